Background: an optimization exercise with open tools, aiming at small area. Do not read the settings as production practice. Where RTL was checked, it was by simulation tests only, not by an equivalence proof against the original. Order is by start time. A run may have started before the one above it ended, and the first run may already hold edits. Not every run is shown, and edits may drop behaviour that the tests do not exercise. Only the layout flow was run in runs 3 to 5, 10 and 11; the RTL was not checked for function there. No driver is modelled on the clock port, so clocking that relies on it looks cheaper here than on a real chip. Power figures rest on the tool's default switching activity, not on a simulated workload.

==> design/flow/config.mk <==
export PLATFORM = sky130hd
export DESIGN_NAME = channel_ctrl
export DESIGN_NICKNAME = channel_ctrl
export VERILOG_FILES = /design/flow/design.v
export SDC_FILE = /design/flow/constraint.sdc
export NUM_CORES = 4
export LEC_CHECK = 0
export CAP_MARGIN = 20
export CORE_MARGIN = 2
export CORE_UTILIZATION = 40
export SLEW_MARGIN = 20
==> design/flow/constraint.sdc <==
create_clock -name core_clock -period 10.0 [get_ports {clk}]
set_input_delay 2.0000 -clock core_clock [delete_from_list [all_inputs] [get_ports {clk}]]
set_output_delay 2.0000 -clock core_clock [all_outputs]
set_load 0.01 [all_outputs]
==> design/flow/design.v <==
module fifo_latch
    #(parameter FIFO_WIDTH = 64,  
    parameter integer unsigned FIFO_DEPTH = 8,    
    parameter FIFO_BITS = $clog2(FIFO_DEPTH)      
    )
    (output logic [FIFO_WIDTH-1:0] data_out,  
    output logic [FIFO_BITS:0] fifo_counter,  
    output logic fifo_full,          
    output logic fifo_half,          
    output logic fifo_empty,         
    input logic [FIFO_WIDTH-1:0] data_in,  
    input logic read_n,                 
    input logic write_n,                
    input logic clk, 
    input logic reset_n);              
logic [FIFO_WIDTH-1:0] fifo_mem [0:FIFO_DEPTH-1];
logic  [FIFO_BITS:0] read_pointer;  
logic [FIFO_BITS:0] write_pointer;  
always_comb begin
    fifo_counter = (write_pointer >= read_pointer) ? (write_pointer - read_pointer + 1'b1) : (FIFO_DEPTH + write_pointer - read_pointer +1'b1);
    fifo_full = (fifo_counter == FIFO_DEPTH-1) ? 1'b1 : 1'b0;
    fifo_half = (fifo_counter >= (FIFO_DEPTH >> 1)) ? 1'b1 : 1'b0;
    fifo_empty = (fifo_counter == 1) ? 1'b1 : 1'b0;
end  
always_ff @ (posedge clk or negedge reset_n) 
    if (!reset_n) 
        read_pointer <= '0;
    else if (!read_n) begin
        if (!fifo_empty) begin
            if (read_pointer >= FIFO_DEPTH-1'b1) 
                read_pointer <= '0;
            else
                read_pointer <= read_pointer + 1'b1;
        end
    end
always_ff @ (posedge clk or negedge reset_n)
    if (!reset_n)
        write_pointer <= '0;
    else if (!write_n) begin
        if (!fifo_full) begin
            if (write_pointer >= FIFO_DEPTH-1'b1) 
                write_pointer <= '0;
            else
                write_pointer <= write_pointer + 1'b1;
        end
    end
always_ff @(posedge clk)
    if (!write_n)
        fifo_mem[write_pointer[FIFO_BITS-1:0]] <= data_in;
always_ff  @(negedge clk or negedge reset_n)
    if (!reset_n)
        data_out <= '0;
    else if (!read_n) 
        data_out <= fifo_mem[read_pointer];
endmodule  
module channel_ctrl
    #(parameter integer unsigned WIDTH = 64,   
    parameter integer unsigned MAIN_FIFO_BITS = 12,
    parameter integer unsigned LOCAL_FIFO_DEPTH = 8) 
    (output logic [WIDTH-2:0] channel_event,  
    output logic [9:0] adc_word,  
    output logic fifo_empty,     
    output logic triggered_natural,   
    output logic csa_reset,      
    output logic sample,         
    output logic clk_out,        
    input logic channel_enabled,  
    input logic hit,             
    input logic [9:0] dout,      
    input logic done,            
    input logic [7:0] chip_id,   
    input logic [5:0] channel_id, 
    input logic [7:0] adc_burst, 
    input logic [7:0] adc_hold_delay, 
    input logic [31:0] timestamp_32b,      
    input logic unsigned [7:0] reset_length,    
    input logic enable_dynamic_reset,   
    input logic cds_mode,            
    input logic mark_first_packet,  
    input logic read_local_fifo_n,   
    input logic external_trigger,      
    input logic cross_trigger,         
    input logic periodic_trigger,    
    input logic periodic_reset,    
    input logic enable_min_delta_adc,  
    input logic threshold_polarity,  
    input logic [9:0] dynamic_reset_threshold,  
    input logic [9:0] digital_threshold,  
    input logic [7:0] min_delta_adc,  
    input logic fifo_full,             
    input logic fifo_half,             
    input logic enable_local_fifo_diagnostics, 
    input logic channel_mask,          
    input logic external_trigger_mask, 
    input logic cross_trigger_mask,        
    input logic periodic_trigger_mask,  
    input logic enable_periodic_trigger_veto,  
    input logic enable_hit_veto,  
    input logic clk,         
    input logic reset_n);    
localparam LOCAL_FIFO_BITS = $clog2(LOCAL_FIFO_DEPTH);  
enum logic [3:0]  
            {IDLE = 4'h0,
            SAMPLE = 4'h1,
            GET_RESET_SAMPLE = 4'h2,
            RESET_CSA = 4'h3,
            CONVERT = 4'h4,
            SAR_DONE = 4'h5,
            SAVE_RESET_SAMPLE = 4'h6,
            REQUEST_READOUT = 4'h7,
            TRANSFER_RESET_SAMPLE = 4'h8,
            WAIT_STATE = 4'h9, 
            TRANSFER_ADC_CODE = 4'ha,
            MODE_RESET = 4'hb} State, Next;
logic triggered_external;    
logic triggered_cross;       
logic triggered_periodic;     
logic triggered_channel;     
logic [1:0] trigger_type;  
logic [1:0] trigger_type_latched;  
logic [7:0] sample_counter;
logic [31:0] timestamp_latched;  
logic strobe_en;   
logic [7:0] adc_burst_counter;  
logic [2:0] wait_counter;  
logic unsigned [7:0] reset_counter;  
logic [WIDTH-2:0] pre_event;  
logic [WIDTH-2:0] reset_event;  
logic [WIDTH-2:0] fifo_event;  
logic [10:0] delta_adc;  
logic [9:0] previous_adc_word;  
logic first_conversion;  
logic periodic_reset_triggered;  
logic csa_reset_triggered;  
logic csa_reset_held;  
logic csa_reset_flag;  
logic last_call;  
logic final_conversion;  
logic readout_mode;  
logic have_reset_sample;  
logic write_local_fifo_n;  
logic [LOCAL_FIFO_BITS:0] local_fifo_counter;  
logic local_fifo_full;  
logic local_fifo_half;  
logic strobe_BAR;  
always_comb clk_out = 1'b0;
always_comb begin
    triggered_natural = hit & ~channel_mask;
    triggered_external = (external_trigger & ~external_trigger_mask);
    triggered_cross = (cross_trigger & ~cross_trigger_mask);
    triggered_periodic = (periodic_trigger & ~periodic_trigger_mask
        & ~(hit & enable_periodic_trigger_veto) & (State == IDLE)); 
    triggered_channel = (triggered_natural | triggered_external
        | triggered_cross | triggered_periodic);
    case ({triggered_natural,triggered_external,
            triggered_cross,triggered_periodic}) 
        4'b1000: trigger_type = 2'b00;
        4'b0100: trigger_type = 2'b01;
        4'b0010: trigger_type = 2'b10;
        4'b0001: trigger_type = 2'b11;
        default: trigger_type = 2'b00;
    endcase
end  
always_comb begin
    csa_reset = ( csa_reset_triggered
                | csa_reset_flag 
                | periodic_reset_triggered);
end  
always_comb begin
    if (have_reset_sample)
        fifo_event = reset_event;
    else
        fifo_event = pre_event;
end  
always_ff @(posedge clk or negedge reset_n) begin
    if (!reset_n) begin
        csa_reset_held <= 1'b0;
        csa_reset_flag <= 1'b0;      
        reset_counter <= 8'h00; 
    end
    else begin
        if (csa_reset_triggered & (reset_length >= 8'h01) ) begin
            if (reset_counter < (reset_length - 1'b1)) begin
                csa_reset_flag <= 1'b1;
                csa_reset_held <= 1'b1;
                reset_counter <= reset_counter + 1'b1;
            end
        end
        if (csa_reset_flag & (!csa_reset_triggered)) begin
            if (reset_counter < (reset_length - 2'b10) ) begin
                csa_reset_held <= 1'b1;
                reset_counter <= reset_counter + 1'b1;
            end
            else begin  
                csa_reset_held <= 1'b0;
                reset_counter <= 8'h00;
                csa_reset_flag <= 1'b0;
            end
        end
        else begin 
            csa_reset_held <= 1'b0;
            reset_counter <= 8'h00;
        end
    end
end  
always_ff @(posedge clk or negedge reset_n) begin
    if (!reset_n)
        State <= IDLE;
    else
        State <= Next;
end  
always_comb begin
    case (State)
        IDLE:   if (channel_enabled) begin
                    if (triggered_channel)      Next = SAMPLE; 
                    else if ((cds_mode == 1'b1)
                            && (have_reset_sample == 1'b0)
                            && (adc_burst_counter == 1'b0)) 
                                                Next = GET_RESET_SAMPLE;
                    else                        Next = IDLE;
                end
                else                        Next = IDLE;
        SAMPLE: if (trigger_type_latched != 2'b00)  Next = RESET_CSA;
                else if (sample_counter < adc_hold_delay) Next = SAMPLE;
                else if (adc_burst_counter < adc_burst) Next = RESET_CSA;
                else if (enable_hit_veto & !hit) Next = IDLE; 
                else                        Next = RESET_CSA;
        GET_RESET_SAMPLE: if ((sample_counter < adc_hold_delay)
                            && (adc_burst_counter < adc_burst)) 
                                            Next = GET_RESET_SAMPLE;
                else                        Next = CONVERT;
        RESET_CSA: if (!first_conversion & enable_dynamic_reset)   Next = CONVERT; 
                else if (adc_burst >= adc_burst_counter) Next = CONVERT;
                else if (reset_counter >= reset_length)   Next = CONVERT;
                else                        Next = CONVERT;
        CONVERT:  if (done == 1'b1)       Next = SAR_DONE;
                else                        Next = CONVERT;
        SAR_DONE: if ((cds_mode == 1'b1)
                        && (have_reset_sample == 1'b0)
                        && (adc_burst_counter == 1'b0)) Next = SAVE_RESET_SAMPLE;
                  else Next = REQUEST_READOUT;
        SAVE_RESET_SAMPLE: Next = IDLE;
        REQUEST_READOUT: if (!local_fifo_full) begin
                            if (have_reset_sample == 1'b1) Next = TRANSFER_RESET_SAMPLE;
                            else              Next = TRANSFER_ADC_CODE;
                            end
                else                        Next = REQUEST_READOUT;
        TRANSFER_RESET_SAMPLE:              Next = WAIT_STATE;
        WAIT_STATE:   if (wait_counter >= 3'b100)  Next = TRANSFER_ADC_CODE;
                    else                            Next = WAIT_STATE;
        TRANSFER_ADC_CODE: if (adc_burst == 8'h00)   Next = IDLE;
                  else if ((adc_burst_counter >= adc_burst) 
                        && (adc_burst > 8'h00)) Next = IDLE;
                  else if (final_conversion == 1'b1)   Next = IDLE;
                  else                      Next = SAMPLE;
        MODE_RESET: if (reset_counter >= reset_length) Next = IDLE;
                  else                      Next = MODE_RESET;
        default:                            Next = IDLE;
    endcase
end  
always_ff @(posedge clk  or negedge reset_n) begin
    if (!reset_n) begin
        pre_event <= 63'b0;
        reset_event <= 63'b0;
        csa_reset_triggered <= 1'b1;
        periodic_reset_triggered <= 1'b0;
        sample <= 1'b1;
        strobe_en <= 1'b0;
        adc_word <= 8'b0;
        sample_counter <= 8'b0;
        adc_burst_counter <= 8'b0;
        timestamp_latched <= 32'b0;
        trigger_type_latched <= 2'b0;
        write_local_fifo_n <= 1'b1;
        previous_adc_word <= 8'b0;
        delta_adc <= 9'h1ff;
        first_conversion <= 1'b1;
        final_conversion <= 1'b0;
        readout_mode <= 1'b0;
        last_call <= 1'b0;
        have_reset_sample <= 1'b0;
        wait_counter <= 3'b0;
    end else begin
        csa_reset_triggered <= 1'b0;
        periodic_reset_triggered <= 1'b0;
        sample <= 1'b0;
        strobe_en <= 1'b0;
        write_local_fifo_n <= 1'b1;
        readout_mode <= 1'b0;
        case(Next)
            IDLE:       begin
                            pre_event <= 63'b0;
                            sample <= 1'b1;
                            adc_burst_counter <= 8'b0;
                            trigger_type_latched <= 2'b0;
                            adc_word <= 8'b0;
                            first_conversion <= 1'b1;
                            final_conversion <= 1'b0;
                            delta_adc <= 9'h1ff;
                            previous_adc_word <= 8'b0;
                            last_call <= 1'b0;
                            wait_counter <= 3'b0;
                            if (periodic_reset) begin
                                periodic_reset_triggered <= 1'b1;
                            end
                        end
            SAMPLE:     begin
                            adc_word <= 8'b0;
                            sample_counter <= sample_counter + 1'b1;
                            if (adc_burst_counter >= adc_burst)
                                trigger_type_latched <= trigger_type;
                            sample <= 1'b1;
                            if (last_call) begin
                                final_conversion <= 1'b1;
                            end
                        end
            GET_RESET_SAMPLE: begin
                            adc_word <= 8'b0;
                            timestamp_latched <= timestamp_32b[27:0];
                            sample_counter <= sample_counter + 1'b1;
                        end
            RESET_CSA:  begin
                            timestamp_latched <= timestamp_32b[27:0];
                            if (mark_first_packet) begin
                                if (first_conversion) begin 
                                    timestamp_latched[27] <= 1'b1; 
                                end
                                else begin
                                    timestamp_latched[27] <= 1'b0; 
                                end
                            end
                            if ( ((reset_counter <= reset_length) 
                                && (first_conversion & (adc_burst == 8'h00)))
                                && (!enable_dynamic_reset)
                                && (!enable_min_delta_adc) 
                                || (adc_burst_counter == (adc_burst-1'b1) )
                                || (final_conversion == 1'b1)) begin
                                csa_reset_triggered <= 1'b1;
                            end
                        end
            CONVERT:  begin 
                            first_conversion <= 1'b0;
                            last_call <= 1'b0;
                            sample_counter <= 16'b0;
                        end  
            SAR_DONE:  begin
                           adc_word <= dout;
                           sample <= 1'b1;
                        end
            SAVE_RESET_SAMPLE: begin
                             have_reset_sample <= 1'b1;
                             reset_event[1:0] <= 2'b01;  
                             reset_event[9:2] <= chip_id;
                             reset_event[15:10] <= channel_id;
                             reset_event[43:16] <= timestamp_latched[27:0];
                             reset_event[45:44] <= 2'b11;  
                             reset_event[55:46] <= adc_word;
                             reset_event[57:56] <= trigger_type_latched;
                             reset_event[59:58] <= {fifo_full,fifo_half};
                             reset_event[61:60] <= {local_fifo_full,local_fifo_half};
                             reset_event[62] <= 1'b1;  
                            if (enable_local_fifo_diagnostics) begin
                                reset_event[43:40] <= local_fifo_counter;
                            end
                            sample <= 1'b1;  
                            end  
            REQUEST_READOUT:begin
                             readout_mode       <= 1'b1;
                             pre_event[1:0]     <= 2'b01;  
                             pre_event[9:2]     <= chip_id;
                             pre_event[15:10]   <= channel_id;
                             pre_event[43:16]   <= timestamp_latched[27:0];
                             pre_event[44]      <= 1'b0;
                             pre_event[45]      <= cds_mode;
                             pre_event[55:46]   <= adc_word;
                             pre_event[57:56]   <= trigger_type_latched;
                             pre_event[59:58]   <= {fifo_full,fifo_half};
                             pre_event[61:60]   <= {local_fifo_full,local_fifo_half};
                             pre_event[62]      <= 1'b1;  
                            if (enable_local_fifo_diagnostics) begin
                                pre_event[43:40] <= local_fifo_counter;
                            end
                            if (threshold_polarity)
                                delta_adc <= adc_word - previous_adc_word;
                            else
                                delta_adc <= previous_adc_word - adc_word;
                            previous_adc_word <= adc_word;
                            sample <= 1'b1;  
                            end  
            TRANSFER_RESET_SAMPLE: begin
                            readout_mode <= 1'b1;
                            write_local_fifo_n <= 1'b0;
                            sample <= 1'b1;
                            end
            WAIT_STATE: begin
                            have_reset_sample <= 1'b0;  
                            wait_counter <= wait_counter + 1'b1;
                            sample <= 1'b1;      
                        end                    
            TRANSFER_ADC_CODE:   begin
                            readout_mode <= 1'b1;
                            adc_burst_counter <= adc_burst_counter + 1'b1;
                            if (adc_word >= digital_threshold)
                                write_local_fifo_n <= 1'b0;
                            sample <= 1'b1;
                            if ( (enable_dynamic_reset & threshold_polarity)
                                && (adc_word >= dynamic_reset_threshold) )
                                last_call <= 1'b1;
                            else if ( (enable_dynamic_reset & !threshold_polarity) 
                                && (adc_word <= dynamic_reset_threshold) )
                                last_call <= 1'b1;
                            else if ( (enable_min_delta_adc)
                            && (delta_adc[9:0] < min_delta_adc) )
                                last_call <= 1'b1;
                            if (final_conversion) last_call <= 1'b0;
                        end
            MODE_RESET:  begin
                            readout_mode <= 1'b1;
                            csa_reset_triggered <= 1'b1;
                            sample <= 1'b1;
                        end
            default:    ;
        endcase
    end
end  
fifo_latch
    #(.FIFO_WIDTH(WIDTH-1),
    .FIFO_DEPTH(LOCAL_FIFO_DEPTH),
    .FIFO_BITS(LOCAL_FIFO_BITS)
    ) fifo_inst (
    .data_out       (channel_event),
    .fifo_counter   (local_fifo_counter),
    .fifo_full      (local_fifo_full),
    .fifo_half      (local_fifo_half),
    .fifo_empty     (fifo_empty),
    .data_in        (fifo_event),
    .read_n         (read_local_fifo_n),
    .write_n        (write_local_fifo_n),
    .clk            (clk),
    .reset_n        (reset_n)
    );
endmodule
==> design/flow/run.sh <==
#!/bin/bash
# synth_recipe.tcl (not shown) runs the flow's synth.tcl, then flattens the netlist and writes it again
# the make line also repeats each setting of config.mk as NAME=value (left out here)
make -C /OpenROAD-flow-scripts/flow DESIGN_CONFIG=/design/flow/config.mk WORK_HOME=/design/flow/orfs CLKGATE_MAP_FILE= SYNTH_SCRIPT=/design/flow/synth_recipe.tcl finish
==> reports/summary.txt, run 1 <==
status: complete, no violations
worst path cell trace: clkdlybuf4s50_1
Area Overhead vs Synth: 17.9%
Power Internal: 7.64 mW
Gate power share: 0.324
Psw: 3.74 mW
post_cts resized: 0
Post-Synth Simple-Gate Area: 0.0537
kind of critical path: reg -> out
Iter 0 DRT Violations: 1300
clk sink count: 766
HPWL after DPL: 46200 um
Placer Congestion: 0.823
DIE HEIGHT: 292 um
placed cell area: 36500 um2
CTS root buf: clkbuf_16
Routed WL per cell: 21.4 um
first-pass GRT wire length: 118000 um
sequential area share after synthesis: 0.650
DRC viols: 0
worst path arrival time: 6.71 ns
Port Buffers: 203
cell with the most instances after synthesis: edfxtp_1
crit path capture type: primary output
# IOs: 210
WL final: 75900 um
clock slew at reported path FFs: 0.04 ns
design area: 39200 um2
#FFs+latches synth: 766
Clock Latency Late Sink: 0.63 ns
Syn Area/Cell: 15.2 um2
ys async rst share: 0.363
CP max stage delay: 0.58 ns
Worst Tran Pin Value: 1.15 ns
Synth top area share: 0.440
DIE AREA: 85500 um2
worst hold margin: 0.429 ns
adder-cell share of the synthesized area: 0.0408
vias in the first global route: 19700
EDFF count, synth: 488
via count: 18800
Slew HR: 0.236
GRT overflow: 0
Syn Inst Count: 2184
leakage: 15.0 nW
clk_skew: 0.0377 ns
Sw Ratio: 0.328
cell taking the most area after synthesis: edfxtp_1
Main synth FF type: edfxtp_1
HP Class: reg -> reg
Placement Rows: 105
DRT antenna net count: 0
Die Width: 292 um
initial antenna violation count: 4
maximum VDD drop: 153 uV
CTS Hold Bufs: 0
first-pass detailed-route iteration total: 5
Worst setup SP type: register
setup tns final: 0 ns
gr usage total: 0.180
Buf+Inv Stages, Crit Path: 1
Post CTS Setup Buffer Count: 0
Post-layout nets: 2638
largest cells by area after synthesis: edfxtp_1 44%, dfrtp_1 15%, mux4_2 8.3%
Max Cap Viol: 0
largest family of logic cells by synthesized area: multiplexers
Ys Warns: 2
post-synthesis compound-gate area fraction: 0.0636
CTS tree: yes
CP max-delay cell: clkdlybuf4s50_1
Fin. Hold Viols: 0
DR vias/cell: 5.32
post-synthesis mux area share: 0.154
Pins Over Slew Limit: 0
P per Cell Area: 290 nW/um2
Seq pwr share: 0.409
H-tree depth: 3
share of layout cells above drive strength 1: 0.184
maximum root-to-sink buffer count: 3
top cells by count, synth: 488 x edfxtp_1, 220 x nand2_1, 204 x dfrtp_1
Post-Synth XOR/XNOR Area: 0.0113
total core area: 82200 um2
Setup-failing EPs final: 0
TritonCTS Buffers: 83
largest net degree at the start of global routing: 116
mapped cell area: 33300 um2
critical path's top delay family: buffers and inverters
Critical Path RT: 8.00 ns
Initial Util: 0.405
CP max FO: 2
clock power share: 0.267
RSZ-0062 raised after global routing: no
Unique masters post-synth: 85
## flip-flops by register name, summed over array words and instances, names as in the netlist, 4 cells and up
signal	count
fifo_inst.fifo_mem	488
fifo_inst.data_out	61
reset_event	59
pre_event	51
timestamp_latched	28
adc_word	10
delta_adc	10
previous_adc_word	9
adc_burst_counter	8
reset_counter	8
sample_counter	8
State	4
fifo_inst.read_pointer	4
fifo_inst.write_pointer	4
## power by group through the flow
stage	combinational (mW)	sequential (mW)	clock (mW)
2_1_floorplan	2.54	4.55	0
3_3_place_gp	3.66	4.69	0
3_5_place_dp	3.75	4.73	0
4_1_cts	3.77	4.67	3.11
5_1_grt	4.05	4.74	3.24
6_report	3.69	4.65	3.03
## placed cells by master (no fill, tap or decap), types with 15 or more instances in the layout
cell type | Yosys | final
a21o_1 | 16 | 16
a21oi_1 | 22 | 22
buf_4 | 3 | 32
clkbuf_1 | 60 | 24
clkbuf_16 | 0 | 86
clkdlybuf4s50_1 | 0 | 201
dfrtn_1 | 61 | 61
dfrtp_1 | 204 | 201
edfxtp_1 | 488 | 488
ha_1 | 102 | 102
inv_1 | 104 | 104
mux2_2 | 82 | 82
mux2_4 | 45 | 45
mux2i_1 | 78 | 78
mux4_2 | 122 | 122
nand2_1 | 220 | 220
nand3_1 | 24 | 24
nor2_1 | 45 | 42
o21ai_0 | 170 | 168
o21ai_1 | 13 | 15
o22ai_1 | 21 | 21
xnor2_1 | 32 | 32
## cell type report
class                   instances  area, um2
clock buffers                 125       2430
repair buffers                235       2290
inverters                     106        402
clock inverters                30        300
diodes                          1       2.50
fillers                      7044      43000
multi-input cells            1208      10800
well taps                    1070       1340
flip-flops and latches        766      21600
## cell families after synthesis
group / Yosys count
other: 1
and+or+nand+nor: 389
xor gates and xnor gates: 43
buffers and inverters: 211
AOI/OAI and AO/OA: 341
DFF: 766
muxes: 327
adders and majority gates: 106
## path summary, 6_finish.rpt
check                                                      start                                  to  slack (ns)  depth (start not counted)
setup reg to reg           fifo_inst.read_pointer[0]$_DFFE_PN0P_  fifo_inst.data_out[53]$_DFFE_NN0N_        2.17                          4
max in group asynchronous                                reset_n  fifo_inst.data_out[61]$_DFFE_NN0N_        2.82                          2
setup / recovery              fifo_inst.data_out[57]$_DFFE_NN0N_                   channel_event[57]        1.29                          1
hold reg to reg               fifo_inst.data_out[35]$_DFFE_NN0N_  fifo_inst.data_out[35]$_DFFE_NN0N_        0.43                          2
hold / removal                fifo_inst.data_out[35]$_DFFE_NN0N_  fifo_inst.data_out[35]$_DFFE_NN0N_        0.43                          2
min in group asynchronous                                reset_n          reset_event[6]$_DFFE_PN0P_        1.43                          1
## per-stage QoR
stage	setup slack [ns]	util	cells	total power [mW]
5_1_grt	1.22	0.477	3540	12.0
3_5_place_dp	1.53	0.444	3385	8.48
2_1_floorplan	2.25	-	2185	7.09
4_1_cts	1.27	0.477	3540	11.5
3_3_place_gp	1.56	0.444	3385	8.36
6_report	1.29	0.477	3541	11.4
## metal layers
| layer | wire [um] | up-vias | global-route usage |
|---|---|---|---|
| li1 | - | 8647 | - |
| met1 | 33800 | 9645 | 0.247 |
| met2 | 36700 | 442 | 0.294 |
| met3 | 4080 | 104 | 0.0313 |
| met4 | 1370 | 4 | 0.0497 |
| met5 | 23 | - | 0 |
==> inputs of run 2 (changes only) <==
==> design/flow/design.v (replaced) <==
module fifo_latch
    #(parameter TS_W = 24,           
      parameter EV_W = 22)           
    (output logic [TS_W-1:0] ts_out,
    output logic [EV_W-1:0] ev_out,
    output logic loaded,             
    output logic [2:0] fifo_count,   
    output logic fifo_full,
    output logic fifo_half,
    output logic fifo_empty,
    input logic [TS_W-1:0] ts_in,
    input logic [EV_W-1:0] ev_in,
    input logic wr_offset,           
    input logic we_ts,               
    input logic we_ev,               
    input logic read_n,
    input logic write_n,             
    input logic clk,
    input logic reset_n);
logic [TS_W-1:0] mem_ts [0:7];
logic [EV_W-1:0] mem_ev [0:7];
logic [2:0] read_pointer, write_pointer, wa;
always_comb begin
    fifo_count = write_pointer - read_pointer;
    fifo_full = (fifo_count == 3'd6);
    fifo_half = (fifo_count >= 3'd3);
    fifo_empty = (fifo_count == 3'd0);
    wa = write_pointer + {2'b0, wr_offset};
end
always_ff @(posedge clk or negedge reset_n)
    if (!reset_n)
        read_pointer <= '0;
    else if (!read_n & !fifo_empty)
        read_pointer <= read_pointer + 1'b1;
always_ff @(posedge clk or negedge reset_n)
    if (!reset_n)
        write_pointer <= '0;
    else if (!write_n & !fifo_full)
        write_pointer <= write_pointer + 1'b1;
always_ff @(posedge clk) begin
    if (we_ts)
        mem_ts[wa] <= ts_in;
    if (we_ev)
        mem_ev[wa] <= ev_in;
end
always_ff @(negedge clk or negedge reset_n)
    if (!reset_n) begin
        ts_out <= '0;
        ev_out <= '0;
        loaded <= 1'b0;
    end else if (!read_n) begin
        ts_out <= mem_ts[read_pointer];
        ev_out <= mem_ev[read_pointer];
        loaded <= 1'b1;
    end
endmodule  
module channel_ctrl
    #(parameter integer WIDTH = 64,
    parameter integer MAIN_FIFO_BITS = 12,
    parameter integer LOCAL_FIFO_DEPTH = 8)
    (output logic [WIDTH-2:0] channel_event,
    output logic [9:0] adc_word,
    output logic fifo_empty,
    output logic triggered_natural,
    output logic csa_reset,
    output logic sample,
    output logic clk_out,
    input logic channel_enabled,
    input logic hit,
    input logic [9:0] dout,
    input logic done,
    input logic [7:0] chip_id,
    input logic [5:0] channel_id,
    input logic [7:0] adc_burst,
    input logic [7:0] adc_hold_delay,
    input logic [31:0] timestamp_32b,
    input logic unsigned [7:0] reset_length,
    input logic enable_dynamic_reset,
    input logic cds_mode,
    input logic mark_first_packet,
    input logic read_local_fifo_n,
    input logic external_trigger,
    input logic cross_trigger,
    input logic periodic_trigger,
    input logic periodic_reset,
    input logic enable_min_delta_adc,
    input logic threshold_polarity,
    input logic [9:0] dynamic_reset_threshold,
    input logic [9:0] digital_threshold,
    input logic [7:0] min_delta_adc,
    input logic fifo_full,
    input logic fifo_half,
    input logic enable_local_fifo_diagnostics,
    input logic channel_mask,
    input logic external_trigger_mask,
    input logic cross_trigger_mask,
    input logic periodic_trigger_mask,
    input logic enable_periodic_trigger_veto,
    input logic enable_hit_veto,
    input logic clk,
    input logic reset_n);
localparam logic [3:0] IDLE = 4'h0,
            SAMPLE = 4'h1,
            GET_RESET_SAMPLE = 4'h2,
            RESET_CSA = 4'h3,
            CONVERT = 4'h4,
            SAR_DONE = 4'h5,
            SAVE_RESET_SAMPLE = 4'h6,
            REQUEST_READOUT = 4'h7,
            TRANSFER_RESET_SAMPLE = 4'h8,
            WAIT_STATE = 4'h9,
            TRANSFER_ADC_CODE = 4'ha;
logic [3:0] State, Next;
logic triggered_external, triggered_cross, triggered_periodic, triggered_channel;
logic [1:0] trigger_type, trigger_type_latched;
logic [7:0] sample_counter;
logic [3:0] ts_hi;               
logic [7:0] adc_burst_counter;
logic [2:0] wait_counter;
logic [7:0] reset_counter;
logic [9:0] delta_adc;
logic [9:0] previous_adc_word;
logic first_conversion, periodic_reset_triggered, csa_reset_triggered;
logic csa_reset_flag, last_call, final_conversion, have_reset_sample;
logic write_local_fifo_n;
logic [2:0] local_fifo_count;
logic local_fifo_full, local_fifo_half, loaded;
logic [23:0] q_ts;
logic [21:0] q_ev, ev_in;
logic we_ts, we_ev, is_reset_event;
always_comb clk_out = 1'b0;
always_comb begin
    triggered_natural = hit & ~channel_mask;
    triggered_external = external_trigger & ~external_trigger_mask;
    triggered_cross = cross_trigger & ~cross_trigger_mask;
    triggered_periodic = periodic_trigger & ~periodic_trigger_mask
        & ~(hit & enable_periodic_trigger_veto) & (State == IDLE);
    triggered_channel = triggered_natural | triggered_external
        | triggered_cross | triggered_periodic;
    case ({triggered_natural,triggered_external,
            triggered_cross,triggered_periodic})
        4'b0100: trigger_type = 2'b01;
        4'b0010: trigger_type = 2'b10;
        4'b0001: trigger_type = 2'b11;
        default: trigger_type = 2'b00;
    endcase
end
always_comb csa_reset = csa_reset_triggered | csa_reset_flag | periodic_reset_triggered;
always_ff @(posedge clk or negedge reset_n) begin
    if (!reset_n) begin
        csa_reset_flag <= 1'b0;
        reset_counter <= 8'h00;
    end else begin
        if (csa_reset_triggered) begin
            if ((reset_length >= 8'h01) && (reset_counter < (reset_length - 1'b1)))
                csa_reset_flag <= 1'b1;
            reset_counter <= 8'h00;
        end else if (csa_reset_flag) begin
            if (reset_counter < (reset_length - 2'b10))
                reset_counter <= reset_counter + 1'b1;
            else begin
                reset_counter <= 8'h00;
                csa_reset_flag <= 1'b0;
            end
        end else
            reset_counter <= 8'h00;
    end
end
always_ff @(posedge clk or negedge reset_n)
    if (!reset_n)
        State <= IDLE;
    else
        State <= Next;
always_comb begin
    case (State)
        IDLE:   if (channel_enabled & triggered_channel) Next = SAMPLE;
                else if (channel_enabled && cds_mode && !have_reset_sample
                        && (adc_burst_counter == 8'h00)) Next = GET_RESET_SAMPLE;
                else Next = IDLE;
        SAMPLE: if (trigger_type_latched != 2'b00) Next = RESET_CSA;
                else if (sample_counter < adc_hold_delay) Next = SAMPLE;
                else if (adc_burst_counter < adc_burst) Next = RESET_CSA;
                else if (enable_hit_veto & !hit) Next = IDLE;
                else Next = RESET_CSA;
        GET_RESET_SAMPLE: if ((sample_counter < adc_hold_delay)
                            && (adc_burst_counter < adc_burst)) Next = GET_RESET_SAMPLE;
                else Next = CONVERT;
        RESET_CSA: Next = CONVERT;
        CONVERT: if (done) Next = SAR_DONE;
                else Next = CONVERT;
        SAR_DONE: if (cds_mode && !have_reset_sample && (adc_burst_counter == 8'h00))
                    Next = SAVE_RESET_SAMPLE;
                else Next = REQUEST_READOUT;
        SAVE_RESET_SAMPLE: Next = IDLE;
        REQUEST_READOUT: if (!local_fifo_full) begin
                    if (have_reset_sample) Next = TRANSFER_RESET_SAMPLE;
                    else Next = TRANSFER_ADC_CODE;
                end else Next = REQUEST_READOUT;
        TRANSFER_RESET_SAMPLE: Next = WAIT_STATE;
        WAIT_STATE: if (wait_counter >= 3'b100) Next = TRANSFER_ADC_CODE;
                else Next = WAIT_STATE;
        TRANSFER_ADC_CODE: if ((adc_burst_counter >= adc_burst) || final_conversion) Next = IDLE;
                else Next = SAMPLE;
        default: Next = IDLE;
    endcase
end
always_ff @(posedge clk)
    if (Next == REQUEST_READOUT) begin
        if (threshold_polarity)
            delta_adc <= adc_word - previous_adc_word;
        else
            delta_adc <= previous_adc_word - adc_word;
    end
always_ff @(posedge clk)
    if (Next == GET_RESET_SAMPLE)
        ts_hi <= timestamp_32b[27:24];
    else if (Next == RESET_CSA)
        ts_hi <= {mark_first_packet ? first_conversion : timestamp_32b[27],
                  timestamp_32b[26:24]};
always_ff @(posedge clk or negedge reset_n) begin
    if (!reset_n) begin
        csa_reset_triggered <= 1'b1;
        periodic_reset_triggered <= 1'b0;
        sample <= 1'b1;
        adc_word <= 10'b0;
        sample_counter <= 8'b0;
        adc_burst_counter <= 8'b0;
        trigger_type_latched <= 2'b0;
        write_local_fifo_n <= 1'b1;
        previous_adc_word <= 10'b0;
        first_conversion <= 1'b1;
        final_conversion <= 1'b0;
        last_call <= 1'b0;
        have_reset_sample <= 1'b0;
        wait_counter <= 3'b0;
    end else begin
        csa_reset_triggered <= 1'b0;
        periodic_reset_triggered <= 1'b0;
        sample <= 1'b0;
        write_local_fifo_n <= 1'b1;
        case (Next)
            IDLE: begin
                sample <= 1'b1;
                adc_burst_counter <= 8'b0;
                trigger_type_latched <= 2'b0;
                adc_word <= 10'b0;
                first_conversion <= 1'b1;
                final_conversion <= 1'b0;
                previous_adc_word <= 10'b0;
                last_call <= 1'b0;
                wait_counter <= 3'b0;
                if (periodic_reset)
                    periodic_reset_triggered <= 1'b1;
            end
            SAMPLE: begin
                adc_word <= 10'b0;
                sample_counter <= sample_counter + 1'b1;
                if (adc_burst_counter >= adc_burst)
                    trigger_type_latched <= trigger_type;
                sample <= 1'b1;
                if (last_call)
                    final_conversion <= 1'b1;
            end
            GET_RESET_SAMPLE: begin
                adc_word <= 10'b0;
                sample_counter <= sample_counter + 1'b1;
            end
            RESET_CSA: begin
                if (((reset_counter <= reset_length)
                        && first_conversion && (adc_burst == 8'h00)
                        && !enable_dynamic_reset && !enable_min_delta_adc)
                    || (adc_burst_counter == (adc_burst - 1'b1))
                    || final_conversion)
                    csa_reset_triggered <= 1'b1;
            end
            CONVERT: begin
                first_conversion <= 1'b0;
                last_call <= 1'b0;
                sample_counter <= 8'b0;
            end
            SAR_DONE: begin
                adc_word <= dout;
                sample <= 1'b1;
            end
            SAVE_RESET_SAMPLE: begin
                have_reset_sample <= 1'b1;
                sample <= 1'b1;
            end
            REQUEST_READOUT: begin
                previous_adc_word <= adc_word;
                sample <= 1'b1;
            end
            TRANSFER_RESET_SAMPLE: begin
                write_local_fifo_n <= 1'b0;
                sample <= 1'b1;
            end
            WAIT_STATE: begin
                have_reset_sample <= 1'b0;
                wait_counter <= wait_counter + 1'b1;
                sample <= 1'b1;
            end
            TRANSFER_ADC_CODE: begin
                adc_burst_counter <= adc_burst_counter + 1'b1;
                if (adc_word >= digital_threshold)
                    write_local_fifo_n <= 1'b0;
                sample <= 1'b1;
                if (final_conversion)
                    last_call <= 1'b0;
                else if ((enable_dynamic_reset & threshold_polarity)
                        && (adc_word >= dynamic_reset_threshold))
                    last_call <= 1'b1;
                else if ((enable_dynamic_reset & !threshold_polarity)
                        && (adc_word <= dynamic_reset_threshold))
                    last_call <= 1'b1;
                else if (enable_min_delta_adc && (delta_adc < {2'b00, min_delta_adc}))
                    last_call <= 1'b1;
            end
            default: ;
        endcase
    end
end
always_comb begin
    we_ts = (Next == GET_RESET_SAMPLE) | (Next == RESET_CSA);
    is_reset_event = (Next == SAVE_RESET_SAMPLE);
    we_ev = is_reset_event | (Next == REQUEST_READOUT);
    ev_in[3:0] = enable_local_fifo_diagnostics ? {1'b0, local_fifo_count + 3'd1} : ts_hi;
    ev_in[5:4] = {is_reset_event | cds_mode, is_reset_event};
    ev_in[15:6] = adc_word;
    ev_in[17:16] = trigger_type_latched;
    ev_in[19:18] = {fifo_full, fifo_half};
    ev_in[21:20] = {local_fifo_full, local_fifo_half};
end
fifo_latch fifo_inst (
    .ts_out     (q_ts),
    .ev_out     (q_ev),
    .loaded     (loaded),
    .fifo_count (local_fifo_count),
    .fifo_full  (local_fifo_full),
    .fifo_half  (local_fifo_half),
    .fifo_empty (fifo_empty),
    .ts_in      (timestamp_32b[23:0]),
    .ev_in      (ev_in),
    .wr_offset  (have_reset_sample),
    .we_ts      (we_ts),
    .we_ev      (we_ev),
    .read_n     (read_local_fifo_n),
    .write_n    (write_local_fifo_n),
    .clk        (clk),
    .reset_n    (reset_n));
always_comb begin
    channel_event[1:0] = {1'b0, loaded};
    channel_event[9:2] = loaded ? chip_id : 8'h00;
    channel_event[15:10] = loaded ? channel_id : 6'h00;
    channel_event[39:16] = q_ts;
    channel_event[61:40] = q_ev;
    channel_event[62] = loaded;
end
endmodule
==> reports/summary.txt, run 2 <==
status: complete, no violations
initial antenna violation count: 0 (-4)
CP max-delay cell: dfrtn_1
Initial Util: 0.404 (about the same)
Area Overhead vs Synth: 21.2%
share of layout cells above drive strength 1: 0.130 (-0.0539)
CTS root buf: clkbuf_16
Main synth FF type: edfxtp_1
P per Cell Area: 270 nW/um2 (-6.9%)
DRC viols: 0 (unchanged)
Post-Synth Simple-Gate Area: 0.0630 (+0.00932)
TritonCTS Buffers: 53 (-36%)
most common cell after layout, fill and taps aside: edfxtp_1
maximum VDD drop: 149 uV (-2.2%)
top cells by count, synth: 382 x edfxtp_1, 102 x ha_1, 94 x nand2_1
reg2reg setup slack: 2.50 ns (+0.33 ns)
CTS tree: yes
first-pass detailed-route iteration total: 5 (unchanged)
Unique masters post-synth: 68 (-20%)
worst path cell trace: and2_1, clkdlybuf4s50_1
Clock Latency Late Sink: 0.60 ns (-0.03 ns)
post-layout util: 0.490 (+0.0130)
Inserted Diodes: 0 (-1)
total core area: 55100 um2 (-33%)
Iter 0 DRT Violations: 690 (-47%)
WL final: 49200 um (-35%)
Placement Rows: 86 (-18%)
DR vias/cell: 5.23 (-1.6%)
Post CTS Setup Buffer Count: 0 (unchanged)
Post-Synth XOR/XNOR Area: 0.0194 (+0.00812)
EDFF count, synth: 382 (-22%)
dpl cells: 2352 (-31%)
Worst Tran Pin Value: 1.09 ns (-0.0592 ns)
Pins Over Slew Limit: 0 (unchanged)
hold path endpoint: fifo_inst.ts_out[18]$_DFFE_NN0N_
post_cts resized: 0 (unchanged)
CTS Hold Bufs: 0 (unchanged)
beginning of the worst hold path: fifo_inst.ts_out[18]$_DFFE_NN0N_
Syn Area/Cell: 15.3 um2 (+0.53%)
DRT antenna net count: 0 (unchanged)
Synth top area share: 0.515 (+0.0747)
via count: 12800 (-32%)
ys async rst share: 0.231 (-0.132)
RR Endpoint: fifo_inst.ts_out[11]$_DFFE_NN0N_
cell with the most instances after synthesis: edfxtp_1
Fin. Hold Viols: 0 (unchanged)
CP max FO: 17 (+15)
worst reg2reg path startpoint: fifo_inst.read_pointer[0]$_DFFE_PN0P_
most frequent cells in the layout: 382 x edfxtp_1, 201 x clkdlybuf4s50_1, 102 x ha_1
HP Class: reg -> reg
gr usage total: 0.174 (-0.00580)
worst path arrival time: 6.89 ns (+0.18 ns)
Syn Inst Count: 1454 (-33%)
largest family of logic cells by synthesized area: multiplexers
worst reg2reg path depth: 4 (unchanged)
cell taking the most area after synthesis: edfxtp_1
sequential area share after synthesis: 0.645 (-0.00540)
maximum root-to-sink buffer count: 3 (unchanged)
Post-layout nets: 1897 (-28%)
Routed WL per cell: 20.1 um (-6.3%)
setup tns final: 0 ns (unchanged)
clk_skew: 0.0351 ns (-0.00264 ns)
crit path from: fifo_inst.loaded$_DFFE_NN0N_
max FFs per register: 192 (-61%)
HPWL after DPL: 30500 um (-34%)
CP max stage delay: 0.60 ns (+0.02 ns)
Die Width: 240 um (-18%)
Port Buffers: 203 (unchanged)
Worst Hold Depth: 2 (unchanged)
DIE AREA: 57600 um2 (-33%)
crit path capture type: primary output
Critical Path RT: 8.00 ns (about the same)
# IOs: 210 (unchanged)
mapped cell area: 22300 um2 (-33%)
adder-cell share of the synthesized area: 0.0600 (+0.0192)
largest cells by area after synthesis: edfxtp_1 52%, mux4_2 9.3%, dfrtp_1 7.2%
Placer Congestion: 0.818 (-0.61%)
clk sink count: 497 (-35%)
Worst setup SP type: register
largest net degree at the start of global routing: 74 (-36%)
post-synthesis compound-gate area fraction: 0.0636 (about the same)
#FFs+latches synth: 497 (-35%)
post-synthesis mux area share: 0.120 (-0.0343)
Setup-failing EPs final: 0 (unchanged)
final std cells w/o fill: 2452 (-31%)
Max Cap Viol: 0 (unchanged)
kind of critical path: reg -> out
Ys Warns: 2 (unchanged)
clock slew at reported path FFs: 0.05 ns (about the same)
DIE HEIGHT: 240 um (-18%)
vias in the first global route: 13100 (-34%)
H-tree depth: 2 (-1)
RSZ-0062 raised after global routing: no
leakage: 9.97 nW (-34%)
GRT overflow: 0 (unchanged)
Slew HR: 0.276 (+0.0394)
first-pass GRT wire length: 76100 um (-35%)
[run 2: where the power goes]
part,internal (mW),switching (mW),total [mW],leakage (nW)
combinational,1.08,1.25,2.33,4.14
clock,1.20,0.810,2.01,0.868
sequential,2.66,0.299,2.96,4.96
total,4.93,2.36,7.29,9.97
[run 2: worst max-delay path by stage]
stage | endpoint | slack (ns)
4_1_cts | channel_event[14] | 1.05
6_report | channel_event[14] | 1.11
5_1_grt | channel_event[2] | 0.98
3_3_place_gp | fifo_inst.ev_out[15]$_DFFE_NN0N_ | 1.63
2_1_floorplan | channel_event[10] | 2.16
3_5_place_dp | fifo_inst.ev_out[11]$_DFFE_NN0N_ | 1.62
[run 2: kinds of logic (layout without fill, tap and decap cells)]
kind of cell | Yosys count | after routing
multiplexers | 151 | 151
AO/OA/AOI/OAI | 215 | 215
other | 1 | 2
AND/OR/NAND/NOR | 280 | 280
XOR/XNOR | 47 | 47
adder cells (fa/ha/maj) | 105 | 105
flip-flops | 497 | 497
buffers and inverters | 158 | 407
[run 2: metal layers]
metal | GRT usage | wire length [um] | part of all wire | up-vias
met5 | 0 | 0 | 0 | -
met4 | 0.0382 | 807 | 0.016 | 0
met3 | 0.0276 | 2160 | 0.044 | 60
met2 | 0.286 | 23800 | 0.48 | 290
met1 | 0.244 | 22500 | 0.46 | 6541
li1 | - | - | - | 5943
[run 2: metrics by stage]
step	setup slack, ns	hold slack [ns]	total power, mW	area, um2
2_1_floorplan	2.16	0.454	4.44	22300
3_3_place_gp	1.63	0.427	5.31	25200
3_5_place_dp	1.62	0.433	5.34	25200
4_1_cts	1.05	0.434	7.37	27000
5_1_grt	0.976	0.450	7.70	27000
6_report	1.11	0.430	7.29	27000
[run 2: layout make-up]
| type | count | area (um2) |
|---|---|---|
| Timing Repair Buffer | 216 | 2170 |
| Clock buffer | 74 | 1450 |
| Fill cell | 4688 | 28100 |
| Clock inverter | 25 | 360 |
| Inverter | 92 | 345 |
| Tap cell | 748 | 936 |
| Sequential cell | 497 | 14400 |
| Multi-Input combinational cell | 800 | 7380 |
[run 2: critical path: cells and delay by family, from the launching register on]
kind	cells	cell delay (ns)
AND/OR/NAND/NOR	1	0.18
flip-flops	1	0.60
buffers and inverters	1	0.53
==> inputs of run 3 (changes only) <==
--- a/design/flow/design.v
+++ b/design/flow/design.v
@@ -117,6 +117,10 @@
 logic [3:0] ts_hi;               
-logic [7:0] adc_burst_counter;
+logic [7:0] adc_burst_counter, burst_next;
+logic burst_lt, burst_zero;
 logic [2:0] wait_counter;
 logic [7:0] reset_counter;
+logic [8:0] rst_diff;
+logic rst_ge0, rst_ge2, rst_more;
 logic [9:0] delta_adc;
+logic rr_repeat, delta_small, past_threshold;
 logic [9:0] previous_adc_word;
@@ -147,3 +151,16 @@
 end
+always_comb begin
+    burst_next = adc_burst_counter + 8'd1;
+    burst_lt = adc_burst_counter < adc_burst;
+    burst_zero = adc_burst_counter == 8'h00;
+end
 always_comb csa_reset = csa_reset_triggered | csa_reset_flag | periodic_reset_triggered;
+always_comb begin
+    rst_diff = {1'b0, reset_length} - {1'b0, reset_counter};
+    rst_ge0 = ~rst_diff[8];                           
+    rst_ge2 = ~rst_diff[8] & (rst_diff[7:1] != 7'd0);  
+    rst_more = (reset_length[7:1] != 7'd0)             
+        ? (~rst_diff[8] & (rst_diff[7:0] > 8'd2))
+        : (reset_counter < {7'h7f, reset_length[0]});
+end
 always_ff @(posedge clk or negedge reset_n) begin
@@ -154,3 +171,3 @@
         if (csa_reset_triggered) begin
-            if ((reset_length >= 8'h01) && (reset_counter < (reset_length - 1'b1)))
+            if (rst_ge2)
                 csa_reset_flag <= 1'b1;
@@ -158,3 +175,3 @@
         end else if (csa_reset_flag) begin
-            if (reset_counter < (reset_length - 2'b10))
+            if (rst_more)
                 reset_counter <= reset_counter + 1'b1;
@@ -177,3 +194,3 @@
                 else if (channel_enabled && cds_mode && !have_reset_sample
-                        && (adc_burst_counter == 8'h00)) Next = GET_RESET_SAMPLE;
+                        && burst_zero) Next = GET_RESET_SAMPLE;
                 else Next = IDLE;
@@ -181,3 +198,3 @@
                 else if (sample_counter < adc_hold_delay) Next = SAMPLE;
-                else if (adc_burst_counter < adc_burst) Next = RESET_CSA;
+                else if (burst_lt) Next = RESET_CSA;
                 else if (enable_hit_veto & !hit) Next = IDLE;
@@ -185,3 +202,3 @@
         GET_RESET_SAMPLE: if ((sample_counter < adc_hold_delay)
-                            && (adc_burst_counter < adc_burst)) Next = GET_RESET_SAMPLE;
+                            && burst_lt) Next = GET_RESET_SAMPLE;
                 else Next = CONVERT;
@@ -190,3 +207,3 @@
                 else Next = CONVERT;
-        SAR_DONE: if (cds_mode && !have_reset_sample && (adc_burst_counter == 8'h00))
+        SAR_DONE: if (cds_mode && !have_reset_sample && burst_zero)
                     Next = SAVE_RESET_SAMPLE;
@@ -201,3 +218,3 @@
                 else Next = WAIT_STATE;
-        TRANSFER_ADC_CODE: if ((adc_burst_counter >= adc_burst) || final_conversion) Next = IDLE;
+        TRANSFER_ADC_CODE: if (!burst_lt || final_conversion) Next = IDLE;
                 else Next = SAMPLE;
@@ -207,8 +224,12 @@
 always_ff @(posedge clk)
-    if (Next == REQUEST_READOUT) begin
-        if (threshold_polarity)
-            delta_adc <= adc_word - previous_adc_word;
-        else
-            delta_adc <= previous_adc_word - adc_word;
-    end
+    if (Next == REQUEST_READOUT)
+        rr_repeat <= (State == REQUEST_READOUT);
+always_comb begin
+    delta_adc = (adc_word + ~previous_adc_word + {9'b0, threshold_polarity})
+                ^ {10{~threshold_polarity}};
+    past_threshold = threshold_polarity ? (adc_word >= dynamic_reset_threshold)
+                                        : (adc_word <= dynamic_reset_threshold);
+    delta_small = rr_repeat ? (min_delta_adc != 8'h00)
+                            : (delta_adc < {2'b00, min_delta_adc});
+end
 always_ff @(posedge clk)
@@ -257,3 +278,3 @@
                 sample_counter <= sample_counter + 1'b1;
-                if (adc_burst_counter >= adc_burst)
+                if (!burst_lt)
                     trigger_type_latched <= trigger_type;
@@ -268,6 +289,6 @@
             RESET_CSA: begin
-                if (((reset_counter <= reset_length)
+                if ((rst_ge0
                         && first_conversion && (adc_burst == 8'h00)
                         && !enable_dynamic_reset && !enable_min_delta_adc)
-                    || (adc_burst_counter == (adc_burst - 1'b1))
+                    || (burst_next == adc_burst)
                     || final_conversion)
@@ -289,3 +310,2 @@
             REQUEST_READOUT: begin
-                previous_adc_word <= adc_word;
                 sample <= 1'b1;
@@ -302,3 +322,4 @@
             TRANSFER_ADC_CODE: begin
-                adc_burst_counter <= adc_burst_counter + 1'b1;
+                previous_adc_word <= adc_word;
+                adc_burst_counter <= burst_next;
                 if (adc_word >= digital_threshold)
@@ -308,9 +329,5 @@
                     last_call <= 1'b0;
-                else if ((enable_dynamic_reset & threshold_polarity)
-                        && (adc_word >= dynamic_reset_threshold))
-                    last_call <= 1'b1;
-                else if ((enable_dynamic_reset & !threshold_polarity)
-                        && (adc_word <= dynamic_reset_threshold))
+                else if (enable_dynamic_reset && past_threshold)
                     last_call <= 1'b1;
-                else if (enable_min_delta_adc && (delta_adc < {2'b00, min_delta_adc}))
+                else if (enable_min_delta_adc && delta_small)
                     last_call <= 1'b1;
==> design/flow/flow/run.sh (new file) <==
#!/bin/bash
# Standard layout, with the port buffers made from the smallest buffer cell.
export BUFFER_PORTS_ARGS="-buffer_cell sky130_fd_sc_hd__buf_1"
bash standard.sh > standard.log 2>&1
==> design/flow/standard.sh (new file) <==
#!/bin/bash
# synth_recipe.tcl (not shown) runs the flow's synth.tcl, then flattens the netlist and writes it again
# the make line also repeats each setting of config.mk as NAME=value (left out here)
make -C /OpenROAD-flow-scripts/flow DESIGN_CONFIG=/design/flow/config.mk WORK_HOME=/design/flow/orfs CLKGATE_MAP_FILE= SYNTH_SCRIPT=/design/flow/synth_recipe.tcl "${@:-finish}"
removed: design/flow/run.sh
==> reports/summary.txt, run 3 <==
RR Endpoint: fifo_inst.ts_out[14]$_DFFE_NN0N_
Seq pwr share: 0.409 (+0.004)
share of layout cells above drive strength 1: 0.136 (+0.00619)
Post-layout nets: 1800 (-5.1%)
DIE HEIGHT: 236 um (-1.8%)
DRC viols: 0 (unchanged)
Fin. Hold Viols: 0 (unchanged)
first-pass GRT wire length: 74100 um (-2.6%)
cell with the most instances after synthesis: edfxtp_1
Post CTS Setup Buffer Count: 0 (unchanged)
worst reg2reg path startpoint: fifo_inst.read_pointer[0]$_DFFE_PN0P_
initial antenna violation count: 2 (+2)
setup tns final: 0 ns (unchanged)
end of the critical path: channel_event[3]
dpl cells: 2225 (-5.4%)
cell taking the most area after synthesis: edfxtp_1
Unique masters post-synth: 75 (+10%)
largest net degree at the start of global routing: 81 (+9.5%)
Worst Tran Pin Value: 1.04 ns (-0.0452 ns)
clock slew at reported path FFs: 0.04 ns (about the same)
Iter 0 DRT Violations: 664 (-3.8%)
Die Width: 236 um (-1.8%)
Area Overhead vs Synth: 15.2%
H-tree depth: 2 (unchanged)
worst reg2reg path depth: 4 (unchanged)
slack of the critical path: 1.45 ns (+0.332 ns)
sequential area share after synthesis: 0.656 (+0.0119)
Initial Util: 0.407 (+0.00243)
mapped cell area: 21500 um2 (-3.7%)
DR top layer: met5
TritonCTS Buffers: 51 (-3.8%)
first-pass detailed-route iteration total: 5 (unchanged)
Syn Area/Cell: 15.5 um2 (+1.2%)
Synth top area share: 0.522 (+0.00696)
pre-CTS WS: 1.60 ns (-0.0239 ns)
crit path from: fifo_inst.loaded$_DFFE_NN0N_
M1 WL: 21600 um (-3.9%)
Gate power share: 0.340 (+0.021)
largest cells by area after synthesis: edfxtp_1 52%, mux4_2 9.7%, dfrtp_1 7.5%
CTS root buf: clkbuf_16
Ys Warns: 2 (unchanged)
Pins Over Slew Limit: 0 (unchanged)
DR vias/cell: 5.31 (+1.5%)
Port Buffers: 203 (unchanged)
reg2reg setup slack: 2.42 ns (-0.08 ns)
Worst setup SP type: register
metal3 WL: 2170 um (+0.37%)
kind of critical path: reg -> out
most frequent cells in the layout: 373 x edfxtp_1, 201 x buf_1, 98 x nand2_1
CTS tree: yes
RSZ-0062 raised after global routing: no
DRT antenna net count: 0 (unchanged)
FILL cells: 4650 (-0.81%)
maximum root-to-sink buffer count: 3 (unchanged)
Sw Ratio: 0.352 (+0.0285)
Psw: 2.62 mW (+11%)
Critical Path RT: 8.00 ns (about the same)
EDFF count, synth: 373 (-2.4%)
HPWL after DPL: 29700 um (-2.4%)
gr usage total: 0.173 (-0.000226)
DIE AREA: 55500 um2 (-3.6%)
CTS Hold Bufs: 0 (unchanged)
post_cts resized: 0 (unchanged)
register area: 14100 um2 (-1.9%)
max FFs per register: 192 (unchanged)
Routed WL per cell: 20.5 um (+2.3%)
Placer Congestion: 0.799 (-2.4%)
# IOs: 210 (unchanged)
#FFs+latches synth: 488 (-1.8%)
worst hold margin: 0.426 ns (-0.00417 ns)
maximum VDD drop: 211 uV (+41%)
Main synth FF type: edfxtp_1
Clock Latency Late Sink: 0.62 ns (+0.02 ns)
CP max FO: 17 (unchanged)
leakage: 8.91 nW (-11%)
most common cell after layout, fill and taps aside: edfxtp_1
P per Cell Area: 301 nW/um2 (+11%)
ys async rst share: 0.236 (+0.00427)
clk sink count: 488 (-1.8%)
Slew HR: 0.301 (+0.0254)
Setup-failing EPs final: 0 (unchanged)
Max Cap Viol: 0 (unchanged)
worst path arrival time: 6.55 ns (-0.34 ns)
top cells by count, synth: 373 x edfxtp_1, 98 x nand2_1, 92 x mux4_2
Power Internal: 4.82 mW (-2.3%)
vias in the first global route: 12600 (-3.6%)
clock power share: 0.251 (-0.025)
WL final: 47700 um (-3.0%)
multi-input logic area: 6880 um2 (-6.9%)
crit path capture type: primary output
via count: 12300 (-3.8%)
total core area: 52800 um2 (-4.2%)
Placement Rows: 84 (-2.3%)
status: complete, no violations
HP Class: reg -> reg
Met2 Wirelength: 22900 um (-3.7%)
Syn Inst Count: 1384 (-4.8%)
GRT overflow: 0 (unchanged)
clk_skew: 0.0674 ns (+0.0323 ns)
final std cells w/o fill: 2324 (-5.2%)
-- run 3: cell count changes after synthesis, moves of 8 or more --
cell      change
ha_1         -29
a22o_1        -9
nor3_1        +8
edfxtp_1      -9
nor2b_1       -9
nor2_1       -10
inv_1         -8
xnor2_1      +10
-- run 3: worst min-delay path by stage --
stage	slack (ns)	cells after the start	to	startpoint
4_1_cts	0.43	2	fifo_inst.ts_out[8]$_DFFE_NN0N_	fifo_inst.ts_out[8]$_DFFE_NN0N_
6_report	0.43	2	fifo_inst.ts_out[14]$_DFFE_NN0N_	fifo_inst.ts_out[14]$_DFFE_NN0N_
2_1_floorplan	0.46	1	wait_counter[0]$_DFFE_PN0P_	wait_counter[0]$_DFFE_PN0P_
3_3_place_gp	0.42	2	fifo_inst.ts_out[16]$_DFFE_NN0N_	fifo_inst.ts_out[16]$_DFFE_NN0N_
5_1_grt	0.45	2	fifo_inst.ev_out[4]$_DFFE_NN0N_	fifo_inst.ev_out[4]$_DFFE_NN0N_
3_5_place_dp	0.43	2	fifo_inst.ts_out[8]$_DFFE_NN0N_	fifo_inst.ts_out[8]$_DFFE_NN0N_
-- run 3: cell families after synthesis --
kind of cell             after synthesis  synth area share
AND/OR/NAND/NOR                      275            0.0636
flip-flops                           488             0.656
other                                  1          0.000175
XOR/XNOR                              53            0.0226
multiplexers                         148             0.123
adder cells (fa/ha/maj)               77            0.0463
AO/OA/AOI/OAI                        196            0.0595
buffers and inverters                146            0.0286
-- run 3: metal layers --
metal	vias to the layer above	GRT usage
met5	-	0
met4	2	0.0492
met3	68	0.0291
met2	293	0.284
met1	6293	0.240
li1	5690	-
-- run 3: final cells by class --
cell class	instances	share of cell area
multi-input cells	751	0.278
flip-flops and latches	488	0.570
repair buffers	216	0.0361
diodes	2	0.000202
clock inverters	27	0.0122
clock buffers	69	0.0560
inverters	83	0.0126
well taps	688	0.0348
-- run 3: power groups by stage --
stage | clock network [mW] | logic [mW] | registers (mW)
floorplan | 0 | 1.85 | 2.92
global placement | 0 | 2.45 | 3.10
detailed placement | 0 | 2.51 | 3.12
CTS | 1.91 | 2.52 | 3.08
global route | 1.99 | 2.78 | 3.10
finish | 1.87 | 2.53 | 3.04
-- run 3: worst max-delay path: stages (launching register included) --
cell and delay [ns]:
dfrtn_1 0.61, and2_1 0.18, buf_1 0.16
-- run 3: through the flow --
stage	util	cell area, um2	power (mW)
3_3_place_gp	0.436	23000	5.55
5_1_grt	0.469	24700	7.86
4_1_cts	0.468	24700	7.51
2_1_floorplan	-	21500	4.77
6_report	0.469	24700	7.44
3_5_place_dp	0.436	23000	5.63
==> inputs of run 4 (changes only) <==
--- a/design/flow/design.v
+++ b/design/flow/design.v
@@ -1,6 +1,4 @@
 module fifo_latch
-    #(parameter TS_W = 24,           
-      parameter EV_W = 22)           
-    (output logic [TS_W-1:0] ts_out,
-    output logic [EV_W-1:0] ev_out,
+    #(parameter W = 46)
+    (output logic [W-1:0] data_out,
     output logic loaded,             
@@ -10,7 +8,4 @@
     output logic fifo_empty,
-    input logic [TS_W-1:0] ts_in,
-    input logic [EV_W-1:0] ev_in,
-    input logic wr_offset,           
-    input logic we_ts,               
-    input logic we_ev,               
+    input logic [W-1:0] data_in,
+    input logic we,                  
     input logic read_n,
@@ -19,11 +14,11 @@
     input logic reset_n);
-logic [TS_W-1:0] mem_ts [0:7];
-logic [EV_W-1:0] mem_ev [0:7];
-logic [2:0] read_pointer, write_pointer, wa;
+logic [W-1:0] mem [0:6];
+logic [2:0] read_pointer, write_pointer;
+logic [3:0] diff;
 always_comb begin
-    fifo_count = write_pointer - read_pointer;
+    diff = {1'b0, write_pointer} - {1'b0, read_pointer};
+    fifo_count = diff[3] ? diff[2:0] + 3'd7 : diff[2:0];
     fifo_full = (fifo_count == 3'd6);
     fifo_half = (fifo_count >= 3'd3);
-    fifo_empty = (fifo_count == 3'd0);
-    wa = write_pointer + {2'b0, wr_offset};
+    fifo_empty = (write_pointer == read_pointer);
 end
@@ -33,3 +28,3 @@
     else if (!read_n & !fifo_empty)
-        read_pointer <= read_pointer + 1'b1;
+        read_pointer <= (read_pointer == 3'd6) ? 3'd0 : read_pointer + 1'b1;
 always_ff @(posedge clk or negedge reset_n)
@@ -38,8 +33,14 @@
     else if (!write_n & !fifo_full)
-        write_pointer <= write_pointer + 1'b1;
-always_ff @(posedge clk) begin
-    if (we_ts)
-        mem_ts[wa] <= ts_in;
-    if (we_ev)
-        mem_ev[wa] <= ev_in;
+        write_pointer <= (write_pointer == 3'd6) ? 3'd0 : write_pointer + 1'b1;
+always_ff @(posedge clk)
+    if (we)
+        mem[write_pointer] <= data_in;
+logic [6:0] rsel;
+logic [W-1:0] data_next;
+always_comb begin
+    for (int i = 0; i < 7; i++)
+        rsel[i] = !read_n && (read_pointer == 3'(i));
+    data_next = read_n ? data_out : '0;
+    for (int i = 0; i < 7; i++)
+        data_next = data_next | (mem[i] & {W{rsel[i]}});
 end
@@ -47,9 +48,8 @@
     if (!reset_n) begin
-        ts_out <= '0;
-        ev_out <= '0;
+        data_out <= '0;
         loaded <= 1'b0;
-    end else if (!read_n) begin
-        ts_out <= mem_ts[read_pointer];
-        ev_out <= mem_ev[read_pointer];
-        loaded <= 1'b1;
+    end else begin
+        data_out <= data_next;
+        if (!read_n)
+            loaded <= 1'b1;
     end
@@ -113,2 +113,22 @@
 logic [3:0] State, Next;
+function automatic less8;
+    input [7:0] a;
+    input [7:0] b;
+    integer i;
+    begin
+        less8 = 1'b0;
+        for (i = 0; i < 8; i = i + 1)
+            less8 = (a[i] ^ b[i]) ? b[i] : less8;
+    end
+endfunction
+function automatic less10;
+    input [9:0] a;
+    input [9:0] b;
+    integer i;
+    begin
+        less10 = 1'b0;
+        for (i = 0; i < 10; i = i + 1)
+            less10 = (a[i] ^ b[i]) ? b[i] : less10;
+    end
+endfunction
 logic triggered_external, triggered_cross, triggered_periodic, triggered_channel;
@@ -116,3 +136,3 @@
 logic [7:0] sample_counter;
-logic [3:0] ts_hi;               
+logic [27:0] ts_latched;
 logic [7:0] adc_burst_counter, burst_next;
@@ -124,3 +144,3 @@
 logic [9:0] delta_adc;
-logic rr_repeat, delta_small, past_threshold;
+logic rr_repeat, rr_polarity, delta_small, past_threshold;
 logic [9:0] previous_adc_word;
@@ -131,5 +151,5 @@
 logic local_fifo_full, local_fifo_half, loaded;
-logic [23:0] q_ts;
-logic [21:0] q_ev, ev_in;
-logic we_ts, we_ev, is_reset_event;
+logic [45:0] q_event, event_in;
+logic [8:0] ev_live, ev_held;
+logic is_reset_event, we_event;
 always_comb clk_out = 1'b0;
@@ -153,3 +173,3 @@
     burst_next = adc_burst_counter + 8'd1;
-    burst_lt = adc_burst_counter < adc_burst;
+    burst_lt = less8(adc_burst_counter, adc_burst);
     burst_zero = adc_burst_counter == 8'h00;
@@ -197,3 +217,3 @@
         SAMPLE: if (trigger_type_latched != 2'b00) Next = RESET_CSA;
-                else if (sample_counter < adc_hold_delay) Next = SAMPLE;
+                else if (less8(sample_counter, adc_hold_delay)) Next = SAMPLE;
                 else if (burst_lt) Next = RESET_CSA;
@@ -201,3 +221,3 @@
                 else Next = RESET_CSA;
-        GET_RESET_SAMPLE: if ((sample_counter < adc_hold_delay)
+        GET_RESET_SAMPLE: if (less8(sample_counter, adc_hold_delay)
                             && burst_lt) Next = GET_RESET_SAMPLE;
@@ -224,11 +244,13 @@
 always_ff @(posedge clk)
-    if (Next == REQUEST_READOUT)
+    if (Next == REQUEST_READOUT) begin
         rr_repeat <= (State == REQUEST_READOUT);
+        rr_polarity <= threshold_polarity;
+    end
 always_comb begin
-    delta_adc = (adc_word + ~previous_adc_word + {9'b0, threshold_polarity})
-                ^ {10{~threshold_polarity}};
-    past_threshold = threshold_polarity ? (adc_word >= dynamic_reset_threshold)
-                                        : (adc_word <= dynamic_reset_threshold);
+    delta_adc = (adc_word + ~previous_adc_word + {9'b0, rr_polarity})
+                ^ {10{~rr_polarity}};
+    past_threshold = threshold_polarity ? !less10(adc_word, dynamic_reset_threshold)
+                                        : !less10(dynamic_reset_threshold, adc_word);
     delta_small = rr_repeat ? (min_delta_adc != 8'h00)
-                            : (delta_adc < {2'b00, min_delta_adc});
+                            : less10(delta_adc, {2'b00, min_delta_adc});
 end
@@ -236,6 +258,9 @@
     if (Next == GET_RESET_SAMPLE)
-        ts_hi <= timestamp_32b[27:24];
+        ts_latched <= timestamp_32b[27:0];
     else if (Next == RESET_CSA)
-        ts_hi <= {mark_first_packet ? first_conversion : timestamp_32b[27],
-                  timestamp_32b[26:24]};
+        ts_latched <= {mark_first_packet ? first_conversion : timestamp_32b[27],
+                       timestamp_32b[26:0]};
+always_ff @(posedge clk)
+    if (Next == REQUEST_READOUT)
+        ev_held <= ev_live;
 always_ff @(posedge clk or negedge reset_n) begin
@@ -324,3 +349,3 @@
                 adc_burst_counter <= burst_next;
-                if (adc_word >= digital_threshold)
+                if (!less10(adc_word, digital_threshold))
                     write_local_fifo_n <= 1'b0;
@@ -339,15 +364,26 @@
 always_comb begin
-    we_ts = (Next == GET_RESET_SAMPLE) | (Next == RESET_CSA);
     is_reset_event = (Next == SAVE_RESET_SAMPLE);
-    we_ev = is_reset_event | (Next == REQUEST_READOUT);
-    ev_in[3:0] = enable_local_fifo_diagnostics ? {1'b0, local_fifo_count + 3'd1} : ts_hi;
-    ev_in[5:4] = {is_reset_event | cds_mode, is_reset_event};
-    ev_in[15:6] = adc_word;
-    ev_in[17:16] = trigger_type_latched;
-    ev_in[19:18] = {fifo_full, fifo_half};
-    ev_in[21:20] = {local_fifo_full, local_fifo_half};
+    we_event = is_reset_event | (State == TRANSFER_ADC_CODE);
+    ev_live[3:0] = enable_local_fifo_diagnostics ? {1'b0, local_fifo_count + 3'd1}
+                                                 : ts_latched[27:24];
+    ev_live[4] = cds_mode;
+    ev_live[6:5] = {fifo_full, fifo_half};
+    ev_live[8:7] = {local_fifo_full, local_fifo_half};
+    event_in[23:0] = ts_latched[23:0];
+    if (is_reset_event) begin
+        event_in[27:24] = ev_live[3:0];
+        event_in[29:28] = 2'b11;
+        event_in[43:42] = ev_live[6:5];
+        event_in[45:44] = ev_live[8:7];
+    end else begin
+        event_in[27:24] = ev_held[3:0];
+        event_in[29:28] = {ev_held[4], 1'b0};
+        event_in[43:42] = ev_held[6:5];
+        event_in[45:44] = ev_held[8:7];
+    end
+    event_in[39:30] = adc_word;
+    event_in[41:40] = trigger_type_latched;
 end
 fifo_latch fifo_inst (
-    .ts_out     (q_ts),
-    .ev_out     (q_ev),
+    .data_out   (q_event),
     .loaded     (loaded),
@@ -357,7 +393,4 @@
     .fifo_empty (fifo_empty),
-    .ts_in      (timestamp_32b[23:0]),
-    .ev_in      (ev_in),
-    .wr_offset  (have_reset_sample),
-    .we_ts      (we_ts),
-    .we_ev      (we_ev),
+    .data_in    (event_in),
+    .we         (we_event),
     .read_n     (read_local_fifo_n),
@@ -370,4 +403,3 @@
     channel_event[15:10] = loaded ? channel_id : 6'h00;
-    channel_event[39:16] = q_ts;
-    channel_event[61:40] = q_ev;
+    channel_event[61:16] = q_event;
     channel_event[62] = loaded;
==> design/flow/flow/run.sh (replaced) <==
#!/bin/bash
# Standard layout (standard.sh), with the port buffers made from the
# smallest buffer cell and a clock tree of smaller buffers.
export BUFFER_PORTS_ARGS="-buffer_cell sky130_fd_sc_hd__buf_1"
export CTS_ARGS="-sink_clustering_enable -repair_clock_nets -dont_use_dummy_load -buf_list {sky130_fd_sc_hd__clkbuf_4} -root_buf sky130_fd_sc_hd__clkbuf_8 -sink_clustering_size 10 -sink_clustering_max_diameter 40"
bash standard.sh > standard.log 2>&1
==> reports/summary.txt, run 4 <==
Routed WL per cell: 21.3 um (+3.5%)
post-layout util: 0.451 (-0.0181)
clock slew at reported path FFs: 0.08 ns (+0.04 ns)
Clock Latency Late Sink: 0.63 ns (about the same)
Worst setup SP type: register
dpl cells: 2290 (+2.9%)
RSZ-0062 raised after global routing: no
final std cells w/o fill: 2362 (+1.6%)
GRT overflow: 0 (unchanged)
Inserted Diodes: 0 (-2)
gr usage total: 0.198 (+0.0243)
Post CTS Setup Buffer Count: 0 (unchanged)
slack of the critical path: 1.46 ns (+0.0110 ns)
status: complete, no violations
mapped cell area: 20000 um2 (-7.0%)
share of layout cells above drive strength 1: 0.0889 (-0.0475)
crit path capture type: primary output
largest family of logic cells by synthesized area: compound AO/OA/AOI/OAI gates
DIE HEIGHT: 227 um (-3.5%)
placed cell area: 21500 um2 (-6.6%)
# IOs: 210 (unchanged)
cell with the most instances after synthesis: edfxtp_1
Iter 0 DRT Violations: 927 (+40%)
kind of critical path: reg -> out
most frequent cells in the layout: 361 x edfxtp_1, 201 x buf_1, 144 x nand2_1
Post-Synth XOR/XNOR Area: 0.0184 (-0.00420)
initial antenna violation count: 4 (+2)
CTS root buf: clkbuf_8
maximum VDD drop: 174 uV (-17%)
Slew HR: 0.324 (+0.0232)
Main synth FF type: edfxtp_1
end of the critical path: channel_event[5]
setup tns final: 0 ns (unchanged)
Fin. Hold Viols: 0 (unchanged)
leakage: 7.43 nW (-17%)
ys async rst share: 0.242 (+0.00594)
CTS Hold Bufs: 0 (unchanged)
reg2reg setup slack: 2.70 ns (+0.28 ns)
worst path arrival time: 6.54 ns (about the same)
Unique masters post-synth: 69 (-8.0%)
Post-layout nets: 1867 (+3.7%)
vias in the first global route: 13100 (+3.5%)
H-tree depth: 3 (+1)
top cells by count, synth: 361 x edfxtp_1, 144 x nand2_1, 94 x a22oi_1
Power, Total: 5.75 mW (-23%)
post-synthesis compound-gate area fraction: 0.120 (+0.0600)
largest cells by area after synthesis: edfxtp_1 54%, dfrtp_1 8.0%, dfrtn_1 5.9%
Area Overhead vs Synth: 10.7%
Pins Over Slew Limit: 0 (unchanged)
cell taking the most area after synthesis: edfxtp_1
Syn Area/Cell: 13.5 um2 (-13%)
worst hold margin: 0.511 ns (+0.0854 ns)
via count: 12900 (+4.9%)
clk_skew: 0.102 ns (+0.0348 ns)
clk sink count: 476 (-2.5%)
EDFF count, synth: 361 (-3.2%)
Placer Congestion: 0.912 (+14%)
HP Class: reg -> reg
Syn Inst Count: 1477 (+6.7%)
first-pass GRT wire length: 76600 um (+3.5%)
P per Cell Area: 260 nW/um2 (-13%)
Post-Synth Simple-Gate Area: 0.0959 (+0.0323)
Worst Tran Pin Value: 1.01 ns (-0.0351 ns)
first-pass detailed-route iteration total: 5 (unchanged)
post_cts resized: 0 (unchanged)
FILL cells: 4490 (-3.4%)
sequential area share after synthesis: 0.687 (+0.0311)
post-synthesis mux area share: 0.0103 (-0.113)
#FFs+latches synth: 476 (-2.5%)
Initial Util: 0.407 (about the same)
CP max FO: 17 (unchanged)
pre-CTS WS: 1.16 ns (-0.435 ns)
Die Width: 227 um (-3.5%)
worst reg2reg path startpoint: fifo_inst.read_pointer[2]$_DFFE_PN0P_
worst reg2reg path depth: 7 (+3)
TritonCTS Buffers: 72 (+41%)
DRC viols: 0 (unchanged)
Placement Rows: 81 (-3.6%)
DR vias/cell: 5.48 (+3.2%)
total core area: 49100 um2 (-7.0%)
crit path from: fifo_inst.loaded$_DFFE_NN0N_
maximum root-to-sink buffer count: 3 (unchanged)
Ys Warns: 2 (unchanged)
most common cell after layout, fill and taps aside: edfxtp_1
CTS tree: yes
adder-cell share of the synthesized area: 0.0365 (-0.00982)
largest net degree at the start of global routing: 88 (+8.6%)
RR Endpoint: fifo_inst.data_out[34]$_DFF_NN0_
Max Cap Viol: 0 (unchanged)
Port Buffers: 203 (unchanged)
DRT antenna net count: 0 (unchanged)
DIE AREA: 51700 um2 (-6.8%)
Synth top area share: 0.543 (+0.0210)
WL final: 50200 um (+5.2%)
HPWL after DPL: 30400 um (+2.2%)
max FFs per register: 322 (+68%)
design area: 22100 um2 (-11%)
Setup-failing EPs final: 0 (unchanged)
Critical Path RT: 8.00 ns (about the same)
-- run 4: cell count changes after synthesis, sizes merged, moves of 15 or more --
cell,change
a221oi,+45
a22oi,+94
clkbuf,+27
ha,-42
maj3,+25
mux2i,-47
mux4,-92
nand2,+46
nand3,+45
nor2b,+17
o22ai,+15
-- run 4: cell type report --
class                   count  area [um2]  share of cell area
flip-flops and latches    476       13700               0.621
multi-input cells         852        5710               0.258
repair buffers            229         977              0.0442
well taps                 664         831              0.0376
clock buffers              72         597              0.0270
inverters                  69         259              0.0117
-- run 4: worst min path at each step --
stage	from	end	slack, ns	cells past startpoint
after floorplan	have_reset_sample$_DFFE_PN0P_	have_reset_sample$_DFFE_PN0P_	0.46	1
after global placement	wait_counter[0]$_DFFE_PN0P_	wait_counter[0]$_DFFE_PN0P_	0.49	1
after detailed placement	wait_counter[0]$_DFFE_PN0P_	wait_counter[0]$_DFFE_PN0P_	0.50	1
after CTS	wait_counter[0]$_DFFE_PN0P_	wait_counter[0]$_DFFE_PN0P_	0.51	1
after global routing	wait_counter[0]$_DFFE_PN0P_	wait_counter[0]$_DFFE_PN0P_	0.54	1
final	wait_counter[0]$_DFFE_PN0P_	wait_counter[0]$_DFFE_PN0P_	0.51	1
-- run 4: kinds of logic after synthesis --
family,after synthesis
other,1
and+or+nand+nor,388
DFF,476
AOI/OAI and AO/OA,341
muxes,19
adders and majority gates,60
buffers and inverters,150
xor gates and xnor gates,42
-- run 4: per-layer routing --
layer / share of wire / track usage / vias up / wire [um]
met2: 0.49 / 0.334 / 463 / 24500
met5: 0.0011 / 0 / - / 54
li1: - / - / 5997 / -
met1: 0.42 / 0.258 / 6389 / 21200
met3: 0.070 / 0.0470 / 89 / 3540
met4: 0.018 / 0.0481 / 8 / 882
-- run 4: power breakdown --
group	switching [mW]	leakage, nW	total (mW)	internal (mW)
logic	1.22	2.33	1.90	0.678
registers	0.275	4.74	2.86	2.59
clock network	0.617	0.355	0.990	0.373
-- run 4: worst max-delay path, cell delays in order (launching register included) --
cell     delay [ns]
dfrtn_1        0.61
and2_1         0.22
buf_1          0.16
==> inputs of run 5 (changes only) <==
==> design/flow/flow/run.sh (replaced) <==
#!/bin/bash
# Standard layout (standard.sh), with the port buffers made from the
# smallest buffer cell and a clock tree of smaller buffers.
export BUFFER_PORTS_ARGS="-buffer_cell sky130_fd_sc_hd__buf_1"
export CTS_ARGS="-sink_clustering_enable -repair_clock_nets -dont_use_dummy_load -buf_list {sky130_fd_sc_hd__clkbuf_8} -root_buf sky130_fd_sc_hd__clkbuf_8 -sink_clustering_size 20 -sink_clustering_max_diameter 50"
bash standard.sh > standard.log 2>&1
==> reports/summary.txt, run 5 <==
clk_skew: 0.0907 ns (-0.0115 ns)
via count: 12700 (-1.7%)
Slew HR: 0.324 (about the same)
Placement Rows: 81 (unchanged)
Fin. Hold Viols: 0 (unchanged)
Port Buffers: 203 (unchanged)
GRT overflow: 0 (unchanged)
# IOs: 210 (unchanged)
Synth top area share: 0.543 (unchanged)
cell taking the most area after synthesis: edfxtp_1
Post CTS Setup Buffer Count: 0 (unchanged)
DIE HEIGHT: 227 um (unchanged)
Placer Congestion: 0.912 (unchanged)
Unique masters post-synth: 69 (unchanged)
Critical Path RT: 8.00 ns (about the same)
ys async rst share: 0.242 (unchanged)
P per Cell Area: 260 nW/um2 (-0.24%)
WL final: 50100 um (-0.28%)
CTS Hold Bufs: 0 (unchanged)
Inserted Diodes: 0 (unchanged)
DRT antenna net count: 0 (unchanged)
Iter 0 DRT Violations: 946 (+2.0%)
kind of critical path: reg -> out
worst path arrival time: 6.55 ns (about the same)
initial antenna violation count: 4 (unchanged)
vias in the first global route: 12800 (-2.0%)
setup tns final: 0 ns (unchanged)
status: complete, no violations
largest cells by area after synthesis: edfxtp_1 54%, dfrtp_1 8.0%, dfrtn_1 5.9%
Worst Tran Pin Value: 1.01 ns (+0.000314 ns)
design area: 22100 um2 (about the same)
Post-layout nets: 1837 (-1.6%)
EDFF count, synth: 361 (unchanged)
Clock Latency Late Sink: 0.66 ns (+0.03 ns)
sequential area share after synthesis: 0.687 (unchanged)
clock slew at reported path FFs: 0.09 ns (about the same)
maximum VDD drop: 167 uV (-4.3%)
share of layout cells above drive strength 1: 0.0725 (-0.0164)
max FFs per register: 322 (unchanged)
CTS root buf: clkbuf_8
DIE AREA: 51700 um2 (unchanged)
crit path capture type: primary output
#FFs+latches synth: 476 (unchanged)
largest net degree at the start of global routing: 88 (unchanged)
Routed WL per cell: 21.5 um (+1.0%)
most frequent cells in the layout: 361 x edfxtp_1, 201 x buf_1, 144 x nand2_1
gr usage total: 0.196 (-0.00196)
most common cell after layout, fill and taps aside: edfxtp_1
clk sink count: 476 (unchanged)
DRC viols: 0 (unchanged)
TritonCTS Buffers: 42 (-42%)
Die Width: 227 um (unchanged)
Worst setup SP type: register
leakage: 7.38 nW (-0.71%)
Setup-failing EPs final: 0 (unchanged)
mapped cell area: 20000 um2 (unchanged)
CTS tree: yes
post-layout util: 0.450 (about the same)
DR vias/cell: 5.46 (-0.46%)
Syn Area/Cell: 13.5 um2 (unchanged)
total core area: 49100 um2 (unchanged)
H-tree depth: 2 (-1)
post_cts resized: 0 (unchanged)
first-pass detailed-route iteration total: 5 (unchanged)
Max Cap Viol: 0 (unchanged)
cell with the most instances after synthesis: edfxtp_1
top cells by count, synth: 361 x edfxtp_1, 144 x nand2_1, 94 x a22oi_1
HPWL after DPL: 30400 um (unchanged)
Area Overhead vs Synth: 10.6% (about the same)
Initial Util: 0.407 (unchanged)
RSZ-0062 raised after global routing: no
Pins Over Slew Limit: 0 (unchanged)
HP Class: reg -> reg
Syn Inst Count: 1477 (unchanged)
CP max FO: 17 (unchanged)
placed cell area: 21500 um2 (unchanged)
Main synth FF type: edfxtp_1
reg2reg setup slack: 2.72 ns (+0.02 ns)
first-pass GRT wire length: 76200 um (-0.63%)
maximum root-to-sink buffer count: 3 (unchanged)
Ys Warns: 2 (unchanged)
run 5: path summary, 6_finish.rpt:
kind / from / end / cells after the start
worst min-delay path: wait_counter[0]$_DFFE_PN0P_ / wait_counter[0]$_DFFE_PN0P_ / 1
max in group asynchronous: reset_n / fifo_inst.data_out[34]$_DFF_NN0_ / 2
worst max register to register: fifo_inst.read_pointer[2]$_DFFE_PN0P_ / fifo_inst.data_out[21]$_DFF_NN0_ / 7
worst min register to register: wait_counter[0]$_DFFE_PN0P_ / wait_counter[0]$_DFFE_PN0P_ / 1
worst max-delay path: fifo_inst.loaded$_DFFE_NN0N_ / channel_event[5] / 2
min in group asynchronous: reset_n / sample_counter[3]$_DFFE_PN0P_ / 2
run 5: layout make-up:
class	count	area [um2]
Clock buffer	42	578
Sequential cell	476	13700
Inverter	69	259
Timing Repair Buffer	229	977
Multi-Input combinational cell	852	5710
Tap cell	664	831
Fill cell	4484	27000
run 5: metal layers:
metal  vias up  GRT usage  wire length [um]
li1       5920          -                 -
met1      6323      0.259             21300
met2       407      0.335             24400
met3        65     0.0419              3510
met4         8     0.0375               732
met5         -          0                49
run 5: stage by stage:
stage	total power, mW	instances	hold slack [ns]	worst slack, ns
after floorplan	4.14	1478	0.456	0.740
after global placement	4.76	2290	0.490	1.20
after detailed placement	4.82	2290	0.499	1.16
after CTS	5.80	2332	0.514	1.38
after global routing	6.11	2332	0.537	1.28
final	5.73	2332	0.512	1.45
run 5: worst max-delay path, cell delays in order, from the launching register on:
cell     delay, ns
dfrtn_1       0.61
and2_1        0.22
buf_1         0.16
run 5: kinds of logic (layout without fill, tap and decap cells):
group | count (synthesis) | count (layout) | share of synthesized area
buf+inv | 150 | 340 | 0.0317
fa+ha+maj | 60 | 60 | 0.0365
simple gates | 388 | 388 | 0.0959
mux | 19 | 19 | 0.0103
compound gates | 341 | 341 | 0.120
other cells | 1 | 2 | 0.000188
flops | 476 | 476 | 0.687
xor+xnor | 42 | 42 | 0.0184
run 5: power breakdown:
group	internal, mW	switching (mW)	total [mW]
sequential	2.59	0.274	2.86
clock	0.375	0.598	0.974
combinational	0.678	1.22	1.90
total	3.64	2.09	5.73
==> inputs of run 6 (changes only) <==
--- a/design/flow/design.v
+++ b/design/flow/design.v
@@ -139,3 +139,2 @@
 logic burst_lt, burst_zero;
-logic [2:0] wait_counter;
 logic [7:0] reset_counter;
@@ -236,3 +235,3 @@
         TRANSFER_RESET_SAMPLE: Next = WAIT_STATE;
-        WAIT_STATE: if (wait_counter >= 3'b100) Next = TRANSFER_ADC_CODE;
+        WAIT_STATE: if (sample_counter[2]) Next = TRANSFER_ADC_CODE;
                 else Next = WAIT_STATE;
@@ -280,3 +279,2 @@
         have_reset_sample <= 1'b0;
-        wait_counter <= 3'b0;
     end else begin
@@ -296,3 +294,2 @@
                 last_call <= 1'b0;
-                wait_counter <= 3'b0;
                 if (periodic_reset)
@@ -343,3 +340,3 @@
                 have_reset_sample <= 1'b0;
-                wait_counter <= wait_counter + 1'b1;
+                sample_counter <= sample_counter + 1'b1;
                 sample <= 1'b1;
@@ -347,2 +344,3 @@
             TRANSFER_ADC_CODE: begin
+                sample_counter <= 8'b0;
                 previous_adc_word <= adc_word;
==> reports/summary.txt, run 6 <==
status: complete, no violations
DIE AREA: 50400 um2 (-2.4%)
Worst Tran Pin Value: 0.974 ns (-0.0325 ns)
Port Buffers: 203 (unchanged)
DRC viols: 0 (unchanged)
CTS tree: yes
crit path from: fifo_inst.loaded$_DFFE_NN0N_
Placement Rows: 80 (-1.2%)
M1 WL: 21200 um (-0.68%)
#FFs+latches synth: 473 (-0.63%)
DR vias/cell: 5.59 (+2.4%)
cell with the most instances after synthesis: edfxtp_1
most frequent cells in the layout: 361 x edfxtp_1, 201 x buf_1, 96 x a22oi_1
# IOs: 210 (unchanged)
register area: 13600 um2 (-0.55%)
TritonCTS Buffers: 43 (+2.4%)
Worst Hold Depth: 2 (+1)
GRT overflow: 0 (unchanged)
ys async rst share: 0.237 (-0.00481)
Area Overhead vs Synth: 10.9%
design area: 21600 um2 (-2.2%)
largest net degree at the start of global routing: 56 (-36%)
largest cells by area after synthesis: edfxtp_1 56%, dfrtp_1 7.8%, dfrtn_1 6.0%
Unique masters post-synth: 77 (+12%)
FILL cells: 4307 (-3.9%)
Initial Util: 0.407 (about the same)
worst path arrival time: 6.51 ns (-0.04 ns)
clock slew at reported path FFs: 0.05 ns (-0.04 ns)
clk sink count: 473 (-0.63%)
RSZ-0062 raised after global routing: no
pre-CTS WS: 1.09 ns (-0.0718 ns)
setup tns final: 0 ns (unchanged)
Seq pwr share: 0.504 (+0.005)
Die Width: 225 um (-1.2%)
CTS root buf: clkbuf_8
worst reg2reg path depth: 7 (unchanged)
cell taking the most area after synthesis: edfxtp_1
gr usage total: 0.192 (-0.00387)
leakage: 7.22 nW (-2.2%)
Inserted Diodes: 0 (unchanged)
top cells by count, synth: 361 x edfxtp_1, 96 x a22oi_1, 90 x nand2_1
Post CTS Setup Buffer Count: 0 (unchanged)
first-pass GRT wire length: 73200 um (-3.9%)
vias in the first global route: 12100 (-5.2%)
via count: 12100 (-4.6%)
CP max FO: 17 (unchanged)
Sw Ratio: 0.359 (-0.00566)
mapped cell area: 19500 um2 (-2.5%)
Slew HR: 0.349 (+0.0249)
post_cts resized: 0 (unchanged)
HP Class: reg -> reg
post-synthesis mux area share: 0.00636 (-0.00398)
clock power share: 0.174 (+0.004)
dpl cells: 2130 (-7.0%)
multi-input logic area: 5300 um2 (-7.1%)
Post-Synth XOR/XNOR Area: 0.0193 (+0.000920)
CTS Hold Bufs: 0 (unchanged)
Worst setup SP type: register
adder-cell share of the synthesized area: 0.0330 (-0.00344)
worst reg2reg path startpoint: fifo_inst.read_pointer[0]$_DFFE_PN0P_
most common cell after layout, fill and taps aside: edfxtp_1
DIE HEIGHT: 225 um (-1.2%)
share of layout cells above drive strength 1: 0.0822 (+0.00961)
placed cell area: 21000 um2 (-2.4%)
Routed WL per cell: 22.1 um (+3.1%)
crit path capture type: primary output
Max Cap Viol: 0 (unchanged)
first-pass detailed-route iteration total: 6 (+1)
Clock Latency Late Sink: 0.66 ns (about the same)
Power Internal: 3.62 mW (-0.65%)
metal3 WL: 2970 um (-15%)
HPWL after DPL: 29400 um (-3.4%)
Pins Over Slew Limit: 0 (unchanged)
Met2 Wirelength: 23100 um (-5.6%)
maximum root-to-sink buffer count: 3 (unchanged)
P per Cell Area: 262 nW/um2 (+0.72%)
final std cells w/o fill: 2173 (-6.8%)
maximum VDD drop: 121 uV (-28%)
largest family of logic cells by synthesized area: compound AO/OA/AOI/OAI gates
H-tree depth: 2 (unchanged)
sequential area share after synthesis: 0.701 (+0.0137)
Post-Synth Simple-Gate Area: 0.0840 (-0.0119)
Setup-failing EPs final: 0 (unchanged)
Synth top area share: 0.557 (+0.0139)
EDFF count, synth: 361 (unchanged)
worst hold margin: 0.483 ns (-0.0289 ns)
beginning of the worst hold path: previous_adc_word[2]$_DFFE_PN0P_
post-synthesis compound-gate area fraction: 0.125 (+0.00517)
max FFs per register: 322 (unchanged)
Psw: 2.03 mW (-3.1%)
total core area: 47800 um2 (-2.5%)
Syn Inst Count: 1353 (-8.4%)
slack of the critical path: 1.49 ns (+0.0354 ns)
Critical Path RT: 8.00 ns (about the same)
Syn Area/Cell: 14.4 um2 (+6.4%)
Main synth FF type: edfxtp_1
Ys Warns: 2 (unchanged)
initial antenna violation count: 0 (-4)
Placer Congestion: 0.833 (-8.6%)
Post-layout nets: 1726 (-6.0%)
DRT antenna net count: 0 (unchanged)
kind of critical path: reg -> out
DR top layer: met4
clk_skew: 0.112 ns (+0.0208 ns)
WL final: 48100 um (-3.9%)
Fin. Hold Viols: 0 (unchanged)
Gate power share: 0.322 (-0.009)
Iter 0 DRT Violations: 1040 (+9.9%)
-- run 6: per-stage QoR --
step | utilization | power (mW)
2_1_floorplan | - | 4.08
3_3_place_gp | 0.438 | 4.66
3_5_place_dp | 0.439 | 4.71
4_1_cts | 0.451 | 5.70
5_1_grt | 0.451 | 6.02
6_report | 0.451 | 5.65
-- run 6: logic make-up after synthesis --
logic type               after synthesis
AND/OR/NAND/NOR                      314
adder cells (fa/ha/maj)               52
flip-flops                           473
other                                  1
XOR/XNOR                              43
buffers and inverters                140
AO/OA/AOI/OAI                        319
multiplexers                          11
-- run 6: final timing paths --
kind | end | slack, ns
setup / recovery | channel_event[11] | 1.49
setup reg to reg | fifo_inst.data_out[15]$_DFF_NN0_ | 2.67
hold reg to reg | previous_adc_word[2]$_DFFE_PN0P_ | 0.48
max in group asynchronous | fifo_inst.loaded$_DFFE_NN0N_ | 2.89
min in group asynchronous | fifo_inst.read_pointer[1]$_DFFE_PN0P_ | 1.50
hold / removal | previous_adc_word[2]$_DFFE_PN0P_ | 0.48
-- run 6: layout make-up --
type,count,area share
repair buffers,231,0.0468
well taps,615,0.0356
flip-flops and latches,473,0.632
multi-input cells,741,0.246
inverters,70,0.0122
clock buffers,43,0.0274
-- run 6: worst max-delay path, stage by stage, from the launching register on --
cell and delay [ns]:
dfrtn_1 0.61, and2_1 0.19, buf_1 0.16
-- run 6: power by group through the flow --
stage	logic (mW)	clock network (mW)	registers, mW
after floorplan	1.26	0	2.81
after global placement	1.79	0	2.88
after detailed placement	1.82	0	2.90
after CTS	1.83	1.02	2.85
after global routing	2.03	1.09	2.89
final	1.82	0.985	2.84
-- run 6: layer usage --
metal  global-route usage  vias up
li1                     -     5603
met1                0.263     6114
met2                0.321      366
met3               0.0329       61
met4               0.0451        0
met5                    0        -
==> inputs of run 7 (changes only) <==
==> design/flow/flow/run.sh (replaced) <==
#!/bin/bash
# Standard layout (standard.sh), with the port buffers made from the
# smallest buffer cell and a clock tree of smaller buffers.
export BUFFER_PORTS_ARGS="-buffer_cell sky130_fd_sc_hd__buf_1"
export CTS_ARGS="-sink_clustering_enable -repair_clock_nets -dont_use_dummy_load -buf_list {sky130_fd_sc_hd__clkbuf_16} -root_buf sky130_fd_sc_hd__clkbuf_8 -sink_clustering_size 30 -sink_clustering_max_diameter 70"
bash standard.sh > standard.log 2>&1
--- a/design/flow/config.mk
+++ b/design/flow/config.mk
@@ -10,2 +10,3 @@
 export CORE_UTILIZATION = 40
+export GPL_TIMING_DRIVEN = 0
 export SLEW_MARGIN = 20
==> reports/summary.txt, run 7 <==
Psw: 2.07 mW (+2.1%)
Setup-failing EPs final: 0 (unchanged)
initial antenna violation count: 2 (+2)
CTS root buf: clkbuf_8
Seq pwr share: 0.482 (-0.022)
post_cts resized: 0 (unchanged)
Post CTS Setup Buffer Count: 0 (unchanged)
Worst setup SP type: register
DR vias/cell: 5.55 (-0.63%)
dpl cells: 2206 (+3.6%)
maximum VDD drop: 169 uV (+40%)
first-pass GRT wire length: 73900 um (+1.0%)
multi-input logic area: 5290 um2 (-0.24%)
Worst Tran Pin Value: 0.905 ns (-0.0693 ns)
Syn Inst Count: 1353 (unchanged)
CP max FO: 10 (-7)
Critical Path RT: 8.00 ns (about the same)
Routed WL per cell: 21.9 um (-0.92%)
vias in the first global route: 12200 (+0.67%)
worst path arrival time: 6.74 ns (+0.23 ns)
FILL cells: 4207 (-2.3%)
Clock Latency Late Sink: 0.74 ns (+0.08 ns)
register area: 13600 um2 (unchanged)
leakage: 7.54 nW (+4.4%)
#FFs+latches synth: 473 (unchanged)
Sw Ratio: 0.354 (-0.00550)
Syn Area/Cell: 14.4 um2 (unchanged)
sequential area share after synthesis: 0.701 (unchanged)
Post-layout nets: 1788 (+3.6%)
top cells by count, synth: 361 x edfxtp_1, 96 x a22oi_1, 90 x nand2_1
H-tree depth: 1 (-1)
DIE AREA: 50400 um2 (unchanged)
WL final: 49000 um (+1.9%)
Power Internal: 3.78 mW (+4.6%)
Max Cap Viol: 0 (unchanged)
gr usage total: 0.193 (+0.00143)
Inserted Diodes: 0 (unchanged)
Die Width: 225 um (unchanged)
Placer Congestion: 0.833 (about the same)
Area Overhead vs Synth: 14.7%
mapped cell area: 19500 um2 (unchanged)
Gate power share: 0.335 (+0.013)
RSZ-0062 raised after global routing: no
GRT overflow: 0 (unchanged)
clk sink count: 473 (unchanged)
TritonCTS Buffers: 29 (-33%)
final std cells w/o fill: 2235 (+2.9%)
DRT antenna net count: 0 (unchanged)
maximum root-to-sink buffer count: 3 (unchanged)
clock power share: 0.184 (+0.010)
CTS Hold Bufs: 0 (unchanged)
Main synth FF type: edfxtp_1
CTS tree: yes
worst hold margin: 0.482 ns (-0.00102 ns)
share of layout cells above drive strength 1: 0.0883 (+0.00611)
clock slew at reported path FFs: 0.06 ns (about the same)
Port Buffers: 202 (-0.49%)
first-pass detailed-route iteration total: 8 (+2)
Unique masters post-synth: 77 (unchanged)
# IOs: 210 (unchanged)
Fin. Hold Viols: 0 (unchanged)
EDFF count, synth: 361 (unchanged)
total core area: 47800 um2 (unchanged)
design area: 22300 um2 (+3.4%)
HP Class: reg -> reg
most frequent cells in the layout: 361 x edfxtp_1, 202 x buf_1, 96 x a22oi_1
Iter 0 DRT Violations: 1207 (+16%)
Initial Util: 0.407 (unchanged)
kind of critical path: reg -> out
crit path capture type: primary output
status: complete, no violations
Placement Rows: 80 (unchanged)
Power, Total: 5.85 mW (+3.7%)
cell with the most instances after synthesis: edfxtp_1
Synth top area share: 0.557 (unchanged)
most common cell after layout, fill and taps aside: edfxtp_1
P per Cell Area: 262 nW/um2 (+0.27%)
DRC viols: 0 (unchanged)
DIE HEIGHT: 225 um (unchanged)
Pins Over Slew Limit: 0 (unchanged)
largest cells by area after synthesis: edfxtp_1 56%, dfrtp_1 7.8%, dfrtn_1 6.0%
Ys Warns: 2 (unchanged)
cell taking the most area after synthesis: edfxtp_1
via count: 12400 (+2.2%)
clk_skew: 0.126 ns (+0.0148 ns)
placed cell area: 21600 um2 (+3.0%)
Slew HR: 0.397 (+0.0477)
HPWL after DPL: 33800 um (+15%)
largest net degree at the start of global routing: 31 (-45%)
ys async rst share: 0.237 (unchanged)
max FFs per register: 322 (unchanged)
## run 7: cell count changes in the layout (fill, tap and decap cells not counted), moves of 2 or more
cell,previous run,this run
buf_2,0,7
buf_12,1,8
clkbuf_16,0,26
clkbuf_8,43,3
buf_4,27,25
buf_16,1,8
buf_6,0,11
clkbuf_1,0,46
## run 7: final timing paths
| check | from | endpoint | slack (ns) | depth (start not counted) |
|---|---|---|---|---|
| worst max-delay path | fifo_inst.loaded$_DFFE_NN0N_ | channel_event[7] | 1.26 | 3 |
| worst min-delay path | previous_adc_word[2]$_DFFE_PN0P_ | previous_adc_word[2]$_DFFE_PN0P_ | 0.48 | 2 |
| worst max register to register | fifo_inst.read_pointer[2]$_DFFE_PN0P_ | fifo_inst.data_out[36]$_DFF_NN0_ | 2.16 | 9 |
| worst min register to register | previous_adc_word[2]$_DFFE_PN0P_ | previous_adc_word[2]$_DFFE_PN0P_ | 0.48 | 2 |
| max in group asynchronous | reset_n | fifo_inst.data_out[34]$_DFF_NN0_ | 2.73 | 4 |
| min in group asynchronous | reset_n | previous_adc_word[7]$_DFFE_PN0P_ | 1.69 | 2 |
## run 7: final cells by class
cell class / instances / area share
repair buffers: 237 / 0.0589
flip-flops and latches: 473 / 0.611
multi-input cells: 741 / 0.237
plain buffers: 70 / 0.0154
well taps: 615 / 0.0345
clock buffers: 29 / 0.0310
inverters: 70 / 0.0118
## run 7: critical path, cell delays in order, from the launching register on
cell and delay (ns):
dfrtn_1 0.52, clkbuf_1 0.27, and2_1 0.17, buf_1 0.16
## run 7: power groups by stage
stage          combinational [mW]  clock, mW  sequential [mW]
2_1_floorplan                1.26          0             2.81
3_3_place_gp                 1.84          0             2.87
3_5_place_dp                 1.95          0             2.87
4_1_cts                      1.97       1.10             2.83
5_1_grt                      2.17       1.17             2.86
6_report                     1.96       1.08             2.82
## run 7: routing by layer
| metal | part of all wire | wire [um] | vias to the layer above | track usage |
|---|---|---|---|---|
| li1 | - | - | 5754 | - |
| met5 | 0.00027 | 13 | - | 0 |
| met1 | 0.44 | 21600 | 6204 | 0.271 |
| met3 | 0.054 | 2650 | 64 | 0.0247 |
| met2 | 0.49 | 23800 | 388 | 0.328 |
| met4 | 0.019 | 950 | 2 | 0.0346 |
## run 7: cells by family after synthesis
group | after synthesis | synth area share
flops | 473 | 0.701
compound gates | 319 | 0.125
simple gates | 314 | 0.0840
buf+inv | 140 | 0.0312
fa+ha+maj | 52 | 0.0330
xor+xnor | 43 | 0.0193
mux | 11 | 0.00636
other cells | 1 | 0.000193
## run 7: per-stage QoR
| stage | utilization | TNS, ns | setup slack [ns] |
|---|---|---|---|
| after CTS | 0.467 | 0 | 1.22 |
| after global placement | 0.439 | -288.29 | -4.12 |
| final | 0.467 | 0 | 1.26 |
| after floorplan | - | 0 | 1.57 |
| after global routing | 0.467 | 0 | 1.11 |
| after detailed placement | 0.452 | 0 | 0.964 |
==> inputs of run 8 (changes only) <==
==> design/flow/flow/run.sh (replaced) <==
#!/bin/bash
# Standard layout (standard.sh), with the port buffers made from the
# smallest buffer cell and a clock tree of smaller buffers.
export BUFFER_PORTS_ARGS="-buffer_cell sky130_fd_sc_hd__buf_1"
export CTS_ARGS="-sink_clustering_enable -repair_clock_nets -dont_use_dummy_load -buf_list {sky130_fd_sc_hd__clkbuf_8} -root_buf sky130_fd_sc_hd__clkbuf_8 -sink_clustering_size 16 -sink_clustering_max_diameter 40"
bash standard.sh > standard.log 2>&1
--- a/design/flow/config.mk
+++ b/design/flow/config.mk
@@ -10,3 +10,2 @@
 export CORE_UTILIZATION = 40
-export GPL_TIMING_DRIVEN = 0
 export SLEW_MARGIN = 20
==> reports/summary.txt, run 8 <==
critical path depth: 2 (-1)
Port Buffers: 203 (+0.50%)
P per Cell Area: 270 nW/um2 (+2.9%)
Main synth FF type: edfxtp_1
Routed WL per cell: 22.0 um (+0.30%)
Inserted Diodes: 0 (unchanged)
Fin. Hold Viols: 0 (unchanged)
Iter 0 DRT Violations: 953 (-21%)
Power Internal: 3.85 mW (+1.9%)
#FFs+latches synth: 473 (unchanged)
Worst Tran Pin Value: 0.966 ns (+0.0617 ns)
status: complete, no violations
Critical Path RT: 8.00 ns (about the same)
GRT overflow: 0 (unchanged)
HP Class: reg -> reg
Pins Over Slew Limit: 0 (unchanged)
initial antenna violation count: 0 (-2)
ys async rst share: 0.237 (unchanged)
Post-layout nets: 1753 (-2.0%)
Slew HR: 0.354 (-0.0426)
Gate power share: 0.305 (-0.030)
Synth top area share: 0.557 (unchanged)
sequential area share after synthesis: 0.701 (unchanged)
Ys Warns: 2 (unchanged)
Unique masters post-synth: 77 (unchanged)
CTS Hold Bufs: 0 (unchanged)
clk_skew: 0.0945 ns (-0.0319 ns)
Syn Area/Cell: 14.4 um2 (unchanged)
Max Cap Viol: 0 (unchanged)
total core area: 47800 um2 (unchanged)
largest net degree at the start of global routing: 56 (+81%)
RSZ-0062 raised after global routing: no
CP max stage delay: 0.62 ns (+0.10 ns)
most common cell after layout, fill and taps aside: edfxtp_1
leakage: 7.42 nW (-1.6%)
WL final: 48400 um (-1.3%)
worst path cell trace: and2_1, buf_1
most frequent cells in the layout: 361 x edfxtp_1, 201 x buf_1, 96 x a22oi_1
maximum VDD drop: 162 uV (-4.2%)
maximum root-to-sink buffer count: 3 (unchanged)
Psw: 2.07 mW (+0.16%)
Post CTS Setup Buffer Count: 0 (unchanged)
Seq pwr share: 0.481 (about the same)
Syn Inst Count: 1353 (unchanged)
TritonCTS Buffers: 70 (+140%)
gr usage total: 0.194 (+0.000201)
DRC viols: 0 (unchanged)
largest cells by area after synthesis: edfxtp_1 56%, dfrtp_1 7.8%, dfrtn_1 6.0%
first-pass GRT wire length: 73700 um (-0.39%)
HPWL after DPL: 29400 um (-13%)
Die Width: 225 um (unchanged)
Sw Ratio: 0.350 (-0.00384)
Buf+Inv Stages, Crit Path: 1 (-1)
Initial Util: 0.407 (unchanged)
end of the critical path: channel_event[11]
worst reg2reg path depth: 7 (-2)
Placer Congestion: 0.833 (about the same)
CP max-delay cell: dfrtn_1
post_cts resized: 0 (unchanged)
via count: 12300 (-1.2%)
crit path capture type: primary output
DIE HEIGHT: 225 um (unchanged)
crit path from: fifo_inst.loaded$_DFFE_NN0N_
CP max FO: 17 (+7)
RR Endpoint: fifo_inst.data_out[31]$_DFF_NN0_
clock power share: 0.214 (+0.030)
max FFs per register: 322 (unchanged)
top cells by count, synth: 361 x edfxtp_1, 96 x a22oi_1, 90 x nand2_1
share of layout cells above drive strength 1: 0.0978 (+0.00952)
Setup-failing EPs final: 0 (unchanged)
Power, Total: 5.93 mW (+1.3%)
DR vias/cell: 5.57 (+0.34%)
DIE AREA: 50400 um2 (unchanged)
first-pass detailed-route iteration total: 6 (-2)
critical path's top delay family: flip-flops
cell taking the most area after synthesis: edfxtp_1
worst reg2reg path startpoint: fifo_inst.read_pointer[0]$_DFFE_PN0P_
FILL cells: 4257 (+1.2%)
kind of critical path: reg -> out
CTS tree: yes
mapped cell area: 19500 um2 (unchanged)
Worst setup SP type: register
DRT antenna net count: 0 (unchanged)
EDFF count, synth: 361 (unchanged)
H-tree depth: 3 (+2)
# IOs: 210 (unchanged)
vias in the first global route: 12300 (+1.0%)
Placement Rows: 80 (unchanged)
Area Overhead vs Synth: 12.8%
reg2reg setup slack: 2.69 ns (+0.53 ns)
worst path arrival time: 6.52 ns (-0.22 ns)
setup tns final: 0 ns (unchanged)
CTS root buf: clkbuf_8
cell with the most instances after synthesis: edfxtp_1
clock slew at reported path FFs: 0.04 ns (-0.02 ns)
Clock Latency Late Sink: 0.65 ns (-0.09 ns)
clk sink count: 473 (unchanged)
-- run 8: per-layer routing --
metal	track usage	up-vias	share of wire
met4	0.0558	0	0.021
met3	0.0370	76	0.060
met5	0	-	0
li1	-	5655	-
met1	0.262	6164	0.44
met2	0.319	364	0.48
-- run 8: power groups by stage --
stage                     clock (mW)  combinational (mW)  sequential [mW]
after floorplan                    0                1.26             2.81
after global placement             0                1.79             2.88
after detailed placement           0                1.82             2.90
after CTS                       1.31                1.83             2.86
after global routing            1.39                2.02             2.90
final                           1.27                1.81             2.85
-- run 8: per-stage QoR --
stage	instance area (um2)	std cells	util	setup slack, ns	hold WS, ns
CTS	22000	2200	0.459	1.43	0.484
global route	22000	2200	0.459	1.37	0.527
finish	22000	2200	0.459	1.48	0.477
floorplan	19500	1354	-	1.57	0.450
detailed placement	21000	2130	0.439	1.09	0.475
global placement	21000	2129	0.438	1.13	0.464
-- run 8: worst min-delay path by stage --
stage,start,to,cells past startpoint
after global routing,previous_adc_word[6]$_DFFE_PN0P_,previous_adc_word[6]$_DFFE_PN0P_,2
final,previous_adc_word[7]$_DFFE_PN0P_,previous_adc_word[7]$_DFFE_PN0P_,2
after global placement,previous_adc_word[2]$_DFFE_PN0P_,previous_adc_word[2]$_DFFE_PN0P_,2
after detailed placement,previous_adc_word[2]$_DFFE_PN0P_,previous_adc_word[2]$_DFFE_PN0P_,2
after floorplan,previous_adc_word[2]$_DFFE_PN0P_,previous_adc_word[2]$_DFFE_PN0P_,2
after CTS,previous_adc_word[2]$_DFFE_PN0P_,previous_adc_word[2]$_DFFE_PN0P_,2
-- run 8: cell type report --
cell class	count	area [um2]	area share
Tap cell	615	769	0.0350
Multi-Input combinational cell	741	5300	0.242
Clock buffer	70	963	0.0439
Timing Repair Buffer	231	1010	0.0460
Inverter	70	263	0.0120
Sequential cell	473	13600	0.622
-- run 8: worst min-delay path, stage by stage, from the launching register on --
cell and delay (ns):
dfrtp_1 0.34, nand2_1 0.05, o21ai_0 0.06
-- run 8: cell families after synthesis --
logic type / after synthesis / synth area share
and+or+nand+nor: 314 / 0.0840
muxes: 11 / 0.00636
other: 1 / 0.000193
xor gates and xnor gates: 43 / 0.0193
AOI/OAI and AO/OA: 319 / 0.125
DFF: 473 / 0.701
adders and majority gates: 52 / 0.0330
buffers and inverters: 140 / 0.0312
==> inputs of run 9 (changes only) <==
==> design/flow/flow/run.sh (replaced) <==
#!/bin/bash
# Standard layout (standard.sh), with the port buffers made from the
# smallest buffer cell and a clock tree of smaller buffers.
export BUFFER_PORTS_ARGS="-buffer_cell sky130_fd_sc_hd__buf_1"
export CTS_ARGS="-sink_clustering_enable -repair_clock_nets -dont_use_dummy_load -buf_list {sky130_fd_sc_hd__clkbuf_4 sky130_fd_sc_hd__clkbuf_8} -root_buf sky130_fd_sc_hd__clkbuf_8 -sink_clustering_size 16 -sink_clustering_max_diameter 45"
bash standard.sh > standard.log 2>&1
==> reports/summary.txt, run 9 <==
slack of the critical path: 1.48 ns (-0.00755 ns)
maximum root-to-sink buffer count: 3 (unchanged)
CP max FO: 17 (unchanged)
Slew HR: 0.356 (+0.00197)
DRC viols: 0 (unchanged)
worst path cell trace: and2_1, buf_1
largest net degree at the start of global routing: 56 (unchanged)
first-pass GRT wire length: 73500 um (-0.27%)
worst hold margin: 0.476 ns (-0.000935 ns)
CP max stage delay: 0.62 ns (about the same)
sequential area share after synthesis: 0.701 (unchanged)
Iter 0 DRT Violations: 949 (-0.42%)
Placement Rows: 80 (unchanged)
cell with the most instances after synthesis: edfxtp_1
CTS tree: yes
CTS Hold Bufs: 0 (unchanged)
clk sink count: 473 (unchanged)
cell taking the most area after synthesis: edfxtp_1
DIE HEIGHT: 225 um (unchanged)
status: complete, no violations
Placer Congestion: 0.833 (unchanged)
H-tree depth: 2 (-1)
# IOs: 210 (unchanged)
Setup-failing EPs final: 0 (unchanged)
vias in the first global route: 12300 (-0.53%)
worst path arrival time: 6.52 ns (about the same)
leakage: 7.31 nW (-1.4%)
WL final: 48200 um (-0.36%)
ys async rst share: 0.237 (unchanged)
Power Internal: 3.73 mW (-3.3%)
Main synth FF type: edfxtp_1
Initial Util: 0.407 (unchanged)
via count: 12200 (-0.24%)
first-pass detailed-route iteration total: 7 (+1)
total core area: 47800 um2 (unchanged)
pre-CTS WS: 1.09 ns (unchanged)
max FFs per register: 322 (unchanged)
Max Cap Viol: 0 (unchanged)
share of layout cells above drive strength 1: 0.0898 (-0.00804)
largest cells by area after synthesis: edfxtp_1 56%, dfrtp_1 7.8%, dfrtn_1 6.0%
#FFs+latches synth: 473 (unchanged)
Worst setup SP type: register
dpl cells: 2130 (unchanged)
most frequent cells in the layout: 361 x edfxtp_1, 201 x buf_1, 96 x a22oi_1
Fin. Hold Viols: 0 (unchanged)
maximum VDD drop: 121 uV (-25%)
EDFF count, synth: 361 (unchanged)
CP max-delay cell: dfrtn_1
gr usage total: 0.192 (-0.00152)
setup tns final: 0 ns (unchanged)
kind of critical path: reg -> out
P per Cell Area: 265 nW/um2 (-1.7%)
Routed WL per cell: 22.1 um (+0.27%)
mapped cell area: 19500 um2 (unchanged)
Die Width: 225 um (unchanged)
top cells by count, synth: 361 x edfxtp_1, 96 x a22oi_1, 90 x nand2_1
Clock Latency Late Sink: 0.68 ns (+0.03 ns)
Worst Tran Pin Value: 0.966 ns (-0.000668 ns)
worst reg2reg path depth: 7 (unchanged)
clock power share: 0.194 (-0.020)
DRT antenna net count: 0 (unchanged)
clk_skew: 0.117 ns (+0.0221 ns)
clock slew at reported path FFs: 0.05 ns (about the same)
initial antenna violation count: 0 (unchanged)
HPWL after DPL: 29400 um (unchanged)
Sw Ratio: 0.354 (+0.00431)
critical path depth: 2 (unchanged)
final std cells w/o fill: 2186 (-0.64%)
Buf+Inv Stages, Crit Path: 1 (unchanged)
critical path's top delay family: flip-flops
Worst Hold Depth: 2 (unchanged)
HP Class: reg -> reg
Port Buffers: 203 (unchanged)
Unique masters post-synth: 77 (unchanged)
Inserted Diodes: 0 (unchanged)
DR vias/cell: 5.59 (+0.39%)
Synth top area share: 0.557 (unchanged)
Seq pwr share: 0.493 (+0.012)
post_cts resized: 0 (unchanged)
crit path capture type: primary output
Syn Area/Cell: 14.4 um2 (unchanged)
Gate power share: 0.313 (+0.008)
CTS root buf: clkbuf_8
Psw: 2.04 mW (-1.4%)
TritonCTS Buffers: 56 (-20%)
Post CTS Setup Buffer Count: 0 (unchanged)
Critical Path RT: 8.00 ns (about the same)
most common cell after layout, fill and taps aside: edfxtp_1
Ys Warns: 2 (unchanged)
GRT overflow: 0 (unchanged)
Post-layout nets: 1739 (-0.80%)
Area Overhead vs Synth: 11.8%
Syn Inst Count: 1353 (unchanged)
RSZ-0062 raised after global routing: no
DIE AREA: 50400 um2 (unchanged)
Power, Total: 5.77 mW (-2.6%)
Pins Over Slew Limit: 0 (unchanged)
## run 9: cell counts after synthesis
No cell type changed its count.
## run 9: layout make-up
cell class | count | area [um2]
Inverter | 70 | 263
Tap cell | 615 | 769
Multi-Input combinational cell | 741 | 5300
Sequential cell | 473 | 13600
Timing Repair Buffer | 231 | 1010
Fill cell | 4270 | 26100
Clock buffer | 56 | 771
## run 9: per-layer routing
metal / track usage / vias to the layer above / wire [um]
met3: 0.0308 / 70 / 2660
met2: 0.322 / 380 / 23300
met4: 0.0534 / 0 / 975
li1: - / 5628 / -
met5: 0 / - / 0
met1: 0.260 / 6151 / 21300
## run 9: worst paths after layout
kind | startpoint | endpoint | slack (ns)
max | fifo_inst.loaded$_DFFE_NN0N_ | channel_event[11] | 1.48
min | previous_adc_word[7]$_DFFE_PN0P_ | previous_adc_word[7]$_DFFE_PN0P_ | 0.48
max reg2reg | fifo_inst.read_pointer[0]$_DFFE_PN0P_ | fifo_inst.data_out[32]$_DFF_NN0_ | 2.66
min reg2reg | previous_adc_word[7]$_DFFE_PN0P_ | previous_adc_word[7]$_DFFE_PN0P_ | 0.48
max in group asynchronous | reset_n | fifo_inst.data_out[30]$_DFF_NN0_ | 2.88
min in group asynchronous | reset_n | fifo_inst.read_pointer[0]$_DFFE_PN0P_ | 1.52
## run 9: cells by family (layout without fill, tap and decap cells)
kind of cell,count (synthesis),after routing,synth area share
mux,11,11,0.00636
simple gates,314,314,0.0840
flops,473,473,0.701
xor+xnor,43,43,0.0193
fa+ha+maj,52,52,0.0330
other cells,1,2,0.000193
compound gates,319,319,0.125
buf+inv,140,357,0.0312
## run 9: power by group through the flow
stage / Clock (mW) / Sequential, mW / Combinational [mW]
after floorplan: 0 / 2.81 / 1.26
final: 1.12 / 2.85 / 1.81
after global placement: 0 / 2.88 / 1.79
after CTS: 1.16 / 2.86 / 1.83
after global routing: 1.23 / 2.89 / 2.02
after detailed placement: 0 / 2.90 / 1.82
## run 9: worst min-delay path: cells and delay by family (launching register included)
kind / cells / cell delay, ns
flip-flops: 1 / 0.34
AO/OA/AOI/OAI: 1 / 0.06
AND/OR/NAND/NOR: 1 / 0.05
## run 9: through the flow
step | utilization | area [um2]
global route | 0.455 | 21800
global placement | 0.438 | 21000
finish | 0.455 | 21800
detailed placement | 0.439 | 21000
floorplan | - | 19500
CTS | 0.455 | 21800
==> inputs of run 10 (changes only) <==
--- a/design/flow/design.v
+++ b/design/flow/design.v
@@ -151,3 +151,3 @@
 logic [45:0] q_event, event_in;
-logic [8:0] ev_live, ev_held;
+logic [6:0] ev_live, ev_held, ev_sel;
 logic is_reset_event, we_event;
@@ -364,19 +364,10 @@
     we_event = is_reset_event | (State == TRANSFER_ADC_CODE);
-    ev_live[3:0] = enable_local_fifo_diagnostics ? {1'b0, local_fifo_count + 3'd1}
-                                                 : ts_latched[27:24];
-    ev_live[4] = cds_mode;
-    ev_live[6:5] = {fifo_full, fifo_half};
-    ev_live[8:7] = {local_fifo_full, local_fifo_half};
+    ev_live = {local_fifo_count, enable_local_fifo_diagnostics, cds_mode,
+               fifo_full, fifo_half};
+    ev_sel = is_reset_event ? ev_live : ev_held;
     event_in[23:0] = ts_latched[23:0];
-    if (is_reset_event) begin
-        event_in[27:24] = ev_live[3:0];
-        event_in[29:28] = 2'b11;
-        event_in[43:42] = ev_live[6:5];
-        event_in[45:44] = ev_live[8:7];
-    end else begin
-        event_in[27:24] = ev_held[3:0];
-        event_in[29:28] = {ev_held[4], 1'b0};
-        event_in[43:42] = ev_held[6:5];
-        event_in[45:44] = ev_held[8:7];
-    end
+    event_in[27:24] = ev_sel[3] ? {1'b0, ev_sel[6:4] + 3'd1} : ts_latched[27:24];
+    event_in[29:28] = {is_reset_event | ev_sel[2], is_reset_event};
+    event_in[43:42] = ev_sel[1:0];
+    event_in[45:44] = {ev_sel[6:4] == 3'd6, ev_sel[6:4] >= 3'd3};
     event_in[39:30] = adc_word;
==> design/flow/flow/run.sh (replaced) <==
#!/bin/bash
# Standard layout (standard.sh), with the port buffers made from the
# smallest buffer cell and a clock tree of smaller buffers.
export BUFFER_PORTS_ARGS="-buffer_cell sky130_fd_sc_hd__buf_1"
export CTS_ARGS="-sink_clustering_enable -repair_clock_nets -dont_use_dummy_load -buf_list {sky130_fd_sc_hd__clkbuf_8} -root_buf sky130_fd_sc_hd__clkbuf_8 -sink_clustering_size 20 -sink_clustering_max_diameter 50"
bash standard.sh > standard.log 2>&1
==> reports/summary.txt, run 10 <==
DRT antenna net count: 0 (unchanged)
hold path endpoint: previous_adc_word[7]$_DFFE_PN0P_
CTS Hold Bufs: 0 (unchanged)
worst reg2reg path depth: 6 (-1)
Die Width: 226 um (+0.82%)
most common cell after layout, fill and taps aside: edfxtp_1
setup tns final: 0 ns (unchanged)
Main synth FF type: edfxtp_1
GRT overflow: 0 (unchanged)
Critical Path RT: 8.00 ns (about the same)
via count: 12700 (+4.1%)
status: complete, no violations
top cells by count, synth: 359 x edfxtp_1, 152 x nand2_1, 93 x a22oi_1
share of layout cells above drive strength 1: 0.0713 (-0.0184)
Routed WL per cell: 21.2 um (-4.0%)
maximum root-to-sink buffer count: 3 (unchanged)
cell taking the most area after synthesis: edfxtp_1
Clock Latency Late Sink: 0.64 ns (-0.04 ns)
first-pass GRT wire length: 74600 um (+1.6%)
Slew HR: 0.315 (-0.0409)
first-pass detailed-route iteration total: 5 (-2)
sequential area share after synthesis: 0.687 (-0.0146)
vias in the first global route: 12500 (+2.0%)
leakage: 7.41 nW (+1.3%)
total core area: 48800 um2 (+2.1%)
Power, Total: 5.31 mW (-8.1%)
HP Class: reg -> reg
beginning of the worst hold path: previous_adc_word[7]$_DFFE_PN0P_
Area Overhead vs Synth: 11.0%
Placement Rows: 81 (+1.3%)
Pins Over Slew Limit: 0 (unchanged)
Initial Util: 0.405 (-0.00165)
# IOs: 210 (unchanged)
HPWL after DPL: 30800 um (+4.9%)
DRC viols: 0 (unchanged)
#FFs+latches synth: 471 (-0.42%)
P per Cell Area: 242 nW/um2 (-8.9%)
initial antenna violation count: 3 (+3)
worst path cell trace: and2_1, buf_1
Fin. Hold Viols: 0 (unchanged)
clk_skew: 0.0852 ns (-0.0314 ns)
kind of critical path: reg -> out
Port Buffers: 203 (unchanged)
Inserted Diodes: 0 (unchanged)
CP max stage delay: 0.60 ns (-0.02 ns)
Syn Area/Cell: 13.4 um2 (-7.0%)
Ys Warns: 2 (unchanged)
RR Endpoint: fifo_inst.data_out[20]$_DFF_NN0_
Max Cap Viol: 0 (unchanged)
Post-layout nets: 1850 (+6.4%)
Worst Tran Pin Value: 1.03 ns (+0.0614 ns)
DIE AREA: 51300 um2 (+1.7%)
Placer Congestion: 0.850 (+2.1%)
Iter 0 DRT Violations: 906 (-4.5%)
Synth top area share: 0.545 (-0.0123)
CP max-delay cell: dfrtn_1
most frequent cells in the layout: 359 x edfxtp_1, 201 x buf_1, 152 x nand2_1
clk sink count: 471 (-0.42%)
CP max FO: 17 (unchanged)
CTS tree: yes
DR vias/cell: 5.43 (-3.0%)
DIE HEIGHT: 226 um (+0.82%)
maximum VDD drop: 102 uV (-16%)
crit path capture type: primary output
Setup-failing EPs final: 0 (unchanged)
Syn Inst Count: 1480 (+9.4%)
worst path arrival time: 6.47 ns (-0.05 ns)
reg2reg setup slack: 2.43 ns (-0.23 ns)
gr usage total: 0.193 (+0.00129)
RSZ-0062 raised after global routing: no
Unique masters post-synth: 81 (+5.2%)
worst reg2reg path startpoint: fifo_inst.read_pointer[1]$_DFFE_PN0P_
cell with the most instances after synthesis: edfxtp_1
WL final: 49700 um (+3.0%)
Worst setup SP type: register
FILL cells: 4459 (+4.4%)
max FFs per register: 322 (unchanged)
mapped cell area: 19800 um2 (+1.7%)
H-tree depth: 2 (unchanged)
ys async rst share: 0.238 (+0.00101)
post_cts resized: 0 (unchanged)
clock slew at reported path FFs: 0.07 ns (+0.02 ns)
CTS root buf: clkbuf_8
EDFF count, synth: 359 (-0.55%)
Post CTS Setup Buffer Count: 0 (unchanged)
Worst Hold Depth: 2 (unchanged)
largest cells by area after synthesis: edfxtp_1 54%, dfrtp_1 7.7%, dfrtn_1 5.9%
largest net degree at the start of global routing: 60 (+7.1%)
TritonCTS Buffers: 42 (-25%)
run 10: final cells by class:
type | count | area (um2) | share of cell area
Timing Repair Buffer | 235 | 1010 | 0.0460
Tap cell | 664 | 831 | 0.0378
Multi-Input combinational cell | 863 | 5690 | 0.259
Sequential cell | 471 | 13600 | 0.619
Inverter | 71 | 267 | 0.0121
Clock buffer | 42 | 578 | 0.0263
run 10: power by group:
group	total, mW	internal, mW	switching [mW]
Combinational	1.64	0.577	1.06
Sequential	2.71	2.48	0.231
Clock	0.960	0.376	0.584
run 10: worst max-delay path by stage:
stage / start / depth (start not counted) / slack (ns) / endpoint
after floorplan: read_local_fifo_n / 6 / 1.56 / fifo_inst.data_out[10]$_DFF_NN0_
after global placement: read_local_fifo_n / 5 / 1.07 / fifo_inst.data_out[8]$_DFF_NN0_
after detailed placement: read_local_fifo_n / 5 / 1.09 / fifo_inst.data_out[40]$_DFF_NN0_
after CTS: fifo_inst.loaded$_DFFE_NN0N_ / 2 / 1.49 / channel_event[8]
after global routing: fifo_inst.loaded$_DFFE_NN0N_ / 2 / 1.42 / channel_event[2]
final: fifo_inst.loaded$_DFFE_NN0N_ / 2 / 1.53 / channel_event[8]
run 10: worst max-delay path: cells and delay by family, from the launching register on:
kind | cells | cell delay, ns
buffers and inverters | 1 | 0.16
flip-flops | 1 | 0.60
AND/OR/NAND/NOR | 1 | 0.18
run 10: cell families after synthesis:
kind of cell / share of synthesized area
AO/OA/AOI/OAI: 0.128
XOR/XNOR: 0.0197
adder cells (fa/ha/maj): 0.0312
buffers and inverters: 0.0309
flip-flops: 0.687
multiplexers: 0.00601
other: 0.000189
AND/OR/NAND/NOR: 0.0975
run 10: metrics by stage:
| stage | std cells | hold slack [ns] | utilization | setup WS [ns] | instance area [um2] |
|---|---|---|---|---|---|
| detailed placement | 2304 | 0.475 | 0.438 | 1.09 | 21400 |
| global route | 2346 | 0.520 | 0.450 | 1.42 | 22000 |
| finish | 2346 | 0.487 | 0.450 | 1.53 | 22000 |
| floorplan | 1481 | 0.456 | - | 1.56 | 19800 |
| CTS | 2346 | 0.490 | 0.450 | 1.49 | 22000 |
| global placement | 2304 | 0.468 | 0.438 | 1.07 | 21400 |
run 10: per-layer routing:
layer  track usage  vias up  wire [um]
li1              -     5961          -
met1         0.265     6309      22000
met2         0.318      385      23700
met3        0.0333       73       2980
met4        0.0537        6       1030
met5             0        -         37
==> inputs of run 11 (changes only) <==
--- a/design/flow/design.v
+++ b/design/flow/design.v
@@ -17,2 +17,3 @@
 logic [3:0] diff;
+logic loaded_q;
 always_comb begin
@@ -38,19 +39,21 @@
 logic [6:0] rsel;
-logic [W-1:0] data_next;
+logic rd, hsel;
+logic [W-1:0] data_hold;
 always_comb begin
+    rd = !read_n && !fifo_empty;
     for (int i = 0; i < 7; i++)
-        rsel[i] = !read_n && (read_pointer == 3'(i));
-    data_next = read_n ? data_out : '0;
+        rsel[i] = rd && (read_pointer == 3'(i));
+    hsel = !rd && loaded_q;
+    data_out = data_hold & {W{hsel}};
     for (int i = 0; i < 7; i++)
-        data_next = data_next | (mem[i] & {W{rsel[i]}});
+        data_out = data_out | (mem[i] & {W{rsel[i]}});
+    loaded = loaded_q | rd;
 end
-always_ff @(negedge clk or negedge reset_n)
-    if (!reset_n) begin
-        data_out <= '0;
-        loaded <= 1'b0;
-    end else begin
-        data_out <= data_next;
-        if (!read_n)
-            loaded <= 1'b1;
-    end
+always_ff @(posedge clk)
+    data_hold <= data_out;
+always_ff @(posedge clk or negedge reset_n)
+    if (!reset_n)
+        loaded_q <= 1'b0;
+    else if (rd)
+        loaded_q <= 1'b1;
 endmodule  
@@ -151,3 +154,3 @@
 logic [45:0] q_event, event_in;
-logic [6:0] ev_live, ev_held, ev_sel;
+logic [8:0] ev_live, ev_held;
 logic is_reset_event, we_event;
@@ -364,10 +367,19 @@
     we_event = is_reset_event | (State == TRANSFER_ADC_CODE);
-    ev_live = {local_fifo_count, enable_local_fifo_diagnostics, cds_mode,
-               fifo_full, fifo_half};
-    ev_sel = is_reset_event ? ev_live : ev_held;
+    ev_live[3:0] = enable_local_fifo_diagnostics ? {1'b0, local_fifo_count + 3'd1}
+                                                 : ts_latched[27:24];
+    ev_live[4] = cds_mode;
+    ev_live[6:5] = {fifo_full, fifo_half};
+    ev_live[8:7] = {local_fifo_full, local_fifo_half};
     event_in[23:0] = ts_latched[23:0];
-    event_in[27:24] = ev_sel[3] ? {1'b0, ev_sel[6:4] + 3'd1} : ts_latched[27:24];
-    event_in[29:28] = {is_reset_event | ev_sel[2], is_reset_event};
-    event_in[43:42] = ev_sel[1:0];
-    event_in[45:44] = {ev_sel[6:4] == 3'd6, ev_sel[6:4] >= 3'd3};
+    if (is_reset_event) begin
+        event_in[27:24] = ev_live[3:0];
+        event_in[29:28] = 2'b11;
+        event_in[43:42] = ev_live[6:5];
+        event_in[45:44] = ev_live[8:7];
+    end else begin
+        event_in[27:24] = ev_held[3:0];
+        event_in[29:28] = {ev_held[4], 1'b0};
+        event_in[43:42] = ev_held[6:5];
+        event_in[45:44] = ev_held[8:7];
+    end
     event_in[39:30] = adc_word;
==> reports/summary.txt, run 11 <==
Unique masters post-synth: 92 (+14%)
Post CTS Setup Buffer Count: 0 (unchanged)
H-tree depth: 2 (unchanged)
Fin. Hold Viols: 0 (unchanged)
register area: 13400 um2 (-1.2%)
min Tclk post-route: 6.86 ns
#FFs+latches synth: 473 (+0.42%)
Initial Util: 0.406 (+0.000950)
final std cells w/o fill: 2286 (-2.6%)
largest cells by area after synthesis: edfxtp_1 55%, dfrtp_1 7.8%, dfxtp_1 4.6%
most frequent cells in the layout: 361 x edfxtp_1, 202 x buf_1, 79 x nor2_1
gr usage total: 0.191 (-0.00195)
multi-input logic area: 5930 um2 (+4.2%)
status: complete, no violations
placed cell area: 21400 um2 (about the same)
Slew HR: 0.301 (-0.0148)
leakage: 7.56 nW (+2.0%)
Critical Path RT: 8.00 ns (about the same)
pre-CTS WS: 2.76 ns (+1.67 ns)
setup tns final: 0 ns (unchanged)
worst path arrival time: 4.86 ns (-1.61 ns)
most common cell after layout, fill and taps aside: edfxtp_1
fmax: 146 MHz
Area Overhead vs Synth: 10.5%
top cells by count, synth: 361 x edfxtp_1, 85 x nor2_1, 74 x a21oi_1
Clock Latency Late Sink: 0.66 ns (+0.02 ns)
Placement Rows: 81 (unchanged)
Ys Warns: 2 (unchanged)
first-pass GRT wire length: 73800 um (-1.1%)
HP Class: reg -> reg
Main synth FF type: edfxtp_1
design area: 22000 um2 (about the same)
vias in the first global route: 12500 (-0.32%)
Post-layout nets: 1790 (-3.2%)
DRT antenna net count: 0 (unchanged)
ys async rst share: 0.140 (-0.0983)
Inserted Diodes: 0 (unchanged)
Routed WL per cell: 21.4 um (+1.2%)
clk sink count: 473 (+0.42%)
part of the cycle the worst path needs: 0.686
CTS Hold Bufs: 0 (unchanged)
worst path cell trace: inv_1, ha_1, and3_1, nor2_1, buf_4, nand2_1, nor2_4, buf_4, a21oi_1, nand3_1, buf_1
kind of critical path: reg -> out
Port Buffers: 203 (unchanged)
maximum root-to-sink buffer count: 3 (unchanged)
largest net degree at the start of global routing: 67 (+12%)
maximum VDD drop: 223 uV (+120%)
Setup-failing EPs final: 0 (unchanged)
EDFF count, synth: 361 (+0.56%)
sequential area share after synthesis: 0.675 (-0.0116)
CP max FO: 52 (+35)
Placer Congestion: 0.867 (+2.0%)
Synth top area share: 0.545 (+0.000621)
dpl cells: 2243 (-2.6%)
FILL cells: 4464 (+0.11%)
DRC viols: 0 (unchanged)
TritonCTS Buffers: 42 (unchanged)
CTS root buf: clkbuf_8
CP max stage delay: 1.12 ns (+0.52 ns)
post_cts resized: 0 (unchanged)
RSZ-0062 raised after global routing: no
Syn Area/Cell: 13.9 um2 (+4.1%)
slack of the critical path: 3.14 ns (+1.61 ns)
mapped cell area: 19900 um2 (+0.44%)
crit path capture type: primary output
Worst Tran Pin Value: 1.05 ns (+0.0222 ns)
Power, Total: 6.36 mW (+20%)
CP max-delay cell: dfrtp_4
total core area: 49000 um2 (+0.21%)
# IOs: 210 (unchanged)
DIE AREA: 51500 um2 (+0.43%)
cell taking the most area after synthesis: edfxtp_1
via count: 12400 (-2.3%)
initial antenna violation count: 1 (-2)
Syn Inst Count: 1428 (-3.5%)
Worst setup SP type: register
post-layout util: 0.449 (-0.000777)
worst hold margin: 0.456 ns (-0.0312 ns)
GRT overflow: 0 (unchanged)
CTS tree: yes
HPWL after DPL: 29600 um (-4.0%)
clk_skew: 0.124 ns (+0.0384 ns)
share of layout cells above drive strength 1: 0.0808 (+0.00942)
first-pass detailed-route iteration total: 7 (+2)
Worst path most repeated cell: buf_4
WL final: 49000 um (-1.4%)
P per Cell Area: 289 nW/um2 (+20%)
clock slew at reported path FFs: 0.10 ns (+0.03 ns)
Iter 0 DRT Violations: 1036 (+14%)
DIE HEIGHT: 227 um (+0.22%)
cell with the most instances after synthesis: edfxtp_1
DR vias/cell: 5.44 (+0.21%)
Max Cap Viol: 0 (unchanged)
Pins Over Slew Limit: 0 (unchanged)
Die Width: 227 um (+0.22%)
max FFs per register: 322 (unchanged)
## run 11: cell families after synthesis
logic type,after synthesis,share of synthesized area
and+or+nand+nor,344,0.0909
xor gates and xnor gates,41,0.0184
AOI/OAI and AO/OA,312,0.119
other,1,0.000189
buffers and inverters,140,0.0315
muxes,69,0.0356
adders and majority gates,48,0.0296
DFF,473,0.675
## run 11: path summary, 6_finish.rpt
check / startpoint / cells after the start / to / slack [ns]
min reg2reg: fifo_inst.mem[3][32]$_DFFE_PP_ / 2 / fifo_inst.data_hold[32]$_DFF_P_ / 0.46
max reg2reg: fifo_inst.read_pointer[2]$_DFFE_PN0P_ / 15 / fifo_inst.mem[6][39]$_DFFE_PP_ / 3.26
min: fifo_inst.mem[3][32]$_DFFE_PP_ / 2 / fifo_inst.data_hold[32]$_DFF_P_ / 0.46
max: fifo_inst.read_pointer[2]$_DFFE_PN0P_ / 11 / channel_event[55] / 3.14
max in group asynchronous: reset_n / 2 / State[0]$_DFF_PN0_ / 7.74
min in group asynchronous: reset_n / 2 / fifo_inst.read_pointer[0]$_DFFE_PN0P_ / 1.58
## run 11: final cells by class
class                   instances  area share
flip-flops and latches        473       0.611
well taps                     664      0.0378
inverters                      63      0.0109
multi-input cells             816       0.270
repair buffers                228      0.0442
clock buffers                  42      0.0263
## run 11: where the power goes
group	internal, mW	leakage (nW)	switching (mW)
combinational	0.893	2.72	1.53
clock	0.375	0.302	0.591
sequential	2.64	4.53	0.320
## run 11: metal layers
metal | wire [um] | vias to the layer above | GRT usage
met5 | 13 | - | 0
met4 | 1070 | 2 | 0.0538
met3 | 3020 | 69 | 0.0329
met2 | 23300 | 372 | 0.312
met1 | 21600 | 6166 | 0.265
li1 | - | 5826 | -
## run 11: critical path, delay by kind of cell (launching register included)
| family | cells | cell delay (ns) |
|---|---|---|
| flip-flops | 1 | 1.12 |
| AO/OA/AOI/OAI | 1 | 0.13 |
| adder cells (fa/ha/maj) | 1 | 0.41 |
| AND/OR/NAND/NOR | 5 | 1.41 |
| buffers and inverters | 4 | 1.09 |
==> inputs of run 12 (changes only) <==
--- a/design/flow/design.v
+++ b/design/flow/design.v
@@ -17,3 +17,2 @@
 logic [3:0] diff;
-logic loaded_q;
 always_comb begin
@@ -39,21 +38,19 @@
 logic [6:0] rsel;
-logic rd, hsel;
-logic [W-1:0] data_hold;
+logic [W-1:0] data_next;
 always_comb begin
-    rd = !read_n && !fifo_empty;
     for (int i = 0; i < 7; i++)
-        rsel[i] = rd && (read_pointer == 3'(i));
-    hsel = !rd && loaded_q;
-    data_out = data_hold & {W{hsel}};
+        rsel[i] = !read_n && (read_pointer == 3'(i));
+    data_next = read_n ? data_out : '0;
     for (int i = 0; i < 7; i++)
-        data_out = data_out | (mem[i] & {W{rsel[i]}});
-    loaded = loaded_q | rd;
+        data_next = data_next | (mem[i] & {W{rsel[i]}});
 end
-always_ff @(posedge clk)
-    data_hold <= data_out;
-always_ff @(posedge clk or negedge reset_n)
-    if (!reset_n)
-        loaded_q <= 1'b0;
-    else if (rd)
-        loaded_q <= 1'b1;
+always_ff @(negedge clk or negedge reset_n)
+    if (!reset_n) begin
+        data_out <= '0;
+        loaded <= 1'b0;
+    end else begin
+        data_out <= data_next;
+        if (!read_n)
+            loaded <= 1'b1;
+    end
 endmodule  
--- a/design/flow/flow/run.sh
+++ b/design/flow/flow/run.sh
@@ -5,2 +5,3 @@
 export CTS_ARGS="-sink_clustering_enable -repair_clock_nets -dont_use_dummy_load -buf_list {sky130_fd_sc_hd__clkbuf_8} -root_buf sky130_fd_sc_hd__clkbuf_8 -sink_clustering_size 20 -sink_clustering_max_diameter 50"
+export RECOVER_POWER=100
 bash standard.sh > standard.log 2>&1
==> reports/summary.txt, run 12 <==
post-layout util: 0.447 (-0.00148)
kind of critical path: in -> reg
worst reg2reg path startpoint: fifo_inst.read_pointer[0]$_DFFE_PN0P_
final std cells w/o fill: 2173 (-4.9%)
gr usage total: 0.192 (+0.000553)
worst path cell trace: clkbuf_1, clkbuf_2, nor3_1, buf_4, a221oi_1, nand3_1
CTS Hold Bufs: 0 (unchanged)
max FFs per register: 322 (unchanged)
#FFs+latches synth: 473 (unchanged)
CP max FO: 50 (-3.8%)
clk sink count: 473 (unchanged)
total core area: 47800 um2 (-2.3%)
Buf+Inv Stages, Crit Path: 3 (-1)
DIE HEIGHT: 225 um (-1.0%)
ys async rst share: 0.237 (+0.0973)
most common cell after layout, fill and taps aside: edfxtp_1
clock slew at reported path FFs: 0.06 ns (-0.04 ns)
crit path capture type: register
Die Width: 225 um (-1.0%)
Main synth FF type: edfxtp_1
Synth top area share: 0.557 (+0.0116)
Gate power share: 0.313 (-0.069)
largest net degree at the start of global routing: 56 (-16%)
Slew HR: -0.682 (-0.982)
clock power share: 0.177 (+0.025)
Syn Inst Count: 1353 (-5.3%)
Worst setup SP type: input port
Placement Rows: 80 (-1.2%)
leakage: 7.15 nW (-5.4%)
CTS tree: yes
# IOs: 210 (unchanged)
DRT antenna net count: 0 (unchanged)
reg2reg setup slack: 1.75 ns (-1.51 ns)
DIE AREA: 50400 um2 (-2.1%)
TritonCTS Buffers: 43 (+2.4%)
Setup-failing EPs final: 0 (unchanged)
Power Internal: 3.59 mW (-8.2%)
HPWL after DPL: 29400 um (-0.71%)
critical path depth: 6 (-5)
vias in the first global route: 12100 (-2.8%)
share of layout cells above drive strength 1: 0.0578 (-0.0230)
Pins Over Slew Limit: 293 (+293)
Worst Hold Depth: 2 (unchanged)
Worst Tran Pin Value: 2.52 ns (+1.47 ns)
CTS root buf: clkbuf_8
Placer Congestion: 0.833 (-3.9%)
post_cts resized: 0 (unchanged)
HP Class: reg -> reg
hold path endpoint: previous_adc_word[2]$_DFFE_PN0P_
initial antenna violation count: 0 (-1)
Clock Latency Late Sink: 0.66 ns (about the same)
Ys Warns: 2 (unchanged)
Syn Area/Cell: 14.4 um2 (+3.3%)
Routed WL per cell: 22.2 um (+3.7%)
first-pass detailed-route iteration total: 6 (-1)
RSZ-0062 raised after global routing: no
Unique masters post-synth: 77 (-16%)
Initial Util: 0.407 (+0.000696)
Port Buffers: 203 (unchanged)
maximum root-to-sink buffer count: 3 (unchanged)
worst reg2reg path depth: 16 (+1)
status: complete, but fails checks
cell taking the most area after synthesis: edfxtp_1
Psw: 2.00 mW (-18%)
Inserted Diodes: 0 (unchanged)
most frequent cells in the layout: 361 x edfxtp_1, 197 x buf_1, 96 x a22oi_1
GRT overflow: 0 (unchanged)
critical path's top delay family: buffers and inverters
Seq pwr share: 0.511 (+0.045)
DR vias/cell: 5.60 (+3.0%)
Sw Ratio: 0.358 (-0.0271)
mapped cell area: 19500 um2 (-2.1%)
largest cells by area after synthesis: edfxtp_1 56%, dfrtp_1 7.8%, dfrtn_1 6.0%
cell with the most instances after synthesis: edfxtp_1
Post-layout nets: 1726 (-3.6%)
dpl cells: 2130 (-5.0%)
beginning of the worst hold path: previous_adc_word[2]$_DFFE_PN0P_
Area Overhead vs Synth: 9.98%
H-tree depth: 2 (unchanged)
CP max-delay cell: clkbuf_2
via count: 12200 (-2.1%)
worst path arrival time: 4.49 ns (-0.37 ns)
Failing Checks: max-capacitance violations, max-slew violations
Critical Path RT: 5.41 ns (-2.59 ns)
FILL cells: 4343 (-2.7%)
sequential area share after synthesis: 0.701 (+0.0262)
RR Endpoint: fifo_inst.mem[1][32]$_DFFE_PP_
maximum VDD drop: 121 uV (-46%)
Post CTS Setup Buffer Count: 0 (unchanged)
CP max stage delay: 1.23 ns (+0.11 ns)
EDFF count, synth: 361 (unchanged)
top cells by count, synth: 361 x edfxtp_1, 96 x a22oi_1, 90 x nand2_1
Iter 0 DRT Violations: 1076 (+3.9%)
Max Cap Viol: 11 (+11)
Fin. Hold Viols: 0 (unchanged)
setup tns final: 0 ns (unchanged)
P per Cell Area: 261 nW/um2 (-9.8%)
clk_skew: 0.107 ns (-0.0171 ns)
DRC viols: 0 (unchanged)
WL final: 48300 um (-1.4%)
first-pass GRT wire length: 73200 um (-0.79%)
## run 12: cell types whose count changed after synthesis, sizes merged, moves of 13 or more
| cell | change |
|---|---|
| a21oi | -47 |
| a221oi | +22 |
| a222oi | -17 |
| a22oi | +48 |
| dfrtn | +47 |
| dfxtp | -46 |
| mux2i | -55 |
| nand2 | +52 |
| nand3 | -30 |
| nand4 | +27 |
| nor2 | -51 |
| o21ai | +13 |
## run 12: cells by family (layout without fill, tap and decap cells)
group                    Yosys count  in the layout  share of synthesized area
XOR/XNOR                          43             43                     0.0193
other                              1              2                   0.000193
flip-flops                       473            473                      0.701
buffers and inverters            140            344                     0.0312
AND/OR/NAND/NOR                  314            314                     0.0840
AO/OA/AOI/OAI                    319            319                      0.125
multiplexers                      11             11                    0.00636
adder cells (fa/ha/maj)           52             52                     0.0330
## run 12: layer usage
metal  vias to the layer above  track usage  share of wire
met5                         -            0              0
met4                         0       0.0451          0.021
met3                        67       0.0329          0.061
met2                       372        0.321           0.48
met1                      6132        0.263           0.44
li1                       5603            -              -
## run 12: worst max path at each step
stage | from | endpoint
2_1_floorplan | read_local_fifo_n | fifo_inst.data_out[11]$_DFF_NN0_
3_3_place_gp | read_local_fifo_n | fifo_inst.data_out[31]$_DFF_NN0_
3_5_place_dp | read_local_fifo_n | fifo_inst.data_out[0]$_DFF_NN0_
4_1_cts | fifo_inst.loaded$_DFFE_NN0N_ | channel_event[11]
5_1_grt | adc_burst[4] | fifo_inst.mem[1][12]$_DFFE_PP_
6_report | read_local_fifo_n | fifo_inst.data_out[31]$_DFF_NN0_
## run 12: cell type report
cell class,count,area [um2],area share
sequential,473,13600,0.638
multi-input combinational,741,5190,0.243
timing repair buffer,231,942,0.0440
tap,615,769,0.0359
clock buffer,43,592,0.0276
inverter,70,263,0.0123
## run 12: stage by stage
stage / hold WS, ns / setup WS (ns) / power, mW / instance area (um2)
5_1_grt: 0.530 / 0.702 / 5.96 / 21400
3_3_place_gp: 0.464 / 1.13 / 4.66 / 21000
6_report: 0.483 / 0.922 / 5.59 / 21400
3_5_place_dp: 0.475 / 1.09 / 4.71 / 21000
2_1_floorplan: 0.450 / 1.57 / 4.08 / 19500
4_1_cts: 0.487 / 1.43 / 5.70 / 21600
## run 12: worst min-delay path, stage by stage (launching register included)
cell and delay (ns):
dfrtp_1 0.34, nand2_1 0.05, o21ai_0 0.06
## run 12: power by group through the flow
stage / clock network (mW) / registers (mW) / logic [mW]
global placement: 0 / 2.88 / 1.79
global route: 1.09 / 2.90 / 1.97
CTS: 1.02 / 2.85 / 1.83
finish: 0.986 / 2.85 / 1.75
detailed placement: 0 / 2.90 / 1.82
floorplan: 0 / 2.81 / 1.26
==> inputs of run 13 (changes only) <==
--- a/design/flow/config.mk
+++ b/design/flow/config.mk
@@ -9,3 +9,4 @@
 export CORE_MARGIN = 2
-export CORE_UTILIZATION = 40
+export CORE_UTILIZATION = 55
+export PLACE_DENSITY = 0.75
 export SLEW_MARGIN = 20
==> reports/summary.txt, run 13 <==
status: complete, but fails checks
Failing Checks: max-capacitance violations, max-slew violations
crit path capture type: register
Post-Synth XOR/XNOR Area: 0.0193 (unchanged)
Syn Inst Count: 1353 (unchanged)
Setup-failing EPs final: 0 (unchanged)
Unique masters post-synth: 77 (unchanged)
Post-layout nets: 1724 (-0.12%)
most common cell after layout, fill and taps aside: edfxtp_1
Worst Tran Pin Value: 2.42 ns (-0.102 ns)
Initial Util: 0.561 (+0.154)
EDFF count, synth: 361 (unchanged)
mapped cell area: 19500 um2 (unchanged)
Port Buffers: 203 (unchanged)
#FFs+latches synth: 473 (unchanged)
Clock Latency Late Sink: 0.62 ns (-0.04 ns)
DRT antenna net count: 0 (unchanged)
DR top layer: met4
CP max-delay cell: clkbuf_2
post-synthesis mux area share: 0.00636 (unchanged)
Met2 Wirelength: 22200 um (-3.2%)
Main synth FF type: edfxtp_1
Max Cap Viol: 10 (-1)
clock slew at reported path FFs: 0.05 ns (about the same)
Fin. Hold Viols: 0 (unchanged)
P per Cell Area: 262 nW/um2 (+0.58%)
cell with the most instances after synthesis: edfxtp_1
post-layout util: 0.611 (+0.164)
setup tns final: 0 ns (unchanged)
CTS Hold Bufs: 0 (unchanged)
metal3 WL: 3990 um (+35%)
HPWL after DPL: 28200 um (-4.0%)
kind of critical path: in -> reg
Die Width: 192 um (-14%)
maximum root-to-sink buffer count: 3 (unchanged)
CTS tree: yes
Area Overhead vs Synth: 8.95%
share of layout cells above drive strength 1: 0.0591 (+0.00136)
Buf+Inv Stages, Crit Path: 3 (unchanged)
post-synthesis compound-gate area fraction: 0.125 (unchanged)
Slew HR: -0.635 (+0.0472)
M1 WL: 18400 um (-14%)
HP Class: reg -> reg
ys async rst share: 0.237 (unchanged)
DR vias/cell: 6.15 (+9.8%)
Routed WL per cell: 22.8 um (+2.4%)
largest net degree at the start of global routing: 53 (-5.4%)
first-pass GRT wire length: 70000 um (-4.4%)
Synth top area share: 0.557 (unchanged)
most frequent cells in the layout: 361 x edfxtp_1, 196 x buf_1, 96 x a22oi_1
DIE HEIGHT: 192 um (-14%)
H-tree depth: 2 (unchanged)
Post-Synth Simple-Gate Area: 0.0840 (unchanged)
CTS root buf: clkbuf_8
initial antenna violation count: 1 (+1)
Pins Over Slew Limit: 242 (-17%)
Critical Path RT: 5.35 ns (-0.06 ns)
Post CTS Setup Buffer Count: 0 (unchanged)
final std cells w/o fill: 2012 (-7.4%)
largest family of logic cells by synthesized area: compound AO/OA/AOI/OAI gates
DIE AREA: 36900 um2 (-27%)
CP max stage delay: 1.05 ns (-0.18 ns)
maximum VDD drop: 275 uV (+130%)
top cells by count, synth: 361 x edfxtp_1, 96 x a22oi_1, 90 x nand2_1
worst path cell trace: clkbuf_1, clkbuf_2, nor4_1, buf_4, a22oi_1, nand4_1
TritonCTS Buffers: 41 (-4.7%)
dpl cells: 1970 (-7.5%)
largest cells by area after synthesis: edfxtp_1 56%, dfrtp_1 7.8%, dfrtn_1 6.0%
Syn Area/Cell: 14.4 um2 (unchanged)
leakage: 7.15 nW (about the same)
# IOs: 210 (unchanged)
sequential area share after synthesis: 0.701 (unchanged)
first-pass detailed-route iteration total: 5 (-1)
Iter 0 DRT Violations: 1008 (-6.3%)
Worst setup SP type: input port
GRT overflow: 0 (unchanged)
gr usage total: 0.251 (+0.0591)
post_cts resized: 0 (unchanged)
RSZ-0062 raised after global routing: no
via count: 12400 (+1.7%)
Placement Rows: 68 (-15%)
vias in the first global route: 12300 (+1.3%)
max FFs per register: 322 (unchanged)
worst hold margin: 0.478 ns (-0.00474 ns)
total core area: 34700 um2 (-27%)
adder-cell share of the synthesized area: 0.0330 (unchanged)
DRC viols: 0 (unchanged)
worst path arrival time: 4.55 ns (+0.06 ns)
Power, Total: 5.57 mW (-0.36%)
clk sink count: 473 (unchanged)
critical path's top delay family: buffers and inverters
WL final: 45800 um (-5.2%)
CP max FO: 42 (-16%)
clk_skew: 0.123 ns (+0.0160 ns)
Placer Congestion: 0.875 (+5.0%)
cell taking the most area after synthesis: edfxtp_1
Ys Warns: 2 (unchanged)
==> run 13: worst reg2reg max path: cells and delay by family (launching register included) <==
| kind | cells | cell delay, ns |
|---|---|---|
| compound gates | 4 | 1.56 |
| simple gates | 3 | 2.48 |
| flops | 1 | 0.62 |
| fa+ha+maj | 4 | 1.25 |
| buf+inv | 4 | 1.63 |
==> run 13: worst paths after layout <==
path                       slack [ns]                                  start                                    end  depth (start not counted)
max in group asynchronous        2.81                                reset_n       fifo_inst.data_out[29]$_DFF_NN0_                          1
max                              0.80                      read_local_fifo_n       fifo_inst.data_out[30]$_DFF_NN0_                          6
min in group asynchronous        1.59                                reset_n  fifo_inst.read_pointer[1]$_DFFE_PN0P_                          1
min                              0.48       previous_adc_word[3]$_DFFE_PN0P_       previous_adc_word[3]$_DFFE_PN0P_                          2
max reg2reg                      2.03  fifo_inst.read_pointer[0]$_DFFE_PN0P_         fifo_inst.mem[4][36]$_DFFE_PP_                         15
min reg2reg                      0.48       previous_adc_word[3]$_DFFE_PN0P_       previous_adc_word[3]$_DFFE_PN0P_                          2
==> run 13: logic make-up after synthesis <==
kind of cell               Yosys count
buffers and inverters              140
xor gates and xnor gates            43
and+or+nand+nor                    314
DFF                                473
other                                1
AOI/OAI and AO/OA                  319
adders and majority gates           52
muxes                               11
==> run 13: per-layer routing <==
layer	vias up	global-route usage
li1	5614	-
met1	6101	0.347
met2	596	0.417
met3	68	0.0389
met4	0	0.0722
met5	-	0
==> run 13: where the power goes <==
| group | total (mW) | internal [mW] | switching (mW) |
|---|---|---|---|
| clock network | 0.941 | 0.367 | 0.575 |
| registers | 2.85 | 2.58 | 0.275 |
| logic | 1.77 | 0.633 | 1.14 |
==> run 13: stage by stage <==
stage               worst slack, ns  instance area [um2]
floorplan                      1.57                19500
global placement               1.19                20800
detailed placement             1.13                20800
CTS                            1.43                21300
global route                  0.700                21200
finish                        0.798                21200
==> run 13: cell type report <==
cell class                      instances  area (um2)
Antenna cell                            1        2.50
Clock buffer                           41         564
Fill cell                            2674       13500
Inverter                               70         263
Multi-Input combinational cell        741        5210
Sequential cell                       473       13600
Tap cell                              455         569
Timing Repair Buffer                  231         948
==> inputs of run 14 (changes only) <==
--- a/design/flow/flow/run.sh
+++ b/design/flow/flow/run.sh
@@ -5,3 +5,3 @@
 export CTS_ARGS="-sink_clustering_enable -repair_clock_nets -dont_use_dummy_load -buf_list {sky130_fd_sc_hd__clkbuf_8} -root_buf sky130_fd_sc_hd__clkbuf_8 -sink_clustering_size 20 -sink_clustering_max_diameter 50"
-export RECOVER_POWER=100
+export POST_CTS_TCL="$PWD/flow/post_cts.tcl"
 bash standard.sh > standard.log 2>&1
==> design/flow/flow/post_cts.tcl (new file) <==
# Sourced by ORFS at the end of CTS (POST_CTS_TCL): downsize cells on paths
# with slack to spare, then repair slew and capacitance again.
estimate_parasitics -placement
repair_timing -recover_power 100 -verbose
repair_design -slew_margin 20 -cap_margin 20 -verbose
detailed_placement
check_placement -verbose
--- a/design/flow/config.mk
+++ b/design/flow/config.mk
@@ -9,4 +9,3 @@
 export CORE_MARGIN = 2
-export CORE_UTILIZATION = 55
-export PLACE_DENSITY = 0.75
+export CORE_UTILIZATION = 40
 export SLEW_MARGIN = 20
==> reports/summary.txt, run 14 <==
Critical Path RT: 8.00 ns (+2.65 ns)
worst reg2reg path startpoint: fifo_inst.read_pointer[0]$_DFFE_PN0P_
Slew HR: 0.280 (+0.915)
CP max FO: 17 (-60%)
largest cells by area after synthesis: edfxtp_1 56%, dfrtp_1 7.8%, dfrtn_1 6.0%
CTS tree: yes
Die Width: 225 um (+17%)
sequential area share after synthesis: 0.701 (unchanged)
Pins Over Slew Limit: 0 (-100%)
vias in the first global route: 12200 (-1.1%)
top cells by count, synth: 361 x edfxtp_1, 96 x a22oi_1, 90 x nand2_1
leakage: 7.29 nW (+2.1%)
#FFs+latches synth: 473 (unchanged)
Initial Util: 0.407 (-0.154)
Post-layout nets: 1737 (+0.75%)
DIE HEIGHT: 225 um (+17%)
Clock Latency Late Sink: 0.67 ns (+0.05 ns)
DR vias/cell: 5.61 (-8.9%)
Routed WL per cell: 22.0 um (-3.2%)
Placer Congestion: 0.833 (-4.8%)
Worst Hold Depth: 2 (unchanged)
Unique masters post-synth: 77 (unchanged)
first-pass detailed-route iteration total: 6 (+1)
setup tns final: 0 ns (unchanged)
clk sink count: 473 (unchanged)
Synth top area share: 0.557 (unchanged)
via count: 12200 (-1.1%)
most common cell after layout, fill and taps aside: edfxtp_1
HPWL after DPL: 29400 um (+4.2%)
reg2reg setup slack: 2.66 ns (+0.63 ns)
status: complete, no violations
worst reg2reg path depth: 7 (-8)
Inserted Diodes: 0 (-1)
Max Cap Viol: 0 (-10)
Worst Tran Pin Value: 1.08 ns (-1.34 ns)
share of layout cells above drive strength 1: 0.0746 (+0.0154)
worst path arrival time: 6.53 ns (+1.98 ns)
initial antenna violation count: 0 (-1)
crit path capture type: primary output
total core area: 47800 um2 (+38%)
max FFs per register: 322 (unchanged)
EDFF count, synth: 361 (unchanged)
ys async rst share: 0.237 (unchanged)
beginning of the worst hold path: previous_adc_word[2]$_DFFE_PN0P_
RSZ-0062 raised after global routing: no
DIE AREA: 50400 um2 (+37%)
maximum VDD drop: 121 uV (-56%)
clk_skew: 0.111 ns (-0.0112 ns)
largest net degree at the start of global routing: 56 (+5.7%)
Iter 0 DRT Violations: 989 (-1.9%)
Syn Inst Count: 1353 (unchanged)
Port Buffers: 203 (unchanged)
cell with the most instances after synthesis: edfxtp_1
final std cells w/o fill: 2184 (+8.5%)
gr usage total: 0.193 (-0.0585)
cell taking the most area after synthesis: edfxtp_1
mapped cell area: 19500 um2 (unchanged)
kind of critical path: reg -> out
HP Class: reg -> reg
Area Overhead vs Synth: 11.4%
RR Endpoint: fifo_inst.data_out[35]$_DFF_NN0_
first-pass GRT wire length: 73500 um (+5.0%)
clock slew at reported path FFs: 0.05 ns (about the same)
# IOs: 210 (unchanged)
worst hold margin: 0.482 ns (+0.00393 ns)
most frequent cells in the layout: 361 x edfxtp_1, 196 x buf_1, 96 x a22oi_1
Worst setup SP type: register
DRC viols: 0 (unchanged)
Placement Rows: 80 (+18%)
Fin. Hold Viols: 0 (unchanged)
Ys Warns: 2 (unchanged)
Setup-failing EPs final: 0 (unchanged)
DRT antenna net count: 0 (unchanged)
hold path endpoint: previous_adc_word[2]$_DFFE_PN0P_
Main synth FF type: edfxtp_1
dpl cells: 2130 (+8.1%)
Syn Area/Cell: 14.4 um2 (unchanged)
WL final: 48100 um (+5.1%)
GRT overflow: 0 (unchanged)
P per Cell Area: 260 nW/um2 (-0.78%)
## run 14: cell counts after synthesis
Identical to the previous run, type by type.
## run 14: layer usage
metal / vias to the layer above / wire length, um / global-route usage
met5: - / 0 / 0
met4: 0 / 779 / 0.0399
li1: 5629 / - / -
met3: 59 / 2940 / 0.0324
met2: 373 / 23400 / 0.322
met1: 6186 / 21100 / 0.266
## run 14: power breakdown
group	total [mW]	leakage, nW	switching (mW)	internal, mW
Clock	0.989	0.309	0.605	0.384
Combinational	1.82	2.27	1.14	0.673
Sequential	2.84	4.71	0.271	2.57
Total	5.65	7.29	2.02	3.63
## run 14: logic make-up (layout without fill, tap and decap cells)
group                      after synthesis  count (layout)  synth area share
AOI/OAI and AO/OA                      319             319             0.125
xor gates and xnor gates                43              43            0.0193
adders and majority gates               52              52            0.0330
buffers and inverters                  140             355            0.0312
DFF                                    473             473             0.701
muxes                                   11              11           0.00636
other                                    1               2          0.000193
and+or+nand+nor                        314             314            0.0840
## run 14: metrics by stage
step	total power [mW]	setup WS, ns	util	cell area (um2)
final	5.65	1.47	0.453	21700
after detailed placement	4.71	1.09	0.439	21000
after floorplan	4.08	1.57	-	19500
after global placement	4.66	1.13	0.438	21000
after global routing	6.02	1.36	0.453	21700
## run 14: cell type report
cell class	count	area (um2)
repair buffers	242	1180
inverters	70	263
well taps	615	769
multi-input cells	741	5240
fillers	4312	26200
clock buffers	43	592
flip-flops and latches	473	13600
## run 14: worst max-delay path, cell delays in order (launching register included)
cell	delay, ns
dfrtn_1	0.62
and2_1	0.19
buf_1	0.16
## run 14: worst max path at each step
stage                                 startpoint                                to  slack [ns]  depth (start not counted)
global route        fifo_inst.loaded$_DFFE_NN0N_                 channel_event[14]        1.36                          2
finish              fifo_inst.loaded$_DFFE_NN0N_                 channel_event[11]        1.47                          2
floorplan                      read_local_fifo_n  fifo_inst.data_out[11]$_DFF_NN0_        1.57                          5
global placement               read_local_fifo_n  fifo_inst.data_out[31]$_DFF_NN0_        1.13                          6
detailed placement             read_local_fifo_n   fifo_inst.data_out[0]$_DFF_NN0_        1.09                          6
==> inputs of run 15 (changes only) <==
==> design/flow/flow/run.sh (replaced) <==
#!/bin/bash
# Standard layout (standard.sh), with the port buffers made from the
# smallest buffer cell and a clock tree of smaller buffers.
export BUFFER_PORTS_ARGS="-buffer_cell sky130_fd_sc_hd__buf_1"
export CTS_ARGS="-sink_clustering_enable -repair_clock_nets -dont_use_dummy_load -buf_list {sky130_fd_sc_hd__clkbuf_8} -root_buf sky130_fd_sc_hd__clkbuf_8 -sink_clustering_size 22 -sink_clustering_max_diameter 50"
bash standard.sh > standard.log 2>&1
removed: design/flow/flow/post_cts.tcl
==> reports/summary.txt, run 15 <==
status: complete, no violations
Met2 Wirelength: 23300 um (-0.31%)
RR Endpoint: fifo_inst.data_out[36]$_DFF_NN0_
Max Cap Viol: 0 (unchanged)
Pins Over Slew Limit: 0 (unchanged)
Fin. Hold Viols: 0 (unchanged)
Area Overhead vs Synth: 10.8%
DR vias/cell: 5.59 (-0.23%)
crit path from: fifo_inst.loaded$_DFFE_NN0N_
top cells by count, synth: 361 x edfxtp_1, 96 x a22oi_1, 90 x nand2_1
DIE HEIGHT: 225 um (unchanged)
WL final: 48100 um (about the same)
Post-layout nets: 1725 (-0.69%)
EDFF count, synth: 361 (unchanged)
#FFs+latches synth: 473 (unchanged)
DR top layer: met4
Gate power share: 0.323 (+0.002)
metal3 WL: 2600 um (-12%)
RSZ-0062 raised after global routing: no
CP max-delay cell: dfrtn_1
worst path cell trace: and2_1, buf_1
total core area: 47800 um2 (unchanged)
setup tns final: 0 ns (unchanged)
Routed WL per cell: 22.2 um (+0.54%)
DRT antenna net count: 0 (unchanged)
CP max FO: 17 (unchanged)
Critical Path RT: 8.00 ns (about the same)
TritonCTS Buffers: 42
Placer Congestion: 0.833 (unchanged)
multi-input logic area: 5300 um2 (+1.2%)
critical path depth: 2 (unchanged)
worst path arrival time: 6.51 ns (-0.02 ns)
DRC viols: 0 (unchanged)
cell with the most instances after synthesis: edfxtp_1
Seq pwr share: 0.505 (+0.002)
maximum VDD drop: 121 uV (+0.34%)
HP Class: reg -> reg
most common cell after layout, fill and taps aside: edfxtp_1
Psw: 2.02 mW (+0.19%)
max FFs per register: 322 (unchanged)
CTS tree: yes
first-pass GRT wire length: 73200 um (-0.38%)
sequential area share after synthesis: 0.701 (unchanged)
register area: 13600 um2 (unchanged)
Inserted Diodes: 0 (unchanged)
ys async rst share: 0.237 (unchanged)
P per Cell Area: 261 nW/um2 (+0.29%)
GRT overflow: 0 (unchanged)
gr usage total: 0.192 (-0.000735)
clock slew at reported path FFs: 0.07 ns (+0.02 ns)
Slew HR: 0.332 (+0.0519)
CTS Hold Bufs: 0
Die Width: 225 um (unchanged)
reg2reg setup slack: 2.66 ns (about the same)
crit path capture type: primary output
DIE AREA: 50400 um2 (unchanged)
cell taking the most area after synthesis: edfxtp_1
Clock Latency Late Sink: 0.67 ns (about the same)
Setup-failing EPs final: 0 (unchanged)
CP max stage delay: 0.61 ns (about the same)
critical path's top delay family: flip-flops
H-tree depth: 2
Sw Ratio: 0.359 (+0.00162)
worst reg2reg path startpoint: fifo_inst.read_pointer[0]$_DFFE_PN0P_
Main synth FF type: edfxtp_1
largest net degree at the start of global routing: 56 (unchanged)
CTS root buf: clkbuf_8
Initial Util: 0.407 (unchanged)
maximum root-to-sink buffer count: 3
end of the critical path: channel_event[11]
Syn Inst Count: 1353 (unchanged)
clk_skew: 0.120 ns (+0.00868 ns)
# IOs: 210 (unchanged)
worst reg2reg path depth: 7 (unchanged)
via count: 12200 (-0.78%)
Iter 0 DRT Violations: 1013 (+2.4%)
Port Buffers: 203 (unchanged)
HPWL after DPL: 29400 um (unchanged)
Post CTS Setup Buffer Count: 0
most frequent cells in the layout: 361 x edfxtp_1, 201 x buf_1, 96 x a22oi_1
Ys Warns: 2 (unchanged)
Syn Area/Cell: 14.4 um2 (unchanged)
Power Internal: 3.61 mW (-0.51%)
mapped cell area: 19500 um2 (unchanged)
leakage: 7.21 nW (-1.1%)
post_cts resized: 0
Worst setup SP type: register
initial antenna violation count: 0 (unchanged)
clk sink count: 473 (unchanged)
first-pass detailed-route iteration total: 8 (+2)
M1 WL: 21400 um (+1.7%)
Placement Rows: 80 (unchanged)
largest cells by area after synthesis: edfxtp_1 56%, dfrtp_1 7.8%, dfrtn_1 6.0%
FILL cells: 4303 (-0.21%)
Unique masters post-synth: 77 (unchanged)
kind of critical path: reg -> out
clock power share: 0.172 (-0.003)
share of layout cells above drive strength 1: 0.0816 (+0.00700)
Buf+Inv Stages, Crit Path: 1 (unchanged)
Worst Tran Pin Value: 0.999 ns (-0.0803 ns)
vias in the first global route: 12100 (-0.35%)
worst hold margin: 0.483 ns (+0.000909 ns)
Synth top area share: 0.557 (unchanged)
## run 15: changes by cell type in the layout (fill, tap and decap cells not counted), moves of 3 or more
cell      before  now
buf_1        196  201
buf_16         6    1
buf_4         16   27
buf_6          3    0
clkbuf_1       9    0
clkbuf_2       8    1
mux2_1         9    0
mux2_2         2   11
nor3_1        19   16
nor3_2         3    6
## run 15: area by class of cell
class / count / area share
well taps: 615 / 0.0357
inverters: 70 / 0.0122
multi-input cells: 741 / 0.246
clock buffers: 42 / 0.0268
repair buffers: 231 / 0.0468
flip-flops and latches: 473 / 0.633
## run 15: per-stage QoR
| step | power (mW) | cell area (um2) | util | worst slack, ns | instances |
|---|---|---|---|---|---|
| floorplan | 4.08 | 19500 | - | 1.57 | 1354 |
| global placement | 4.66 | 21000 | 0.438 | 1.13 | 2129 |
| detailed placement | 4.71 | 21000 | 0.439 | 1.09 | 2130 |
| CTS | 5.69 | 21600 | 0.451 | 1.43 | 2172 |
| global route | 6.00 | 21600 | 0.451 | 1.36 | 2172 |
| finish | 5.63 | 21600 | 0.451 | 1.49 | 2172 |
## run 15: tightest hold or removal path: cells and delay by family (launching register included)
| family | cells | cell delay (ns) |
|---|---|---|
| compound gates | 1 | 0.06 |
| flops | 1 | 0.35 |
| simple gates | 1 | 0.05 |
## run 15: routing by layer
metal | up-vias | global-route usage
li1 | 5602 | -
met1 | 6164 | 0.263
met3 | 57 | 0.0324
met4 | 0 | 0.0434
met5 | - | 0
met2 | 329 | 0.321
## run 15: power by group through the flow
| stage | combinational [mW] | clock (mW) | sequential (mW) |
|---|---|---|---|
| after detailed placement | 1.82 | 0 | 2.90 |
| after global placement | 1.79 | 0 | 2.88 |
| after global routing | 2.03 | 1.08 | 2.89 |
| final | 1.82 | 0.971 | 2.85 |
| after CTS | 1.83 | 1.01 | 2.85 |
| after floorplan | 1.26 | 0 | 2.81 |
## run 15: how the worst min path moves through the flow
stage                                        to                              from  cells past startpoint
6_report       previous_adc_word[7]$_DFFE_PN0P_  previous_adc_word[7]$_DFFE_PN0P_                      2
5_1_grt        previous_adc_word[6]$_DFFE_PN0P_  previous_adc_word[6]$_DFFE_PN0P_                      2
4_1_cts        previous_adc_word[2]$_DFFE_PN0P_  previous_adc_word[2]$_DFFE_PN0P_                      2
3_5_place_dp   previous_adc_word[2]$_DFFE_PN0P_  previous_adc_word[2]$_DFFE_PN0P_                      2
3_3_place_gp   previous_adc_word[2]$_DFFE_PN0P_  previous_adc_word[2]$_DFFE_PN0P_                      2
2_1_floorplan  previous_adc_word[2]$_DFFE_PN0P_  previous_adc_word[2]$_DFFE_PN0P_                      2
## run 15: cells by family after synthesis
kind of cell	synth area share
adders and majority gates	0.0330
xor gates and xnor gates	0.0193
muxes	0.00636
other	0.000193
DFF	0.701
buffers and inverters	0.0312
and+or+nand+nor	0.0840
AOI/OAI and AO/OA	0.125
==> inputs of run 16 (changes only) <==
==> design/flow/flow/run.sh (replaced) <==
#!/bin/bash
# Standard layout (standard.sh), with the port buffers made from the
# smallest buffer cell and a clock tree of smaller buffers.
export BUFFER_PORTS_ARGS="-buffer_cell sky130_fd_sc_hd__buf_1"
export CTS_ARGS="-sink_clustering_enable -repair_clock_nets -dont_use_dummy_load -buf_list {sky130_fd_sc_hd__clkbuf_8} -root_buf sky130_fd_sc_hd__clkbuf_8 -sink_clustering_size 18 -sink_clustering_max_diameter 50"
bash standard.sh > standard.log 2>&1
==> reports/summary.txt, run 16 <==
CTS tree: yes
Main synth FF type: edfxtp_1
HPWL after DPL: 29400 um (unchanged)
maximum VDD drop: 120 uV (-0.71%)
clk sink count: 473 (unchanged)
CTS Hold Bufs: 0 (unchanged)
share of layout cells above drive strength 1: 0.0833 (+0.00177)
Port Buffers: 203 (unchanged)
DIE AREA: 50400 um2 (unchanged)
leakage: 7.24 nW (+0.30%)
Max Cap Viol: 0 (unchanged)
cell taking the most area after synthesis: edfxtp_1
Placer Congestion: 0.833 (unchanged)
Clock Latency Late Sink: 0.65 ns (-0.02 ns)
#FFs+latches synth: 473 (unchanged)
Routed WL per cell: 22.2 um (+0.24%)
H-tree depth: 2 (unchanged)
Placement Rows: 80 (unchanged)
clk_skew: 0.112 ns (-0.00788 ns)
Syn Area/Cell: 14.4 um2 (unchanged)
Slew HR: 0.332 (-0.000341)
total core area: 47800 um2 (unchanged)
RSZ-0062 raised after global routing: no
P per Cell Area: 262 nW/um2 (+0.42%)
Iter 0 DRT Violations: 1063 (+4.9%)
sequential area share after synthesis: 0.701 (unchanged)
top cells by count, synth: 361 x edfxtp_1, 96 x a22oi_1, 90 x nand2_1
DRT antenna net count: 0 (unchanged)
via count: 12200 (+0.30%)
Fin. Hold Viols: 0 (unchanged)
Post-layout nets: 1728 (+0.17%)
Post CTS Setup Buffer Count: 0 (unchanged)
max FFs per register: 322 (unchanged)
Worst setup SP type: register
HP Class: reg -> reg
first-pass detailed-route iteration total: 7 (-1)
initial antenna violation count: 0 (unchanged)
setup tns final: 0 ns (unchanged)
WL final: 48300 um (+0.38%)
most frequent cells in the layout: 361 x edfxtp_1, 201 x buf_1, 96 x a22oi_1
Die Width: 225 um (unchanged)
CTS root buf: clkbuf_8
Synth top area share: 0.557 (unchanged)
Power, Total: 5.67 mW (+0.61%)
Pins Over Slew Limit: 0 (unchanged)
most common cell after layout, fill and taps aside: edfxtp_1
Initial Util: 0.407 (unchanged)
crit path capture type: primary output
status: complete, no violations
Ys Warns: 2 (unchanged)
first-pass GRT wire length: 73300 um (+0.17%)
ys async rst share: 0.237 (unchanged)
Syn Inst Count: 1353 (unchanged)
Area Overhead vs Synth: 11.0%
# IOs: 210 (unchanged)
clock slew at reported path FFs: 0.07 ns (about the same)
vias in the first global route: 12200 (+0.37%)
FILL cells: 4302 (-0.023%)
gr usage total: 0.192 (+0.000230)
largest net degree at the start of global routing: 56 (unchanged)
DRC viols: 0 (unchanged)
kind of critical path: reg -> out
TritonCTS Buffers: 45 (+7.1%)
DIE HEIGHT: 225 um (unchanged)
Worst Tran Pin Value: 1.00 ns (+0.00288 ns)
cell with the most instances after synthesis: edfxtp_1
Critical Path RT: 8.00 ns (about the same)
Inserted Diodes: 0 (unchanged)
GRT overflow: 0 (unchanged)
DR vias/cell: 5.60 (+0.17%)
mapped cell area: 19500 um2 (unchanged)
maximum root-to-sink buffer count: 3 (unchanged)
worst path arrival time: 6.50 ns (about the same)
CP max FO: 17 (unchanged)
post_cts resized: 0 (unchanged)
Unique masters post-synth: 77 (unchanged)
EDFF count, synth: 361 (unchanged)
Setup-failing EPs final: 0 (unchanged)
largest cells by area after synthesis: edfxtp_1 56%, dfrtp_1 7.8%, dfrtn_1 6.0%
-- run 16: final timing paths --
path / slack (ns) / startpoint / cells after the start / to
setup / recovery: 1.50 / fifo_inst.loaded$_DFFE_NN0N_ / 2 / channel_event[11]
hold / removal: 0.48 / previous_adc_word[7]$_DFFE_PN0P_ / 2 / previous_adc_word[7]$_DFFE_PN0P_
setup reg to reg: 2.69 / fifo_inst.read_pointer[0]$_DFFE_PN0P_ / 7 / fifo_inst.data_out[36]$_DFF_NN0_
hold reg to reg: 0.48 / previous_adc_word[7]$_DFFE_PN0P_ / 2 / previous_adc_word[7]$_DFFE_PN0P_
max in group asynchronous: 2.88 / reset_n / 1 / fifo_inst.loaded$_DFFE_NN0N_
min in group asynchronous: 1.52 / reset_n / 1 / fifo_inst.read_pointer[1]$_DFFE_PN0P_
-- run 16: power by group --
part | internal [mW] | total (mW) | switching [mW]
logic | 0.663 | 1.82 | 1.15
clock network | 0.400 | 1.01 | 0.607
registers | 2.57 | 2.85 | 0.272
-- run 16: routing by layer --
metal / share of wire / vias up / GRT usage / wire length (um)
li1: - / 5604 / - / -
met2: 0.48 / 362 / 0.321 / 23200
met1: 0.44 / 6159 / 0.264 / 21500
met3: 0.055 / 64 / 0.0277 / 2660
met5: 0 / - / 0 / 0
met4: 0.020 / 0 / 0.0511 / 952
-- run 16: cell families (layout without fill, tap and decap cells) --
| kind of cell | after synthesis | count (layout) | synth area share |
|---|---|---|---|
| muxes | 11 | 11 | 0.00636 |
| DFF | 473 | 473 | 0.701 |
| and+or+nand+nor | 314 | 314 | 0.0840 |
| buffers and inverters | 140 | 346 | 0.0312 |
| xor gates and xnor gates | 43 | 43 | 0.0193 |
| AOI/OAI and AO/OA | 319 | 319 | 0.125 |
| other | 1 | 2 | 0.000193 |
| adders and majority gates | 52 | 52 | 0.0330 |
-- run 16: final cells by class --
cell class,count,area [um2],area share
flip-flops and latches,473,13600,0.631
multi-input cells,741,5300,0.245
well taps,615,769,0.0356
clock buffers,45,619,0.0287
inverters,70,263,0.0122
repair buffers,231,1010,0.0467
-- run 16: critical path: stages, from the launching register on --
cell and delay [ns]:
dfrtn_1 0.61, and2_1 0.19, buf_1 0.16
-- run 16: metrics by stage --
stage | setup slack [ns] | utilization | hold WS, ns | cells | instance area [um2]
floorplan | 1.57 | - | 0.450 | 1354 | 19500
global placement | 1.13 | 0.438 | 0.464 | 2129 | 21000
detailed placement | 1.09 | 0.439 | 0.475 | 2130 | 21000
CTS | 1.44 | 0.452 | 0.487 | 2175 | 21600
global route | 1.37 | 0.452 | 0.530 | 2175 | 21600
finish | 1.50 | 0.452 | 0.484 | 2175 | 21600
==> inputs of run 17 (changes only) <==
--- a/design/flow/design.v
+++ b/design/flow/design.v
@@ -17,2 +17,3 @@
 logic [3:0] diff;
+logic loaded_q, running;
 always_comb begin
@@ -38,19 +39,26 @@
 logic [6:0] rsel;
-logic [W-1:0] data_next;
+logic rd, hsel;
+logic [W-1:0] data_hold;
 always_comb begin
+    rd = !read_n && running;
     for (int i = 0; i < 7; i++)
-        rsel[i] = !read_n && (read_pointer == 3'(i));
-    data_next = read_n ? data_out : '0;
+        rsel[i] = rd && (read_pointer == 3'(i));
+    hsel = read_n && loaded_q;
+    data_out = data_hold & {W{hsel}};
     for (int i = 0; i < 7; i++)
-        data_next = data_next | (mem[i] & {W{rsel[i]}});
+        data_out = data_out | (mem[i] & {W{rsel[i]}});
+    loaded = loaded_q | rd;
 end
-always_ff @(negedge clk or negedge reset_n)
-    if (!reset_n) begin
-        data_out <= '0;
-        loaded <= 1'b0;
-    end else begin
-        data_out <= data_next;
-        if (!read_n)
-            loaded <= 1'b1;
-    end
+always_ff @(posedge clk)
+    data_hold <= data_out;
+always_ff @(posedge clk or negedge reset_n)
+    if (!reset_n)
+        running <= 1'b0;
+    else
+        running <= 1'b1;
+always_ff @(posedge clk or negedge reset_n)
+    if (!reset_n)
+        loaded_q <= 1'b0;
+    else if (rd)
+        loaded_q <= 1'b1;
 endmodule  
==> design/flow/flow/run.sh (replaced) <==
#!/bin/bash
# Standard layout (standard.sh), with the port buffers made from the
# smallest buffer cell and a clock tree of smaller buffers.
export BUFFER_PORTS_ARGS="-buffer_cell sky130_fd_sc_hd__buf_1"
export CTS_ARGS="-sink_clustering_enable -repair_clock_nets -dont_use_dummy_load -buf_list {sky130_fd_sc_hd__clkbuf_8} -root_buf sky130_fd_sc_hd__clkbuf_8 -sink_clustering_size 20 -sink_clustering_max_diameter 50"
bash standard.sh > standard.log 2>&1
==> reports/summary.txt, run 17 <==
RR Endpoint: fifo_inst.mem[4][4]$_DFFE_PP_
H-tree depth: 2 (unchanged)
setup tns final: 0 ns (unchanged)
CP max stage delay: 0.76 ns (+0.15 ns)
Pins Over Slew Limit: 0 (unchanged)
ys async rst share: 0.141 (-0.0954)
worst path cell trace: buf_1, nand2b_1, maj3_1, maj3_1, o21ai_2, a41oi_1, a211oi_2, nand3_1, nand2_1, nand2b_1, nor2_4, buf_4
Synth top area share: 0.565 (+0.00814)
maximum VDD drop: 114 uV (-5.6%)
Post CTS Setup Buffer Count: 0 (unchanged)
most frequent cells in the layout: 361 x edfxtp_1, 202 x buf_1, 93 x a222oi_1
post_cts resized: 0 (unchanged)
leakage: 7.07 nW (-2.3%)
CTS Hold Bufs: 0 (unchanged)
most common cell after layout, fill and taps aside: edfxtp_1
Unique masters post-synth: 79 (+2.6%)
via count: 12100 (-0.33%)
reg2reg setup slack: 3.91 ns (+1.22 ns)
total core area: 47500 um2 (-0.63%)
vias in the first global route: 12200 (+0.21%)
largest net degree at the start of global routing: 68 (+21%)
maximum root-to-sink buffer count: 3 (unchanged)
share of layout cells above drive strength 1: 0.0783 (-0.00506)
Clock Latency Late Sink: 0.65 ns (about the same)
Initial Util: 0.404 (-0.00333)
end of the critical path: fifo_inst.mem[4][4]$_DFFE_PP_
CP max FO: 27 (+10)
status: complete, no violations
Critical Path RT: 10.26 ns (+2.26 ns)
max FFs per register: 322 (unchanged)
DIE HEIGHT: 223 um (-0.71%)
worst path arrival time: 6.59 ns (+0.09 ns)
GRT overflow: 0 (unchanged)
gr usage total: 0.189 (-0.00358)
first-pass detailed-route iteration total: 6 (-1)
Fin. Hold Viols: 0 (unchanged)
Setup-failing EPs final: 0 (unchanged)
Slew HR: 0.386 (+0.0539)
initial antenna violation count: 2 (+2)
Worst setup SP type: input port
CP max-delay cell: a211oi_2
HPWL after DPL: 27800 um (-5.2%)
cell taking the most area after synthesis: edfxtp_1
Syn Area/Cell: 14.3 um2 (-0.48%)
Ys Warns: 2 (unchanged)
part of the cycle the worst path needs: 0.633
Iter 0 DRT Violations: 1242 (+17%)
Post-layout nets: 1701 (-1.6%)
design area: 21200 um2 (-2.0%)
WL final: 46600 um (-3.5%)
Syn Inst Count: 1340 (-0.96%)
Placement Rows: 80 (unchanged)
clk_skew: 0.0885 ns (-0.0236 ns)
Worst Tran Pin Value: 0.919 ns (-0.0830 ns)
CTS tree: yes
# IOs: 210 (unchanged)
clock slew at reported path FFs: 0.12 ns (+0.05 ns)
post-layout util: 0.446 (-0.00615)
DRT antenna net count: 0 (unchanged)
largest cells by area after synthesis: edfxtp_1 57%, dfrtp_1 8.2%, a222oi_1 4.9%
placed cell area: 20600 um2 (-1.7%)
first-pass GRT wire length: 72000 um (-1.8%)
clk sink count: 474 (+0.21%)
FILL cells: 4270 (-0.74%)
sequential area share after synthesis: 0.701 (about the same)
EDFF count, synth: 361 (unchanged)
Main synth FF type: edfxtp_1
top cells by count, synth: 361 x edfxtp_1, 93 x a222oi_1, 63 x dfrtp_1
min Tclk post-route: 6.33 ns
RSZ-0062 raised after global routing: no
cell with the most instances after synthesis: edfxtp_1
kind of critical path: in -> reg
Routed WL per cell: 21.7 um (-2.3%)
DRC viols: 0 (unchanged)
Area Overhead vs Synth: 10.4%
crit path from: adc_hold_delay[5]
Placer Congestion: 0.858 (+3.1%)
CTS root buf: clkbuf_8
worst reg2reg path depth: 17 (+10)
TritonCTS Buffers: 40 (-11%)
Max Cap Viol: 0 (unchanged)
DIE AREA: 49700 um2 (-1.4%)
DR vias/cell: 5.65 (+0.88%)
worst reg2reg path startpoint: fifo_inst.read_pointer[1]$_DFFE_PN0P_
Die Width: 223 um (-0.71%)
mapped cell area: 19200 um2 (-1.4%)
P per Cell Area: 250 nW/um2 (-4.8%)
fmax: 158 MHz
crit path capture type: register
#FFs+latches synth: 474 (+0.21%)
HP Class: reg -> reg
Port Buffers: 203 (unchanged)
-- run 17: cell count changes after synthesis, sizes merged, moves of 6 or more --
cell / delta
a222oi: +64
dfrtn: -47
a22oi: -46
dfxtp: +46
nand2: -28
nand3: +27
nand4: -25
a221oi: -22
a22o: -19
nor2: +14
a21oi: +11
maj3: +6
xor2: -6
-- run 17: kinds of logic after synthesis --
family,synth area share
AOI/OAI and AO/OA,0.124
xor gates and xnor gates,0.0196
adders and majority gates,0.0367
buffers and inverters,0.0310
DFF,0.701
muxes,0.00685
other,0.000391
and+or+nand+nor,0.0811
-- run 17: how the worst min path moves through the flow --
stage	startpoint	to	slack (ns)	depth (start not counted)
global route	fifo_inst.mem[0][45]$_DFFE_PP_	fifo_inst.data_hold[45]$_DFF_P_	0.49	2
finish	fifo_inst.mem[0][45]$_DFFE_PP_	fifo_inst.data_hold[45]$_DFF_P_	0.47	2
floorplan	fifo_inst.loaded_q$_DFFE_PN0P_	fifo_inst.loaded_q$_DFFE_PN0P_	0.45	1
CTS	fifo_inst.mem[0][45]$_DFFE_PP_	fifo_inst.data_hold[45]$_DFF_P_	0.47	2
global placement	fifo_inst.loaded_q$_DFFE_PN0P_	fifo_inst.loaded_q$_DFFE_PN0P_	0.46	1
detailed placement	fifo_inst.loaded_q$_DFFE_PN0P_	fifo_inst.loaded_q$_DFFE_PN0P_	0.47	1
-- run 17: layer usage --
layer	vias to the layer above	GRT usage	routed length, um
li1	5592	-	-
met1	6111	0.255	20500
met2	387	0.312	22400
met3	57	0.0412	3060
met4	2	0.0420	696
met5	-	0	10
-- run 17: report_power, final --
group / internal (mW) / total (mW) / switching, mW
clock: 0.359 / 0.949 / 0.590
sequential: 2.53 / 2.75 / 0.216
combinational: 0.554 / 1.59 / 1.04
total: 3.45 / 5.29 / 1.84
-- run 17: per-stage QoR --
stage | std cells | hold WS, ns | total power, mW | setup slack, ns
2_1_floorplan | 1341 | 0.446 | 3.84 | 2.49
3_3_place_gp | 2108 | 0.463 | 4.36 | 3.05
3_5_place_dp | 2108 | 0.471 | 4.40 | 3.03
4_1_cts | 2148 | 0.473 | 5.35 | 3.65
5_1_grt | 2149 | 0.491 | 5.64 | 3.32
6_report | 2149 | 0.472 | 5.29 | 3.67
-- run 17: cell type report --
| class | count | area [um2] | area share |
|---|---|---|---|
| antenna | 1 | 2.50 | 0.000118 |
| timing repair buffer | 223 | 913 | 0.0431 |
| multi-input combinational | 727 | 5250 | 0.248 |
| inverter | 69 | 259 | 0.0122 |
| clock buffer | 40 | 551 | 0.0260 |
| tap | 615 | 769 | 0.0363 |
| sequential | 474 | 13400 | 0.635 |
-- run 17: critical path, delay by kind of cell --
| family | cells | cell delay (ns) |
|---|---|---|
| AO/OA/AOI/OAI | 3 | 1.09 |
| buffers and inverters | 2 | 0.63 |
| AND/OR/NAND/NOR | 5 | 2.12 |
| adder cells (fa/ha/maj) | 2 | 0.73 |
==> inputs of run 18 (changes only) <==
==> design/flow/flow/run.sh (replaced) <==
#!/bin/bash
# Standard layout (standard.sh), with the port buffers made from the
# smallest buffer cell and a clock tree of smaller buffers.
export BUFFER_PORTS_ARGS="-buffer_cell sky130_fd_sc_hd__buf_1"
export CTS_ARGS="-sink_clustering_enable -repair_clock_nets -dont_use_dummy_load -buf_list {sky130_fd_sc_hd__clkbuf_8} -root_buf sky130_fd_sc_hd__clkbuf_8 -sink_clustering_size 22 -sink_clustering_max_diameter 45"
bash standard.sh > standard.log 2>&1
==> reports/summary.txt, run 18 <==
status: complete, no violations
HP Class: reg -> reg
vias in the first global route: 12200 (+0.23%)
leakage: 7.12 nW (+0.71%)
clock slew at reported path FFs: 0.11 ns (about the same)
layer with the highest usage: met2
Worst setup SP type: input port
Seq pwr share: 0.513 (-0.007)
clk sink count: 474 (unchanged)
DIE AREA: 49700 um2 (unchanged)
Ys Warns: 2 (unchanged)
TritonCTS Buffers: 47 (+18%)
Gate power share: 0.297 (-0.004)
Syn Inst Count: 1340 (unchanged)
DR vias/cell: 5.63 (-0.41%)
Worst Tran Pin Value: 0.899 ns (-0.0198 ns)
top cells by count, synth: 361 x edfxtp_1, 93 x a222oi_1, 63 x dfrtp_1
DRT antenna net count: 0 (unchanged)
Max Cap Viol: 0 (unchanged)
Iter 0 DRT Violations: 1156 (-6.9%)
FILL cells: 4242 (-0.66%)
fmax: 157 MHz (-0.50%)
CTS tree: yes
clock power share: 0.190 (+0.011)
Worst Hold Depth: 2 (unchanged)
Fin. Hold Viols: 0 (unchanged)
WL final: 46700 um (+0.14%)
CP max-delay cell: a211oi_2
DRC viols: 0 (unchanged)
met3 Usage GRT: 0.0378 (-0.00342)
cell with the most instances after synthesis: edfxtp_1
GR Util met1: 0.254 (-0.00123)
P per Cell Area: 252 nW/um2 (+0.85%)
total core area: 47500 um2 (unchanged)
post_cts resized: 0 (unchanged)
#FFs+latches synth: 474 (unchanged)
final std cells w/o fill: 2156 (+0.33%)
maximum root-to-sink buffer count: 3 (unchanged)
CP max stage delay: 0.78 ns (+0.02 ns)
Routed WL per cell: 21.7 um (-0.18%)
largest cells by area after synthesis: edfxtp_1 57%, dfrtp_1 8.2%, a222oi_1 4.9%
Main synth FF type: edfxtp_1
part of the cycle the worst path needs: 0.636 (+0.00321)
GR Layer Usage met2: 0.310 (-0.00202)
RSZ-0062 raised after global routing: no
kind of critical path: in -> reg
largest net degree at the start of global routing: 68 (unchanged)
Post CTS Setup Buffer Count: 0 (unchanged)
CTS root buf: clkbuf_8
Placer Congestion: 0.858 (unchanged)
setup tns final: 0 ns (unchanged)
design area: 21300 um2 (+0.46%)
worst reg2reg path startpoint: fifo_inst.read_pointer[1]$_DFFE_PN0P_
Power Internal: 3.50 mW (+1.7%)
maximum VDD drop: 114 uV (+0.20%)
max FFs per register: 322 (unchanged)
Initial Util: 0.404 (unchanged)
CP max FO: 27 (unchanged)
critical path depth: 12 (unchanged)
crit path from: adc_hold_delay[5]
Power, Total: 5.36 mW (+1.3%)
placed cell area: 20600 um2 (unchanged)
via count: 12100 (-0.082%)
Setup-failing EPs final: 0 (unchanged)
worst reg2reg path depth: 17 (unchanged)
worst path cell trace: buf_1, nand2b_1, maj3_1, maj3_1, o21ai_2, a41oi_1, a211oi_2, nand3_1, nand2_1, nand2b_1, nor2_4, buf_4
worst hold margin: 0.470 ns (-0.00158 ns)
gr usage total: 0.188 (-0.000550)
Syn Area/Cell: 14.3 um2 (unchanged)
hold path endpoint: fifo_inst.data_hold[4]$_DFF_P_
dpl cells: 2108 (unchanged)
H-tree depth: 2 (unchanged)
min Tclk post-route: 6.36 ns (+0.0321 ns)
initial antenna violation count: 2 (unchanged)
Buf+Inv Stages, Crit Path: 2 (unchanged)
most frequent cells in the layout: 361 x edfxtp_1, 202 x buf_1, 93 x a222oi_1
Slew HR: 0.400 (+0.0147)
Unique masters post-synth: 79 (unchanged)
RR Endpoint: fifo_inst.mem[4][4]$_DFFE_PP_
first-pass GRT wire length: 71900 um (about the same)
beginning of the worst hold path: fifo_inst.mem[4][4]$_DFFE_PP_
Synth top area share: 0.565 (unchanged)
GRT overflow: 0 (unchanged)
Die Width: 223 um (unchanged)
DIE HEIGHT: 223 um (unchanged)
Placement Rows: 80 (unchanged)
Port Buffers: 203 (unchanged)
Clock Latency Late Sink: 0.65 ns (about the same)
sequential area share after synthesis: 0.701 (unchanged)
first-pass detailed-route iteration total: 6 (unchanged)
crit path capture type: register
Critical Path RT: 10.26 ns (about the same)
Psw: 1.85 mW (+0.55%)
most common cell after layout, fill and taps aside: edfxtp_1
clk_skew: 0.0931 ns (+0.00460 ns)
Sw Ratio: 0.346 (-0.00262)
Pins Over Slew Limit: 0 (unchanged)
mapped cell area: 19200 um2 (unchanged)
# IOs: 210 (unchanged)
critical path's top delay family: simple AND/OR/NAND/NOR gates
ys async rst share: 0.141 (unchanged)
CTS Hold Bufs: 0 (unchanged)
HPWL after DPL: 27800 um (unchanged)
cell taking the most area after synthesis: edfxtp_1
Area Overhead vs Synth: 10.9%
reg2reg setup slack: 3.89 ns (-0.02 ns)
share of layout cells above drive strength 1: 0.0825 (+0.00419)
worst path arrival time: 6.62 ns (+0.03 ns)
Post-layout nets: 1708 (+0.41%)
EDFF count, synth: 361 (unchanged)
[run 18: cell types whose count changed in the layout (fill, tap and decap cells not counted)]
| cell | before | now |
|---|---|---|
| clkbuf_8 | 40 | 47 |
[run 18: power groups by stage]
stage | registers, mW | clock network [mW] | logic, mW
after floorplan | 2.70 | 0 | 1.14
final | 2.75 | 1.02 | 1.59
after CTS | 2.75 | 1.05 | 1.61
after global routing | 2.79 | 1.13 | 1.79
after global placement | 2.78 | 0 | 1.58
after detailed placement | 2.79 | 0 | 1.61
[run 18: per-layer routing]
metal | part of all wire | vias up
met5 | 0.00021 | -
met3 | 0.074 | 65
met1 | 0.43 | 6041
li1 | - | 5608
met4 | 0.019 | 2
met2 | 0.48 | 423
[run 18: worst max path at each step]
stage,to
finish,fifo_inst.mem[4][4]$_DFFE_PP_
global route,fifo_inst.mem[4][4]$_DFFE_PP_
CTS,channel_event[44]
detailed placement,fifo_inst.mem[4][18]$_DFFE_PP_
global placement,fifo_inst.mem[4][16]$_DFFE_PP_
floorplan,fifo_inst.mem[0][0]$_DFFE_PP_
[run 18: tightest hold or removal path, delay by kind of cell, from the launching register on]
kind | cells | cell delay, ns
flip-flops | 1 | 0.32
AND/OR/NAND/NOR | 1 | 0.10
AO/OA/AOI/OAI | 1 | 0.06
[run 18: stage by stage]
stage | utilization | setup WS [ns]
floorplan | - | 2.49
global placement | 0.434 | 3.05
detailed placement | 0.434 | 3.03
CTS | 0.448 | 3.64
global route | 0.448 | 3.31
finish | 0.448 | 3.64
[run 18: cell families (layout without fill, tap and decap cells)]
kind of cell / count (synthesis) / count (layout) / share of synthesized area
adder cells (fa/ha/maj): 58 / 58 / 0.0367
multiplexers: 12 / 12 / 0.00685
XOR/XNOR: 42 / 42 / 0.0196
AO/OA/AOI/OAI: 305 / 305 / 0.124
buffers and inverters: 140 / 339 / 0.0310
other: 2 / 4 / 0.000391
flip-flops: 474 / 474 / 0.701
AND/OR/NAND/NOR: 307 / 307 / 0.0811
[run 18: area by class of cell]
| cell class | count | area [um2] | area share |
|---|---|---|---|
| antenna | 1 | 2.50 | 0.000118 |
| clock buffer | 47 | 647 | 0.0304 |
| inverter | 69 | 259 | 0.0122 |
| multi-input combinational | 727 | 5250 | 0.247 |
| sequential | 474 | 13400 | 0.632 |
| tap | 615 | 769 | 0.0362 |
| timing repair buffer | 223 | 913 | 0.0429 |
==> inputs of run 19 (changes only) <==
==> design/flow/flow/run.sh (replaced) <==
#!/bin/bash
# Standard layout (standard.sh), with the port buffers made from the
# smallest buffer cell and a clock tree of smaller buffers.
export BUFFER_PORTS_ARGS="-buffer_cell sky130_fd_sc_hd__buf_1"
export CTS_ARGS="-sink_clustering_enable -repair_clock_nets -dont_use_dummy_load -buf_list {sky130_fd_sc_hd__clkbuf_8} -root_buf sky130_fd_sc_hd__clkbuf_8 -sink_clustering_size 20 -sink_clustering_max_diameter 60"
bash standard.sh > standard.log 2>&1
==> reports/summary.txt, run 19 <==
most frequent cells in the layout: 361 x edfxtp_1, 202 x buf_1, 93 x a222oi_1
clk_skew: 0.115 ns (+0.0215 ns)
Met2 Wirelength: 22200 um (-0.61%)
cell with the most instances after synthesis: edfxtp_1
metal3 WL: 3100 um (-11%)
CTS root buf: clkbuf_8
Routed WL per cell: 21.7 um (+0.15%)
gr usage total: 0.187 (-0.000694)
clock slew at reported path FFs: 0.11 ns (about the same)
DRC viols: 0 (unchanged)
DIE AREA: 49700 um2 (unchanged)
via count: 12100 (-0.082%)
Buf+Inv Stages, Crit Path: 2 (unchanged)
max FFs per register: 322 (unchanged)
slack of the critical path: 3.59 ns (-0.0486 ns)
largest cells by area after synthesis: edfxtp_1 57%, dfrtp_1 8.2%, a222oi_1 4.9%
post_cts resized: 0 (unchanged)
GRT overflow: 0 (unchanged)
part of the cycle the worst path needs: 0.641 (+0.00486)
Critical Path RT: 10.22 ns (-0.04 ns)
TritonCTS Buffers: 36 (-23%)
Setup-failing EPs final: 0 (unchanged)
dpl cells: 2108 (unchanged)
Post-Synth XOR/XNOR Area: 0.0196 (unchanged)
most common cell after layout, fill and taps aside: edfxtp_1
cell taking the most area after synthesis: edfxtp_1
WL final: 46500 um (-0.36%)
Main synth FF type: edfxtp_1
Max Cap Viol: 0 (unchanged)
final std cells w/o fill: 2145 (-0.51%)
Iter 0 DRT Violations: 1097 (-5.1%)
largest family of logic cells by synthesized area: compound AO/OA/AOI/OAI gates
Pins Over Slew Limit: 0 (unchanged)
initial antenna violation count: 2 (unchanged)
# IOs: 210 (unchanged)
worst path arrival time: 6.63 ns (about the same)
worst hold margin: 0.455 ns (-0.0151 ns)
CP max FO: 27 (unchanged)
#FFs+latches synth: 474 (unchanged)
Syn Area/Cell: 14.3 um2 (unchanged)
critical path's top delay family: simple AND/OR/NAND/NOR gates
M1 WL: 20400 um (+1.6%)
first-pass detailed-route iteration total: 6 (unchanged)
HPWL after DPL: 27800 um (unchanged)
maximum VDD drop: 112 uV (-1.8%)
HP Class: reg -> reg
worst path cell trace: buf_1, nand2b_1, maj3_1, maj3_1, o21ai_2, a41oi_1, a211oi_2, nand3_1, nand2_1, nand2b_1, nor2_4, buf_4
kind of critical path: in -> reg
CTS tree: yes
crit path capture type: register
Post-Synth Simple-Gate Area: 0.0811 (unchanged)
Slew HR: 0.384 (-0.0164)
clk sink count: 474 (unchanged)
Ys Warns: 2 (unchanged)
Syn Inst Count: 1340 (unchanged)
sequential area share after synthesis: 0.701 (unchanged)
CP max stage delay: 0.78 ns (about the same)
Initial Util: 0.404 (unchanged)
first-pass GRT wire length: 71600 um (-0.51%)
status: complete, no violations
Fin. Hold Viols: 0 (unchanged)
RSZ-0062 raised after global routing: no
DR top layer: met5
Worst Tran Pin Value: 0.922 ns (+0.0225 ns)
vias in the first global route: 12100 (-0.60%)
Worst setup SP type: input port
leakage: 7.04 nW (-1.1%)
adder-cell share of the synthesized area: 0.0367 (unchanged)
design area: 21100 um2 (-0.71%)
H-tree depth: 2 (unchanged)
P per Cell Area: 248 nW/um2 (-1.5%)
post-synthesis compound-gate area fraction: 0.124 (unchanged)
DR vias/cell: 5.65 (+0.43%)
CTS Hold Bufs: 0 (unchanged)
fmax: 156 MHz (-0.76%)
Power, Total: 5.24 mW (-2.2%)
total core area: 47500 um2 (unchanged)
Die Width: 223 um (unchanged)
Placement Rows: 80 (unchanged)
pre-CTS WS: 3.03 ns (unchanged)
Unique masters post-synth: 79 (unchanged)
top cells by count, synth: 361 x edfxtp_1, 93 x a222oi_1, 63 x dfrtp_1
Post-layout nets: 1697 (-0.64%)
Post CTS Setup Buffer Count: 0 (unchanged)
Synth top area share: 0.565 (unchanged)
mapped cell area: 19200 um2 (unchanged)
min Tclk post-route: 6.41 ns (+0.0486 ns)
placed cell area: 20600 um2 (unchanged)
DRT antenna net count: 0 (unchanged)
Clock Latency Late Sink: 0.63 ns (-0.02 ns)
largest net degree at the start of global routing: 68 (unchanged)
Area Overhead vs Synth: 10.1%
ys async rst share: 0.141 (unchanged)
maximum root-to-sink buffer count: 3 (unchanged)
DIE HEIGHT: 223 um (unchanged)
Port Buffers: 203 (unchanged)
setup tns final: 0 ns (unchanged)
CP max-delay cell: a211oi_2
Placer Congestion: 0.858 (unchanged)
post-layout util: 0.444 (-0.00318)
post-synthesis mux area share: 0.00685 (unchanged)
EDFF count, synth: 361 (unchanged)
share of layout cells above drive strength 1: 0.0759 (-0.00660)
==> run 19: cell counts after synthesis <==
No cell type changed its count.
==> run 19: power by group <==
part | switching, mW | internal (mW) | total (mW)
Clock | 0.575 | 0.324 | 0.899
Sequential | 0.216 | 2.53 | 2.75
Combinational | 1.04 | 0.554 | 1.59
Total | 1.83 | 3.41 | 5.24
==> run 19: area by class of cell <==
| class | instances | area [um2] |
|---|---|---|
| Sequential cell | 474 | 13400 |
| Inverter | 69 | 259 |
| Tap cell | 615 | 769 |
| Clock buffer | 36 | 495 |
| Multi-Input combinational cell | 727 | 5250 |
| Fill cell | 4270 | 26400 |
| Timing Repair Buffer | 223 | 913 |
| Antenna cell | 1 | 2.50 |
==> run 19: path summary, 6_finish.rpt <==
kind	startpoint	end	slack, ns	depth (start not counted)
setup / recovery	adc_hold_delay[5]	fifo_inst.mem[4][4]$_DFFE_PP_	3.59	12
setup reg to reg	fifo_inst.read_pointer[1]$_DFFE_PN0P_	fifo_inst.mem[4][4]$_DFFE_PP_	3.88	17
min in group asynchronous	reset_n	adc_burst_counter[4]$_DFFE_PN0P_	1.59	2
max in group asynchronous	reset_n	previous_adc_word[0]$_DFFE_PN0P_	7.72	2
hold / removal	fifo_inst.mem[4][30]$_DFFE_PP_	fifo_inst.data_hold[30]$_DFF_P_	0.45	2
hold reg to reg	fifo_inst.mem[4][30]$_DFFE_PP_	fifo_inst.data_hold[30]$_DFF_P_	0.45	2
==> run 19: kinds of logic after synthesis <==
logic type,count (synthesis)
muxes,12
buffers and inverters,140
adders and majority gates,58
and+or+nand+nor,307
xor gates and xnor gates,42
other,2
AOI/OAI and AO/OA,305
DFF,474
==> run 19: layer usage <==
metal,vias up,track usage
met3,56,0.0331
met1,6088,0.256
met5,-,0
met2,399,0.308
li1,5584,-
met4,2,0.0546
==> run 19: worst reg2reg max path, stage by stage (launching register included) <==
cell	delay [ns]
dfrtp_1	0.50
inv_1	0.18
ha_1	0.31
nor2b_1	0.13
o21ai_1	0.19
nor2b_1	0.27
xnor2_1	0.24
inv_1	0.08
ha_1	0.19
nand2_1	0.16
inv_2	0.10
a21o_1	0.17
a211oi_2	0.70
nand3_1	0.73
nand2_1	0.29
nand2b_1	0.24
nor2_4	0.73
buf_4	0.55
==> inputs of run 20 (changes only) <==
==> design/flow/flow/run.sh (replaced) <==
#!/bin/bash
# Standard layout (standard.sh), with the port buffers made from the
# smallest buffer cell and a clock tree of smaller buffers.
export BUFFER_PORTS_ARGS="-buffer_cell sky130_fd_sc_hd__buf_1"
export CTS_ARGS="-sink_clustering_enable -repair_clock_nets -dont_use_dummy_load -buf_list {sky130_fd_sc_hd__clkbuf_8 sky130_fd_sc_hd__clkbuf_16} -root_buf sky130_fd_sc_hd__clkbuf_8 -sink_clustering_size 20 -sink_clustering_max_diameter 80"
bash standard.sh > standard.log 2>&1
==> reports/summary.txt, run 20 <==
Pins Over Slew Limit: 0 (unchanged)
Main synth FF type: edfxtp_1
HP Class: reg -> reg
Setup-failing EPs final: 0 (unchanged)
Power, Total: 5.39 mW (+2.9%)
min Tclk post-route: 6.32 ns (-0.0934 ns)
most frequent cells in the layout: 361 x edfxtp_1, 202 x buf_1, 93 x a222oi_1
P per Cell Area: 253 nW/um2 (+2.1%)
fmax: 158 MHz (+1.5%)
post_cts resized: 0 (unchanged)
worst reg2reg path startpoint: fifo_inst.read_pointer[1]$_DFFE_PN0P_
Unique masters post-synth: 79 (unchanged)
cell with the most instances after synthesis: edfxtp_1
first-pass GRT wire length: 71600 um (about the same)
CTS Hold Bufs: 0 (unchanged)
worst path arrival time: 6.59 ns (-0.04 ns)
DRC viols: 0 (unchanged)
part of the cycle the worst path needs: 0.632 (-0.00934)
CP max FO: 27 (unchanged)
FILL cells: 4243 (-0.63%)
crit path from: adc_hold_delay[5]
CTS tree: yes
Synth top area share: 0.565 (unchanged)
HPWL after DPL: 27800 um (unchanged)
DRT antenna net count: 0 (unchanged)
largest net degree at the start of global routing: 68 (unchanged)
#FFs+latches synth: 474 (unchanged)
Clock Latency Late Sink: 0.72 ns (+0.09 ns)
DR vias/cell: 5.64 (-0.31%)
ys async rst share: 0.141 (unchanged)
largest cells by area after synthesis: edfxtp_1 57%, dfrtp_1 8.2%, a222oi_1 4.9%
Port Buffers: 203 (unchanged)
Critical Path RT: 10.28 ns (+0.06 ns)
mapped cell area: 19200 um2 (unchanged)
total core area: 47500 um2 (unchanged)
crit path capture type: register
via count: 12000 (-0.68%)
gr usage total: 0.186 (-0.00174)
clk sink count: 474 (unchanged)
H-tree depth: 1 (-1)
Area Overhead vs Synth: 11.0%
maximum root-to-sink buffer count: 3 (unchanged)
Placer Congestion: 0.858 (unchanged)
DIE HEIGHT: 223 um (unchanged)
WL final: 46500 um (about the same)
Slew HR: 0.397 (+0.0133)
first-pass detailed-route iteration total: 6 (unchanged)
RR Endpoint: fifo_inst.mem[4][27]$_DFFE_PP_
worst reg2reg path depth: 17 (unchanged)
status: complete, no violations
leakage: 7.11 nW (+1.0%)
Initial Util: 0.404 (unchanged)
GRT overflow: 0 (unchanged)
setup tns final: 0 ns (unchanged)
Syn Area/Cell: 14.3 um2 (unchanged)
Worst Hold Depth: 2 (unchanged)
Fin. Hold Viols: 0 (unchanged)
reg2reg setup slack: 3.81 ns (-0.07 ns)
CTS root buf: clkbuf_8
top cells by count, synth: 361 x edfxtp_1, 93 x a222oi_1, 63 x dfrtp_1
worst hold margin: 0.426 ns (-0.0288 ns)
RSZ-0062 raised after global routing: no
Post CTS Setup Buffer Count: 0 (unchanged)
cell taking the most area after synthesis: edfxtp_1
DIE AREA: 49700 um2 (unchanged)
kind of critical path: in -> reg
Die Width: 223 um (unchanged)
share of layout cells above drive strength 1: 0.0710 (-0.00486)
beginning of the worst hold path: fifo_inst.mem[4][30]$_DFFE_PP_
EDFF count, synth: 361 (unchanged)
clk_skew: 0.112 ns (-0.00289 ns)
initial antenna violation count: 2 (unchanged)
Worst setup SP type: input port
# IOs: 210 (unchanged)
vias in the first global route: 12100 (-0.51%)
Max Cap Viol: 0 (unchanged)
Post-layout nets: 1689 (-0.47%)
maximum VDD drop: 147 uV (+32%)
hold path endpoint: fifo_inst.data_hold[30]$_DFF_P_
dpl cells: 2108 (unchanged)
most common cell after layout, fill and taps aside: edfxtp_1
Iter 0 DRT Violations: 1204 (+9.8%)
Syn Inst Count: 1340 (unchanged)
clock slew at reported path FFs: 0.08 ns (-0.03 ns)
TritonCTS Buffers: 28 (-22%)
Ys Warns: 2 (unchanged)
Placement Rows: 80 (unchanged)
final std cells w/o fill: 2137 (-0.37%)
max FFs per register: 322 (unchanged)
sequential area share after synthesis: 0.701 (unchanged)
Worst Tran Pin Value: 0.904 ns (-0.0178 ns)
Routed WL per cell: 21.8 um (+0.30%)
## run 20: cell count changes in the layout (fill, tap and decap cells not counted), sizes merged
| cell | previous run | this run |
|---|---|---|
| clkbuf | 36 | 28 |
## run 20: kinds of logic after synthesis
kind of cell / after synthesis / share of synthesized area
compound gates: 305 / 0.124
xor+xnor: 42 / 0.0196
fa+ha+maj: 58 / 0.0367
buf+inv: 140 / 0.0310
flops: 474 / 0.701
mux: 12 / 0.00685
other cells: 2 / 0.000391
simple gates: 307 / 0.0811
## run 20: cell type report
| type | instances | area, um2 | area share |
|---|---|---|---|
| antenna | 1 | 2.50 | 0.000117 |
| inverter | 69 | 259 | 0.0122 |
| tap | 615 | 769 | 0.0361 |
| multi-input combinational | 727 | 5250 | 0.246 |
| timing repair buffer | 223 | 913 | 0.0429 |
| clock buffer | 28 | 667 | 0.0313 |
| sequential | 474 | 13400 | 0.631 |
## run 20: power by group
group / total, mW / internal [mW] / switching [mW] / leakage (nW)
clock: 1.05 / 0.464 / 0.590 / 0.330
sequential: 2.75 / 2.53 / 0.216 / 4.55
combinational: 1.59 / 0.554 / 1.04 / 2.23
## run 20: worst max-delay path by stage
stage,to,cells after the start
6_report,fifo_inst.mem[4][27]$_DFFE_PP_,12
5_1_grt,fifo_inst.mem[4][27]$_DFFE_PP_,17
4_1_cts,channel_event[44],8
3_5_place_dp,fifo_inst.mem[4][18]$_DFFE_PP_,12
3_3_place_gp,fifo_inst.mem[4][16]$_DFFE_PP_,12
2_1_floorplan,fifo_inst.mem[0][0]$_DFFE_PP_,10
## run 20: routing by layer
layer,vias up,GRT usage,wire (um)
met2,376,0.311,22300
met3,50,0.0327,2880
li1,5578,-,-
met4,2,0.0320,709
met5,-,0,10
met1,6040,0.257,20600
## run 20: through the flow
step           setup slack (ns)  instance area, um2   util
2_1_floorplan              2.49               19200      -
4_1_cts                    3.65               21300  0.448
5_1_grt                    3.23               21300  0.448
3_5_place_dp               3.03               20600  0.434
3_3_place_gp               3.05               20600  0.434
6_report                   3.68               21300  0.448
## run 20: worst max-delay path: stages
cell,delay (ns)
buf_1,0.08
nand2b_1,0.14
maj3_1,0.36
maj3_1,0.37
o21ai_2,0.15
a41oi_1,0.20
a211oi_2,0.78
nand3_1,0.69
nand2_1,0.28
nand2b_1,0.25
nor2_4,0.75
buf_4,0.55
==> inputs of run 21 (changes only) <==
==> design/flow/flow/run.sh (replaced) <==
#!/bin/bash
# Standard layout (standard.sh), with the port buffers made from the
# smallest buffer cell and a clock tree of smaller buffers.
export BUFFER_PORTS_ARGS="-buffer_cell sky130_fd_sc_hd__buf_1"
export CTS_ARGS="-sink_clustering_enable -repair_clock_nets -dont_use_dummy_load -buf_list {sky130_fd_sc_hd__clkbuf_8} -root_buf sky130_fd_sc_hd__clkbuf_8 -sink_clustering_size 20 -sink_clustering_max_diameter 70"
bash standard.sh > standard.log 2>&1
==> reports/summary.txt, run 21 <==
Critical Path RT: 10.22 ns (-0.06 ns)
initial antenna violation count: 2 (unchanged)
clk sink count: 474 (unchanged)
worst path arrival time: 6.63 ns (+0.04 ns)
final std cells w/o fill: 2139 (+0.094%)
Syn Inst Count: 1340 (unchanged)
CTS Hold Bufs: 0 (unchanged)
TritonCTS Buffers: 30 (+7.1%)
# IOs: 210 (unchanged)
Unique masters post-synth: 79 (unchanged)
H-tree depth: 1 (unchanged)
Max Cap Viol: 0 (unchanged)
CTS root buf: clkbuf_8
CP max stage delay: 0.79 ns (about the same)
Pins Over Slew Limit: 0 (unchanged)
post_cts resized: 0 (unchanged)
Post CTS Setup Buffer Count: 0 (unchanged)
first-pass detailed-route iteration total: 7 (+1)
RSZ-0062 raised after global routing: no
largest net degree at the start of global routing: 68 (unchanged)
Post-layout nets: 1691 (+0.12%)
mapped cell area: 19200 um2 (unchanged)
fmax: 156 MHz (-1.5%)
Initial Util: 0.404 (unchanged)
gr usage total: 0.185 (-0.000868)
Clock Latency Late Sink: 0.67 ns (-0.05 ns)
Routed WL per cell: 21.6 um (-0.64%)
DRT antenna net count: 0 (unchanged)
EDFF count, synth: 361 (unchanged)
Worst Tran Pin Value: 0.911 ns (+0.00732 ns)
maximum root-to-sink buffer count: 3 (unchanged)
setup tns final: 0 ns (unchanged)
Setup-failing EPs final: 0 (unchanged)
top cells by count, synth: 361 x edfxtp_1, 93 x a222oi_1, 63 x dfrtp_1
sequential area share after synthesis: 0.701 (unchanged)
ys async rst share: 0.141 (unchanged)
worst path cell trace: buf_1, nand2b_1, maj3_1, maj3_1, o21ai_2, a41oi_1, a211oi_2, nand3_1, nand2_1, nand2b_1, nor2_4, buf_4
Placement Rows: 80 (unchanged)
vias in the first global route: 12100 (+0.25%)
Area Overhead vs Synth: 9.71%
cell with the most instances after synthesis: edfxtp_1
crit path capture type: register
Fin. Hold Viols: 0 (unchanged)
dpl cells: 2108 (unchanged)
kind of critical path: in -> reg
status: complete, no violations
maximum VDD drop: 109 uV (-26%)
Post-Synth Simple-Gate Area: 0.0811 (unchanged)
post-synthesis compound-gate area fraction: 0.124 (unchanged)
clk_skew: 0.116 ns (+0.00455 ns)
total core area: 47500 um2 (unchanged)
HP Class: reg -> reg
Worst setup SP type: input port
largest cells by area after synthesis: edfxtp_1 57%, dfrtp_1 8.2%, a222oi_1 4.9%
min Tclk post-route: 6.41 ns (+0.0933 ns)
Placer Congestion: 0.858 (unchanged)
DIE AREA: 49700 um2 (unchanged)
most frequent cells in the layout: 361 x edfxtp_1, 202 x buf_1, 93 x a222oi_1
adder-cell share of the synthesized area: 0.0367 (unchanged)
HPWL after DPL: 27800 um (unchanged)
Synth top area share: 0.565 (unchanged)
clock slew at reported path FFs: 0.10 ns (+0.02 ns)
cell taking the most area after synthesis: edfxtp_1
Main synth FF type: edfxtp_1
most common cell after layout, fill and taps aside: edfxtp_1
DR vias/cell: 5.64 (about the same)
WL final: 46300 um (-0.55%)
GRT overflow: 0 (unchanged)
post-synthesis mux area share: 0.00685 (unchanged)
largest family of logic cells by synthesized area: compound AO/OA/AOI/OAI gates
DIE HEIGHT: 223 um (unchanged)
Slew HR: 0.391 (-0.00599)
CTS tree: yes
#FFs+latches synth: 474 (unchanged)
Buf+Inv Stages, Crit Path: 2 (unchanged)
DRC viols: 0 (unchanged)
Post-Synth XOR/XNOR Area: 0.0196 (unchanged)
part of the cycle the worst path needs: 0.641 (+0.00933)
share of layout cells above drive strength 1: 0.0722 (+0.00122)
leakage: 7.00 nW (-1.6%)
Die Width: 223 um (unchanged)
Port Buffers: 203 (unchanged)
Iter 0 DRT Violations: 1207 (+0.25%)
via count: 12100 (+0.17%)
critical path's top delay family: simple AND/OR/NAND/NOR gates
Syn Area/Cell: 14.3 um2 (unchanged)
first-pass GRT wire length: 71400 um (-0.30%)
Ys Warns: 2 (unchanged)
CP max-delay cell: a211oi_2
CP max FO: 27 (unchanged)
max FFs per register: 322 (unchanged)
P per Cell Area: 245 nW/um2 (-3.2%)
[run 21: kinds of logic (layout without fill, tap and decap cells)]
kind of cell	Yosys count	in the layout
compound gates	305	305
buf+inv	140	322
fa+ha+maj	58	58
mux	12	12
simple gates	307	307
flops	474	474
xor+xnor	42	42
other cells	2	4
[run 21: tightest hold or removal path, delay by kind of cell, from the launching register on]
kind	cells	cell delay, ns
flops	1	0.33
simple gates	1	0.09
compound gates	1	0.07
[run 21: area by class of cell]
class,instances,area [um2]
Antenna cell,1,2.50
Timing Repair Buffer,223,913
Inverter,69,259
Fill cell,4281,26500
Tap cell,615,769
Clock buffer,30,413
Sequential cell,474,13400
Multi-Input combinational cell,727,5250
[run 21: worst paths after layout]
path	from	endpoint	slack, ns	depth (start not counted)
setup / recovery	adc_hold_delay[5]	fifo_inst.mem[4][43]$_DFFE_PP_	3.59	12
hold / removal	fifo_inst.mem[0][43]$_DFFE_PP_	fifo_inst.data_hold[43]$_DFF_P_	0.43	2
setup reg to reg	fifo_inst.read_pointer[1]$_DFFE_PN0P_	fifo_inst.mem[4][43]$_DFFE_PP_	3.79	17
hold reg to reg	fifo_inst.mem[0][43]$_DFFE_PP_	fifo_inst.data_hold[43]$_DFF_P_	0.43	2
max in group asynchronous	reset_n	previous_adc_word[0]$_DFFE_PN0P_	7.76	2
min in group asynchronous	reset_n	fifo_inst.read_pointer[1]$_DFFE_PN0P_	1.58	2
[run 21: layer usage]
layer / up-vias / wire length [um] / track usage
met5: - / 11 / 0
met4: 2 / 862 / 0.0370
met3: 49 / 3180 / 0.0296
met2: 436 / 22200 / 0.309
met1: 6005 / 20000 / 0.256
li1: 5574 / - / -
[run 21: metrics by stage]
step           worst slack [ns]  hold slack (ns)  cell area (um2)  total power, mW   util
3_3_place_gp               3.05            0.463            20600             4.36  0.434
5_1_grt                    3.27            0.459            21000             5.50  0.443
4_1_cts                    3.65            0.431            21000             5.21  0.443
6_report                   3.59            0.432            21000             5.16  0.443
3_5_place_dp               3.03            0.471            20600             4.40  0.434
2_1_floorplan              2.49            0.446            19200             3.84      -
[run 21: power by group]
group          internal [mW]  switching [mW]
registers               2.53           0.216
logic                  0.554            1.04
clock network          0.269           0.553
==> inputs of run 22 (changes only) <==
==> design/flow/flow/run.sh (replaced) <==
#!/bin/bash
# Standard layout (standard.sh), with the port buffers made from the
# smallest buffer cell and a clock tree of smaller buffers.
export BUFFER_PORTS_ARGS="-buffer_cell sky130_fd_sc_hd__buf_1"
export CTS_ARGS="-sink_clustering_enable -repair_clock_nets -dont_use_dummy_load -buf_list {sky130_fd_sc_hd__clkbuf_8} -root_buf sky130_fd_sc_hd__clkbuf_8 -sink_clustering_size 17 -sink_clustering_max_diameter 75"
bash standard.sh > standard.log 2>&1
==> reports/summary.txt, run 22 <==
cell with the most instances after synthesis: edfxtp_1
Placement Rows: 80 (unchanged)
HPWL after DPL: 27800 um (unchanged)
CTS tree: yes
Max Cap Viol: 0 (unchanged)
Port Buffers: 203 (unchanged)
#FFs+latches synth: 474 (unchanged)
largest cells by area after synthesis: edfxtp_1 57%, dfrtp_1 8.2%, a222oi_1 4.9%
Main synth FF type: edfxtp_1
Syn Inst Count: 1340 (unchanged)
first-pass detailed-route iteration total: 6 (-1)
DIE AREA: 49700 um2 (unchanged)
Iter 0 DRT Violations: 1249 (+3.5%)
gr usage total: 0.187 (+0.00237)
worst path arrival time: 6.61 ns (-0.02 ns)
Critical Path RT: 10.21 ns (about the same)
Unique masters post-synth: 79 (unchanged)
CP max-delay cell: a211oi_2
design area: 21100 um2 (+0.27%)
Clock Latency Late Sink: 0.62 ns (-0.05 ns)
total core area: 47500 um2 (unchanged)
Ys Warns: 2 (unchanged)
clock slew at reported path FFs: 0.11 ns (about the same)
part of the cycle the worst path needs: 0.640 (-0.000736)
P per Cell Area: 247 nW/um2 (+0.98%)
post-layout util: 0.444 (+0.00121)
first-pass GRT wire length: 71600 um (+0.32%)
GRT overflow: 0 (unchanged)
EDFF count, synth: 361 (unchanged)
share of layout cells above drive strength 1: 0.0747 (+0.00243)
Slew HR: 0.398 (+0.00649)
TritonCTS Buffers: 34 (+13%)
Routed WL per cell: 21.7 um (+0.15%)
worst hold margin: 0.481 ns (+0.0487 ns)
worst path cell trace: buf_1, nand2b_1, maj3_1, maj3_1, o21ai_2, a41oi_1, a211oi_2, nand3_1, nand2_1, nand2b_1, nor2_4, buf_4
CTS Hold Bufs: 0 (unchanged)
largest net degree at the start of global routing: 68 (unchanged)
CP max stage delay: 0.78 ns (about the same)
clk sink count: 474 (unchanged)
maximum root-to-sink buffer count: 3 (unchanged)
Setup-failing EPs final: 0 (unchanged)
Power, Total: 5.22 mW (+1.3%)
HP Class: reg -> reg
cell taking the most area after synthesis: edfxtp_1
Area Overhead vs Synth: 10.0%
initial antenna violation count: 2 (unchanged)
# IOs: 210 (unchanged)
sequential area share after synthesis: 0.701 (unchanged)
vias in the first global route: 12100 (+0.058%)
Worst setup SP type: input port
maximum VDD drop: 109 uV (+0.19%)
WL final: 46400 um (+0.38%)
DRC viols: 0 (unchanged)
status: complete, no violations
Die Width: 223 um (unchanged)
register area: 13400 um2 (unchanged)
Synth top area share: 0.565 (unchanged)
leakage: 7.03 nW (+0.41%)
DRT antenna net count: 0 (unchanged)
Post-layout nets: 1695 (+0.24%)
crit path capture type: register
DR vias/cell: 5.65 (+0.13%)
RSZ-0062 raised after global routing: no
H-tree depth: 2 (+1)
Fin. Hold Viols: 0 (unchanged)
CTS root buf: clkbuf_8
critical path's top delay family: simple AND/OR/NAND/NOR gates
Buf+Inv Stages, Crit Path: 2 (unchanged)
setup tns final: 0 ns (unchanged)
multi-input logic area: 5250 um2 (unchanged)
Post CTS Setup Buffer Count: 0 (unchanged)
kind of critical path: in -> reg
via count: 12100 (+0.36%)
most common cell after layout, fill and taps aside: edfxtp_1
post_cts resized: 0 (unchanged)
fmax: 156 MHz (+0.11%)
CP max FO: 27 (unchanged)
ys async rst share: 0.141 (unchanged)
Placer Congestion: 0.858 (unchanged)
placed cell area: 20600 um2 (unchanged)
DIE HEIGHT: 223 um (unchanged)
clk_skew: 0.0821 ns (-0.0342 ns)
max FFs per register: 322 (unchanged)
min Tclk post-route: 6.40 ns (-0.00736 ns)
Syn Area/Cell: 14.3 um2 (unchanged)
most frequent cells in the layout: 361 x edfxtp_1, 202 x buf_1, 93 x a222oi_1
Pins Over Slew Limit: 0 (unchanged)
mapped cell area: 19200 um2 (unchanged)
Worst Tran Pin Value: 0.903 ns (-0.00807 ns)
FILL cells: 4265 (-0.37%)
top cells by count, synth: 361 x edfxtp_1, 93 x a222oi_1, 63 x dfrtp_1
Initial Util: 0.404 (unchanged)
run 22: cell counts after synthesis:
No cell type changed its count.
run 22: kinds of logic after synthesis:
group | count (synthesis) | share of synthesized area
AOI/OAI and AO/OA | 305 | 0.124
xor gates and xnor gates | 42 | 0.0196
adders and majority gates | 58 | 0.0367
buffers and inverters | 140 | 0.0310
DFF | 474 | 0.701
muxes | 12 | 0.00685
other | 2 | 0.000391
and+or+nand+nor | 307 | 0.0811
run 22: where the power goes:
part,switching [mW],leakage [nW],internal (mW)
clock network,0.581,0.244,0.308
registers,0.216,4.55,2.53
logic,1.03,2.23,0.553
run 22: worst paths after layout:
kind	startpoint	endpoint	slack, ns	cells past startpoint
worst max-delay path	adc_hold_delay[5]	fifo_inst.mem[4][43]$_DFFE_PP_	3.60	12
worst min register to register	fifo_inst.mem[4][25]$_DFFE_PP_	fifo_inst.data_hold[25]$_DFF_P_	0.48	2
max in group asynchronous	reset_n	previous_adc_word[1]$_DFFE_PN0P_	7.77	2
worst max register to register	fifo_inst.read_pointer[1]$_DFFE_PN0P_	fifo_inst.mem[4][43]$_DFFE_PP_	3.84	17
min in group asynchronous	reset_n	adc_burst_counter[4]$_DFFE_PN0P_	1.61	2
worst min-delay path	fifo_inst.mem[4][25]$_DFFE_PP_	fifo_inst.data_hold[25]$_DFF_P_	0.48	2
run 22: worst min-delay path: cells and delay by family, from the launching register on:
family	cells	cell delay (ns)
simple gates	1	0.10
compound gates	1	0.06
flops	1	0.33
run 22: cell type report:
type                            count  area share
Tap cell                          615      0.0365
Sequential cell                   474       0.637
Inverter                           69      0.0123
Antenna cell                        2    0.000237
Timing Repair Buffer              223      0.0433
Clock buffer                       34      0.0222
Multi-Input combinational cell    727       0.249
run 22: per-layer routing:
layer  vias up  GRT usage  routed length [um]  share of wire
li1       5586          -                   -              -
met2       400      0.309               22100           0.48
met3        57     0.0335                3030          0.065
met4         2     0.0496                 881          0.019
met1      6065      0.256               20400           0.44
met5         -          0                  10        0.00022
run 22: metrics by stage:
| stage | std cells | setup WS, ns |
|---|---|---|
| after global placement | 2108 | 3.05 |
| final | 2144 | 3.60 |
| after global routing | 2143 | 3.26 |
| after detailed placement | 2108 | 3.03 |
| after CTS | 2142 | 3.65 |
| after floorplan | 1341 | 2.49 |
==> inputs of run 23 (changes only) <==
--- a/design/flow/design.v
+++ b/design/flow/design.v
@@ -17,3 +17,2 @@
 logic [3:0] diff;
-logic loaded_q, running;
 always_comb begin
@@ -39,26 +38,19 @@
 logic [6:0] rsel;
-logic rd, hsel;
-logic [W-1:0] data_hold;
+logic [W-1:0] data_next;
 always_comb begin
-    rd = !read_n && running;
     for (int i = 0; i < 7; i++)
-        rsel[i] = rd && (read_pointer == 3'(i));
-    hsel = read_n && loaded_q;
-    data_out = data_hold & {W{hsel}};
+        rsel[i] = !read_n && (read_pointer == 3'(i));
+    data_next = read_n ? data_out : '0;
     for (int i = 0; i < 7; i++)
-        data_out = data_out | (mem[i] & {W{rsel[i]}});
-    loaded = loaded_q | rd;
+        data_next = data_next | (mem[i] & {W{rsel[i]}});
 end
-always_ff @(posedge clk)
-    data_hold <= data_out;
-always_ff @(posedge clk or negedge reset_n)
-    if (!reset_n)
-        running <= 1'b0;
-    else
-        running <= 1'b1;
-always_ff @(posedge clk or negedge reset_n)
-    if (!reset_n)
-        loaded_q <= 1'b0;
-    else if (rd)
-        loaded_q <= 1'b1;
+always_ff @(negedge clk or negedge reset_n)
+    if (!reset_n) begin
+        data_out <= '0;
+        loaded <= 1'b0;
+    end else begin
+        data_out <= data_next;
+        if (!read_n)
+            loaded <= 1'b1;
+    end
 endmodule  
==> design/flow/flow/run.sh (replaced) <==
#!/bin/bash
# Standard layout (standard.sh), with the port buffers made from the
# smallest buffer cell and a clock tree of smaller buffers.
export BUFFER_PORTS_ARGS="-buffer_cell sky130_fd_sc_hd__buf_1"
export CTS_ARGS="-sink_clustering_enable -repair_clock_nets -dont_use_dummy_load -buf_list {sky130_fd_sc_hd__clkbuf_8} -root_buf sky130_fd_sc_hd__clkbuf_8 -sink_clustering_size 20 -sink_clustering_max_diameter 70"
bash standard.sh > standard.log 2>&1
==> reports/summary.txt, run 23 <==
largest cells by area after synthesis: edfxtp_1 56%, dfrtp_1 7.8%, dfrtn_1 6.0%
Seq pwr share: 0.511 (-0.015)
DIE HEIGHT: 225 um (+0.72%)
Critical Path RT: 8.00 ns (-2.21 ns)
worst hold margin: 0.478 ns (-0.00299 ns)
Power, Total: 5.56 mW (+6.5%)
most common cell after layout, fill and taps aside: edfxtp_1
setup tns final: 0 ns (unchanged)
dpl cells: 2130 (+1.0%)
post-layout util: 0.449 (+0.00524)
Iter 0 DRT Violations: 908 (-27%)
H-tree depth: 2 (unchanged)
Clock Latency Late Sink: 0.63 ns (about the same)
TritonCTS Buffers: 36 (+5.9%)
Initial Util: 0.407 (+0.00333)
final std cells w/o fill: 2166 (+1.0%)
P per Cell Area: 259 nW/um2 (+4.6%)
Synth top area share: 0.557 (-0.00814)
initial antenna violation count: 0 (-2)
clock slew at reported path FFs: 0.05 ns (-0.06 ns)
Main synth FF type: edfxtp_1
crit path capture type: primary output
clk_skew: 0.106 ns (+0.0236 ns)
Psw: 2.01 mW (+9.6%)
CTS tree: yes
maximum VDD drop: 128 uV (+18%)
Routed WL per cell: 22.2 um (+2.5%)
# IOs: 210 (unchanged)
Area Overhead vs Synth: 10.4%
Ys Warns: 2 (unchanged)
Post-layout nets: 1719 (+1.4%)
ys async rst share: 0.237 (+0.0954)
Setup-failing EPs final: 0 (unchanged)
GRT overflow: 0 (unchanged)
RSZ-0062 raised after global routing: no
via count: 12100 (+0.066%)
top cells by count, synth: 361 x edfxtp_1, 96 x a22oi_1, 90 x nand2_1
cell taking the most area after synthesis: edfxtp_1
kind of critical path: reg -> out
max FFs per register: 322 (unchanged)
Slew HR: 0.351 (-0.0470)
CTS root buf: clkbuf_8
WL final: 48100 um (+3.5%)
worst path arrival time: 6.49 ns (-0.12 ns)
Worst Tran Pin Value: 0.974 ns (+0.0705 ns)
Max Cap Viol: 0 (unchanged)
#FFs+latches synth: 473 (-0.21%)
Unique masters post-synth: 77 (-2.5%)
Pins Over Slew Limit: 0 (unchanged)
EDFF count, synth: 361 (unchanged)
mapped cell area: 19500 um2 (+1.5%)
DRC viols: 0 (unchanged)
CTS Hold Bufs: 0 (unchanged)
sequential area share after synthesis: 0.701 (about the same)
Placement Rows: 80 (unchanged)
share of layout cells above drive strength 1: 0.0780 (+0.00336)
status: complete, no violations
Sw Ratio: 0.361 (+0.0102)
HPWL after DPL: 29400 um (+5.5%)
total core area: 47800 um2 (+0.63%)
gr usage total: 0.191 (+0.00374)
post_cts resized: 0 (unchanged)
clock power share: 0.164 (-0.006)
vias in the first global route: 12200 (+0.26%)
Port Buffers: 203 (unchanged)
HP Class: reg -> reg
cell with the most instances after synthesis: edfxtp_1
Fin. Hold Viols: 0 (unchanged)
DRT antenna net count: 0 (unchanged)
Syn Inst Count: 1353 (+0.97%)
Worst setup SP type: register
Gate power share: 0.325 (+0.021)
leakage: 7.17 nW (+2.0%)
Syn Area/Cell: 14.4 um2 (+0.49%)
Post CTS Setup Buffer Count: 0 (unchanged)
first-pass detailed-route iteration total: 7 (+1)
DIE AREA: 50400 um2 (+1.4%)
clk sink count: 473 (-0.21%)
Placer Congestion: 0.833 (-3.0%)
maximum root-to-sink buffer count: 3 (unchanged)
largest net degree at the start of global routing: 56 (-18%)
Die Width: 225 um (+0.72%)
first-pass GRT wire length: 72900 um (+1.9%)
Power Internal: 3.56 mW (+4.9%)
most frequent cells in the layout: 361 x edfxtp_1, 201 x buf_1, 96 x a22oi_1
Inserted Diodes: 0 (-2)
CP max FO: 17 (-37%)
DR vias/cell: 5.59 (-0.95%)
run 23: cells by family after synthesis:
logic type                 after synthesis  share of synthesized area
DFF                                    473                      0.701
AOI/OAI and AO/OA                      319                      0.125
and+or+nand+nor                        314                     0.0840
buffers and inverters                  140                     0.0312
adders and majority gates               52                     0.0330
xor gates and xnor gates                43                     0.0193
muxes                                   11                    0.00636
other                                    1                   0.000193
run 23: final cells by class:
type	count	area [um2]
clock buffers	36	495
fillers	4321	26400
inverters	70	263
multi-input cells	741	5300
flip-flops and latches	473	13600
well taps	615	769
repair buffers	231	1010
run 23: through the flow:
step | area [um2] | setup slack, ns
after detailed placement | 21000 | 1.09
after floorplan | 19500 | 1.57
after CTS | 21500 | 1.45
after global placement | 21000 | 1.13
after global routing | 21500 | 1.40
final | 21500 | 1.51
run 23: power by group through the flow:
| stage | clock, mW | sequential [mW] | combinational, mW |
|---|---|---|---|
| finish | 0.912 | 2.85 | 1.81 |
| global placement | 0 | 2.88 | 1.79 |
| global route | 1.01 | 2.89 | 2.03 |
| detailed placement | 0 | 2.90 | 1.82 |
| floorplan | 0 | 2.81 | 1.26 |
| CTS | 0.949 | 2.85 | 1.83 |
run 23: routing by layer:
layer	routed length, um	up-vias	share of wire	global-route usage
li1	-	5586	-	-
met1	21100	6110	0.44	0.260
met2	23300	357	0.48	0.321
met3	2700	65	0.056	0.0269
met4	983	0	0.020	0.0517
met5	0	-	0	0
run 23: path summary, 6_finish.rpt:
check | startpoint | to | depth (start not counted) | slack (ns)
worst max-delay path | fifo_inst.loaded$_DFFE_NN0N_ | channel_event[11] | 2 | 1.51
worst min-delay path | previous_adc_word[7]$_DFFE_PN0P_ | previous_adc_word[7]$_DFFE_PN0P_ | 2 | 0.48
worst max register to register | fifo_inst.read_pointer[0]$_DFFE_PN0P_ | fifo_inst.data_out[36]$_DFF_NN0_ | 7 | 2.66
worst min register to register | previous_adc_word[7]$_DFFE_PN0P_ | previous_adc_word[7]$_DFFE_PN0P_ | 2 | 0.48
max in group asynchronous | reset_n | fifo_inst.loaded$_DFFE_NN0N_ | 1 | 2.86
min in group asynchronous | reset_n | fifo_inst.read_pointer[0]$_DFFE_PN0P_ | 1 | 1.53
run 23: critical path, cell delays in order, from the launching register on:
cell and delay (ns):
dfrtn_1 0.62, and2_1 0.19, buf_1 0.16

## re-timing with driven ports
In the flow no input, the clock included, has a driving cell. The finished layouts below were timed again as built, in two steps.
Step 1 (the two cells are an assumption about what drives the block):
set clk [get_ports {clk}]
set_driving_cell -lib_cell sky130_fd_sc_hd__clkbuf_16 $clk
set_driving_cell -lib_cell sky130_fd_sc_hd__buf_2 [delete_from_list [all_inputs] $clk]
Step 2 adds t to the input delays and takes it off the output delays; t is the mean of the earliest and latest rising clock arrival at the registers after step 1. Input paths then give back, and output paths get back, about the clock's delay inside the block.
Slacks: no drivers / after step 1 / after step 2; pairs: no drivers / after step 1.
run | t, ns | setup WS [ns] | worst hold slack (ns) | clock arrival spread, ns
run 11 | 0.650 | 3.137 / 3.086 / 2.907 | 0.456 / 0.456 / 0.456 | 0.129 / 0.129
run 17 | 0.658 | 3.672 / 3.681 / 3.037 | 0.472 / 0.472 / 0.472 | 0.091 / 0.091
run 18 | 0.657 | 3.640 / 3.653 / 3.006 | 0.470 / 0.470 / 0.470 | 0.093 / 0.093
run 19 | 0.631 | 3.591 / 3.616 / 2.984 | 0.455 / 0.455 / 0.455 | 0.126 / 0.125
run 20 | 0.714 | 3.685 / 3.661 / 2.994 | 0.426 / 0.426 / 0.426 | 0.113 / 0.114
run 21 | 0.662 | 3.591 / 3.614 / 2.951 | 0.432 / 0.432 / 0.432 | 0.119 / 0.119
run 22 | 0.633 | 3.599 / 3.623 / 2.990 | 0.481 / 0.481 / 0.481 | 0.082 / 0.082
After both steps setup and hold are still met in every run listed. The setup slack of run 20, which loses most, moves by -0.024 ns with the drivers and by -0.691 ns with both steps.
